Context: an optimization exercise on an open-source flow, tuned for small area. The choices shown serve that exercise and are no tape-out recipe. Where RTL was checked, it was by simulation tests only, not by an equivalence proof against the original. Runs are listed by start time; runs that overlapped did not see each other's results, and the first one shown may already differ from the original design. Not every run is shown, and edits may drop behaviour that the tests do not exercise. For runs 9 and 14, only the layout was checked, not whether the RTL still works. No driver is modelled on the clock port, so clocking that relies on it looks cheaper here than on a real chip.

$ cat flow/config.mk
export PLATFORM = sky130hd
export DESIGN_NAME = mac_addr
export DESIGN_NICKNAME = mac_addr
export VERILOG_FILES = /design/flow/design.v
export SDC_FILE = /design/flow/constraint.sdc
export NUM_CORES = 4
export LEC_CHECK = 0
export CAP_MARGIN = 20
export CORE_MARGIN = 2
export CORE_UTILIZATION = 35
export SLEW_MARGIN = 20
$ cat flow/constraint.sdc
create_clock -name core_clock -period 10.0 [get_ports {sys_clk}]
set_input_delay 2.0000 -clock core_clock [delete_from_list [all_inputs] [get_ports {sys_clk}]]
set_output_delay 2.0000 -clock core_clock [all_outputs]
set_load 0.01 [all_outputs]
$ cat flow/design.v
module crc_10(
  input [47:0] data_in,
  input crc_en,
  input crc_init,
  output [9:0] crc_out,
  input rst_n,
  input clk);
  reg [9:0] lfsr_q,lfsr_c;
  assign crc_out = lfsr_q;
  always @(*) begin
    lfsr_c[0] = lfsr_q[1] ^ lfsr_q[3] ^ lfsr_q[4] ^ lfsr_q[8] ^ data_in[0] ^ data_in[1] ^ data_in[2] ^ data_in[3] ^ data_in[4] ^ data_in[9] ^ data_in[15] ^ data_in[16] ^ data_in[17] ^ data_in[19] ^ data_in[23] ^ data_in[24] ^ data_in[27] ^ data_in[28] ^ data_in[30] ^ data_in[31] ^ data_in[32] ^ data_in[33] ^ data_in[34] ^ data_in[36] ^ data_in[37] ^ data_in[39] ^ data_in[41] ^ data_in[42] ^ data_in[46];
    lfsr_c[1] = lfsr_q[0] ^ lfsr_q[1] ^ lfsr_q[2] ^ lfsr_q[3] ^ lfsr_q[5] ^ lfsr_q[8] ^ lfsr_q[9] ^ data_in[0] ^ data_in[5] ^ data_in[9] ^ data_in[10] ^ data_in[15] ^ data_in[18] ^ data_in[19] ^ data_in[20] ^ data_in[23] ^ data_in[25] ^ data_in[27] ^ data_in[29] ^ data_in[30] ^ data_in[35] ^ data_in[36] ^ data_in[38] ^ data_in[39] ^ data_in[40] ^ data_in[41] ^ data_in[43] ^ data_in[46] ^ data_in[47];
    lfsr_c[2] = lfsr_q[1] ^ lfsr_q[2] ^ lfsr_q[3] ^ lfsr_q[4] ^ lfsr_q[6] ^ lfsr_q[9] ^ data_in[1] ^ data_in[6] ^ data_in[10] ^ data_in[11] ^ data_in[16] ^ data_in[19] ^ data_in[20] ^ data_in[21] ^ data_in[24] ^ data_in[26] ^ data_in[28] ^ data_in[30] ^ data_in[31] ^ data_in[36] ^ data_in[37] ^ data_in[39] ^ data_in[40] ^ data_in[41] ^ data_in[42] ^ data_in[44] ^ data_in[47];
    lfsr_c[3] = lfsr_q[0] ^ lfsr_q[2] ^ lfsr_q[3] ^ lfsr_q[4] ^ lfsr_q[5] ^ lfsr_q[7] ^ data_in[2] ^ data_in[7] ^ data_in[11] ^ data_in[12] ^ data_in[17] ^ data_in[20] ^ data_in[21] ^ data_in[22] ^ data_in[25] ^ data_in[27] ^ data_in[29] ^ data_in[31] ^ data_in[32] ^ data_in[37] ^ data_in[38] ^ data_in[40] ^ data_in[41] ^ data_in[42] ^ data_in[43] ^ data_in[45];
    lfsr_c[4] = lfsr_q[0] ^ lfsr_q[5] ^ lfsr_q[6] ^ data_in[0] ^ data_in[1] ^ data_in[2] ^ data_in[4] ^ data_in[8] ^ data_in[9] ^ data_in[12] ^ data_in[13] ^ data_in[15] ^ data_in[16] ^ data_in[17] ^ data_in[18] ^ data_in[19] ^ data_in[21] ^ data_in[22] ^ data_in[24] ^ data_in[26] ^ data_in[27] ^ data_in[31] ^ data_in[34] ^ data_in[36] ^ data_in[37] ^ data_in[38] ^ data_in[43] ^ data_in[44];
    lfsr_c[5] = lfsr_q[0] ^ lfsr_q[3] ^ lfsr_q[4] ^ lfsr_q[6] ^ lfsr_q[7] ^ lfsr_q[8] ^ data_in[0] ^ data_in[4] ^ data_in[5] ^ data_in[10] ^ data_in[13] ^ data_in[14] ^ data_in[15] ^ data_in[18] ^ data_in[20] ^ data_in[22] ^ data_in[24] ^ data_in[25] ^ data_in[30] ^ data_in[31] ^ data_in[33] ^ data_in[34] ^ data_in[35] ^ data_in[36] ^ data_in[38] ^ data_in[41] ^ data_in[42] ^ data_in[44] ^ data_in[45] ^ data_in[46];
    lfsr_c[6] = lfsr_q[1] ^ lfsr_q[4] ^ lfsr_q[5] ^ lfsr_q[7] ^ lfsr_q[8] ^ lfsr_q[9] ^ data_in[1] ^ data_in[5] ^ data_in[6] ^ data_in[11] ^ data_in[14] ^ data_in[15] ^ data_in[16] ^ data_in[19] ^ data_in[21] ^ data_in[23] ^ data_in[25] ^ data_in[26] ^ data_in[31] ^ data_in[32] ^ data_in[34] ^ data_in[35] ^ data_in[36] ^ data_in[37] ^ data_in[39] ^ data_in[42] ^ data_in[43] ^ data_in[45] ^ data_in[46] ^ data_in[47];
    lfsr_c[7] = lfsr_q[0] ^ lfsr_q[2] ^ lfsr_q[5] ^ lfsr_q[6] ^ lfsr_q[8] ^ lfsr_q[9] ^ data_in[2] ^ data_in[6] ^ data_in[7] ^ data_in[12] ^ data_in[15] ^ data_in[16] ^ data_in[17] ^ data_in[20] ^ data_in[22] ^ data_in[24] ^ data_in[26] ^ data_in[27] ^ data_in[32] ^ data_in[33] ^ data_in[35] ^ data_in[36] ^ data_in[37] ^ data_in[38] ^ data_in[40] ^ data_in[43] ^ data_in[44] ^ data_in[46] ^ data_in[47];
    lfsr_c[8] = lfsr_q[0] ^ lfsr_q[1] ^ lfsr_q[3] ^ lfsr_q[6] ^ lfsr_q[7] ^ lfsr_q[9] ^ data_in[3] ^ data_in[7] ^ data_in[8] ^ data_in[13] ^ data_in[16] ^ data_in[17] ^ data_in[18] ^ data_in[21] ^ data_in[23] ^ data_in[25] ^ data_in[27] ^ data_in[28] ^ data_in[33] ^ data_in[34] ^ data_in[36] ^ data_in[37] ^ data_in[38] ^ data_in[39] ^ data_in[41] ^ data_in[44] ^ data_in[45] ^ data_in[47];
    lfsr_c[9] = lfsr_q[0] ^ lfsr_q[2] ^ lfsr_q[3] ^ lfsr_q[7] ^ data_in[0] ^ data_in[1] ^ data_in[2] ^ data_in[3] ^ data_in[8] ^ data_in[14] ^ data_in[15] ^ data_in[16] ^ data_in[18] ^ data_in[22] ^ data_in[23] ^ data_in[26] ^ data_in[27] ^ data_in[29] ^ data_in[30] ^ data_in[31] ^ data_in[32] ^ data_in[33] ^ data_in[35] ^ data_in[36] ^ data_in[38] ^ data_in[40] ^ data_in[41] ^ data_in[45];
  end  
  always @(posedge clk or negedge rst_n) begin
    if(!rst_n) begin
        lfsr_q <= {10{1'b1}};
    end
    else if(crc_init)
        lfsr_q <= {10{1'b1}};
    else begin
        lfsr_q <= crc_en ? lfsr_c : lfsr_q;
    end
  end  
endmodule  
module mac_table_ram #(
    parameter AW = 6
) (
    input  wire        clk,
    input  wire        rst_n,
    input  wire        wea,
    input  wire [AW-1:0] addra,
    input  wire [63:0] dina,
    output reg  [63:0] douta,
    input  wire        web,
    input  wire [AW-1:0] addrb,
    input  wire [63:0] dinb,
    output reg  [63:0] doutb
);
reg [61:0] mem [0:(1<<AW)-1];
reg [(1<<AW)-1:0] valid;
reg [(1<<AW)-1:0] seen;
reg [63:0] douta_s1;
reg [63:0] doutb_s1;
always @(posedge clk) begin
    if(web)
        mem[addrb] <= dinb[61:0];
    if(wea)
        mem[addra] <= dina[61:0];
end
always @(posedge clk or negedge rst_n) begin
    if(!rst_n) begin
        valid <= {(1<<AW){1'b0}};
        seen  <= {(1<<AW){1'b0}};
    end else begin
        if(web) begin
            valid[addrb] <= dinb[63];
            seen[addrb]  <= dinb[62];
        end
        if(wea) begin
            valid[addra] <= dina[63];
            seen[addra]  <= dina[62];
        end
    end
end
always @(posedge clk) begin
    douta_s1 <= {valid[addra], seen[addra], mem[addra]};
    douta    <= douta_s1;
    if(web)
        doutb_s1 <= dinb;
    else
        doutb_s1 <= {valid[addrb], seen[addrb], mem[addrb]};
    doutb    <= doutb_s1;
end
endmodule
module mac_addr#(
    parameter OLD_TIME = 16'd1500,
    parameter AW = 4, 
    parameter TABLE_END = 10'd1 << AW 
)
(
    input wire sys_clk,
    input wire sys_rst_n,
	input wire mac_addr_en		, 
	input wire [47:0] D_mac		, 
	input wire [47:0] S_mac		, 
    input wire [2:0] S_port_num, 
    output wire [2:0] D_port_num, 
    output reg D_port_num_en, 
    output reg flooding 
);
localparam IDLE     = 5'b0_0001;
localparam HASH     = 5'b0_0010;
localparam SEARCH   = 5'b0_0100; 
localparam WRITE    = 5'b0_1000; 
localparam FLOODING = 5'b1_0000;
reg [4:0] cur_state;
reg [4:0] next_state;
reg [2:0] search_cnt;
reg [2:0] write_cnt;
reg crc_en;
reg crc_init;
wire [9:0] D_mac_addr;
wire [9:0] S_mac_addr;
reg [9:0] mac_addr;
reg [63:0] D_mac_table;
reg [63:0] S_mac_table;
reg [63:0] S_mac_table_din;
reg S_mac_table_we;
wire [63:0] mac_table;
always @(posedge sys_clk or negedge sys_rst_n) begin
    if(!sys_rst_n)
        search_cnt <= 3'b0;
    else
        case(next_state)
            SEARCH:
                search_cnt <= search_cnt + 1;
            default: 
                search_cnt <= 3'b0;
        endcase
end
always @(posedge sys_clk or negedge sys_rst_n) begin
    if(!sys_rst_n)
        write_cnt <= 3'b0;
    else
        case(next_state)
            WRITE:
                write_cnt <= write_cnt + 1;
            default:
                write_cnt <= 3'b0;
        endcase
end
always @(posedge sys_clk or negedge sys_rst_n) begin
    if(!sys_rst_n)
        cur_state <= IDLE;
    else
        cur_state <= next_state;
end
always @(*) begin
    next_state = IDLE;
    case(cur_state)
        IDLE:
            if(mac_addr_en && D_mac == 48'hff_ff_ff_ff_ff_ff)
                next_state = FLOODING;
            else if(mac_addr_en)
                next_state = HASH;
            else    
                next_state = cur_state;
        HASH:
            next_state = SEARCH;
        SEARCH:
            if(search_cnt == 3'd3 && D_mac_table[63] == 1'b0)
                next_state = FLOODING;
            else if(search_cnt == 3'd3)
                next_state = WRITE;
            else
                next_state = cur_state;
        WRITE:
            if(write_cnt == 3'd4)
                next_state = IDLE;
            else
                next_state = cur_state;
        FLOODING:
            next_state = WRITE;
    endcase
end
always @(*) begin
    if(cur_state == FLOODING)
        flooding = 1'b1;
    else    
        flooding = 1'b0;
end
always @(posedge sys_clk or negedge sys_rst_n) begin
    if(!sys_rst_n)
        crc_en <= 1'b0;
    else
        case (next_state)
            HASH: 
                crc_en <= 1'b1;
            default: crc_en <= 1'b0;
        endcase
end
always @(*) begin
    if(!sys_rst_n)
        crc_init = 1'b0;
    else
        case (cur_state)
            IDLE: 
                if(mac_addr_en)
                    crc_init = 1'b1;
                else
                    crc_init = 1'b0;
            default: crc_init = 1'b0;
        endcase
end
always @(*) begin
    if(!sys_rst_n)
        mac_addr = 10'b0;
    else
        case (cur_state)
            SEARCH: 
                mac_addr = D_mac_addr;
            WRITE:
                mac_addr = S_mac_addr;
            default: mac_addr = 10'b0;
        endcase
end
assign D_port_num = D_mac_table[12:10];
reg [63:0] D_mac_table_q;
always @(posedge sys_clk or negedge sys_rst_n) begin
    if(!sys_rst_n)
        D_mac_table_q <= 64'b0;
    else if(cur_state == SEARCH && search_cnt == 3'd3)
        D_mac_table_q <= mac_table;
end
always @(*) begin
    if(cur_state == SEARCH && search_cnt == 3'd3)
        D_mac_table = mac_table;
    else
        D_mac_table = D_mac_table_q;
end
always @(*) begin
    if(!sys_rst_n)
        D_port_num_en = 1'b0;
    else
        case (cur_state)
            SEARCH: 
                if(search_cnt == 3'd3 && D_mac_table[63] != 1'b0)
                    D_port_num_en = 1'b1;
                else
                    D_port_num_en = 1'b0;
            default: 
                D_port_num_en = 1'b0;
        endcase
end
always @(posedge sys_clk or negedge sys_rst_n) begin
    if(!sys_rst_n)
        S_mac_table <= 64'b0;
    else if(cur_state == WRITE && write_cnt == 3'd3)
        S_mac_table <= mac_table;
end
always @(*) begin
    S_mac_table_we = 1'b0;
    S_mac_table_din = 64'b0;
    if(cur_state == WRITE && write_cnt == 3'd4) begin
        S_mac_table_we = 1'b1;
        if(S_mac_table[63] == 1'b1 && S_mac_table[60:13] == S_mac)
            S_mac_table_din = {1'b1, 1'b1, 1'b0, S_mac_table[60:0]};
        else
            S_mac_table_din = {1'b1, 1'b1, 1'b0, S_mac, S_port_num, 10'b0};
    end
end
localparam OLD_IDLE = 2'b01;
localparam OLDING  = 2'b10;
reg [15:0] old_cnt;
reg [3:0] search_write_cnt;
reg [1:0] old_cur_state;
reg [1:0] old_next_state;
reg olding_we;
reg [9:0] olding_addr;
reg [63:0] wr_olding_table;
wire [63:0] rd_olding_table;
always @(posedge sys_clk or negedge sys_rst_n) begin
    if(!sys_rst_n)
        old_cnt <= 16'd0;
    else
        case(old_next_state)
            OLD_IDLE:
                old_cnt <= old_cnt + 1;
            default:
                old_cnt <= 16'd0;
        endcase
end
always @(posedge sys_clk or negedge sys_rst_n) begin
    if(!sys_rst_n)
        search_write_cnt <= 4'd0;
    else 
        case(old_next_state)
            OLDING:
                if(search_write_cnt == 4'd2)
                    search_write_cnt <= 4'd0;
                else
                    search_write_cnt <= search_write_cnt + 1;
            default:
                search_write_cnt <= 4'd0;
        endcase
end
always @(posedge sys_clk or negedge sys_rst_n) begin
    if(!sys_rst_n)
        old_cur_state <= OLD_IDLE;
    else
        old_cur_state <= old_next_state;
end
always @(*) begin
    old_next_state = OLD_IDLE;
    case(old_cur_state)
        OLD_IDLE:
            if(old_cnt == OLD_TIME)
                old_next_state = OLDING;
            else
                old_next_state = old_cur_state;
        OLDING:
            if(olding_addr == TABLE_END) 
                old_next_state = OLD_IDLE;
            else
                old_next_state = old_cur_state;
        default: old_next_state = OLD_IDLE;
    endcase
end
always @(*) begin
    olding_we = 1'b0;
    wr_olding_table = 64'd0;
    if(old_cur_state == OLDING)
        case(search_write_cnt)
            4'd2: begin
                    case(rd_olding_table[63:62])
                        2'b11:
                            wr_olding_table = {2'b10,rd_olding_table[61:0]};
                        2'b10:
                            wr_olding_table = {2'b00,rd_olding_table[61:0]};
                        default:
                            wr_olding_table = 64'd0;
                    endcase
                    olding_we = 1'b1;
                end
            default:
                olding_we = 1'b0;
        endcase
end
always @(posedge sys_clk or negedge sys_rst_n) begin
    if(!sys_rst_n)
        olding_addr <= 10'd0;
    else
        case(old_next_state)
            OLDING:
                if(olding_we == 1'b1)
                    olding_addr <= olding_addr + 1;
                else
                    olding_addr <= olding_addr;
            default:
                olding_addr <= 10'd0;
        endcase
end
crc_10 crc_10_instD(
    .data_in    (D_mac), 
    .crc_en     (crc_en), 
    .crc_init   (crc_init), 
    .crc_out    (D_mac_addr), 
    .rst_n      (sys_rst_n), 
    .clk        (sys_clk) 
    );
crc_10 crc_10_instS(
    .data_in    (S_mac), 
    .crc_en     (crc_en), 
    .crc_init   (crc_init), 
    .crc_out    (S_mac_addr), 
    .rst_n      (sys_rst_n), 
    .clk        (sys_clk) 
    );
mac_table_ram #(.AW(AW)) mac_table_ram_inst (
    .clk(sys_clk),
    .rst_n(sys_rst_n),
    .wea(S_mac_table_we),
    .addra(mac_addr[AW-1:0]),
    .dina(S_mac_table_din),
    .douta(mac_table),
    .web(olding_we),
    .addrb(olding_addr[AW-1:0]),
    .dinb(wr_olding_table),
    .doutb(rd_olding_table)
);
endmodule
$ cat flow/run.sh
#!/bin/bash
# synth_recipe.tcl (not shown) runs the flow's synth.tcl, then flattens the netlist and writes it again
# the make line also repeats each setting of config.mk as NAME=value (left out here)
make -C /OpenROAD-flow-scripts/flow DESIGN_CONFIG=/design/flow/config.mk WORK_HOME=/design/flow/orfs CLKGATE_MAP_FILE= SYNTH_SCRIPT=/design/flow/synth_recipe.tcl finish
==> results.toml, run 1 <==
[status]
status = "finished clean"

[timing]
slew_headroom_pct = 14.2
skew_ns = 0.0434
report.final.slew_viol_count = 0
period_share_pct = 61.6
max_freq_mhz = 162
setup_tns_ns = 0
setup_viol_count_final = 0
holdWs_ns = 0.305
fin_crit_ns = 6.16
worst_pin_slew_ns = 1.27
hold_viol_final = 0
rsz0062_at_grt = "no"

[grt]
grt_pass1_wl_mm = 360
grt_overflow = 0
grt_pass1_vias = 51400
antenna_found_initial = 18
grt_max_degree = 147
grt_util_all_layers_pct = 25.8

[logic_synthesis]
yosys_warnings = 3
syn_nets = 6190
ys_types = 78
synth_cells = 6067
avgSynthCellArea_um2 = 10.7
seq_area_frac_synth_pct = 50.0
synth.ff_latch_count = 1177
async_flop_share_pct = 12.8
synth_edf_count = 816
synth_flop_cell = "edfxtp_1"
synthesis.area_um2 = 65000

[placement]
postPlaceCellArea_um2 = 67900
gp_congestion = 0.894
port_buffers = 106
placed_cells = 8110
hpwl_mm = 136

[clocking]
insertion_delay_ns = 0.81
hold_buffers = 0
root_buffer = "clkbuf_16"
postCtsSetupBuffers = 0
cts_sinks = 1177
cts_tree = "yes"
cts_max_path_buffers = 3
path_clk_slew_ns = 0.06
numCtsBuffers = 133
cts_resized = 0
h-tree-depth = 4

[setup_path]
slowest_stage = "nor2_4"
max_stage_delay_ns = 0.79
cp_top_family = "simple AND/OR/NAND/NOR gates"
path_class = "in -> reg"
start_kind = "input pin"
path_max_fanout = 97
r2r_setup_slack_ns = 5.00
end_kind = "flop"
critPathRequiredTime_ns = 10.40
crit_chain = "clkbuf_8 > or4b_4 > a21o_4 > inv_8 > ha_1 > nand2_1 > nor2_4 > inv_1 > nand2_4"
critical_path.n_buffers_inverters = 3
crit_arrival_ns = 6.55

[layout]
nFillCells = 17500
instances_no_fill = 8370
nets = 5889
syn_to_final_growth_pct = 11.5
layout-drive-gt1-share_pct = 12.9
fin_area_um2 = 72400

[die]
ios = 107
fp.dieW_um = 435
rows = 158
die_area_um2 = 189000
initial_core_util_pct = 35.1
die_height_um = 435
core_um2 = 185000

[routing]
drt-total-wl_mm = 252
vias = 53200
drt_iter0_markers = 7727
vias_per_cell = 6.35
ant_nets = 0
drcViolationCount = 0
dr.pass1.iters = 8
routedWlPerCell_um = 30.1

[job]
maxCapViolCount = 0

[min_path]
hold_class = "reg -> reg"
-- layer usage --
metal  GRT usage [%]  vias up  wire length [um]
met3            5.36      883             29500
met5               0        -                21
li1                -    22100                 -
met2            40.8     4022            115000
met4            15.1        4             15700
met1            32.7    26200             91500
-- registers in the layout (all words and copies together), names as in the netlist, 2 cells and up --
name / flops
D_mac_table_q: 3
S_mac_table: 52
crc_10_instD.lfsr_q: 10
crc_10_instS.lfsr_q: 10
cur_state: 5
mac_table_ram_inst.douta: 52
mac_table_ram_inst.douta_s1: 52
mac_table_ram_inst.doutb: 53
mac_table_ram_inst.doutb_s1: 53
mac_table_ram_inst.mem: 816
mac_table_ram_inst.seen: 16
mac_table_ram_inst.valid: 16
old_cnt: 16
old_cur_state: 2
olding_addr: 10
search_cnt: 3
search_write_cnt: 4
write_cnt: 3
-- Yosys cell counts, drive strengths merged, types with 53 or more instances --
| library cell | count | area share [%] |
|---|---|---|
| a311oi | 208 | 2.8 |
| and3 | 217 | 2.1 |
| buf | 232 | 1.9 |
| clkbuf | 446 | 2.6 |
| dfrtp | 129 | 5.0 |
| dfxtp | 210 | 6.5 |
| edfxtp | 816 | 38 |
| mux2 | 53 | 0.92 |
| mux4 | 265 | 9.2 |
| nand2 | 1626 | 9.4 |
| nor2 | 93 | 0.60 |
| o21ai | 295 | 2.3 |
| o31ai | 771 | 8.9 |
| or4 | 55 | 0.64 |
| xnor2 | 183 | 2.5 |
| xor2 | 96 | 1.3 |
-- layout by cell type, fill, tap and decap left out, types with 32 or more instances in the layout --
master | synthesis | layout
nand2_1 | 1623 | 1605
and3_1 | 217 | 217
or3_1 | 51 | 51
nor2_1 | 83 | 76
xor2_1 | 96 | 96
clkbuf_16 | 0 | 142
buf_4 | 20 | 124
xnor2_1 | 183 | 183
xnor3_1 | 45 | 45
dfrtp_1 | 129 | 126
a311oi_1 | 208 | 208
clkdlybuf4s50_1 | 0 | 104
mux4_2 | 265 | 265
o21ai_0 | 283 | 281
dfxtp_1 | 210 | 210
mux2_2 | 53 | 53
o31ai_1 | 771 | 771
nand3_1 | 43 | 32
or4_1 | 54 | 54
clkbuf_1 | 446 | 32
edfxtp_1 | 816 | 816
-- area by class of cell --
class / count / area, um^2 / share of cell area [%]
sequential: 1177 / 32500 / 44.9
multi-input combinational: 4183 / 29900 / 41.3
clock buffer: 199 / 4010 / 5.54
tap: 2480 / 3100 / 4.28
timing repair buffer: 242 / 2230 / 3.08
clock inverter: 49 / 507 / 0.700
inverter: 29 / 131 / 0.181
antenna: 11 / 27.5 / 0.0380
-- worst reg2reg max path, cell delays in order, from the launching register on --
cell     delay (ns)
dfrtp_1        0.49
or4b_4         0.61
a21o_4         0.34
inv_8          0.61
ha_1           0.39
nand2_1        0.25
nor2_4         0.79
inv_1          0.26
nand2_4        0.79
-- worst paths after layout --
kind / from / end / cells past startpoint
setup / recovery: sys_rst_n / mac_table_ram_inst.mem[5][30] / 9
hold / removal: mac_table_ram_inst.doutb_s1[25] / mac_table_ram_inst.doutb[25] / 0
setup reg to reg: cur_state[4] / mac_table_ram_inst.mem[5][30] / 8
hold reg to reg: mac_table_ram_inst.doutb_s1[25] / mac_table_ram_inst.doutb[25] / 0
max in group asynchronous: sys_rst_n / S_mac_table[44] / 2
min in group asynchronous: sys_rst_n / search_cnt[2] / 1
-- through the flow --
step	setup WS [ns]	utilization [%]
final	3.84	39.2
after CTS	3.72	39.2
after global routing	3.61	39.2
after global placement	2.97	36.7
after floorplan	2.91	-
after detailed placement	2.89	36.7
-- kinds of logic after synthesis --
logic type | Yosys count | share of synthesized area (%)
multiplexers | 326 | 10.3
buffers and inverters | 707 | 4.63
AND/OR/NAND/NOR | 2169 | 14.4
XOR/XNOR | 326 | 5.39
AO/OA/AOI/OAI | 1341 | 14.8
flip-flops | 1177 | 50.0
adder cells (fa/ha/maj) | 21 | 0.404
Power of run 1 is not shown: the default activity estimate is doubtful for this run.
==> inputs of run 2 (changes only) <==
==> flow/design.v (replaced) <==
module crc_10(
  input  [47:0] data_in,
  output [3:0]  crc_out);
  assign crc_out[0] =   ^(data_in & 48'h46b7d98b821f);
  assign crc_out[1] = ~(^(data_in & 48'hcbd86a9c8621));
  assign crc_out[2] =   ^(data_in & 48'h97b0d5390c42);
  assign crc_out[3] =   ^(data_in & 48'h2f61aa721884);
endmodule
module mac_table_ram (
    input  wire        clk,
    input  wire        rst_n,
    input  wire [3:0]  idx,
    input  wire [47:0] mac,        
    input  wire [2:0]  port,       
    input  wire        we,         
    input  wire        we_port,    
    output reg         rd_valid,
    output reg  [2:0]  rd_port,
    output wire        rd_match,   
    input  wire        age,        
    input  wire [3:0]  age_addr
);
wire [43:0] key = {mac[47:8], mac[4], mac[2:0]};
wire [3:0]  ext = {mac[7], mac[6], mac[5], mac[3]};
reg [43:0] tab_key  [0:15];
reg [2:0]  tab_port [0:15];
reg [3:0]  ext15;
reg [15:0] valid;
reg [15:0] seen;
wire [15:0] sel = 16'd1 << idx;
wire [15:0] asel = 16'd1 << age_addr;
integer k;
always @(posedge clk) begin
    for (k = 0; k < 16; k = k + 1) begin
        if (we && sel[k])
            tab_key[k] <= key;
        if (we && we_port && sel[k])
            tab_port[k] <= port;
    end
    if (we && sel[15])
        ext15 <= ext;
end
always @(posedge clk or negedge rst_n) begin
    if (!rst_n) begin
        valid <= 16'd0;
        seen  <= 16'd0;
    end else begin
        for (k = 0; k < 16; k = k + 1) begin
            if (we && sel[k]) begin
                valid[k] <= 1'b1;
                seen[k]  <= 1'b1;
            end else if (age && asel[k]) begin
                valid[k] <= seen[k];
                seen[k]  <= 1'b0;
            end
        end
    end
end
reg [43:0] rd_key;
always @(*) begin
    rd_valid = 1'b0;
    rd_port  = 3'd0;
    rd_key   = 44'd0;
    for (k = 0; k < 16; k = k + 1) begin
        rd_valid = rd_valid | (sel[k] & valid[k]);
        rd_port  = rd_port  | ({3{sel[k]}} & tab_port[k]);
        rd_key   = rd_key   | ({44{sel[k]}} & tab_key[k]);
    end
end
assign rd_match = (rd_key == key) && (!sel[15] || ext15 == ext);
endmodule
module mac_addr#(
    parameter OLD_TIME = 16'd1500,
    parameter AW = 4, 
    parameter TABLE_END = 10'd1 << AW 
)
(
    input wire sys_clk,
    input wire sys_rst_n,
    input wire mac_addr_en,
    input wire [47:0] D_mac,
    input wire [47:0] S_mac,
    input wire [2:0] S_port_num,
    output wire [2:0] D_port_num,
    output wire D_port_num_en,
    output wire flooding
);
localparam [3:0] IDLE = 4'd0, HASH = 4'd1, S1 = 4'd2, S2 = 4'd3, S3 = 4'd4,
                 FLOOD = 4'd5, W1 = 4'd6, W2 = 4'd7, W3 = 4'd8, W4 = 4'd9;
reg [3:0] st;
reg [3:0] st_nx;
reg       vsnap;         
wire bcast = &D_mac;
always @(*) begin
    case (st)
        IDLE:    st_nx = mac_addr_en ? (bcast ? FLOOD : HASH) : IDLE;
        S3:      st_nx = vsnap ? W1 : FLOOD;
        W4:      st_nx = IDLE;
        default: st_nx = st + 4'd1;
    endcase
end
always @(posedge sys_clk or negedge sys_rst_n) begin
    if (!sys_rst_n)
        st <= IDLE;
    else
        st <= st_nx;
end
assign flooding      = (st == FLOOD);
assign D_port_num_en = (st == S3) && vsnap;
wire        dphase = (st == HASH) || (st == S1) || (st == S2) || (st == S3);
wire [3:0]  h;
crc_10 crc_10_inst(
    .data_in (dphase ? D_mac : S_mac),
    .crc_out (h)
);
wire [3:0] idx = (!dphase && bcast) ? 4'd15 : h;
reg [1:0] sub;
reg [9:0] grp;
always @(posedge sys_clk or negedge sys_rst_n) begin
    if (!sys_rst_n) begin
        sub <= 2'd0;
        grp <= 10'd508;
    end else if (sub == 2'd2) begin
        sub <= 2'd0;
        grp <= (grp == 10'd1023) ? 10'd508 : grp + 10'd1;
    end else
        sub <= sub + 2'd1;
end
wire sweep = &grp[9:4];
wire age   = sweep && (sub == 2'd2);
wire age_soon = sweep && (sub != 2'd2) && (grp[3:0] == idx);
wire rd_valid;
wire rd_match;
always @(posedge sys_clk or negedge sys_rst_n) begin
    if (!sys_rst_n)
        vsnap <= 1'b0;
    else if (st == S1 || st == W1)
        vsnap <= rd_valid;
end
mac_table_ram mac_table_ram_inst (
    .clk      (sys_clk),
    .rst_n    (sys_rst_n),
    .idx      (idx),
    .mac      (S_mac),
    .port     (S_port_num),
    .we       ((st == W4) && !age_soon),
    .we_port  (!(vsnap && rd_match)),
    .rd_valid (rd_valid),
    .rd_port  (D_port_num),
    .rd_match (rd_match),
    .age      (age),
    .age_addr (grp[3:0])
);
endmodule
==> run 2 against run 1 <==
  * Still clean
  * First-iteration DRC count is 58% lower
  * Global-route usage is 2.8 points lower
  * Hold slack better by 0.16 ns
  * Die area is 50% lower
  * Final cell count is 56% lower
  * Count of clock-buffer cells in the layout is 98 lower
  * Design area is 47% lower
  * Maximum frequency is 31% lower
  * Register-to-register slack worse by 2.4 ns
  * Largest cell class unchanged
==> results.toml, run 2 <==
[setup_path]
crit_path_start = "S_mac[0]"
path_max_fanout = 18
slowest_stage = "or2_2"
ff2ff_path_depth = 21
end_kind = "output port"
crit_path_end = "D_port_num[1]"
crit_arrival_ns = 6.87
critPathRequiredTime_ns = 8.00
start_kind = "input pin"
max_stage_delay_ns = 0.71
path_class = "in -> out"
timing.rr.start = "st[0]"
crit_chain = "clkdlybuf4s50_1 > buf_4 > xnor3_1 > xnor2_1 > xnor3_1 > mux2i_1 > xnor2_2 > nor4_1 > or2_2 > a211oi_1 > nand4_1 > clkdlybuf4s50_1"
r2r_setup_slack_ns = 2.58
r2r_end = "mac_table_ram_inst.tab_port[15][0]"

[logic_synthesis]
synthesis.area_um2 = 32500
ys_types = 72
avgSynthCellArea_um2 = 15.4
yosys.area_share.simple_pct = 7.73
synth_flop_cell = "edfxtp_1"
synthAdderAreaFrac_pct = 0.385
synth-compound-area-share_pct = 9.30
synth_cells = 2106
synth_top_family_by_area = "compound AO/OA/AOI/OAI gates"
yosys-top-cells-area = "edfxtp_1 (70%), dfrtp_1 (3.2%), nand2_1 (2.9%)"
synth_edf_count = 756
synth_top_area_share_pct = 69.8
synth_mux_area_share_pct = 2.45
synthXorXnorAreaFrac_pct = 4.73
synth.ff_latch_count = 805
yosys.area.top_type = "edfxtp_1"
seq_area_frac_synth_pct = 73.6
ys_top_cells_by_count = "edfxtp_1 (756), nand2_1 (252), a21oi_1 (94)"
syn_nets = 2218
synth_most_common_cell = "edfxtp_1"
yosys_warnings = 4
async_flop_share_pct = 6.09

[clocking]
root_buffer = "clkbuf_16"
path_clk_slew_ns = 0.06
numCtsBuffers = 84
insertion_delay_ns = 0.66
h-tree-depth = 3
cts_sinks = 805
postCtsSetupBuffers = 0
hold_buffers = 0
cts_tree = "yes"
cts_resized = 0
cts_max_path_buffers = 3

[layout]
layout-drive-gt1-share_pct = 13.0
nFillCells = 8215
fin_area_um2 = 38600
regMostFlops = "mac_table_ram_inst.tab_key"
syn_to_final_growth_pct = 18.6
largest_reg_flops = 704
n_antenna_cell = 0
final_common_cell = "edfxtp_1"
nets = 2444
top_regs = "mac_table_ram_inst.tab_key (704), mac_table_ram_inst.tab_port (48)"
mostFrequentLayoutCells = "edfxtp_1 (756), nand2_1 (252), buf_4 (113)"

[placement]
port_buffers = 106
gp_congestion = 0.897
hpwl_mm = 69.0
postPlaceCellArea_um2 = 36000

[grt]
antenna_found_initial = 3
use_met1_pct = 31.4
grt_overflow = 0
met2_usage_pct = 36.4
grt.busiest_layer = "met2"
grt_pass1_vias = 20800
grt_util_met3_pct = 4.71
grt_max_degree = 50
grt_pass1_wl_mm = 156
grt_util_all_layers_pct = 23.0

[routing]
routedWlPerCell_um = 30.4
vias = 21300
drt_iter0_markers = 3269
drt-total-wl_mm = 111
ant_nets = 0
vias_per_cell = 5.85
dr.pass1.iters = 6
drcViolationCount = 0

[job]
maxCapViolCount = 0

[min_path]
hold_class = "reg -> reg"
worst_hold_startpoint = "sub[1]"

[timing]
setup_viol_count_final = 0
max_freq_mhz = 113
fin_crit_ns = 8.87
slew_headroom_pct = 32.8
setup_tns_ns = 0
worst_pin_slew_ns = 1.01
report.final.slew_viol_count = 0
hold_viol_final = 0
skew_ns = 0.0269
period_share_pct = 88.7
rsz0062_at_grt = "no"

[die]
die_area_um2 = 95300
ios = 107
rows = 111
fp.dieW_um = 309
initial_core_util_pct = 35.4
die_height_um = 309
core_um2 = 91800

[status]
status = "finished clean"
-- run 2: worst min path at each step --
stage / to / slack, ns / cells after the start
after floorplan: sub[0] / 0.43 / 1
after global placement: sub[0] / 0.45 / 1
after detailed placement: mac_table_ram_inst.seen[7] / 0.46 / 2
after CTS: sub[0] / 0.47 / 1
after global routing: sub[0] / 0.48 / 1
final: sub[0] / 0.47 / 1
-- run 2: cells by family (layout without fill, tap and decap cells) --
| kind of cell | after synthesis | after routing |
|---|---|---|
| adder cells (fa/ha/maj) | 10 | 10 |
| XOR/XNOR | 133 | 133 |
| multiplexers | 78 | 78 |
| AO/OA/AOI/OAI | 411 | 411 |
| flip-flops | 805 | 805 |
| AND/OR/NAND/NOR | 542 | 542 |
| buffers and inverters | 127 | 420 |
-- run 2: worst max-delay path, delay by kind of cell --
family                    cells  cell delay, ns
xor gates and xnor gates      4            1.54
and+or+nand+nor               3            1.26
buffers and inverters         3            1.23
muxes                         1            0.64
AOI/OAI and AO/OA             1            0.19
-- run 2: through the flow --
| stage | instances | worst slack (ns) | hold slack [ns] | utilization, % |
|---|---|---|---|---|
| 6_report | 3642 | 1.13 | 0.465 | 42.0 |
| 5_1_grt | 3642 | 0.911 | 0.480 | 42.0 |
| 4_1_cts | 3642 | 1.17 | 0.472 | 42.0 |
| 3_5_place_dp | 3489 | 0.926 | 0.463 | 39.2 |
| 3_3_place_gp | 3488 | 0.988 | 0.452 | 39.2 |
| 2_1_floorplan | 2106 | 2.93 | 0.431 | - |
-- run 2: per-layer routing --
layer | share of wire, % | up-vias
met5 | 0.0099 | -
met4 | 4.0 | 2
met3 | 11 | 228
met2 | 46 | 1401
met1 | 39 | 10900
li1 | - | 8781
-- run 2: area by class of cell --
class / instances / area, um^2 / share of cell area [%]
Sequential cell: 805 / 23900 / 62.1
Inverter: 31 / 116 / 0.302
Clock buffer: 101 / 2170 / 5.62
Multi-Input combinational cell: 1174 / 8110 / 21.0
Tap cell: 1243 / 1560 / 4.03
Timing Repair Buffer: 236 / 2240 / 5.82
Clock inverter: 52 / 424 / 1.10
Power of run 2 is not shown: default switching activity piles up to over one toggle a cycle in this logic, so the estimate is an artifact.
==> inputs of run 3 (changes only) <==
==> flow/design.v (replaced) <==
module crc_10(
  input  [47:0] data_in,
  output [3:0]  crc_out);
  assign crc_out[0] =   ^(data_in & 48'h46b7d98b821f);
  assign crc_out[1] = ~(^(data_in & 48'hcbd86a9c8621));
  assign crc_out[2] =   ^(data_in & 48'h97b0d5390c42);
  assign crc_out[3] =   ^(data_in & 48'h2f61aa721884);
endmodule
module mac_table_ram (
    input  wire        clk,
    input  wire        rst_n,
    input  wire [3:0]  idx,        
    input  wire [47:0] mac,        
    input  wire [2:0]  port,       
    input  wire        we,         
    input  wire        keep_v,     
    input  wire        flag_we,    
    output wire        rd_valid,   
    output wire [2:0]  rd_port,    
    input  wire        age,        
    input  wire [3:0]  age_addr
);
localparam W = 47;   
wire [43:0] key = {mac[47:8], mac[4], mac[2:0]};
wire [3:0]  ext = {mac[7], mac[6], mac[5], mac[3]};
reg  [16*W-1:0] ring;
reg  [3:0]      pos;
reg  [3:0]      ext15;
reg  [15:0]     valid;
reg  [15:0]     seen;
wire [3:0] slot = pos - idx;
wire       at_tap = (slot[1:0] == 2'd0);
wire [1:0] tap = slot[3:2];
wire [W-1:0] tap_q [0:3];
assign tap_q[0] = ring[ 0*W +: W];
assign tap_q[1] = ring[ 4*W +: W];
assign tap_q[2] = ring[ 8*W +: W];
assign tap_q[3] = ring[12*W +: W];
wire [W-1:0] cur = tap_q[tap];
wire match = (cur[43:0] == key) && (idx != 4'd15 || ext15 == ext);
wire [2:0] new_port = (keep_v && match) ? cur[46:44] : port;
wire wr = we && at_tap;
integer x;
always @(posedge clk) begin
    for (x = 0; x < 16; x = x + 1) begin
        if (x % 4 == 0 && wr && tap == x / 4)
            ring[((x + 1) % 16)*W +: W] <= {new_port, key};
        else
            ring[((x + 1) % 16)*W +: W] <= ring[x*W +: W];
    end
    if (wr && idx == 4'd15)
        ext15 <= ext;
end
always @(posedge clk or negedge rst_n) begin
    if (!rst_n)
        pos <= 4'd0;
    else
        pos <= pos + 4'd1;
end
reg [2:0] rd_port_r;
always @(*) begin
    rd_port_r = 3'd0;
    for (x = 0; x < 16; x = x + 1)
        if (slot == x)
            rd_port_r = ring[x*W + 44 +: 3];
end
assign rd_port = rd_port_r;
wire [15:0] sel  = 16'd1 << idx;
wire [15:0] asel = 16'd1 << age_addr;
always @(posedge clk or negedge rst_n) begin
    if (!rst_n) begin
        valid <= 16'd0;
        seen  <= 16'd0;
    end else begin
        for (x = 0; x < 16; x = x + 1) begin
            if (flag_we && sel[x]) begin
                valid[x] <= 1'b1;
                seen[x]  <= 1'b1;
            end else if (age && asel[x]) begin
                valid[x] <= seen[x];
                seen[x]  <= 1'b0;
            end
        end
    end
end
assign rd_valid = valid[idx];
endmodule
module mac_addr#(
    parameter OLD_TIME = 16'd1500,
    parameter AW = 4, 
    parameter TABLE_END = 10'd1 << AW 
)
(
    input wire sys_clk,
    input wire sys_rst_n,
    input wire mac_addr_en,
    input wire [47:0] D_mac,
    input wire [47:0] S_mac,
    input wire [2:0] S_port_num,
    output wire [2:0] D_port_num,
    output wire D_port_num_en,
    output wire flooding
);
localparam [3:0] IDLE = 4'd0, HASH = 4'd1, S1 = 4'd2, S2 = 4'd3, S3 = 4'd4,
                 FLOOD = 4'd5, W1 = 4'd6, W2 = 4'd7, W3 = 4'd8, W4 = 4'd9;
reg [3:0] st;
reg [3:0] st_nx;
reg       vsnap;         
reg       skip_q;        
wire bcast = &D_mac;
always @(*) begin
    case (st)
        IDLE:    st_nx = mac_addr_en ? (bcast ? FLOOD : HASH) : IDLE;
        S3:      st_nx = vsnap ? W1 : FLOOD;
        W4:      st_nx = IDLE;
        default: st_nx = st + 4'd1;
    endcase
end
always @(posedge sys_clk or negedge sys_rst_n) begin
    if (!sys_rst_n)
        st <= IDLE;
    else
        st <= st_nx;
end
assign flooding      = (st == FLOOD);
assign D_port_num_en = (st == S3) && vsnap;
wire        dphase = (st == HASH) || (st == S1) || (st == S2) || (st == S3);
wire [3:0]  h;
crc_10 crc_10_inst(
    .data_in (dphase ? D_mac : S_mac),
    .crc_out (h)
);
wire [3:0] idx = (!dphase && bcast) ? 4'd15 : h;
reg  [1:0] sub;
reg  [9:0] grp;
wire [9:0] grp_inc = grp + 10'd1;
always @(posedge sys_clk or negedge sys_rst_n) begin
    if (!sys_rst_n) begin
        sub <= 2'd0;
        grp <= 10'd508;
    end else if (sub == 2'd2) begin
        sub <= 2'd0;
        grp <= (grp == 10'd1023) ? 10'd508 : grp_inc;
    end else
        sub <= sub + 2'd1;
end
wire age = (&grp[9:4]) && (sub == 2'd2);
wire skip_w1 = (&grp_inc[9:4]) && (sub != 2'd2) && (grp_inc[3:0] == idx);
wire skip = (st == W1) ? skip_w1 : skip_q;
wire in_w = (st == W1) || (st == W2) || (st == W3) || (st == W4);
wire rd_valid;
always @(posedge sys_clk or negedge sys_rst_n) begin
    if (!sys_rst_n) begin
        vsnap  <= 1'b0;
        skip_q <= 1'b0;
    end else begin
        if (st == S1 || st == W1)
            vsnap <= rd_valid;
        if (st == W1)
            skip_q <= skip_w1;
    end
end
mac_table_ram mac_table_ram_inst (
    .clk      (sys_clk),
    .rst_n    (sys_rst_n),
    .idx      (idx),
    .mac      (S_mac),
    .port     (S_port_num),
    .we       (in_w && !skip),
    .keep_v   ((st == W1) ? rd_valid : vsnap),
    .flag_we  ((st == W4) && !skip),
    .rd_valid (rd_valid),
    .rd_port  (D_port_num),
    .age      (age),
    .age_addr (grp[3:0])
);
endmodule
==> run 3 against run 2 <==
  * Final cell count shrank 22%
  * Critical path type unchanged
  * Global-route usage shrank 8.4 points
  * Via count shrank 39%
  * Sequential share of layout area shrank 5.8 points
  * Synthesized cell count shrank 19%
  * Maximum frequency shrank 7.2%
  * Largest cell class unchanged
  * Design area shrank 24%
  * First-iteration DRC count shrank 76%
  * Hold slack lost 0.15 ns
  * Count of clock-buffer cells in the layout grew 11
==> results.toml, run 3 <==
[status]
status = "finished clean"

[layout]
mostFrequentLayoutCells = "dfxtp_1 (752), mux2_2 (180), clkdlybuf4s50_1 (105)"
syn_to_final_growth_pct = 21.4
regMostFlops = "mac_table_ram_inst.ring"
nets = 1989
nFillCells = 6195
top_regs = "mac_table_ram_inst.ring (752), mac_table_ram_inst.seen (16), mac_table_ram_inst.valid (16)"
layout-drive-gt1-share_pct = 21.9
finalCoreUtilization_pct = 42.9
largest_reg_flops = 752
final_common_cell = "dfxtp_1"

[die]
core_um2 = 68500
rows = 96
initial_core_util_pct = 35.3
ios = 107
die_area_um2 = 71200
die_height_um = 267
fp.dieW_um = 267

[logic_synthesis]
synthesis.area_um2 = 24200
yosys-top-cells-area = "dfxtp_1 (62%), mux2_2 (8.4%), dfrtp_1 (4.9%)"
synth_most_common_cell = "dfxtp_1"
synth_top_area_share_pct = 62.2
synth_flop_cell = "dfxtp_1"
ys_top_cells_by_count = "dfxtp_1 (752), mux2_2 (180), nand2_1 (104)"
ys_types = 73
avgSynthCellArea_um2 = 14.1
yosys_warnings = 2
syn_nets = 1828
async_flop_share_pct = 6.67
seq_area_frac_synth_pct = 68.3
yosys.area.top_type = "dfxtp_1"
synth.ff_latch_count = 810
synth_cells = 1711
synth_edf_count = 4

[timing]
holdWs_ns = 0.316
report.final.slew_viol_count = 0
skew_ns = 0.0198
period_share_pct = 95.6
setup_viol_count_final = 0
slew_headroom_pct = 34.4
setup_tns_ns = 0
rsz0062_at_grt = "no"
max_freq_mhz = 105
fin_crit_ns = 9.56
hold_viol_final = 0
worst_pin_slew_ns = 0.984

[routing]
ant_nets = 0
drcViolationCount = 0
vias_per_cell = 4.63
routedWlPerCell_um = 18.1
drt_iter0_markers = 788
vias = 13100
dr.pass1.iters = 5
drt-total-wl_mm = 51.2

[placement]
hpwl_mm = 33.7
port_buffers = 106
gp_congestion = 0.876

[clocking]
cts_tree = "yes"
cts_max_path_buffers = 3
path_clk_slew_ns = 0.06
insertion_delay_ns = 0.62
cts_sinks = 810
h-tree-depth = 3
numCtsBuffers = 82
root_buffer = "clkbuf_16"
postCtsSetupBuffers = 0

[setup_path]
path_max_fanout = 6
path_class = "in -> out"
crit_arrival_ns = 7.56
ff2ff_path_depth = 19
start_kind = "input pin"
end_kind = "output port"
critPathRequiredTime_ns = 8.00

[grt]
grt_pass1_wl_mm = 79.5
antenna_found_initial = 8
grt_max_degree = 55
grt_util_all_layers_pct = 14.7
grt_overflow = 0
grt_pass1_vias = 13500

[min_path]
min_path_cells = 0
hold_class = "reg -> reg"

[job]
maxCapViolCount = 0
[run 3: cell types whose count changed after synthesis, sizes merged, moves of 37 or more]
cell / before / now
a22oi: 86 / 4
nand4: 65 / 25
a21oi: 94 / 17
nand2: 254 / 104
a221oi: 38 / 1
dfxtp: 0 / 752
mux2: 2 / 181
edfxtp: 756 / 4
mux4: 0 / 44
nand3: 85 / 37
[run 3: area by class of cell]
| type | count | area, um^2 | area share (%) |
|---|---|---|---|
| diodes | 3 | 7.51 | 0.0256 |
| clock buffers | 112 | 2370 | 8.06 |
| clock inverters | 40 | 568 | 1.93 |
| inverters | 18 | 67.6 | 0.230 |
| multi-input cells | 820 | 7370 | 25.1 |
| flip-flops and latches | 810 | 16500 | 56.3 |
| well taps | 882 | 1100 | 3.76 |
| repair buffers | 140 | 1340 | 4.55 |
[run 3: cell families after synthesis]
group / synth area share, %
buf+inv: 1.40
flops: 68.3
xor+xnor: 6.39
mux: 14.3
compound gates: 3.28
simple gates: 5.53
fa+ha+maj: 0.807
[run 3: repair_timing]
| item | in CTS | in global routing |
|---|---|---|
| hold buffers | 0 | 0 |
| setup endpoints to repair | 0 | 2 |
| resized for setup | 0 | 1 |
[run 3: per-stage QoR]
stage               instance area, um^2  setup WS, ns  cells
finish                            29400         0.440   2825
global route                      29400        0.0704   2823
CTS                               29300         0.344   2822
detailed placement                26400         0.406   2670
global placement                  26400         0.428   2670
floorplan                         24200          1.21   1711
[run 3: critical path, stage by stage]
cell and delay (ns):
clkdlybuf4s50_1 0.65, xnor3_1 0.41, xnor3_1 0.20, xnor3_1 0.35
mux2_2 0.37, or3_1 0.41, and3_1 0.24, inv_1 0.09
ha_1 0.19, inv_1 0.05, a21o_1 0.15, a21oi_1 0.22
xnor2_2 0.24, xor2_4 0.24, nand2_1 0.16, o32a_1 0.33
o221a_2 0.25, o22ai_1 0.21, o21ai_0 0.12, o211a_1 0.14
clkdlybuf4s50_1 0.51
[run 3: path summary, 6_finish.rpt]
| kind | startpoint | endpoint | slack (ns) |
|---|---|---|---|
| worst min-delay path | mac_table_ram_inst.ring[309] | mac_table_ram_inst.ring[356] | 0.32 |
| worst max register to register | st[0] | mac_table_ram_inst.ring[655] | 2.60 |
| worst min register to register | mac_table_ram_inst.ring[309] | mac_table_ram_inst.ring[356] | 0.32 |
| min in group asynchronous | sys_rst_n | grp[9] | 1.52 |
| worst max-delay path | S_mac[37] | D_port_num[2] | 0.44 |
| max in group asynchronous | sys_rst_n | mac_table_ram_inst.seen[0] | 7.99 |
[run 3: per-layer routing]
metal | up-vias | GRT usage, % | wire (um) | share of wire (%)
met4 | 10 | 5.62 | 1410 | 2.8
met1 | 6437 | 19.7 | 24000 | 47
li1 | 6251 | - | - | -
met2 | 274 | 22.9 | 23200 | 45
met5 | - | 0 | 55 | 0.11
met3 | 99 | 3.44 | 2650 | 5.2
Power of run 3 is not shown: the default activity estimate is doubtful for this run.
==> inputs of run 4 (changes only) <==
--- a/flow/config.mk
+++ b/flow/config.mk
@@ -8,4 +8,7 @@
 export CAP_MARGIN = 20
 export CORE_MARGIN = 2
-export CORE_UTILIZATION = 35
+export CORE_UTILIZATION = 50
+export CTS_BUF_LIST = sky130_fd_sc_hd__clkbuf_8
+export CTS_CLUSTER_DIAMETER = 60
+export CTS_CLUSTER_SIZE = 20
 export SLEW_MARGIN = 20
==> run 4 against run 3 <==
  * Still clean
  * Synthesized cell count unchanged
  * Non-clock buffer count fell by 6
  * First-iteration DRC count shrank 5.2%
==> results.toml, run 4 <==
[status]
status = "finished clean"

[setup_path]
max_stage_delay_ns = 0.58
critical_path.n_buffers_inverters = 5
end_kind = "output port"
crit_arrival_ns = 7.70
path_max_fanout = 7
start_kind = "input pin"
path_class = "in -> out"
slowest_stage = "clkdlybuf4s50_1"
cp_top_family = "XOR/XNOR gates"
crit_chain = "clkdlybuf4s50_1 > xnor2_1 > buf_4 > xnor3_1 > xnor3_1 > mux2_2 > or3_1 > and3_1 > inv_1 > ha_1 > inv_1 > a21o_1 > a21oi_1 > xnor2_2 > xor2_4 > nand2_1 > o32a_1 > o221a_2 > o22ai_1 > o21ai_0 > o211a_1 > clkdlybuf4s50_1"
critPathRequiredTime_ns = 8.00

[logic_synthesis]
synth_most_common_cell = "dfxtp_1"
yosys-top-cells-area = "dfxtp_1 (62%), mux2_2 (8.4%), dfrtp_1 (4.9%)"
seq_area_frac_synth_pct = 68.3
syn_nets = 1828
ys_types = 73
synth_top_area_share_pct = 62.2
synth_cells = 1711
synth_flop_cell = "dfxtp_1"
yosys.area.top_type = "dfxtp_1"
ys_top_cells_by_count = "dfxtp_1 (752), mux2_2 (180), nand2_1 (104)"
yosys_warnings = 2
avgSynthCellArea_um2 = 14.1
synth.ff_latch_count = 810
synthesis.area_um2 = 24200
async_flop_share_pct = 6.67
synth_edf_count = 4

[die]
die_height_um = 224
fp.dieW_um = 224
ios = 107
core_um2 = 47700
initial_core_util_pct = 50.7
rows = 80
die_area_um2 = 50200

[job]
maxCapViolCount = 0

[clocking]
numCtsBuffers = 51
root_buffer = "clkbuf_8"
cts_resized = 0
cts_max_path_buffers = 3
cts_tree = "yes"
cts_sinks = 810
insertion_delay_ns = 0.69
hold_buffers = 0
h-tree-depth = 2
path_clk_slew_ns = 0.12
postCtsSetupBuffers = 0

[layout]
regMostFlops = "mac_table_ram_inst.ring"
largest_reg_flops = 752
final_common_cell = "dfxtp_1"
syn_to_final_growth_pct = 11.5
top_regs = "mac_table_ram_inst.ring (752), mac_table_ram_inst.seen (16), mac_table_ram_inst.valid (16)"
nFillCells = 3922
layout-drive-gt1-share_pct = 18.6
nets = 1952
mostFrequentLayoutCells = "dfxtp_1 (752), mux2_2 (180), clkdlybuf4s50_1 (105)"
finalCoreUtilization_pct = 56.5

[timing]
period_share_pct = 97.0
slew_headroom_pct = 36.7
hold_viol_final = 0
worst_pin_slew_ns = 0.950
setup_viol_count_final = 0
report.final.slew_viol_count = 0
max_freq_mhz = 103
skew_ns = 0.0356
finalWorstSetupSlack_ns = 0.297
rsz0062_at_grt = "no"
setup_tns_ns = 0
fin_crit_ns = 9.70

[routing]
ant_nets = 0
drt_iter0_markers = 747
dr.pass1.iters = 5
routedWlPerCell_um = 19.5
drt-total-wl_mm = 48.1
vias = 12700
vias_per_cell = 5.14
drcViolationCount = 0

[grt]
antenna_found_initial = 4
grt_overflow = 0
grt_pass1_wl_mm = 75.1
grt_pass1_vias = 13000
grt_util_all_layers_pct = 19.6
grt_max_degree = 55

[placement]
hpwl_mm = 31.5
dp_slack_ns = 0.362
port_buffers = 106
gp_congestion = 0.850

[min_path]
hold_class = "reg -> reg"
==> run 4: per-layer routing <==
metal	track usage (%)	vias to the layer above	part of all wire, %
li1	-	6103	-
met1	27.3	6271	48
met2	30.8	233	45
met3	3.88	80	4.3
met4	6.11	4	2.8
met5	0	-	0.062
==> run 4: worst reg2reg max path, cell delays in order, from the launching register on <==
cell and delay, ns:
dfrtp_1 0.43, inv_1 0.10, ha_1 0.27, nor4_2 0.65
or3_1 0.38, mux2i_1 0.35, or4_1 0.17, o2111ai_1 0.16
o21ai_1 0.44, inv_1 0.09, ha_1 0.28, a21o_1 0.18
a21oi_1 0.22, xnor2_2 0.21, xor2_4 0.28, buf_4 0.47
mux4_2 0.43, xor2_1 0.21, nor4_1 0.57, nand4_1 0.24
buf_4 0.22, or4_1 0.55, o21ai_1 0.28, a31oi_1 0.14
==> run 4: layout make-up <==
class	instances	area, um^2	share of cell area, %
antenna	2	5.00	0.0185
tap	615	769	2.85
inverter	18	67.6	0.250
timing repair buffer	134	1300	4.83
sequential	810	16500	61.3
multi-input combinational	820	7370	27.3
clock buffer	53	729	2.70
clock inverter	19	199	0.737
==> run 4: logic make-up after synthesis <==
| group | share of synthesized area, % |
|---|---|
| flip-flops | 68.3 |
| XOR/XNOR | 6.39 |
| buffers and inverters | 1.40 |
| AO/OA/AOI/OAI | 3.28 |
| multiplexers | 14.3 |
| AND/OR/NAND/NOR | 5.53 |
| adder cells (fa/ha/maj) | 0.807 |
==> run 4: path summary, 6_finish.rpt <==
path / start / end / slack [ns] / depth (start not counted)
worst max-delay path: S_mac[19] / D_port_num[2] / 0.30 / 22
worst min-delay path: mac_table_ram_inst.ring[651] / mac_table_ram_inst.ring[698] / 0.31 / 0
worst max register to register: st[0] / mac_table_ram_inst.ring[91] / 2.59 / 23
worst min register to register: mac_table_ram_inst.ring[651] / mac_table_ram_inst.ring[698] / 0.31 / 0
max in group asynchronous: sys_rst_n / st[1] / 8.10 / 2
min in group asynchronous: sys_rst_n / grp[9] / 1.44 / 2
==> run 4: stage by stage <==
stage / hold slack (ns) / instances / cell area [um^2]
after global routing: 0.317 / 2470 / 27000
after CTS: 0.315 / 2469 / 27000
final: 0.313 / 2471 / 27000
after floorplan: 0.310 / 1711 / 24200
after global placement: 0.310 / 2397 / 26000
after detailed placement: 0.312 / 2397 / 26000
Power of run 4 is not shown: the default activity estimate is doubtful for this run.
==> inputs of run 5 (changes only) <==
--- a/flow/config.mk
+++ b/flow/config.mk
@@ -9,6 +9,6 @@
 export CORE_MARGIN = 2
 export CORE_UTILIZATION = 50
-export CTS_BUF_LIST = sky130_fd_sc_hd__clkbuf_8
-export CTS_CLUSTER_DIAMETER = 60
-export CTS_CLUSTER_SIZE = 20
+export CTS_BUF_LIST = sky130_fd_sc_hd__clkbuf_16
+export CTS_CLUSTER_DIAMETER = 100
+export CTS_CLUSTER_SIZE = 30
 export SLEW_MARGIN = 20
==> run 5 against run 4 <==
  * Area after synthesis unchanged
  * Routed wire length decreased by 1.6%
  * Final cell count decreased by 1.4%
  * Critical endpoint unchanged
  * Register-to-register slack got worse by 0.04 ns
  * Maximum frequency increased by 0.49%
  * Via count decreased by 1.2%
  * Non-clock buffer count unchanged
  * Setup slack improved by 0.047 ns
  * First-iteration DRC count increased by 6.3%
  * Count of clock-buffer cells in the layout decreased by 22
  * Die area unchanged
  * Design area decreased by 0.37%
  * Critical path type unchanged
==> results.toml, run 5 <==
[die]
ios = 107
rows = 80
die_height_um = 224
initial_core_util_pct = 50.7
fp.dieW_um = 224
die_area_um2 = 50200
core_um2 = 47700

[setup_path]
max_stage_delay_ns = 0.57
crit_chain = "clkdlybuf4s50_1 > xnor2_1 > buf_4 > xnor3_1 > xnor3_1 > mux2_2 > or3_1 > and3_1 > inv_1 > ha_1 > inv_1 > a21o_1 > a21oi_1 > xnor2_2 > xor2_4 > nand2_1 > o32a_1 > o221a_2 > o22ai_1 > o21ai_0 > o211a_1 > clkdlybuf4s50_1"
path_class = "in -> out"
path_max_fanout = 7
start_kind = "input pin"
cp_top_family = "XOR/XNOR gates"
end_kind = "output port"
critPathRequiredTime_ns = 8.00
critical_path.n_buffers_inverters = 5
slowest_stage = "clkdlybuf4s50_1"
crit_arrival_ns = 7.66

[layout]
finalCoreUtilization_pct = 56.3
syn_to_final_growth_pct = 11.1
largest_reg_flops = 752
final_common_cell = "dfxtp_1"
mostFrequentLayoutCells = "dfxtp_1 (752), mux2_2 (180), clkdlybuf4s50_1 (105)"
regMostFlops = "mac_table_ram_inst.ring"
nets = 1932
top_regs = "mac_table_ram_inst.ring (752), mac_table_ram_inst.seen (16), mac_table_ram_inst.valid (16)"
layout-drive-gt1-share_pct = 17.2
instances_no_fill = 2437

[logic_synthesis]
yosys_warnings = 2
synth_cells = 1711
synth_edf_count = 4
synthesis.area_um2 = 24200
yosys-top-cells-area = "dfxtp_1 (62%), mux2_2 (8.4%), dfrtp_1 (4.9%)"
async_flop_share_pct = 6.67
ys_top_cells_by_count = "dfxtp_1 (752), mux2_2 (180), nand2_1 (104)"
ys_types = 73
yosys.area.top_type = "dfxtp_1"
synth_most_common_cell = "dfxtp_1"
synth.ff_latch_count = 810
synth_flop_cell = "dfxtp_1"
syn_nets = 1828
synth_top_area_share_pct = 62.2
seq_area_frac_synth_pct = 68.3
avgSynthCellArea_um2 = 14.1

[timing]
period_share_pct = 96.6
worst_pin_slew_ns = 0.956
max_freq_mhz = 104
fin_crit_ns = 9.66
slew_headroom_pct = 36.3
skew_ns = 0.0213
setup_tns_ns = 0
report.final.slew_viol_count = 0
setup_viol_count_final = 0
hold_viol_final = 0
finalWorstSetupSlack_ns = 0.344
rsz0062_at_grt = "no"

[grt]
grt_pass1_wl_mm = 74.2
grt_overflow = 0
antenna_found_initial = 3
grt_util_all_layers_pct = 19.1
grt_pass1_vias = 12800
grt_max_degree = 55

[routing]
drt-total-wl_mm = 47.3
ant_nets = 0
vias_per_cell = 5.15
drcViolationCount = 0
vias = 12500
dr.pass1.iters = 5
drt_iter0_markers = 794
routedWlPerCell_um = 19.4

[placement]
dp_slack_ns = 0.362
port_buffers = 106
gp_congestion = 0.850
placed_cells = 2397
hpwl_mm = 31.5

[clocking]
postCtsSetupBuffers = 0
path_clk_slew_ns = 0.11
cts_max_path_buffers = 3
hold_buffers = 0
root_buffer = "clkbuf_16"
numCtsBuffers = 31
insertion_delay_ns = 0.63
cts_tree = "yes"
h-tree-depth = 1
cts_sinks = 810
cts_resized = 0

[min_path]
hold_class = "reg -> reg"

[job]
maxCapViolCount = 0

[status]
status = "finished clean"
## run 5: layer usage
| metal | vias up | routed length (um) | global-route usage, % |
|---|---|---|---|
| li1 | 6064 | - | - |
| met1 | 6197 | 22900 | 27.3 |
| met2 | 214 | 21500 | 30.9 |
| met3 | 60 | 2000 | 2.78 |
| met4 | 4 | 907 | 4.52 |
| met5 | - | 30 | 0 |
## run 5: cell type report
cell class                 instances  area [um^2]
antenna                            1         2.50
clock buffer                      31          776
clock inverter                     8         56.3
fill                            3912        20900
inverter                          18         67.6
multi-input combinational        820         7370
sequential                       810        16500
tap                              615          769
timing repair buffer             134         1300
## run 5: logic make-up after synthesis
kind of cell             share of synthesized area [%]
AO/OA/AOI/OAI                                     3.28
XOR/XNOR                                          6.39
adder cells (fa/ha/maj)                          0.807
buffers and inverters                             1.40
flip-flops                                        68.3
multiplexers                                      14.3
AND/OR/NAND/NOR                                   5.53
## run 5: metrics by stage
stage	instance area (um^2)	hold slack, ns
2_1_floorplan	24200	0.310
3_5_place_dp	26000	0.312
6_report	26900	0.322
3_3_place_gp	26000	0.310
5_1_grt	26900	0.330
4_1_cts	26900	0.328
## run 5: final timing paths
kind / start / endpoint / slack [ns] / depth (start not counted)
worst max register to register: st[0] / mac_table_ram_inst.ring[656] / 2.55 / 23
min in group asynchronous: sys_rst_n / grp[1] / 1.49 / 2
worst max-delay path: S_mac[19] / D_port_num[2] / 0.34 / 22
worst min-delay path: mac_table_ram_inst.ring[747] / mac_table_ram_inst.ring[42] / 0.32 / 0
max in group asynchronous: sys_rst_n / mac_table_ram_inst.valid[8] / 8.05 / 2
worst min register to register: mac_table_ram_inst.ring[747] / mac_table_ram_inst.ring[42] / 0.32 / 0
Power of run 5 is not shown: the default activity estimate is doubtful for this run.
==> inputs of run 6 (changes only) <==
==> flow/flow/run.sh (new file) <==
#!/bin/bash
# The standard layout (standard.sh: the standard flow's synthesis and ORFS flow) with two
# changes: the port buffers are the smallest buffer (buf_1), and clock tree
# synthesis uses larger sink clusters and no dummy loads.
set -e
export BUFFER_PORTS_ARGS="-buffer_cell sky130_fd_sc_hd__buf_1"
export CTS_ARGS="-sink_clustering_enable -repair_clock_nets -sink_clustering_size 30 -sink_clustering_max_diameter 100 -buf_list sky130_fd_sc_hd__clkbuf_16 -dont_use_dummy_load"
bash standard.sh > standard.log 2>&1
==> flow/standard.sh (new file) <==
#!/bin/bash
# synth_recipe.tcl (not shown) runs the flow's synth.tcl, then flattens the netlist and writes it again
# the make line also repeats each setting of config.mk as NAME=value (left out here)
make -C /OpenROAD-flow-scripts/flow DESIGN_CONFIG=/design/flow/config.mk WORK_HOME=/design/flow/orfs CLKGATE_MAP_FILE= SYNTH_SCRIPT=/design/flow/synth_recipe.tcl "${@:-finish}"
--- a/flow/config.mk
+++ b/flow/config.mk
@@ -9,6 +9,3 @@
 export CORE_MARGIN = 2
 export CORE_UTILIZATION = 50
-export CTS_BUF_LIST = sky130_fd_sc_hd__clkbuf_16
-export CTS_CLUSTER_DIAMETER = 100
-export CTS_CLUSTER_SIZE = 30
 export SLEW_MARGIN = 20
removed: flow/run.sh
==> run 6 against run 5 <==
  * Synthesized cell count did not move
  * First-iteration DRC count fell by 2.1%
  * Routed wire length rose by 2.7%
  * Register-to-register slack got worse by 0.18 ns
  * Final cell count fell by 0.62%
  * Still clean
  * Sequential share of layout area rose by 1.8 points
  * Hold slack got worse by 0.025 ns
  * Setup slack improved by 0.50 ns
  * Via count fell by 0.65%
  * Flip-flop and latch count did not move
  * Core utilization fell by 1.6 points
  * Clock skew rose by 0.039 ns
==> results.toml, run 6 <==
[status]
status = "finished clean"

[logic_synthesis]
yosys-top-cells-area = "dfxtp_1 (62%), mux2_2 (8.4%), dfrtp_1 (4.9%)"
ys_top_cells_by_count = "dfxtp_1 (752), mux2_2 (180), nand2_1 (104)"
synthesis.area_um2 = 24200
synth.ff_latch_count = 810
async_flop_share_pct = 6.67
synth_edf_count = 4
syn_nets = 1828
avgSynthCellArea_um2 = 14.1
ys_types = 73
yosys_warnings = 2
synth_cells = 1711
yosys.area.top_type = "dfxtp_1"
synth_top_area_share_pct = 62.2
seq_area_frac_synth_pct = 68.3
synth_flop_cell = "dfxtp_1"
synth_most_common_cell = "dfxtp_1"

[layout]
layout-drive-gt1-share_pct = 16.7
regMostFlops = "mac_table_ram_inst.ring"
fin_area_um2 = 26100
final_common_cell = "dfxtp_1"
largest_reg_flops = 752
nets = 1925
finalCoreUtilization_pct = 54.7
top_regs = "mac_table_ram_inst.ring (752), mac_table_ram_inst.seen (16), mac_table_ram_inst.valid (16)"
mostFrequentLayoutCells = "dfxtp_1 (752), mux2_2 (180), buf_1 (105)"
syn_to_final_growth_pct = 7.93

[routing]
drt_iter0_markers = 777
vias_per_cell = 5.14
dr.pass1.iters = 5
ant_nets = 0
vias = 12500
routedWlPerCell_um = 20.1
drt-total-wl_mm = 48.6
drcViolationCount = 0

[timing]
report.final.slew_viol_count = 0
skew_ns = 0.0606
holdWs_ns = 0.297
period_share_pct = 91.6
rsz0062_at_grt = "no"
slew_headroom_pct = 39.2
setup_tns_ns = 0
fin_crit_ns = 9.16
setup_viol_count_final = 0
worst_pin_slew_ns = 0.910
hold_viol_final = 0
max_freq_mhz = 109

[placement]
port_buffers = 106
gp_congestion = 0.932
postPlaceCellArea_um2 = 25300
hpwl_mm = 33.3

[setup_path]
ff2ff_path_depth = 22
r2r_end = "mac_table_ram_inst.ring[657]"
critPathRequiredTime_ns = 8.00
r2r_setup_slack_ns = 2.37
crit_arrival_ns = 7.16
end_kind = "output port"
path_max_fanout = 17
crit_path_end = "D_port_num[2]"
crit_path_start = "S_mac[31]"
start_kind = "input pin"
timing.rr.start = "st[0]"
path_class = "in -> out"

[clocking]
numCtsBuffers = 31
path_clk_slew_ns = 0.11
cts_resized = 0
hold_buffers = 0
cts_sinks = 810
h-tree-depth = 1
cts_tree = "yes"
root_buffer = "clkbuf_16"
cts_max_path_buffers = 3
insertion_delay_ns = 0.63
postCtsSetupBuffers = 0

[die]
initial_core_util_pct = 50.7
die_area_um2 = 50200
ios = 107
core_um2 = 47700
die_height_um = 224
rows = 80
fp.dieW_um = 224

[min_path]
hold_class = "reg -> reg"
min_path_cells = 0

[grt]
grt_pass1_vias = 12700
grt_util_all_layers_pct = 19.5
grt_overflow = 0
grt_pass1_wl_mm = 75.0
antenna_found_initial = 5
grt_max_degree = 55

[job]
maxCapViolCount = 0
==> run 6: cell families after synthesis <==
group	synth area share, %
fa+ha+maj	0.807
flops	68.3
xor+xnor	6.39
buf+inv	1.40
compound gates	3.28
simple gates	5.53
mux	14.3
==> run 6: per-layer routing <==
metal	track usage, %	wire length [um]	vias to the layer above
li1	-	-	6027
met1	27.8	23500	6133
met2	30.8	21800	215
met3	3.36	2210	75
met4	5.03	1050	8
met5	0	52	-
==> run 6: worst min-delay path by stage <==
stage	end	start	slack [ns]
after floorplan	mac_table_ram_inst.ring[0]	mac_table_ram_inst.ring[705]	0.31
after global placement	mac_table_ram_inst.ring[130]	mac_table_ram_inst.ring[83]	0.31
after detailed placement	mac_table_ram_inst.ring[14]	mac_table_ram_inst.ring[719]	0.31
after CTS	mac_table_ram_inst.ring[179]	mac_table_ram_inst.ring[132]	0.29
after global routing	mac_table_ram_inst.ring[573]	mac_table_ram_inst.ring[526]	0.30
final	mac_table_ram_inst.ring[179]	mac_table_ram_inst.ring[132]	0.30
==> run 6: cell type report <==
type / count / area, um^2
Tap cell: 615 / 769
Sequential cell: 810 / 16500
Clock buffer: 31 / 776
Fill cell: 3952 / 21600
Antenna cell: 1 / 2.50
Multi-Input combinational cell: 820 / 7370
Inverter: 18 / 67.6
Timing Repair Buffer: 127 / 594
==> run 6: worst max-delay path, stage by stage <==
cell and delay, ns:
buf_1 0.39, xnor3_1 0.55, xnor3_1 0.20, xnor3_1 0.33, mux2_2 0.37, o21ai_0 0.23, and3_1 0.27, inv_1 0.09
ha_1 0.22, fa_1 0.51, xor2_4 0.62, nand2_1 0.27, o32a_1 0.25, o221a_2 0.25, o22ai_1 0.19, o21ai_0 0.13
o211a_1 0.16, buf_1 0.13
==> run 6: through the flow <==
step	cells	worst slack [ns]
finish	2422	0.845
global placement	2390	0.798
detailed placement	2390	0.676
CTS	2421	0.839
floorplan	1711	1.21
global route	2421	0.508
Power of run 6 is not shown: the default activity estimate is doubtful for this run.
==> inputs of run 7 (changes only) <==
==> flow/flow/run.sh (replaced) <==
#!/bin/bash
# The standard layout (standard.sh: the standard flow's synthesis and ORFS flow) with two
# changes: the port buffers are the smallest buffer (buf_1), and clock tree
# synthesis uses larger sink clusters and no dummy loads.
set -e
export BUFFER_PORTS_ARGS="-buffer_cell sky130_fd_sc_hd__buf_1"
export CTS_ARGS="-sink_clustering_enable -repair_clock_nets -sink_clustering_size 40 -sink_clustering_max_diameter 45 -buf_list sky130_fd_sc_hd__clkbuf_16 -dont_use_dummy_load"
bash standard.sh > standard.log 2>&1
==> run 7 against run 6 <==
  * Still clean
  * Design area is 4.4% higher
  * Final cell count is 1.9% higher
  * Clock skew is 0.010 ns higher
  * First-iteration DRC count is 1.7% higher
  * Global-route usage is 0.70 points higher
  * Maximum frequency is 0.25% higher
  * Area after synthesis stayed put
==> results.toml, run 7 <==
[clocking]
numCtsBuffers = 77
cts_max_path_buffers = 3
cts_resized = 0
path_clk_slew_ns = 0.08
cts_sinks = 810
hold_buffers = 0
postCtsSetupBuffers = 0
cts_tree = "yes"
root_buffer = "clkbuf_16"
h-tree-depth = 3
insertion_delay_ns = 0.62

[routing]
routedWlPerCell_um = 20.0
vias = 12800
drt-total-wl_mm = 49.5
drcViolationCount = 0
dr.pass1.iters = 5
ant_nets = 0
drt_iter0_markers = 790
vias_per_cell = 5.17

[logic_synthesis]
synthXorXnorAreaFrac_pct = 6.39
ys_types = 73
synth_top_area_share_pct = 62.2
yosys_warnings = 2
synthAdderAreaFrac_pct = 0.807
synthesis.area_um2 = 24200
yosys.area_share.simple_pct = 5.53
async_flop_share_pct = 6.67
synth.ff_latch_count = 810
synth_flop_cell = "dfxtp_1"
yosys-top-cells-area = "dfxtp_1 (62%), mux2_2 (8.4%), dfrtp_1 (4.9%)"
synth_cells = 1711
synth_top_family_by_area = "multiplexers"
avgSynthCellArea_um2 = 14.1
synth_most_common_cell = "dfxtp_1"
synth_edf_count = 4
synth-compound-area-share_pct = 3.28
syn_nets = 1828
synth_mux_area_share_pct = 14.3
ys_top_cells_by_count = "dfxtp_1 (752), mux2_2 (180), nand2_1 (104)"
yosys.area.top_type = "dfxtp_1"
seq_area_frac_synth_pct = 68.3

[layout]
nets = 1971
syn_to_final_growth_pct = 12.7
ff_latch_area_um2 = 16500
final_common_cell = "dfxtp_1"
top_regs = "mac_table_ram_inst.ring (752), mac_table_ram_inst.seen (16), mac_table_ram_inst.valid (16)"
nFillCells = 3838
instances_no_fill = 2469
multi_input_area_um2 = 7370
layout-drive-gt1-share_pct = 18.7
regMostFlops = "mac_table_ram_inst.ring"
mostFrequentLayoutCells = "dfxtp_1 (752), mux2_2 (180), buf_1 (105)"
largest_reg_flops = 752

[setup_path]
crit_path_end = "D_port_num[2]"
r2r_end = "mac_table_ram_inst.ring[657]"
timing.rr.start = "st[0]"
path_max_fanout = 17
start_kind = "input pin"
path_class = "in -> out"
r2r_setup_slack_ns = 2.36
crit_arrival_ns = 7.13
critPathRequiredTime_ns = 8.00
crit_path_start = "S_mac[19]"
ff2ff_path_depth = 22
end_kind = "output port"

[timing]
report.final.slew_viol_count = 0
worst_pin_slew_ns = 0.862
fin_crit_ns = 9.13
setup_viol_count_final = 0
period_share_pct = 91.3
setup_tns_ns = 0
slew_headroom_pct = 42.4
max_freq_mhz = 109
rsz0062_at_grt = "no"
skew_ns = 0.0707
hold_viol_final = 0

[grt]
grt_pass1_vias = 13000
grt_overflow = 0
grt_pass1_wl_mm = 76.6
grt_max_degree = 55
antenna_found_initial = 5
grt_util_all_layers_pct = 20.2

[status]
status = "finished clean"

[die]
die_height_um = 224
ios = 107
initial_core_util_pct = 50.7
rows = 80
fp.dieW_um = 224
core_um2 = 47700
die_area_um2 = 50200

[placement]
gp_congestion = 0.932
placed_cells = 2390
port_buffers = 106
hpwl_mm = 33.3

[min_path]
min_path_cells = 0
hold_class = "reg -> reg"
worst_hold_startpoint = "mac_table_ram_inst.ring[312]"

[job]
maxCapViolCount = 0
[run 7: logic make-up after synthesis]
family                   count (synthesis)
adder cells (fa/ha/maj)                 15
AND/OR/NAND/NOR                        276
AO/OA/AOI/OAI                          120
buffers and inverters                   81
multiplexers                           265
XOR/XNOR                               144
flip-flops                             810
[run 7: area by class of cell]
type,count,share of cell area (%)
Antenna cell,2,0.0184
Clock buffer,77,7.07
Inverter,18,0.248
Multi-Input combinational cell,820,27.0
Sequential cell,810,60.6
Tap cell,615,2.82
Timing Repair Buffer,127,2.18
[run 7: through the flow]
step | worst slack, ns | instance area (um^2) | utilization [%] | hold slack [ns]
3_5_place_dp | 0.676 | 25300 | 53.1 | 0.312
2_1_floorplan | 1.21 | 24200 | - | 0.310
6_report | 0.868 | 27300 | 57.1 | 0.280
4_1_cts | 0.867 | 27300 | 57.1 | 0.283
5_1_grt | 0.518 | 27300 | 57.1 | 0.283
3_3_place_gp | 0.798 | 25300 | 53.1 | 0.310
[run 7: how the worst min path moves through the flow]
stage	slack [ns]	endpoint
6_report	0.28	mac_table_ram_inst.ring[359]
5_1_grt	0.28	mac_table_ram_inst.ring[359]
4_1_cts	0.28	mac_table_ram_inst.ring[359]
3_5_place_dp	0.31	mac_table_ram_inst.ring[14]
3_3_place_gp	0.31	mac_table_ram_inst.ring[130]
2_1_floorplan	0.31	mac_table_ram_inst.ring[0]
[run 7: metal layers]
layer / vias up / wire, um / global-route usage [%]
met3: 98 / 2380 / 5.13
met5: - / 52 / 0
met1: 6290 / 23500 / 27.8
li1: 6136 / - / -
met4: 8 / 1340 / 6.45
met2: 241 / 22200 / 31.2
[run 7: worst max-delay path, stage by stage]
cell and delay, ns:
buf_1 0.18, xnor2_1 0.54, xnor3_1 0.43, xnor3_1 0.33, mux2_2 0.37, o21ai_0 0.24
and3_1 0.28, inv_1 0.09, ha_1 0.21, fa_1 0.51, xor2_4 0.61, nand2_1 0.26
o32a_1 0.23, o221a_2 0.25, o22ai_1 0.19, o21ai_0 0.13, o211a_1 0.16, buf_1 0.13
Power of run 7 is not shown: the default activity estimate is doubtful for this run.
==> inputs of run 8 (changes only) <==
==> flow/flow/run.sh (replaced) <==
#!/bin/bash
# The standard layout (standard.sh: the standard flow's synthesis and ORFS flow) with two
# changes: the port buffers are the smallest buffer (buf_1), and clock tree
# synthesis uses larger sink clusters and no dummy loads.
set -e
export BUFFER_PORTS_ARGS="-buffer_cell sky130_fd_sc_hd__buf_1"
export CTS_ARGS="-sink_clustering_enable -repair_clock_nets -sink_clustering_size 36 -sink_clustering_max_diameter 60 -buf_list sky130_fd_sc_hd__clkbuf_16 -dont_use_dummy_load"
bash standard.sh > standard.log 2>&1
==> run 8 against run 7 <==
  * Still clean
  * Setup slack worse by 0.0059 ns
  * Register-to-register slack better by 0.02 ns
  * Non-clock buffer count unchanged
  * Maximum frequency about the same
  * Routed wire length down 0.95%
  * Area after synthesis unchanged
  * Critical path depth unchanged
  * Core utilization down 1.8 points
  * Via count down 1.8%
  * Clock skew down 0.0014 ns
==> results.toml, run 8 <==
[routing]
vias = 12500
drt-total-wl_mm = 49.0
drcViolationCount = 0
dr.pass1.iters = 5
routedWlPerCell_um = 20.1
drt_iter0_markers = 757
vias_per_cell = 5.15
ant_nets = 0

[layout]
regMostFlops = "mac_table_ram_inst.ring"
ff_latch_area_um2 = 16500
nets = 1936
mostFrequentLayoutCells = "dfxtp_1 (752), mux2_2 (180), buf_1 (105)"
syn_to_final_growth_pct = 9.09
nFillCells = 3919
layout-drive-gt1-share_pct = 17.2
largest_reg_flops = 752
multi_input_area_um2 = 7370
final_common_cell = "dfxtp_1"
top_regs = "mac_table_ram_inst.ring (752), mac_table_ram_inst.seen (16), mac_table_ram_inst.valid (16)"

[setup_path]
r2r_end = "mac_table_ram_inst.ring[657]"
path_class = "in -> out"
end_kind = "output port"
critPathRequiredTime_ns = 8.00
timing.rr.start = "st[0]"
start_kind = "input pin"
ff2ff_path_depth = 19
crit_arrival_ns = 7.14
r2r_setup_slack_ns = 2.38
path_max_fanout = 17

[placement]
hpwl_mm = 33.3
port_buffers = 106
gp_congestion = 0.932

[timing]
setup_tns_ns = 0
period_share_pct = 91.4
max_freq_mhz = 109
skew_ns = 0.0694
report.final.slew_viol_count = 0
fin_crit_ns = 9.14
worst_pin_slew_ns = 0.886
rsz0062_at_grt = "no"
setup_viol_count_final = 0
hold_viol_final = 0
slew_headroom_pct = 40.8

[grt]
grt_overflow = 0
antenna_found_initial = 5
grt_pass1_wl_mm = 75.6
grt_util_all_layers_pct = 19.8
grt_pass1_vias = 12700
grt_max_degree = 55

[logic_synthesis]
synth_flop_cell = "dfxtp_1"
ys_types = 73
async_flop_share_pct = 6.67
synth.ff_latch_count = 810
synth_most_common_cell = "dfxtp_1"
yosys_warnings = 2
syn_nets = 1828
avgSynthCellArea_um2 = 14.1
synth_cells = 1711
yosys.area.top_type = "dfxtp_1"
ys_top_cells_by_count = "dfxtp_1 (752), mux2_2 (180), nand2_1 (104)"
synthesis.area_um2 = 24200
synth_top_area_share_pct = 62.2
synth_edf_count = 4
yosys-top-cells-area = "dfxtp_1 (62%), mux2_2 (8.4%), dfrtp_1 (4.9%)"
seq_area_frac_synth_pct = 68.3

[clocking]
insertion_delay_ns = 0.61
cts_sinks = 810
h-tree-depth = 2
postCtsSetupBuffers = 0
hold_buffers = 0
cts_resized = 0
cts_max_path_buffers = 3
root_buffer = "clkbuf_16"
numCtsBuffers = 42
path_clk_slew_ns = 0.08
cts_tree = "yes"

[die]
rows = 80
core_um2 = 47700
die_height_um = 224
fp.dieW_um = 224
ios = 107
die_area_um2 = 50200
initial_core_util_pct = 50.7

[status]
status = "finished clean"

[job]
maxCapViolCount = 0

[min_path]
holdPathEnd = "mac_table_ram_inst.ring[210]"
hold_class = "reg -> reg"
min_path_cells = 0
worst_hold_startpoint = "mac_table_ram_inst.ring[163]"
-- run 8: kinds of logic (layout without fill, tap and decap cells) --
group / after synthesis / in the layout / synth area share (%)
flip-flops: 810 / 810 / 68.3
multiplexers: 265 / 265 / 14.3
AND/OR/NAND/NOR: 276 / 276 / 5.53
buffers and inverters: 81 / 187 / 1.40
adder cells (fa/ha/maj): 15 / 15 / 0.807
XOR/XNOR: 144 / 144 / 6.39
AO/OA/AOI/OAI: 120 / 120 / 3.28
other: 0 / 3 / 0
-- run 8: critical path, stage by stage --
cell and delay, ns:
buf_1 0.19, xnor2_1 0.54, xnor3_1 0.43, xnor3_1 0.33, mux2_2 0.37, o21ai_0 0.24
and3_1 0.28, inv_1 0.09, ha_1 0.21, fa_1 0.51, xor2_4 0.62, nand2_1 0.26
o32a_1 0.23, o221a_2 0.25, o22ai_1 0.19, o21ai_0 0.12, o211a_1 0.16, buf_1 0.13
-- run 8: routing by layer --
layer | GRT usage, % | part of all wire [%] | up-vias
li1 | - | - | 6063
met1 | 27.8 | 48 | 6158
met2 | 31.0 | 45 | 233
met3 | 3.97 | 4.6 | 82
met4 | 6.45 | 2.6 | 6
met5 | 0 | 0.084 | -
-- run 8: through the flow --
stage | hold slack (ns) | area [um^2] | util, % | setup WS (ns) | std cells
floorplan | 0.310 | 24200 | - | 1.21 | 1711
global placement | 0.310 | 25300 | 53.1 | 0.798 | 2390
detailed placement | 0.312 | 25300 | 53.1 | 0.676 | 2390
CTS | 0.277 | 26400 | 55.3 | 0.868 | 2432
global route | 0.277 | 26400 | 55.3 | 0.519 | 2432
finish | 0.278 | 26400 | 55.3 | 0.862 | 2435
-- run 8: how the worst max path moves through the flow --
stage	start	to
2_1_floorplan	S_mac[17]	D_port_num[2]
3_3_place_gp	S_mac[19]	mac_table_ram_inst.ring[657]
3_5_place_dp	S_mac[19]	mac_table_ram_inst.ring[657]
4_1_cts	S_mac[19]	D_port_num[2]
5_1_grt	S_mac[19]	D_port_num[2]
6_report	S_mac[19]	D_port_num[2]
-- run 8: final cells by class --
type                    instances  area share, %
well taps                     615           2.92
diodes                          3         0.0284
inverters                      18          0.256
multi-input cells             820           27.9
repair buffers                127           2.25
flip-flops and latches        810           62.7
clock buffers                  42           3.98
Power of run 8 is not shown: the default activity estimate is doubtful for this run.
==> inputs of run 9 (changes only) <==
--- a/flow/design.v
+++ b/flow/design.v
@@ -13,9 +13,10 @@
     input  wire [47:0] mac,        
     input  wire [2:0]  port,       
-    input  wire        we,         
+    input  wire        we_nx,      
     input  wire        keep_v,     
     input  wire        flag_we,    
+    input  wire        port_cap,   
     output wire        rd_valid,   
-    output wire [2:0]  rd_port,    
+    output reg  [2:0]  rd_port,    
     input  wire        age,        
     input  wire [3:0]  age_addr
@@ -29,41 +30,42 @@
 reg  [15:0]     valid;
 reg  [15:0]     seen;
-wire [3:0] slot = pos - idx;
-wire       at_tap = (slot[1:0] == 2'd0);
-wire [1:0] tap = slot[3:2];
-wire [W-1:0] tap_q [0:3];
-assign tap_q[0] = ring[ 0*W +: W];
-assign tap_q[1] = ring[ 4*W +: W];
-assign tap_q[2] = ring[ 8*W +: W];
-assign tap_q[3] = ring[12*W +: W];
-wire [W-1:0] cur = tap_q[tap];
+reg  [3:0]      wr;          
+wire [3:0] slot    = pos - idx;
+wire [3:0] slot_nx = slot + 4'd1;
+wire [3:0] wr_nx   = {4{we_nx && slot_nx[1:0] == 2'd0}} & (4'd1 << slot_nx[3:2]);
+always @(posedge clk or negedge rst_n) begin
+    if (!rst_n) begin
+        pos <= 4'd0;
+        wr  <= 4'd0;
+    end else begin
+        pos <= pos + 4'd1;
+        wr  <= wr_nx;
+    end
+end
+wire [W-1:0] cur = ({W{wr[0]}} & ring[ 0*W +: W]) | ({W{wr[1]}} & ring[ 4*W +: W]) |
+                   ({W{wr[2]}} & ring[ 8*W +: W]) | ({W{wr[3]}} & ring[12*W +: W]);
 wire match = (cur[43:0] == key) && (idx != 4'd15 || ext15 == ext);
 wire [2:0] new_port = (keep_v && match) ? cur[46:44] : port;
-wire wr = we && at_tap;
 integer x;
 always @(posedge clk) begin
     for (x = 0; x < 16; x = x + 1) begin
-        if (x % 4 == 0 && wr && tap == x / 4)
+        if (x % 4 == 0 && wr[x / 4])
             ring[((x + 1) % 16)*W +: W] <= {new_port, key};
         else
             ring[((x + 1) % 16)*W +: W] <= ring[x*W +: W];
     end
-    if (wr && idx == 4'd15)
+    if (|wr && idx == 4'd15)
         ext15 <= ext;
 end
-always @(posedge clk or negedge rst_n) begin
-    if (!rst_n)
-        pos <= 4'd0;
-    else
-        pos <= pos + 4'd1;
-end
-reg [2:0] rd_port_r;
+reg [2:0] slot_port;
 always @(*) begin
-    rd_port_r = 3'd0;
+    slot_port = 3'd0;
     for (x = 0; x < 16; x = x + 1)
         if (slot == x)
-            rd_port_r = ring[x*W + 44 +: 3];
+            slot_port = ring[x*W + 44 +: 3];
 end
-assign rd_port = rd_port_r;
+always @(posedge clk)
+    if (port_cap)
+        rd_port <= slot_port;
 wire [15:0] sel  = 16'd1 << idx;
 wire [15:0] asel = 16'd1 << age_addr;
@@ -125,5 +127,5 @@
 assign flooding      = (st == FLOOD);
 assign D_port_num_en = (st == S3) && vsnap;
-wire        dphase = (st == HASH) || (st == S1) || (st == S2) || (st == S3);
+wire        dphase = (st == HASH) || (st == S1);
 wire [3:0]  h;
 crc_10 crc_10_inst(
@@ -146,7 +148,9 @@
 end
 wire age = (&grp[9:4]) && (sub == 2'd2);
-wire skip_w1 = (&grp_inc[9:4]) && (sub != 2'd2) && (grp_inc[3:0] == idx);
-wire skip = (st == W1) ? skip_w1 : skip_q;
-wire in_w = (st == W1) || (st == W2) || (st == W3) || (st == W4);
+wire [9:0] grp_inc2 = grp + 10'd2;
+wire skip_nx = (sub == 2'd0 && (&grp_inc[9:4]) && grp_inc[3:0] == idx) ||
+               (sub == 2'd2 && (&grp_inc2[9:4]) && grp_inc2[3:0] == idx);
+wire nx_w1 = (st == S3 && vsnap) || (st == FLOOD);
+wire nx_w  = nx_w1 || (st == W1) || (st == W2) || (st == W3);
 wire rd_valid;
 always @(posedge sys_clk or negedge sys_rst_n) begin
@@ -157,6 +161,6 @@
         if (st == S1 || st == W1)
             vsnap <= rd_valid;
-        if (st == W1)
-            skip_q <= skip_w1;
+        if (nx_w1)
+            skip_q <= skip_nx;
     end
 end
@@ -167,7 +171,8 @@
     .mac      (S_mac),
     .port     (S_port_num),
-    .we       (in_w && !skip),
+    .we_nx    (nx_w && !(nx_w1 ? skip_nx : skip_q)),
     .keep_v   ((st == W1) ? rd_valid : vsnap),
-    .flag_we  ((st == W4) && !skip),
+    .flag_we  ((st == W4) && !skip_q),
+    .port_cap (st == S1),
     .rd_valid (rd_valid),
     .rd_port  (D_port_num),
==> flow/flow/run.sh (replaced) <==
#!/bin/bash
# The standard layout (standard.sh: the standard flow's synthesis and ORFS flow) with two
# changes: the port buffers are the smallest buffer (buf_1), and clock tree
# synthesis uses larger sink clusters and no dummy loads.
set -e
export BUFFER_PORTS_ARGS="-buffer_cell sky130_fd_sc_hd__buf_1"
export CTS_ARGS="-sink_clustering_enable -repair_clock_nets -sink_clustering_size 30 -sink_clustering_max_diameter 100 -buf_list sky130_fd_sc_hd__clkbuf_16 -dont_use_dummy_load"
bash standard.sh > standard.log 2>&1
==> run 9 against run 8 <==
  * Design area down 1.3%
  * Register-to-register slack improved by 2.5 ns
  * Critical path type is now in -> reg
  * First-iteration DRC count is 1.5% higher
  * Final cell count is 0.12% higher
  * Sequential share of layout area up 1.6 points
  * Highest routed layer unchanged
  * Count of clock-buffer cells in the layout shrank 11
  * Still clean on timing, DRC and antenna
  * Clock skew is 0.021 ns lower
  * Setup slack improved by 2.6 ns
  * Die area grew 0.38%
  * Critical path depth is the same
  * Flip-flop and latch count increased by 7
  * Core utilization shrank 0.82 points
==> results.toml, run 9 <==
[setup_path]
max_stage_delay_ns = 0.59
critPathRequiredTime_ns = 10.34
path_max_fanout = 16
crit_path_end = "mac_table_ram_inst.rd_port[0]"
r2r_setup_slack_ns = 4.90
start_kind = "input pin"
critical_path_depth = 18
path_class = "in -> reg"
crit_chain = "buf_1 > xnor3_1 > xnor2_1 > xnor3_1 > mux2i_2 > xor2_2 > nand2_1 > inv_1 > ha_1 > a21o_1 > a21oi_1 > xnor2_1 > xnor2_2 > and2_1 > a22o_1 > a22o_1 > a221oi_1 > a311oi_1"
crit_arrival_ns = 6.89
ff2ff_path_depth = 17
cp_top_family = "XOR/XNOR gates"
timing.rr.start = "st[0]"
slowest_stage = "xor2_2"
crit_path_start = "S_mac[27]"
end_kind = "flop"
r2r_end = "mac_table_ram_inst.rd_port[0]"
critical_path.n_buffers_inverters = 2

[routing]
drt_iter0_markers = 768
drt-total-wl_mm = 44.7
dr.pass1.iters = 6
ant_nets = 0
routedWlPerCell_um = 18.3
drcViolationCount = 0
vias_per_cell = 5.17
vias = 12600

[die]
core_um2 = 47800
die_area_um2 = 50400
die_height_um = 224
fp.dieW_um = 224
initial_core_util_pct = 50.8
rows = 80
ios = 107

[logic_synthesis]
ys_top_cells_by_count = "dfxtp_1 (752), mux2_2 (183), xnor2_1 (102)"
synth_cells = 1747
synth_edf_count = 7
syn_nets = 1865
yosys_warnings = 2
seq_area_frac_synth_pct = 68.9
synth_most_common_cell = "dfxtp_1"
synth_top_area_share_pct = 62.0
ys_types = 73
async_flop_share_pct = 7.10
avgSynthCellArea_um2 = 13.9
synth.ff_latch_count = 817
synth_flop_cell = "dfxtp_1"
yosys.area.top_type = "dfxtp_1"
yosys-top-cells-area = "dfxtp_1 (62%), mux2_2 (8.5%), dfrtp_1 (5.3%)"
synthesis.area_um2 = 24300

[timing]
setup_viol_count_final = 0
slew_headroom_pct = 42.0
report.final.slew_viol_count = 0
max_freq_mhz = 153
setup_tns_ns = 0
hold_viol_final = 0
rsz0062_at_grt = "no"
fin_crit_ns = 6.55
period_share_pct = 65.5
skew_ns = 0.0481
worst_pin_slew_ns = 0.866

[layout]
n_antenna_cell = 0
largest_reg_flops = 752
mostFrequentLayoutCells = "dfxtp_1 (752), mux2_2 (183), buf_1 (105)"
final_common_cell = "dfxtp_1"
nFillCells = 4044
nets = 1943
regMostFlops = "mac_table_ram_inst.ring"
layout-drive-gt1-share_pct = 15.1
top_regs = "mac_table_ram_inst.ring (752), mac_table_ram_inst.seen (16), mac_table_ram_inst.valid (16)"
finalCoreUtilization_pct = 54.4
syn_to_final_growth_pct = 7.27

[clocking]
cts_tree = "yes"
h-tree-depth = 1
root_buffer = "clkbuf_16"
insertion_delay_ns = 0.62
postCtsSetupBuffers = 0
cts_resized = 0
path_clk_slew_ns = 0.11
cts_sinks = 817
numCtsBuffers = 31
hold_buffers = 0
cts_max_path_buffers = 3

[grt]
grt_util_all_layers_pct = 17.8
grt_pass1_vias = 12600
grt_pass1_wl_mm = 71.0
grt_max_degree = 59
antenna_found_initial = 3
grt_overflow = 0

[min_path]
hold_class = "reg -> reg"

[placement]
gp_congestion = 0.881
port_buffers = 106
hpwl_mm = 29.9

[status]
status = "finished clean"

[job]
maxCapViolCount = 0
run 9: changes by cell type in the layout (fill, tap and decap cells not counted), moves of 19 or more:
cell      before  now
a22o_1         1   52
xnor2_1       81  101
a221oi_1       0   46
mux2i_1       40   21
mux4_2        39    5
xor2_1        41   19
run 9: cells by family (layout without fill, tap and decap cells):
logic type      count (synthesis)  count (layout)  share of synthesized area (%)
buf+inv                        90             166                           1.48
simple gates                  257             257                           5.11
flops                         817             817                           68.9
mux                           228             228                           11.0
xor+xnor                      145             145                           6.51
compound gates                194             194                           6.18
fa+ha+maj                      16              16                          0.855
run 9: metal layers:
layer | global-route usage (%) | part of all wire [%]
met1 | 25.3 | 49
met2 | 28.3 | 45
met3 | 3.03 | 3.8
met4 | 5.15 | 2.8
met5 | 0 | 0.090
run 9: layout make-up:
class / count / area, um^2 / share of cell area (%)
sequential: 817 / 16700 / 64.3
multi-input combinational: 840 / 7210 / 27.7
clock buffer: 31 / 776 / 2.98
tap: 615 / 769 / 2.95
timing repair buffer: 118 / 489 / 1.88
inverter: 17 / 63.8 / 0.245
run 9: worst min path at each step:
| stage | to | from | cells past startpoint |
|---|---|---|---|
| after floorplan | mac_table_ram_inst.ring[0] | mac_table_ram_inst.ring[705] | 0 |
| after global placement | mac_table_ram_inst.ring[599] | mac_table_ram_inst.ring[552] | 0 |
| after detailed placement | mac_table_ram_inst.ring[378] | mac_table_ram_inst.ring[331] | 0 |
| after CTS | mac_table_ram_inst.ring[34] | mac_table_ram_inst.ring[739] | 0 |
| after global routing | mac_table_ram_inst.ring[175] | mac_table_ram_inst.ring[128] | 0 |
| final | mac_table_ram_inst.ring[175] | mac_table_ram_inst.ring[128] | 0 |
run 9: metrics by stage:
step | std cells | hold slack (ns) | cell area [um^2] | setup WS (ns)
2_1_floorplan | 1747 | 0.310 | 24300 | 4.02
3_3_place_gp | 2407 | 0.310 | 25300 | 2.77
3_5_place_dp | 2407 | 0.312 | 25300 | 2.56
4_1_cts | 2438 | 0.293 | 26000 | 3.20
5_1_grt | 2438 | 0.290 | 26100 | 3.05
6_report | 2438 | 0.291 | 26100 | 3.45
Power of run 9 is not shown: the default activity estimate is doubtful for this run.
==> inputs of run 10 (changes only) <==
--- a/flow/design.v
+++ b/flow/design.v
@@ -31,4 +31,5 @@
 reg  [15:0]     seen;
 reg  [3:0]      wr;          
+reg  [3:0]      hold;        
 wire [3:0] slot    = pos - idx;
 wire [3:0] slot_nx = slot + 4'd1;
@@ -36,9 +37,11 @@
 always @(posedge clk or negedge rst_n) begin
     if (!rst_n) begin
-        pos <= 4'd0;
-        wr  <= 4'd0;
+        pos  <= 4'd0;
+        wr   <= 4'd0;
+        hold <= 4'hf;
     end else begin
-        pos <= pos + 4'd1;
-        wr  <= wr_nx;
+        pos  <= pos + 4'd1;
+        wr   <= wr_nx;
+        hold <= ~wr_nx;
     end
 end
@@ -50,6 +53,7 @@
 always @(posedge clk) begin
     for (x = 0; x < 16; x = x + 1) begin
-        if (x % 4 == 0 && wr[x / 4])
-            ring[((x + 1) % 16)*W +: W] <= {new_port, key};
+        if (x % 4 == 0)
+            ring[((x + 1) % 16)*W +: W] <= ({W{wr[x / 4]}} & {new_port, key}) |
+                                           ({W{hold[x / 4]}} & ring[x*W +: W]);
         else
             ring[((x + 1) % 16)*W +: W] <= ring[x*W +: W];
==> run 10 against run 9 <==
  * Non-clock buffer count increased by 2
  * Global-route usage increased by 2.4 points
  * Final cell count increased by 1.4%
  * Critical path depth decreased by 4
  * First-iteration DRC count increased by 14%
  * Design area decreased by 0.30%
  * Flip-flop and latch count increased by 4
  * Critical path type unchanged
  * Critical endpoint is now mac_table_ram_inst.rd_port[2]
==> results.toml, run 10 <==
[setup_path]
crit_chain = "buf_1 > xnor2_1 > xnor3_1 > mux2_2 > xnor3_2 > xnor2_4 > nand2_1 > ha_1 > fa_1 > xnor2_1 > o21ai_0 > a211o_1 > a211o_1 > a22oi_1"
path_max_fanout = 12
crit_path_end = "mac_table_ram_inst.rd_port[2]"
crit_arrival_ns = 7.16
end_kind = "flop"
r2r_end = "mac_table_ram_inst.rd_port[2]"
critPathRequiredTime_ns = 10.45
slowest_stage = "xnor2_1"
path_class = "in -> reg"
timing.rr.start = "st[0]"
max_stage_delay_ns = 0.71
crit_path_start = "S_mac[37]"
start_kind = "input pin"
r2r_setup_slack_ns = 4.81
ff2ff_path_depth = 15
critical_path.n_buffers_inverters = 1
cp_top_family = "XOR/XNOR gates"
critical_path_depth = 14

[grt]
grt_overflow = 0
antenna_found_initial = 1
grt_pass1_wl_mm = 78.6
grt_max_degree = 65
grt_pass1_vias = 13400
grt_util_all_layers_pct = 20.2

[clocking]
path_clk_slew_ns = 0.11
cts_max_path_buffers = 3
postCtsSetupBuffers = 0
root_buffer = "clkbuf_16"
hold_buffers = 0
cts_resized = 0
cts_tree = "yes"
cts_sinks = 821
h-tree-depth = 1
numCtsBuffers = 31
insertion_delay_ns = 0.63

[timing]
hold_viol_final = 0
fin_crit_ns = 6.71
slew_headroom_pct = 34.8
report.final.slew_viol_count = 0
setup_tns_ns = 0
setup_viol_count_final = 0
finalWorstSetupSlack_ns = 3.29
period_share_pct = 67.1
max_freq_mhz = 149
rsz0062_at_grt = "no"
worst_pin_slew_ns = 0.976
skew_ns = 0.0566

[logic_synthesis]
synth_most_common_cell = "dfxtp_1"
synth-compound-area-share_pct = 13.4
syn_nets = 1943
synth_top_area_share_pct = 61.8
yosys.area.top_type = "dfxtp_1"
yosys-top-cells-area = "dfxtp_1 (62%), a22o_1 (8.1%), dfrtp_1 (5.2%)"
seq_area_frac_synth_pct = 69.0
synth_edf_count = 7
synth_top_family_by_area = "compound AO/OA/AOI/OAI gates"
synth_mux_area_share_pct = 2.27
synth_cells = 1825
ys_types = 74
synth_flop_cell = "dfxtp_1"
yosys.area_share.simple_pct = 5.13
yosys_warnings = 2
ys_top_cells_by_count = "dfxtp_1 (752), a22o_1 (225), nand2_1 (84)"
avgSynthCellArea_um2 = 13.4
synthXorXnorAreaFrac_pct = 7.04
synth.ff_latch_count = 821
synthesis.area_um2 = 24400
async_flop_share_pct = 7.55
synthAdderAreaFrac_pct = 0.852

[placement]
gp_congestion = 0.887
dp_slack_ns = 2.61
port_buffers = 106
hpwl_mm = 32.8

[layout]
largest_reg_flops = 752
nFillCells = 4030
final_common_cell = "dfxtp_1"
nets = 1976
syn_to_final_growth_pct = 6.56
ff_latch_area_um2 = 16800
regMostFlops = "mac_table_ram_inst.ring"
n_antenna_cell = 0
multi_input_area_um2 = 7000
top_regs = "mac_table_ram_inst.ring (752), mac_table_ram_inst.seen (16), mac_table_ram_inst.valid (16)"
layout-drive-gt1-share_pct = 5.39
mostFrequentLayoutCells = "dfxtp_1 (752), a22o_1 (225), buf_1 (105)"

[die]
die_area_um2 = 50500
initial_core_util_pct = 50.8
rows = 80
ios = 107
core_um2 = 47900
die_height_um = 225
fp.dieW_um = 225

[routing]
drt_iter0_markers = 875
vias_per_cell = 5.56
routedWlPerCell_um = 20.8
drcViolationCount = 0
drt-total-wl_mm = 51.3
ant_nets = 0
vias = 13700
dr.pass1.iters = 5

[status]
status = "finished clean"

[min_path]
min_path_cells = 0
hold_class = "reg -> reg"
worst_hold_startpoint = "mac_table_ram_inst.ring[653]"

[job]
maxCapViolCount = 0
==> run 10: metal layers <==
metal / up-vias / track usage [%] / share of wire [%] / routed length (um)
li1: 6493 / - / - / -
met1: 6778 / 29.2 / 48 / 24600
met2: 378 / 31.0 / 44 / 22400
met3: 82 / 3.31 / 5.5 / 2830
met4: 2 / 6.45 / 2.8 / 1450
met5: - / 0 / 0.025 / 13
==> run 10: final cells by class <==
| cell class | count | area share, % |
|---|---|---|
| well taps | 615 | 2.96 |
| multi-input cells | 864 | 27.0 |
| inverters | 20 | 0.289 |
| repair buffers | 120 | 1.94 |
| clock buffers | 31 | 2.99 |
| flip-flops and latches | 821 | 64.9 |
==> run 10: how the worst min path moves through the flow <==
stage,endpoint,slack [ns]
floorplan,mac_table_ram_inst.ring[0],0.31
global placement,mac_table_ram_inst.ring[177],0.31
detailed placement,mac_table_ram_inst.ring[191],0.31
CTS,mac_table_ram_inst.ring[700],0.29
global route,mac_table_ram_inst.ring[700],0.30
finish,mac_table_ram_inst.ring[700],0.29
==> run 10: cell families (layout without fill, tap and decap cells) <==
family / after synthesis / after routing
muxes: 48 / 48
buffers and inverters: 140 / 171
AOI/OAI and AO/OA: 402 / 402
and+or+nand+nor: 250 / 250
DFF: 821 / 821
xor gates and xnor gates: 148 / 148
adders and majority gates: 16 / 16
==> run 10: metrics by stage <==
step	hold slack [ns]	utilization (%)	cell area [um^2]	cells
detailed placement	0.312	52.5	25200	2440
global placement	0.310	52.5	25200	2440
floorplan	0.310	-	24400	1825
CTS	0.291	54.2	26000	2471
finish	0.294	54.2	26000	2471
global route	0.296	54.2	26000	2471
Power of run 10 is not shown: the default activity estimate is doubtful for this run.
==> inputs of run 11 (changes only) <==
==> flow/flow/run.sh (replaced) <==
#!/bin/bash
# The standard layout (standard.sh: the standard flow's synthesis and ORFS flow) with two
# changes: the port buffers are the smallest buffer (buf_1), and clock tree
# synthesis uses larger sink clusters and no dummy loads.
set -e
export BUFFER_PORTS_ARGS="-buffer_cell sky130_fd_sc_hd__buf_1"
export CTS_ARGS="-sink_clustering_enable -repair_clock_nets -sink_clustering_size 36 -sink_clustering_max_diameter 100 -buf_list sky130_fd_sc_hd__clkbuf_16 -dont_use_dummy_load"
bash standard.sh > standard.log 2>&1
==> run 11 against run 10 <==
  * Final cell count down 0.12%
  * Clock skew decreased by 0.021 ns
  * Die area stayed put
  * Still clean
  * Hold slack gained 0.017 ns
  * Area after synthesis did not move
==> results.toml, run 11 <==
[layout]
nFillCells = 4030
layout-drive-gt1-share_pct = 5.18
ff_latch_area_um2 = 16800
multi_input_area_um2 = 7000
regMostFlops = "mac_table_ram_inst.ring"
syn_to_final_growth_pct = 6.15
final_common_cell = "dfxtp_1"
nets = 1972
largest_reg_flops = 752
instances_no_fill = 2468
top_regs = "mac_table_ram_inst.ring (752), mac_table_ram_inst.seen (16), mac_table_ram_inst.valid (16)"
mostFrequentLayoutCells = "dfxtp_1 (752), a22o_1 (225), buf_1 (105)"

[logic_synthesis]
synthesis.area_um2 = 24400
yosys-top-cells-area = "dfxtp_1 (62%), a22o_1 (8.1%), dfrtp_1 (5.2%)"
avgSynthCellArea_um2 = 13.4
synth_flop_cell = "dfxtp_1"
synth_most_common_cell = "dfxtp_1"
synth_top_area_share_pct = 61.8
async_flop_share_pct = 7.55
synth_edf_count = 7
syn_nets = 1943
synth.ff_latch_count = 821
seq_area_frac_synth_pct = 69.0
ys_types = 74
synth_cells = 1825
yosys.area.top_type = "dfxtp_1"
ys_top_cells_by_count = "dfxtp_1 (752), a22o_1 (225), nand2_1 (84)"
yosys_warnings = 2

[setup_path]
critPathRequiredTime_ns = 10.45
ff2ff_path_depth = 15
timing.rr.start = "st[0]"
crit_arrival_ns = 7.17
end_kind = "flop"
crit_path_start = "S_mac[37]"
r2r_setup_slack_ns = 4.79
start_kind = "input pin"
path_class = "in -> reg"
path_max_fanout = 12

[job]
maxCapViolCount = 0

[routing]
routedWlPerCell_um = 20.7
drcViolationCount = 0
vias = 13700
dr.pass1.iters = 5
drt_iter0_markers = 1039
drt-total-wl_mm = 51.1
vias_per_cell = 5.55
ant_nets = 0

[die]
die_height_um = 225
core_um2 = 47900
initial_core_util_pct = 50.8
fp.dieW_um = 225
die_area_um2 = 50500
ios = 107
rows = 80

[timing]
worst_pin_slew_ns = 0.973
fin_crit_ns = 6.72
rsz0062_at_grt = "no"
finalWorstSetupSlack_ns = 3.28
setup_tns_ns = 0
skew_ns = 0.0353
report.final.slew_viol_count = 0
slew_headroom_pct = 35.0
period_share_pct = 67.2
max_freq_mhz = 149
hold_viol_final = 0
setup_viol_count_final = 0

[grt]
antenna_found_initial = 1
grt_util_all_layers_pct = 20.1
grt_pass1_vias = 13400
grt_pass1_wl_mm = 78.3
grt_overflow = 0
grt_max_degree = 65

[min_path]
hold_class = "reg -> reg"
worst_hold_startpoint = "mac_table_ram_inst.ring[512]"
min_path_cells = 0

[clocking]
cts_resized = 0
numCtsBuffers = 27
cts_sinks = 821
h-tree-depth = 1
postCtsSetupBuffers = 0
cts_tree = "yes"
root_buffer = "clkbuf_16"
insertion_delay_ns = 0.61
cts_max_path_buffers = 3
path_clk_slew_ns = 0.12
hold_buffers = 0

[placement]
gp_congestion = 0.887
placed_cells = 2440
dp_slack_ns = 2.61
hpwl_mm = 32.8
port_buffers = 106

[status]
status = "finished clean"
[run 11: changes by cell type in the layout (fill, tap and decap cells not counted)]
cell       before  now
clkbuf_16      31   27
diode_2         0    1
[run 11: layout make-up]
cell class | instances | area share (%)
Tap cell | 615 | 2.97
Clock buffer | 27 | 2.61
Sequential cell | 821 | 65.1
Inverter | 20 | 0.290
Multi-Input combinational cell | 864 | 27.1
Timing Repair Buffer | 120 | 1.95
Antenna cell | 1 | 0.00967
[run 11: worst paths after layout]
| path | end |
|---|---|
| max | mac_table_ram_inst.rd_port[2] |
| min reg2reg | mac_table_ram_inst.ring[559] |
| max reg2reg | mac_table_ram_inst.rd_port[2] |
| max in group asynchronous | mac_table_ram_inst.wr[3] |
| min in group asynchronous | mac_table_ram_inst.valid[10] |
| min | mac_table_ram_inst.ring[559] |
[run 11: cells by family after synthesis]
| group | after synthesis | share of synthesized area, % |
|---|---|---|
| mux | 48 | 2.27 |
| fa+ha+maj | 16 | 0.852 |
| buf+inv | 140 | 2.25 |
| xor+xnor | 148 | 7.04 |
| simple gates | 250 | 5.13 |
| flops | 821 | 69.0 |
| compound gates | 402 | 13.4 |
[run 11: worst max-delay path: stages]
cell,delay [ns]
buf_1,0.17
xnor2_1,0.65
xnor3_1,0.53
mux2_2,0.34
xnor3_2,0.53
xnor2_4,0.35
nand2_1,0.20
ha_1,0.30
fa_1,0.46
xnor2_1,0.70
o21ai_0,0.21
a211o_1,0.30
a211o_1,0.29
a22oi_1,0.13
[run 11: through the flow]
step | area (um^2) | utilization (%) | hold WS [ns]
6_report | 25900 | 54.0 | 0.311
5_1_grt | 25900 | 54.0 | 0.306
4_1_cts | 25900 | 53.9 | 0.303
3_5_place_dp | 25200 | 52.5 | 0.312
3_3_place_gp | 25200 | 52.5 | 0.310
2_1_floorplan | 24400 | - | 0.310
[run 11: metal layers]
metal  track usage [%]  part of all wire (%)  vias to the layer above
li1                  -                     -                     6478
met1              29.3                    48                     6788
met2              31.0                    44                      359
met3              3.29                   5.3                       76
met4              5.75                   2.8                        0
met5                 0                     0                        -
Power of run 11 is not shown: the default activity estimate is doubtful for this run.
==> inputs of run 12 (changes only) <==
==> flow/flow/run.sh (replaced) <==
#!/bin/bash
# The standard layout (standard.sh: the standard flow's synthesis and ORFS flow) with two
# changes: the port buffers are the smallest buffer (buf_1), and clock tree
# synthesis uses larger sink clusters and no dummy loads.
set -e
export BUFFER_PORTS_ARGS="-buffer_cell sky130_fd_sc_hd__buf_1"
export CTS_ARGS="-sink_clustering_enable -repair_clock_nets -sink_clustering_size 34 -sink_clustering_max_diameter 130 -buf_list sky130_fd_sc_hd__clkbuf_16 -dont_use_dummy_load"
bash standard.sh > standard.log 2>&1
==> run 12 against run 11 <==
  * First-iteration DRC count is 7.5% lower
  * Count of clock-buffer cells in the layout is 1 higher
  * Maximum frequency is 0.47% higher
  * Die area stayed put
  * Critical endpoint unchanged
  * Critical path depth stayed put
  * Synthesized cell count stayed put
  * Global-route usage is 0.065 points higher
  * Flip-flop and latch count stayed put
==> results.toml, run 12 <==
[status]
status = "finished clean"

[setup_path]
ff2ff_path_depth = 15
crit_chain = "buf_1 > xnor2_1 > xnor3_1 > mux2_2 > xnor3_2 > xnor2_4 > nand2_1 > ha_1 > fa_1 > xnor2_1 > o21ai_0 > a211o_1 > a211o_1 > a22oi_1"
r2r_setup_slack_ns = 4.81
crit_arrival_ns = 7.15
r2r_end = "mac_table_ram_inst.rd_port[2]"
critPathRequiredTime_ns = 10.46
end_kind = "flop"
max_stage_delay_ns = 0.71
path_max_fanout = 12
timing.rr.start = "st[0]"
start_kind = "input pin"
slowest_stage = "xnor2_1"
path_class = "in -> reg"

[clocking]
postCtsSetupBuffers = 0
hold_buffers = 0
numCtsBuffers = 28
cts_max_path_buffers = 3
root_buffer = "clkbuf_16"
cts_tree = "yes"
h-tree-depth = 1
cts_resized = 0
insertion_delay_ns = 0.62
cts_sinks = 821
path_clk_slew_ns = 0.12

[logic_synthesis]
yosys.area_share.simple_pct = 5.13
synthAdderAreaFrac_pct = 0.852
async_flop_share_pct = 7.55
synth_top_area_share_pct = 61.8
synth-compound-area-share_pct = 13.4
synthesis.area_um2 = 24400
yosys.area.top_type = "dfxtp_1"
synth_cells = 1825
synth_edf_count = 7
ys_top_cells_by_count = "dfxtp_1 (752), a22o_1 (225), nand2_1 (84)"
syn_nets = 1943
synth_top_family_by_area = "compound AO/OA/AOI/OAI gates"
synth_flop_cell = "dfxtp_1"
synth_mux_area_share_pct = 2.27
avgSynthCellArea_um2 = 13.4
ys_types = 74
seq_area_frac_synth_pct = 69.0
synth.ff_latch_count = 821
yosys-top-cells-area = "dfxtp_1 (62%), a22o_1 (8.1%), dfrtp_1 (5.2%)"
yosys_warnings = 2
synthXorXnorAreaFrac_pct = 7.04
synth_most_common_cell = "dfxtp_1"

[layout]
n_antenna_cell = 0
syn_to_final_growth_pct = 6.25
layout-drive-gt1-share_pct = 5.23
regMostFlops = "mac_table_ram_inst.ring"
mostFrequentLayoutCells = "dfxtp_1 (752), a22o_1 (225), buf_1 (105)"
largest_reg_flops = 752
final_common_cell = "dfxtp_1"
top_regs = "mac_table_ram_inst.ring (752), mac_table_ram_inst.seen (16), mac_table_ram_inst.valid (16)"
nets = 1973

[die]
rows = 80
fp.dieW_um = 225
initial_core_util_pct = 50.8
ios = 107
die_height_um = 225
die_area_um2 = 50500
core_um2 = 47900

[routing]
vias = 13600
dr.pass1.iters = 5
drt-total-wl_mm = 51.2
highest_layer = "met5"
wl_met2_mm = 22.5
drt_iter0_markers = 961
wl_met3_mm = 2.67
vias_per_cell = 5.52
met1_length_mm = 24.6
ant_nets = 0
drcViolationCount = 0
routedWlPerCell_um = 20.7

[grt]
grt_pass1_vias = 13400
grt_max_degree = 65
grt_util_all_layers_pct = 20.2
grt_overflow = 0
antenna_found_initial = 1
grt_pass1_wl_mm = 78.5

[timing]
max_freq_mhz = 149
hold_viol_final = 0
rsz0062_at_grt = "no"
setup_viol_count_final = 0
fin_crit_ns = 6.69
report.final.slew_viol_count = 0
skew_ns = 0.0585
worst_pin_slew_ns = 0.951
slew_headroom_pct = 36.5
period_share_pct = 66.9
setup_tns_ns = 0

[placement]
gp_congestion = 0.887
hpwl_mm = 32.8
port_buffers = 106

[job]
maxCapViolCount = 0

[min_path]
min_path_cells = 0
holdPathEnd = "mac_table_ram_inst.ring[719]"
hold_class = "reg -> reg"
worst_hold_startpoint = "mac_table_ram_inst.ring[672]"
-- run 12: cell type report --
cell class                      count  area [um^2]
Clock buffer                       28          701
Fill cell                        4035        22000
Inverter                           20         75.1
Multi-Input combinational cell    864         7000
Sequential cell                   821        16800
Tap cell                          615          769
Timing Repair Buffer              120          504
-- run 12: critical path, delay by kind of cell --
kind                     cells  cell delay (ns)
buffers and inverters        1             0.16
XOR/XNOR                     5             2.76
multiplexers                 1             0.34
AND/OR/NAND/NOR              1             0.20
adder cells (fa/ha/maj)      2             0.76
AO/OA/AOI/OAI                4             0.92
-- run 12: kinds of logic after synthesis --
kind of cell             after synthesis
AND/OR/NAND/NOR                      250
flip-flops                           821
buffers and inverters                140
XOR/XNOR                             148
AO/OA/AOI/OAI                        402
adder cells (fa/ha/maj)               16
multiplexers                          48
-- run 12: worst max path at each step --
stage	slack, ns	cells past startpoint	from	end
after floorplan	3.89	17	S_mac[37]	mac_table_ram_inst.rd_port[2]
after global placement	2.73	14	S_mac[37]	mac_table_ram_inst.rd_port[2]
after detailed placement	2.61	14	S_mac[37]	mac_table_ram_inst.rd_port[2]
after global routing	2.96	14	S_mac[37]	mac_table_ram_inst.rd_port[2]
after CTS	3.25	14	S_mac[37]	mac_table_ram_inst.rd_port[2]
final	3.31	14	S_mac[37]	mac_table_ram_inst.rd_port[2]
-- run 12: metrics by stage --
step / setup slack, ns / util [%] / instances / hold WS, ns / cell area, um^2
after floorplan: 3.89 / - / 1825 / 0.310 / 24400
final: 3.31 / 54.0 / 2468 / 0.293 / 25900
after global placement: 2.73 / 52.5 / 2440 / 0.310 / 25200
after CTS: 3.25 / 54.0 / 2468 / 0.295 / 25900
after global routing: 2.96 / 54.0 / 2468 / 0.297 / 25900
after detailed placement: 2.61 / 52.5 / 2440 / 0.312 / 25200
-- run 12: per-layer routing --
layer  vias up  global-route usage [%]
li1       6475                       -
met1      6727                    29.4
met2       348                    31.0
met3        77                    3.32
met4         2                    5.79
met5         -                       0
Power of run 12 is not shown: the default activity estimate is doubtful for this run.
==> inputs of run 13 (changes only) <==
==> flow/flow/run.sh (replaced) <==
#!/bin/bash
# The standard layout (standard.sh: the standard flow's synthesis and ORFS flow) with two
# changes: the port buffers are the smallest buffer (buf_1), and clock tree
# synthesis uses larger sink clusters and no dummy loads.
set -e
export BUFFER_PORTS_ARGS="-buffer_cell sky130_fd_sc_hd__buf_1"
export CTS_ARGS="-sink_clustering_enable -repair_clock_nets -sink_clustering_size 30 -sink_clustering_max_diameter 100 -buf_list sky130_fd_sc_hd__clkbuf_16 -dont_use_dummy_load"
bash standard.sh > standard.log 2>&1
--- a/flow/config.mk
+++ b/flow/config.mk
@@ -8,4 +8,4 @@
 export CAP_MARGIN = 20
 export CORE_MARGIN = 2
-export CORE_UTILIZATION = 50
+export CORE_UTILIZATION = 70
 export SLEW_MARGIN = 20
==> run 13 against run 12 <==
  * Still clean
  * Die area shrank 28%
  * Global-route usage grew 8.4 points
  * Sequential share of layout area grew 0.32 points
  * Non-clock buffer count shrank 1
  * Synthesized cell count is the same
  * Highest routed layer is now met4
==> results.toml, run 13 <==
[status]
status = "finished clean"

[timing]
skew_ns = 0.0750
slew_headroom_pct = 36.7
fin_crit_ns = 6.63
rsz0062_at_grt = "no"
setup_tns_ns = 0
setup_viol_count_final = 0
max_freq_mhz = 151
period_share_pct = 66.3
hold_viol_final = 0
report.final.slew_viol_count = 0
worst_pin_slew_ns = 0.943

[logic_synthesis]
yosys_warnings = 2
ys_types = 74
async_flop_share_pct = 7.55
synth_top_area_share_pct = 61.8
synthesis.area_um2 = 24400
synth_cells = 1825
synth_edf_count = 7
synth_most_common_cell = "dfxtp_1"
synth_flop_cell = "dfxtp_1"
syn_nets = 1943
ys_top_cells_by_count = "dfxtp_1 (752), a22o_1 (225), nand2_1 (84)"
yosys.area.top_type = "dfxtp_1"
seq_area_frac_synth_pct = 69.0
synth.ff_latch_count = 821
avgSynthCellArea_um2 = 13.4
yosys-top-cells-area = "dfxtp_1 (62%), a22o_1 (8.1%), dfrtp_1 (5.2%)"

[layout]
top_regs = "mac_table_ram_inst.ring (752), mac_table_ram_inst.seen (16), mac_table_ram_inst.valid (16)"
regMostFlops = "mac_table_ram_inst.ring"
largest_reg_flops = 752
finalCoreUtilization_pct = 74.8
syn_to_final_growth_pct = 5.73
layout-drive-gt1-share_pct = 5.34
mostFrequentLayoutCells = "dfxtp_1 (752), a22o_1 (225), buf_1 (105)"
fin_area_um2 = 25800
nets = 1975
final_common_cell = "dfxtp_1"

[setup_path]
path_max_fanout = 12
crit_arrival_ns = 7.11
start_kind = "input pin"
max_stage_delay_ns = 0.77
ff2ff_path_depth = 15
r2r_setup_slack_ns = 4.79
slowest_stage = "xnor2_1"
end_kind = "flop"
critical_path_depth = 14
path_class = "in -> reg"
cp_top_family = "XOR/XNOR gates"
critPathRequiredTime_ns = 10.48
crit_chain = "buf_1 > xnor2_1 > xnor3_1 > mux2_2 > xnor3_2 > xnor2_4 > nand2_1 > ha_1 > fa_1 > xnor2_1 > o21ai_0 > a211o_1 > a211o_1 > a22oi_1"
critical_path.n_buffers_inverters = 1

[die]
die_area_um2 = 36300
rows = 68
ios = 107
fp.dieW_um = 191
core_um2 = 34500
initial_core_util_pct = 70.7
die_height_um = 191

[placement]
port_buffers = 106
hpwl_mm = 32.6
postPlaceCellArea_um2 = 25000
gp_congestion = 0.942

[clocking]
cts_max_path_buffers = 3
cts_sinks = 821
hold_buffers = 0
cts_tree = "yes"
h-tree-depth = 1
cts_resized = 0
postCtsSetupBuffers = 0
numCtsBuffers = 31
insertion_delay_ns = 0.63
root_buffer = "clkbuf_16"
path_clk_slew_ns = 0.11

[min_path]
min_path_cells = 0
hold_class = "reg -> reg"

[routing]
vias_per_cell = 6.05
routedWlPerCell_um = 22.2
vias = 14000
ant_nets = 0
drt-total-wl_mm = 51.2
drcViolationCount = 0
drt_iter0_markers = 1019
dr.pass1.iters = 5

[grt]
grt_pass1_vias = 14000
grt_pass1_wl_mm = 79.8
grt_util_all_layers_pct = 28.6
grt_overflow = 0
grt_max_degree = 63
antenna_found_initial = 2

[job]
maxCapViolCount = 0
==> run 13: path summary, 6_finish.rpt <==
check,from,endpoint
setup reg to reg,st[0],mac_table_ram_inst.rd_port[2]
max in group asynchronous,sys_rst_n,mac_table_ram_inst.wr[1]
hold / removal,mac_table_ram_inst.ring[306],mac_table_ram_inst.ring[353]
hold reg to reg,mac_table_ram_inst.ring[306],mac_table_ram_inst.ring[353]
setup / recovery,S_mac[37],mac_table_ram_inst.rd_port[2]
min in group asynchronous,sys_rst_n,mac_table_ram_inst.wr[3]
==> run 13: kinds of logic (layout without fill, tap and decap cells) <==
logic type,Yosys count,after routing,synth area share (%)
flip-flops,821,821,69.0
adder cells (fa/ha/maj),16,16,0.852
XOR/XNOR,148,148,7.04
multiplexers,48,48,2.27
AND/OR/NAND/NOR,250,250,5.13
other,0,3,0
buffers and inverters,140,170,2.25
AO/OA/AOI/OAI,402,402,13.4
==> run 13: final cells by class <==
type                            count  area (um^2)
Sequential cell                   821        16800
Fill cell                        2252         8690
Multi-Input combinational cell    864         7000
Clock buffer                       31          776
Tap cell                          455          569
Timing Repair Buffer              119          497
Inverter                           20         75.1
Antenna cell                        3         7.51
==> run 13: stage by stage <==
stage          std cells  worst slack, ns  hold WS, ns
5_1_grt             2310             3.23        0.298
4_1_cts             2310             3.34        0.292
3_3_place_gp        2279             2.91        0.310
2_1_floorplan       1825             3.89        0.310
3_5_place_dp        2279             2.68        0.312
6_report            2313             3.37        0.297
==> run 13: routing by layer <==
layer / part of all wire, % / vias to the layer above / track usage (%)
met3: 5.9 / 86 / 4.09
met4: 2.2 / 0 / 6.86
met2: 46 / 435 / 46.1
met1: 46 / 6981 / 41.1
met5: 0 / - / 0
li1: - / 6501 / -
Power of run 13 is not shown: the default activity estimate is doubtful for this run.
==> inputs of run 14 (changes only) <==
--- a/flow/design.v
+++ b/flow/design.v
@@ -13,6 +13,8 @@
     input  wire [47:0] mac,        
     input  wire [2:0]  port,       
-    input  wire        we_nx,      
-    input  wire        keep_v,     
+    input  wire        we,         
+    input  wire        pv_age,     
+    input  wire        pv_snap,    
+    input  wire        pv_use_snap,  
     input  wire        flag_we,    
     input  wire        port_cap,   
@@ -30,35 +32,31 @@
 reg  [15:0]     valid;
 reg  [15:0]     seen;
-reg  [3:0]      wr;          
-reg  [3:0]      hold;        
-wire [3:0] slot    = pos - idx;
-wire [3:0] slot_nx = slot + 4'd1;
-wire [3:0] wr_nx   = {4{we_nx && slot_nx[1:0] == 2'd0}} & (4'd1 << slot_nx[3:2]);
-always @(posedge clk or negedge rst_n) begin
-    if (!rst_n) begin
-        pos  <= 4'd0;
-        wr   <= 4'd0;
-        hold <= 4'hf;
-    end else begin
-        pos  <= pos + 4'd1;
-        wr   <= wr_nx;
-        hold <= ~wr_nx;
-    end
-end
-wire [W-1:0] cur = ({W{wr[0]}} & ring[ 0*W +: W]) | ({W{wr[1]}} & ring[ 4*W +: W]) |
-                   ({W{wr[2]}} & ring[ 8*W +: W]) | ({W{wr[3]}} & ring[12*W +: W]);
+wire [3:0] slot = pos - idx;
+wire [2:0] tsel = {slot == 4'd10, slot == 4'd5, slot == 4'd0};
+wire [W-1:0] cur = ({W{tsel[0]}} & ring[ 0*W +: W]) |
+                   ({W{tsel[1]}} & ring[ 5*W +: W]) |
+                   ({W{tsel[2]}} & ring[10*W +: W]);
+wire rd_seen = seen[idx];
+assign rd_valid = valid[idx];
+wire pv = pv_use_snap ? pv_snap : (pv_age ? rd_seen : rd_valid);
 wire match = (cur[43:0] == key) && (idx != 4'd15 || ext15 == ext);
-wire [2:0] new_port = (keep_v && match) ? cur[46:44] : port;
+wire [2:0] new_port = (pv && match) ? cur[46:44] : port;
+wire [2:0] wr = {3{we}} & tsel;
 integer x;
 always @(posedge clk) begin
     for (x = 0; x < 16; x = x + 1) begin
-        if (x % 4 == 0)
-            ring[((x + 1) % 16)*W +: W] <= ({W{wr[x / 4]}} & {new_port, key}) |
-                                           ({W{hold[x / 4]}} & ring[x*W +: W]);
+        if ((x == 0 && wr[0]) || (x == 5 && wr[1]) || (x == 10 && wr[2]))
+            ring[((x + 1) % 16)*W +: W] <= {new_port, key};
         else
             ring[((x + 1) % 16)*W +: W] <= ring[x*W +: W];
     end
-    if (|wr && idx == 4'd15)
+    if (we && |tsel && idx == 4'd15)
         ext15 <= ext;
+end
+always @(posedge clk or negedge rst_n) begin
+    if (!rst_n)
+        pos <= 4'd0;
+    else
+        pos <= pos + 4'd1;
 end
 reg [2:0] slot_port;
@@ -90,5 +88,4 @@
     end
 end
-assign rd_valid = valid[idx];
 endmodule
 module mac_addr#(
@@ -113,6 +110,6 @@
 reg [3:0] st_nx;
 reg       vsnap;         
-reg       skip_q;        
 wire bcast = &D_mac;
+wire start_bc = (st == IDLE) && mac_addr_en && bcast;
 always @(*) begin
     case (st)
@@ -140,5 +137,6 @@
 reg  [1:0] sub;
 reg  [9:0] grp;
-wire [9:0] grp_inc = grp + 10'd1;
+wire [9:0] grp1 = grp + 10'd1;
+wire [9:0] grp2 = grp + 10'd2;
 always @(posedge sys_clk or negedge sys_rst_n) begin
     if (!sys_rst_n) begin
@@ -147,40 +145,62 @@
     end else if (sub == 2'd2) begin
         sub <= 2'd0;
-        grp <= (grp == 10'd1023) ? 10'd508 : grp_inc;
+        grp <= (grp == 10'd1023) ? 10'd508 : grp1;
     end else
         sub <= sub + 2'd1;
 end
 wire age = (&grp[9:4]) && (sub == 2'd2);
-wire [9:0] grp_inc2 = grp + 10'd2;
-wire skip_nx = (sub == 2'd0 && (&grp_inc[9:4]) && grp_inc[3:0] == idx) ||
-               (sub == 2'd2 && (&grp_inc2[9:4]) && grp_inc2[3:0] == idx);
-wire nx_w1 = (st == S3 && vsnap) || (st == FLOOD);
-wire nx_w  = nx_w1 || (st == W1) || (st == W2) || (st == W3);
+wire in_w = (st == W1) || (st == W2) || (st == W3) || (st == W4);
+wire wwin = start_bc || (st == S2) || (st == S3) || (st == FLOOD) || in_w;
+reg  [2:0] d;
+reg  [1:0] n_w;
+always @(*) begin
+    case (st)
+        IDLE:    begin d = 3'd5;              n_w = 2'd2; end
+        S2:      begin d = vsnap ? 3'd5 : 3'd6; n_w = vsnap ? 2'd2 : 2'd3; end
+        S3:      begin d = vsnap ? 3'd4 : 3'd5; n_w = vsnap ? 2'd1 : 2'd2; end
+        FLOOD:   begin d = 3'd4;              n_w = 2'd1; end
+        W1:      begin d = 3'd3;              n_w = 2'd0; end
+        W2:      begin d = 3'd2;              n_w = 2'd0; end
+        W3:      begin d = 3'd1;              n_w = 2'd0; end
+        default: begin d = 3'd0;              n_w = 2'd0; end
+    endcase
+end
+wire [3:0] u = {1'b0, d} + {2'b00, sub};
+reg  [1:0] j;
+reg        hit12;
+always @(*) begin
+    case (u)
+        4'd0, 4'd1: begin j = 2'd0; hit12 = 1'b1; end
+        4'd3, 4'd4: begin j = 2'd1; hit12 = 1'b1; end
+        4'd6, 4'd7: begin j = 2'd2; hit12 = 1'b1; end
+        default:    begin j = 2'd0; hit12 = 1'b0; end
+    endcase
+end
+wire [9:0] grp_j = (j == 2'd0) ? grp : (j == 2'd1) ? grp1 : grp2;
+wire skip = hit12 && (&grp_j[9:4]) && (grp_j[3:0] == idx);
+wire pv_age = (&grp[9:4]) && (grp[3:0] == idx) && ({1'b0, 2'd2 - sub} < {1'b0, n_w});
 wire rd_valid;
 always @(posedge sys_clk or negedge sys_rst_n) begin
-    if (!sys_rst_n) begin
-        vsnap  <= 1'b0;
-        skip_q <= 1'b0;
-    end else begin
-        if (st == S1 || st == W1)
-            vsnap <= rd_valid;
-        if (nx_w1)
-            skip_q <= skip_nx;
-    end
+    if (!sys_rst_n)
+        vsnap <= 1'b0;
+    else if (st == S1 || st == W1)
+        vsnap <= rd_valid;
 end
 mac_table_ram mac_table_ram_inst (
-    .clk      (sys_clk),
-    .rst_n    (sys_rst_n),
-    .idx      (idx),
-    .mac      (S_mac),
-    .port     (S_port_num),
-    .we_nx    (nx_w && !(nx_w1 ? skip_nx : skip_q)),
-    .keep_v   ((st == W1) ? rd_valid : vsnap),
-    .flag_we  ((st == W4) && !skip_q),
-    .port_cap (st == S1),
-    .rd_valid (rd_valid),
-    .rd_port  (D_port_num),
-    .age      (age),
-    .age_addr (grp[3:0])
+    .clk         (sys_clk),
+    .rst_n       (sys_rst_n),
+    .idx         (idx),
+    .mac         (S_mac),
+    .port        (S_port_num),
+    .we          (wwin && !skip),
+    .pv_age      (pv_age),
+    .pv_snap     (vsnap),
+    .pv_use_snap ((st == W2) || (st == W3) || (st == W4)),
+    .flag_we     ((st == W4) && !skip),
+    .port_cap    (st == S1),
+    .rd_valid    (rd_valid),
+    .rd_port     (D_port_num),
+    .age         (age),
+    .age_addr    (grp[3:0])
 );
 endmodule
--- a/flow/config.mk
+++ b/flow/config.mk
@@ -8,4 +8,4 @@
 export CAP_MARGIN = 20
 export CORE_MARGIN = 2
-export CORE_UTILIZATION = 70
+export CORE_UTILIZATION = 50
 export SLEW_MARGIN = 20
==> run 14 against run 13 <==
  * Largest cell class unchanged
  * Core utilization is 20 points lower
  * Hold slack worse by 0.020 ns
  * Non-clock buffer count is 28 higher
  * Critical path type unchanged
  * First-iteration DRC count is 3.3% higher
  * Die area is 45% higher
  * Routed wire length is 24% higher
  * Critical endpoint is now mac_table_ram_inst.ring[91]
==> results.toml, run 14 <==
[status]
status = "finished clean"

[timing]
hold_viol_final = 0
max_freq_mhz = 117
setup_viol_count_final = 0
fin_crit_ns = 8.54
report.final.slew_viol_count = 0
worst_pin_slew_ns = 0.961
skew_ns = 0.0588
period_share_pct = 85.4
rsz0062_at_grt = "no"
slew_headroom_pct = 35.9
holdWs_ns = 0.277
setup_tns_ns = 0

[routing]
dr.pass1.iters = 6
wl_met2_mm = 28.0
met1_length_mm = 29.8
drt-total-wl_mm = 63.4
wl_met3_mm = 3.59
ant_nets = 0
drcViolationCount = 0
vias = 15300
drt_iter0_markers = 1053
routedWlPerCell_um = 22.7
vias_per_cell = 5.49
highest_layer = "met5"

[clocking]
postCtsSetupBuffers = 0
hold_buffers = 0
cts_max_path_buffers = 3
path_clk_slew_ns = 0.11
cts_tree = "yes"
cts_resized = 0
insertion_delay_ns = 0.58
root_buffer = "clkbuf_16"
cts_sinks = 812
h-tree-depth = 2
numCtsBuffers = 34

[die]
initial_core_util_pct = 50.7
die_area_um2 = 52700
ios = 107
die_height_um = 229
fp.dieW_um = 229
core_um2 = 50200
rows = 82

[logic_synthesis]
async_flop_share_pct = 6.53
synth_most_common_cell = "dfxtp_1"
yosys_warnings = 2
avgSynthCellArea_um2 = 12.5
synth_flop_cell = "dfxtp_1"
ys_top_cells_by_count = "dfxtp_1 (752), nand2_1 (162), o21ai_0 (113)"
syn_nets = 2154
synth.ff_latch_count = 812
ys_types = 91
synthesis.area_um2 = 25400
synth_cells = 2029
yosys-top-cells-area = "dfxtp_1 (59%), mux2_2 (4.7%), dfrtp_1 (4.5%)"
seq_area_frac_synth_pct = 65.3
synth_top_area_share_pct = 59.2
yosys.area.top_type = "dfxtp_1"
synth_edf_count = 7

[setup_path]
slowest_stage = "fa_2"
crit_path_frequent_cell = "xnor2_1"
max_stage_delay_ns = 0.85
crit_arrival_ns = 8.97
end_kind = "flop"
start_kind = "input pin"
crit_path_start = "S_mac[19]"
timing.rr.start = "st[0]"
crit_chain = "buf_1 > xnor2_1 > xnor3_1 > xnor3_1 > mux2i_2 > buf_4 > xnor2_1 > nand2_1 > ha_1 > fa_2 > buf_4 > nand2b_1 > nor2_2 > a22oi_1 > xnor2_1 > or3_1 > nor4_1 > mux2i_1 > a211o_1 > nor4_4 > and3_4 > a311oi_2 > mux2_1"
path_max_fanout = 19
path_class = "in -> reg"
critPathRequiredTime_ns = 10.43

[layout]
nets = 2242
largest_reg_flops = 752
final_common_cell = "dfxtp_1"
mostFrequentLayoutCells = "dfxtp_1 (752), nand2_1 (162), o21ai_0 (113)"
layout-drive-gt1-share_pct = 12.0
regMostFlops = "mac_table_ram_inst.ring"
syn_to_final_growth_pct = 8.10
top_regs = "mac_table_ram_inst.ring (752), mac_table_ram_inst.seen (16), mac_table_ram_inst.valid (16)"

[placement]
port_buffers = 106
gp_congestion = 0.981
hpwl_mm = 46.1

[grt]
grt_pass1_wl_mm = 94.8
grt_pass1_vias = 14900
grt_util_all_layers_pct = 24.0
grt_overflow = 0
grt_max_degree = 61
antenna_found_initial = 3

[job]
maxCapViolCount = 0

[min_path]
hold_class = "reg -> reg"
worst_hold_startpoint = "mac_table_ram_inst.ring[231]"
-- run 14: changes by cell type in the layout (fill, tap and decap cells not counted), sizes merged, moves of 26 or more --
cell,delta
a221oi,-41
o21ai,+71
nand2,+77
mux2,+115
a22o,-214
buf,+28
inv,+26
nor2,+37
xor2,-28
-- run 14: final cells by class --
cell class                      count  area (um^2)
Tap cell                          672          841
Multi-Input combinational cell   1076         8280
Antenna cell                        2         5.00
Clock buffer                       34          851
Inverter                           46          173
Fill cell                        4292        22700
Sequential cell                   812        16600
Timing Repair Buffer              147          732
-- run 14: worst paths after layout --
check	slack (ns)	endpoint	depth (start not counted)
max in group asynchronous	7.95	vsnap	2
min reg2reg	0.28	mac_table_ram_inst.ring[278]	0
max reg2reg	2.34	mac_table_ram_inst.ring[91]	22
min	0.28	mac_table_ram_inst.ring[278]	0
max	1.46	mac_table_ram_inst.ring[91]	23
min in group asynchronous	1.55	sub[1]	2
-- run 14: logic make-up after synthesis --
group,after synthesis,share of synthesized area (%)
AO/OA/AOI/OAI,328,8.58
XOR/XNOR,106,5.74
adder cells (fa/ha/maj),23,1.19
buffers and inverters,141,2.40
flip-flops,812,65.3
multiplexers,179,8.29
AND/OR/NAND/NOR,440,8.50
-- run 14: worst max-delay path: cells and delay by family --
| family | cells | cell delay [ns] |
|---|---|---|
| AND/OR/NAND/NOR | 7 | 2.05 |
| multiplexers | 3 | 0.60 |
| AO/OA/AOI/OAI | 3 | 0.70 |
| buffers and inverters | 3 | 0.74 |
| adder cells (fa/ha/maj) | 2 | 1.07 |
| XOR/XNOR | 5 | 1.77 |
-- run 14: through the flow --
step | utilization (%) | instance area, um^2 | instances | setup WS, ns
floorplan | - | 25400 | 2029 | 2.30
global placement | 53.1 | 26600 | 2753 | 1.22
detailed placement | 53.1 | 26600 | 2753 | 1.05
CTS | 54.8 | 27500 | 2787 | 1.59
global route | 54.8 | 27500 | 2787 | 1.10
finish | 54.8 | 27500 | 2789 | 1.46
-- run 14: per-layer routing --
layer / vias to the layer above / global-route usage (%)
met5: - / 0
met4: 2 / 7.06
met3: 109 / 3.70
met2: 468 / 38.0
met1: 7477 / 34.0
li1: 7245 / -
Power of run 14 is not shown: the default activity estimate is doubtful for this run.
==> inputs of run 15 (changes only) <==
==> flow/design.v: back to that of run 10 <==
==> flow/flow/run.sh (replaced) <==
#!/bin/bash
# The standard layout (standard.sh: the standard flow's synthesis and ORFS flow) with two
# changes: the port buffers are the smallest buffer (buf_1), and clock tree
# synthesis uses larger sink clusters and no dummy loads.
set -e
export BUFFER_PORTS_ARGS="-buffer_cell sky130_fd_sc_hd__buf_1"
export CTS_ARGS="-sink_clustering_enable -repair_clock_nets -sink_clustering_size 30 -sink_clustering_max_diameter 100 -buf_list {sky130_fd_sc_hd__clkbuf_8 sky130_fd_sc_hd__clkbuf_16} -dont_use_dummy_load"
bash standard.sh > standard.log 2>&1
==> run 15 against run 14 <==
  * First-iteration DRC count is 17% lower
  * Critical path type unchanged
  * Critical endpoint is now mac_table_ram_inst.rd_port[2]
  * Maximum frequency is 27% higher
  * Core utilization is 0.60 points lower
  * Highest routed layer unchanged
==> results.toml, run 15 <==
[clocking]
numCtsBuffers = 31
cts_tree = "yes"
cts_resized = 0
hold_buffers = 0
cts_max_path_buffers = 3
path_clk_slew_ns = 0.11
h-tree-depth = 1
cts_sinks = 821
postCtsSetupBuffers = 0
root_buffer = "clkbuf_16"
insertion_delay_ns = 0.63

[setup_path]
r2r_setup_slack_ns = 4.81
max_stage_delay_ns = 0.71
path_class = "in -> reg"
crit_arrival_ns = 7.16
slowest_stage = "xnor2_1"
ff2ff_path_depth = 15
critPathRequiredTime_ns = 10.45
timing.rr.start = "st[0]"
critical_path_depth = 14
path_max_fanout = 12
crit_path_end = "mac_table_ram_inst.rd_port[2]"
crit_chain = "buf_1 > xnor2_1 > xnor3_1 > mux2_2 > xnor3_2 > xnor2_4 > nand2_1 > ha_1 > fa_1 > xnor2_1 > o21ai_0 > a211o_1 > a211o_1 > a22oi_1"
start_kind = "input pin"
critical_path.n_buffers_inverters = 1
r2r_end = "mac_table_ram_inst.rd_port[2]"
crit_path_start = "S_mac[37]"
end_kind = "flop"
cp_top_family = "XOR/XNOR gates"

[timing]
setup_viol_count_final = 0
max_freq_mhz = 149
period_share_pct = 67.1
worst_pin_slew_ns = 0.976
fin_crit_ns = 6.71
hold_viol_final = 0
setup_tns_ns = 0
finalWorstSetupSlack_ns = 3.29
skew_ns = 0.0566
rsz0062_at_grt = "no"
report.final.slew_viol_count = 0
slew_headroom_pct = 34.8

[die]
rows = 80
initial_core_util_pct = 50.8
ios = 107
die_height_um = 225
fp.dieW_um = 225
core_um2 = 47900
die_area_um2 = 50500

[routing]
vias = 13700
drt_iter0_markers = 875
vias_per_cell = 5.56
ant_nets = 0
drcViolationCount = 0
routedWlPerCell_um = 20.8
dr.pass1.iters = 5
drt-total-wl_mm = 51.3

[layout]
layout-drive-gt1-share_pct = 5.39
mostFrequentLayoutCells = "dfxtp_1 (752), a22o_1 (225), buf_1 (105)"
largest_reg_flops = 752
n_antenna_cell = 0
ff_latch_area_um2 = 16800
nets = 1976
final_common_cell = "dfxtp_1"
top_regs = "mac_table_ram_inst.ring (752), mac_table_ram_inst.seen (16), mac_table_ram_inst.valid (16)"
regMostFlops = "mac_table_ram_inst.ring"
syn_to_final_growth_pct = 6.56
nFillCells = 4030
finalCoreUtilization_pct = 54.2
multi_input_area_um2 = 7000
fin_area_um2 = 26000

[logic_synthesis]
synthesis.area_um2 = 24400
synth_most_common_cell = "dfxtp_1"
synth_top_area_share_pct = 61.8
yosys-top-cells-area = "dfxtp_1 (62%), a22o_1 (8.1%), dfrtp_1 (5.2%)"
ys_types = 74
ys_top_cells_by_count = "dfxtp_1 (752), a22o_1 (225), nand2_1 (84)"
synth_edf_count = 7
syn_nets = 1943
synth_cells = 1825
async_flop_share_pct = 7.55
avgSynthCellArea_um2 = 13.4
yosys_warnings = 2
synth_flop_cell = "dfxtp_1"
yosys.area.top_type = "dfxtp_1"
seq_area_frac_synth_pct = 69.0
synth.ff_latch_count = 821

[min_path]
hold_class = "reg -> reg"

[status]
status = "finished clean"

[grt]
grt_util_all_layers_pct = 20.2
grt_max_degree = 65
antenna_found_initial = 1
grt_pass1_wl_mm = 78.6
grt_pass1_vias = 13400
grt_overflow = 0

[job]
maxCapViolCount = 0

[placement]
dp_slack_ns = 2.61
port_buffers = 106
gp_congestion = 0.887
postPlaceCellArea_um2 = 25200
hpwl_mm = 32.8
==> run 15: cell types whose count changed in the layout (fill, tap and decap cells not counted), moves of 28 or more <==
| cell | change |
|---|---|
| a22o_1 | +214 |
| mux2_2 | -102 |
| nand2_1 | -78 |
| o21ai_0 | -72 |
| a221oi_1 | +40 |
| nor2_1 | -36 |
| xor2_1 | +28 |
==> run 15: per-layer routing <==
layer  global-route usage [%]  wire length [um]  vias to the layer above
li1                         -                 -                     6493
met1                     29.2             24600                     6778
met2                     31.0             22400                      378
met3                     3.31              2830                       82
met4                     6.45              1450                        2
met5                        0                13                        -
==> run 15: worst min-delay path by stage <==
stage | to | cells after the start | slack, ns | from
floorplan | mac_table_ram_inst.ring[0] | 0 | 0.31 | mac_table_ram_inst.ring[705]
global placement | mac_table_ram_inst.ring[177] | 0 | 0.31 | mac_table_ram_inst.ring[130]
detailed placement | mac_table_ram_inst.ring[191] | 0 | 0.31 | mac_table_ram_inst.ring[144]
CTS | mac_table_ram_inst.ring[700] | 0 | 0.29 | mac_table_ram_inst.ring[653]
global route | mac_table_ram_inst.ring[700] | 0 | 0.30 | mac_table_ram_inst.ring[653]
finish | mac_table_ram_inst.ring[700] | 0 | 0.29 | mac_table_ram_inst.ring[653]
==> run 15: final cells by class <==
type	count	area share (%)
clock buffer	31	2.99
inverter	20	0.289
multi-input combinational	864	27.0
sequential	821	64.9
tap	615	2.96
timing repair buffer	120	1.94
==> run 15: per-stage QoR <==
| stage | hold WS (ns) | cells |
|---|---|---|
| 2_1_floorplan | 0.310 | 1825 |
| 3_3_place_gp | 0.310 | 2440 |
| 3_5_place_dp | 0.312 | 2440 |
| 4_1_cts | 0.291 | 2471 |
| 5_1_grt | 0.296 | 2471 |
| 6_report | 0.294 | 2471 |
==> run 15: cells by family after synthesis <==
logic type,synth area share [%]
flops,69.0
compound gates,13.4
simple gates,5.13
fa+ha+maj,0.852
xor+xnor,7.04
buf+inv,2.25
mux,2.27
Power of run 15 is not shown: the default activity estimate is doubtful for this run.
==> inputs of run 16 (changes only) <==
==> flow/flow/run.sh (replaced) <==
#!/bin/bash
# The standard layout (standard.sh: the standard flow's synthesis and ORFS flow) with two
# changes: the port buffers are the smallest buffer (buf_1), and clock tree
# synthesis uses larger sink clusters and no dummy loads.
set -e
export BUFFER_PORTS_ARGS="-buffer_cell sky130_fd_sc_hd__buf_1"
export CTS_ARGS="-sink_clustering_enable -repair_clock_nets -sink_clustering_size 18 -sink_clustering_max_diameter 80 -buf_list sky130_fd_sc_hd__clkbuf_8 -dont_use_dummy_load"
bash standard.sh > standard.log 2>&1
==> run 16 against run 15 <==
  * Still clean
  * Maximum frequency is 0.15% higher
  * Routed wire length increased by 0.71%
  * Register-to-register slack got worse by 0.04 ns
  * Non-clock buffer count is the same
  * Clock skew increased by 0.0040 ns
  * First-iteration DRC count fell by 0.34%
  * Die area unchanged
  * Global-route usage up 0.37 points
  * Synthesized cell count unchanged
  * Sequential share of layout area increased by 0.14 points
  * Critical path depth did not move
  * Setup slack better by 0.010 ns
  * Critical path type unchanged
  * Critical endpoint unchanged
  * Largest cell class unchanged
==> results.toml, run 16 <==
[status]
status = "finished clean"

[routing]
drcViolationCount = 0
ant_nets = 0
vias_per_cell = 5.53
vias = 13800
dr.pass1.iters = 7
routedWlPerCell_um = 20.7
drt-total-wl_mm = 51.7
drt_iter0_markers = 872

[logic_synthesis]
async_flop_share_pct = 7.55
yosys.area.top_type = "dfxtp_1"
synth_cells = 1825
synthesis.area_um2 = 24400
synth_top_area_share_pct = 61.8
yosys_warnings = 2
synth_edf_count = 7
ys_types = 74
avgSynthCellArea_um2 = 13.4
synth.ff_latch_count = 821
synth_most_common_cell = "dfxtp_1"
yosys-top-cells-area = "dfxtp_1 (62%), a22o_1 (8.1%), dfrtp_1 (5.2%)"
seq_area_frac_synth_pct = 69.0
ys_top_cells_by_count = "dfxtp_1 (752), a22o_1 (225), nand2_1 (84)"
syn_nets = 1943
synth_flop_cell = "dfxtp_1"

[layout]
layout-drive-gt1-share_pct = 6.45
multi_input_area_um2 = 7000
ff_latch_area_um2 = 16800
nets = 1997
largest_reg_flops = 752
top_regs = "mac_table_ram_inst.ring (752), mac_table_ram_inst.seen (16), mac_table_ram_inst.valid (16)"
nFillCells = 4048
syn_to_final_growth_pct = 6.32
final_common_cell = "dfxtp_1"
regMostFlops = "mac_table_ram_inst.ring"
mostFrequentLayoutCells = "dfxtp_1 (752), a22o_1 (225), buf_1 (105)"

[grt]
grt_max_degree = 65
grt_pass1_wl_mm = 79.4
antenna_found_initial = 2
grt_pass1_vias = 13700
grt_util_all_layers_pct = 20.6
grt_overflow = 0

[clocking]
root_buffer = "clkbuf_8"
numCtsBuffers = 52
insertion_delay_ns = 0.67
path_clk_slew_ns = 0.10
cts_sinks = 821
cts_tree = "yes"
postCtsSetupBuffers = 0
cts_resized = 0
hold_buffers = 0
cts_max_path_buffers = 3
h-tree-depth = 2

[die]
die_height_um = 225
fp.dieW_um = 225
core_um2 = 47900
ios = 107
rows = 80
initial_core_util_pct = 50.8
die_area_um2 = 50500

[timing]
fin_crit_ns = 6.70
hold_viol_final = 0
slew_headroom_pct = 34.5
worst_pin_slew_ns = 0.981
setup_tns_ns = 0
setup_viol_count_final = 0
rsz0062_at_grt = "no"
report.final.slew_viol_count = 0
max_freq_mhz = 149
period_share_pct = 67.0
skew_ns = 0.0607

[placement]
port_buffers = 106
hpwl_mm = 32.8
gp_congestion = 0.887

[setup_path]
critPathRequiredTime_ns = 10.45
path_max_fanout = 12
start_kind = "input pin"
end_kind = "flop"
crit_arrival_ns = 7.16
path_class = "in -> reg"

[job]
maxCapViolCount = 0

[min_path]
hold_class = "reg -> reg"
==> run 16: cell counts after synthesis <==
No cell type changed its count.
==> run 16: cells by family (layout without fill, tap and decap cells) <==
group                    count (synthesis)  after routing  share of synthesized area, %
flip-flops                             821            821                          69.0
AO/OA/AOI/OAI                          402            402                          13.4
AND/OR/NAND/NOR                        250            250                          5.13
XOR/XNOR                               148            148                          7.04
buffers and inverters                  140            192                          2.25
multiplexers                            48             48                          2.27
adder cells (fa/ha/maj)                 16             16                         0.852
other                                    0              1                             0
==> run 16: path summary, 6_finish.rpt <==
check	from	endpoint	slack (ns)	depth (start not counted)
setup reg to reg	st[0]	mac_table_ram_inst.rd_port[2]	4.77	15
setup / recovery	S_mac[37]	mac_table_ram_inst.rd_port[2]	3.30	14
max in group asynchronous	sys_rst_n	mac_table_ram_inst.wr[1]	7.90	2
hold / removal	mac_table_ram_inst.ring[536]	mac_table_ram_inst.ring[583]	0.30	0
hold reg to reg	mac_table_ram_inst.ring[536]	mac_table_ram_inst.ring[583]	0.30	0
min in group asynchronous	sys_rst_n	mac_table_ram_inst.wr[3]	1.52	2
==> run 16: cell type report <==
class,instances,area share (%)
antenna,1,0.00966
multi-input combinational,864,27.0
timing repair buffer,120,1.95
tap,615,2.97
sequential,821,65.0
inverter,20,0.290
clock buffer,52,2.76
==> run 16: worst max-delay path: stages <==
cell and delay (ns):
buf_1 0.16, xnor2_1 0.64, xnor3_1 0.53, mux2_2 0.34
xnor3_2 0.53, xnor2_4 0.35, nand2_1 0.20, ha_1 0.30
fa_1 0.46, xnor2_1 0.72, o21ai_0 0.20, a211o_1 0.30
a211o_1 0.29, a22oi_1 0.14
==> run 16: through the flow <==
step / hold WS, ns / cell area [um^2] / cells / util (%) / setup slack (ns)
2_1_floorplan: 0.310 / 24400 / 1825 / - / 3.89
3_3_place_gp: 0.310 / 25200 / 2440 / 52.5 / 2.73
3_5_place_dp: 0.312 / 25200 / 2440 / 52.5 / 2.61
4_1_cts: 0.289 / 25900 / 2492 / 54.0 / 3.28
5_1_grt: 0.309 / 25900 / 2493 / 54.1 / 2.97
6_report: 0.302 / 25900 / 2493 / 54.1 / 3.30
==> run 16: layer usage <==
layer / GRT usage, % / share of wire, % / vias to the layer above
li1: - / - / 6528
met1: 29.1 / 48 / 6819
met2: 31.3 / 44 / 343
met3: 4.36 / 5.6 / 100
met4: 7.09 / 3.0 / 2
met5: 0 / 0.025 / -
Power of run 16 is not shown: the default activity estimate is doubtful for this run.
==> inputs of run 17 (changes only) <==
--- a/flow/design.v
+++ b/flow/design.v
@@ -46,14 +46,18 @@
     end
 end
-wire [W-1:0] cur = ({W{wr[0]}} & ring[ 0*W +: W]) | ({W{wr[1]}} & ring[ 4*W +: W]) |
-                   ({W{wr[2]}} & ring[ 8*W +: W]) | ({W{wr[3]}} & ring[12*W +: W]);
-wire match = (cur[43:0] == key) && (idx != 4'd15 || ext15 == ext);
-wire [2:0] new_port = (keep_v && match) ? cur[46:44] : port;
+wire [43:0] cur = ({44{wr[0]}} & ring[ 0*W +: 44]) | ({44{wr[1]}} & ring[ 4*W +: 44]) |
+                  ({44{wr[2]}} & ring[ 8*W +: 44]) | ({44{wr[3]}} & ring[12*W +: 44]);
+wire match = (cur == key) && (idx != 4'd15 || ext15 == ext);
+wire [3:0] wr_port = wr & {4{!(keep_v && match)}};
+wire [3:0] hold_port = hold | (wr & {4{keep_v && match}});
 integer x;
 always @(posedge clk) begin
     for (x = 0; x < 16; x = x + 1) begin
-        if (x % 4 == 0)
-            ring[((x + 1) % 16)*W +: W] <= ({W{wr[x / 4]}} & {new_port, key}) |
-                                           ({W{hold[x / 4]}} & ring[x*W +: W]);
+        if (x % 4 == 0) begin
+            ring[((x + 1) % 16)*W +: 44] <= ({44{wr[x / 4]}} & key) |
+                                            ({44{hold[x / 4]}} & ring[x*W +: 44]);
+            ring[((x + 1) % 16)*W + 44 +: 3] <= ({3{wr_port[x / 4]}} & port) |
+                                                ({3{hold_port[x / 4]}} & ring[x*W + 44 +: 3]);
+        end
         else
             ring[((x + 1) % 16)*W +: W] <= ring[x*W +: W];
--- a/flow/flow/run.sh
+++ b/flow/flow/run.sh
@@ -2,5 +2,6 @@
 # The standard layout (standard.sh: the standard flow's synthesis and ORFS flow) with two
 # changes: the port buffers are the smallest buffer (buf_1), and clock tree
-# synthesis uses larger sink clusters and no dummy loads.
+# synthesis uses clkbuf_8 buffers on clusters of up to 18 sinks and no dummy
+# loads.
 set -e
 export BUFFER_PORTS_ARGS="-buffer_cell sky130_fd_sc_hd__buf_1"
==> run 17 against run 16 <==
  * First-iteration DRC count increased by 4.4%
  * Via count decreased by 0.84%
  * Core utilization decreased by 0.17 points
  * Global-route usage decreased by 0.13 points
  * Design area decreased by 0.52%
  * Setup slack improved by 0.34 ns
  * Highest routed layer unchanged
==> results.toml, run 17 <==
[timing]
max_freq_mhz = 157
hold_viol_final = 0
worst_pin_slew_ns = 0.870
setup_tns_ns = 0
skew_ns = 0.0866
report.final.slew_viol_count = 0
setup_viol_count_final = 0
rsz0062_at_grt = "no"
period_share_pct = 63.6
slew_headroom_pct = 41.6
fin_crit_ns = 6.36
holdWs_ns = 0.240

[layout]
final_common_cell = "dfxtp_1"
nFillCells = 4110
n_antenna_cell = 0
regMostFlops = "mac_table_ram_inst.ring"
multi_input_area_um2 = 6910
syn_to_final_growth_pct = 6.21
fin_area_um2 = 25800
top_regs = "mac_table_ram_inst.ring (752), mac_table_ram_inst.seen (16), mac_table_ram_inst.valid (16)"
mostFrequentLayoutCells = "dfxtp_1 (752), a22o_1 (220), nand2_1 (143)"
ff_latch_area_um2 = 16900
layout-drive-gt1-share_pct = 6.12
nets = 1998
largest_reg_flops = 752

[logic_synthesis]
yosys-top-cells-area = "dfxtp_1 (62%), a22o_1 (7.9%), dfrtp_1 (5.3%)"
synth_most_common_cell = "dfxtp_1"
avgSynthCellArea_um2 = 13.3
yosys_warnings = 2
async_flop_share_pct = 7.55
synth_edf_count = 7
yosys.area.top_type = "dfxtp_1"
syn_nets = 1947
seq_area_frac_synth_pct = 69.3
ys_top_cells_by_count = "dfxtp_1 (752), a22o_1 (220), nand2_1 (143)"
synth_top_area_share_pct = 62.0
ys_types = 72
synth.ff_latch_count = 821
synth_cells = 1829
synth_flop_cell = "dfxtp_1"
synthesis.area_um2 = 24300

[setup_path]
path_class = "in -> reg"
slowest_stage = "fa_1"
max_stage_delay_ns = 0.94
crit_arrival_ns = 6.73
critPathRequiredTime_ns = 10.37
start_kind = "input pin"
path_max_fanout = 17
end_kind = "flop"
r2r_end = "mac_table_ram_inst.ring[469]"
timing.rr.start = "mac_table_ram_inst.wr[3]"
r2r_setup_slack_ns = 4.86
crit_path_frequent_cell = "xnor3_1"
crit_chain = "buf_1 > xnor2_1 > xnor3_1 > xnor3_1 > mux2i_4 > xor2_4 > nand2_1 > ha_1 > fa_1 > mux4_2 > a2111oi_0 > a21oi_1"
ff2ff_path_depth = 11

[routing]
highest_layer = "met5"
wl_met2_mm = 23.4
drt-total-wl_mm = 51.1
dr.pass1.iters = 5
vias = 13700
vias_per_cell = 5.49
ant_nets = 0
drcViolationCount = 0
routedWlPerCell_um = 20.5
wl_met3_mm = 2.06
met1_length_mm = 24.6
drt_iter0_markers = 910

[grt]
grt_pass1_wl_mm = 79.0
grt_pass1_vias = 13600
grt_max_degree = 63
grt_util_all_layers_pct = 20.4
antenna_found_initial = 4
grt_overflow = 0

[clocking]
h-tree-depth = 2
numCtsBuffers = 52
cts_tree = "yes"
postCtsSetupBuffers = 0
insertion_delay_ns = 0.68
cts_sinks = 821
hold_buffers = 0
cts_resized = 0
root_buffer = "clkbuf_8"
cts_max_path_buffers = 3
path_clk_slew_ns = 0.11

[min_path]
holdPathEnd = "mac_table_ram_inst.ring[193]"
hold_class = "reg -> reg"
worst_hold_startpoint = "mac_table_ram_inst.ring[146]"
min_path_cells = 0

[placement]
port_buffers = 106
hpwl_mm = 31.8
postPlaceCellArea_um2 = 25100
gp_congestion = 0.873

[die]
core_um2 = 47800
ios = 107
initial_core_util_pct = 50.7
die_area_um2 = 50300
fp.dieW_um = 224
rows = 80
die_height_um = 224

[status]
status = "finished clean"

[job]
maxCapViolCount = 0
## run 17: logic make-up after synthesis
logic type                 after synthesis  synth area share (%)
AOI/OAI and AO/OA                      356                  12.3
xor gates and xnor gates               140                  6.72
adders and majority gates               16                 0.856
buffers and inverters                  134                  2.19
DFF                                    821                  69.3
muxes                                   27                  1.79
and+or+nand+nor                        335                  6.82
## run 17: worst max-delay path, delay by kind of cell
kind	cells	cell delay, ns
and+or+nand+nor	1	0.18
AOI/OAI and AO/OA	2	0.52
buffers and inverters	1	0.19
xor gates and xnor gates	4	1.89
adders and majority gates	2	1.20
muxes	2	0.73
## run 17: cell type report
type / count / area share, %
inverter: 15 / 0.218
timing repair buffer: 116 / 1.84
sequential: 821 / 65.4
multi-input combinational: 874 / 26.8
tap: 615 / 2.98
clock buffer: 52 / 2.78
## run 17: per-stage QoR
step                setup WS [ns]  cells  util (%)
finish                       3.64   2493      53.9
global route                 3.42   2493      53.9
CTS                          3.70   2493      53.9
detailed placement           2.98   2441      52.4
global placement             3.05   2441      52.4
floorplan                    3.98   1829         -
## run 17: layer usage
layer	up-vias	global-route usage [%]
li1	6501	-
met5	-	0
met2	272	32.7
met3	89	3.50
met1	6806	28.9
met4	8	5.06
## run 17: worst max-delay path by stage
stage               startpoint                            end  slack, ns  depth (start not counted)
detailed placement   S_mac[42]  mac_table_ram_inst.rd_port[0]       2.98                         12
global route         S_mac[42]  mac_table_ram_inst.rd_port[0]       3.42                         12
CTS                  S_mac[42]  mac_table_ram_inst.rd_port[0]       3.70                         12
finish               S_mac[42]  mac_table_ram_inst.rd_port[0]       3.64                         12
floorplan            S_mac[30]  mac_table_ram_inst.rd_port[0]       3.98                         14
global placement     S_mac[42]  mac_table_ram_inst.rd_port[0]       3.05                         12
Power of run 17 is not shown: the default activity estimate is doubtful for this run.
==> inputs of run 18 (changes only) <==
==> flow/flow/run.sh (replaced) <==
#!/bin/bash
# The standard layout (standard.sh: the standard flow's synthesis and ORFS flow) with two
# changes: the port buffers are the smallest buffer (buf_1), and clock tree
# synthesis uses larger sink clusters and no dummy loads.
set -e
export BUFFER_PORTS_ARGS="-buffer_cell sky130_fd_sc_hd__buf_1"
export CTS_ARGS="-sink_clustering_enable -repair_clock_nets -sink_clustering_size 30 -sink_clustering_max_diameter 100 -buf_list sky130_fd_sc_hd__clkbuf_16 -dont_use_dummy_load"
bash standard.sh > standard.log 2>&1
==> run 18 against run 17 <==
  * Area after synthesis unchanged
  * Core utilization up 0.13 points
  * Die area unchanged
  * Maximum frequency is 0.13% higher
  * Sequential share of layout area shrank 0.16 points
  * Count of clock-buffer cells in the layout shrank 21
  * Critical path type unchanged
  * First-iteration DRC count is 0.44% lower
  * Critical path depth is the same
  * Setup slack better by 0.0085 ns
  * Routed wire length is 1.7% lower
  * Hold slack gained 0.038 ns
==> results.toml, run 18 <==
[setup_path]
start_kind = "input pin"
crit_path_frequent_cell = "xnor3_1"
ff2ff_path_depth = 11
crit_chain = "buf_1 > xnor3_1 > xnor3_2 > xnor3_1 > mux2i_4 > xor2_4 > nand2_1 > ha_1 > fa_1 > mux4_2 > a2111oi_0 > a21oi_1"
slowest_stage = "fa_1"
timing.rr.start = "mac_table_ram_inst.wr[2]"
max_stage_delay_ns = 0.92
end_kind = "flop"
path_class = "in -> reg"
r2r_setup_slack_ns = 4.83
crit_path_start = "S_mac[31]"
critPathRequiredTime_ns = 10.31
crit_arrival_ns = 6.66
r2r_end = "mac_table_ram_inst.ring[469]"
path_max_fanout = 17
crit_path_end = "mac_table_ram_inst.rd_port[0]"

[min_path]
hold_class = "reg -> reg"

[routing]
vias_per_cell = 5.46
drt_iter0_markers = 906
vias = 13500
ant_nets = 0
drt-total-wl_mm = 50.2
drcViolationCount = 0
routedWlPerCell_um = 20.3
dr.pass1.iters = 5

[die]
core_um2 = 47800
rows = 80
die_area_um2 = 50300
fp.dieW_um = 224
die_height_um = 224
initial_core_util_pct = 50.7
ios = 107

[grt]
grt_pass1_wl_mm = 78.2
grt_util_all_layers_pct = 20.0
grt_max_degree = 63
antenna_found_initial = 5
grt_pass1_vias = 13400
grt_overflow = 0

[clocking]
cts_max_path_buffers = 3
h-tree-depth = 1
path_clk_slew_ns = 0.10
hold_buffers = 0
cts_sinks = 821
cts_tree = "yes"
numCtsBuffers = 31
cts_resized = 0
insertion_delay_ns = 0.64
postCtsSetupBuffers = 0
root_buffer = "clkbuf_16"

[logic_synthesis]
yosys.area.top_type = "dfxtp_1"
yosys-top-cells-area = "dfxtp_1 (62%), a22o_1 (7.9%), dfrtp_1 (5.3%)"
synth.ff_latch_count = 821
synth_most_common_cell = "dfxtp_1"
synth_top_area_share_pct = 62.0
synth_cells = 1829
synth_top_family_by_area = "compound AO/OA/AOI/OAI gates"
seq_area_frac_synth_pct = 69.3
yosys_warnings = 2
async_flop_share_pct = 7.55
synthAdderAreaFrac_pct = 0.856
synth_flop_cell = "dfxtp_1"
synth_edf_count = 7
yosys.area_share.simple_pct = 6.82
ys_types = 72
synthesis.area_um2 = 24300
syn_nets = 1947
synth-compound-area-share_pct = 12.3
avgSynthCellArea_um2 = 13.3
ys_top_cells_by_count = "dfxtp_1 (752), a22o_1 (220), nand2_1 (143)"
synthXorXnorAreaFrac_pct = 6.72
synth_mux_area_share_pct = 1.79

[timing]
worst_pin_slew_ns = 0.889
period_share_pct = 63.5
max_freq_mhz = 158
setup_tns_ns = 0
rsz0062_at_grt = "no"
setup_viol_count_final = 0
fin_crit_ns = 6.35
hold_viol_final = 0
report.final.slew_viol_count = 0
skew_ns = 0.0633
slew_headroom_pct = 40.3

[placement]
gp_congestion = 0.873
port_buffers = 106
postPlaceCellArea_um2 = 25100
hpwl_mm = 31.8

[layout]
nets = 1977
fin_area_um2 = 25800
largest_reg_flops = 752
top_regs = "mac_table_ram_inst.ring (752), mac_table_ram_inst.seen (16), mac_table_ram_inst.valid (16)"
final_common_cell = "dfxtp_1"
regMostFlops = "mac_table_ram_inst.ring"
layout-drive-gt1-share_pct = 5.06
syn_to_final_growth_pct = 6.46
mostFrequentLayoutCells = "dfxtp_1 (752), a22o_1 (220), nand2_1 (143)"

[job]
maxCapViolCount = 0

[status]
status = "finished clean"
==> run 18: cell counts after synthesis <==
Identical to the previous run, type by type.
==> run 18: critical path: cells and delay by family <==
family / cells / cell delay, ns
mux: 2 / 0.72
simple gates: 1 / 0.18
xor+xnor: 4 / 1.70
buf+inv: 1 / 0.34
compound gates: 2 / 0.52
fa+ha+maj: 2 / 1.18
==> run 18: final cells by class <==
| class | instances | area [um^2] |
|---|---|---|
| inverters | 15 | 56.3 |
| multi-input cells | 874 | 6910 |
| well taps | 615 | 769 |
| repair buffers | 116 | 474 |
| fillers | 4087 | 22000 |
| clock buffers | 31 | 776 |
| diodes | 1 | 2.50 |
| flip-flops and latches | 821 | 16900 |
==> run 18: logic make-up (layout without fill, tap and decap cells) <==
group	Yosys count	in the layout
adder cells (fa/ha/maj)	16	16
AND/OR/NAND/NOR	335	335
AO/OA/AOI/OAI	356	356
multiplexers	27	27
flip-flops	821	821
buffers and inverters	134	162
XOR/XNOR	140	140
other	0	1
==> run 18: worst min path at each step <==
stage | startpoint | end | slack [ns] | depth (start not counted)
5_1_grt | mac_table_ram_inst.ring[536] | mac_table_ram_inst.ring[583] | 0.30 | 0
2_1_floorplan | mac_table_ram_inst.ring[705] | mac_table_ram_inst.ring[0] | 0.31 | 0
4_1_cts | mac_table_ram_inst.ring[146] | mac_table_ram_inst.ring[193] | 0.28 | 0
6_report | mac_table_ram_inst.ring[644] | mac_table_ram_inst.ring[691] | 0.28 | 0
3_3_place_gp | mac_table_ram_inst.ring[174] | mac_table_ram_inst.ring[221] | 0.31 | 0
3_5_place_dp | mac_table_ram_inst.ring[137] | mac_table_ram_inst.ring[184] | 0.31 | 0
==> run 18: stage by stage <==
| stage | util, % | hold slack, ns | instances | worst slack (ns) |
|---|---|---|---|---|
| detailed placement | 52.4 | 0.312 | 2441 | 2.98 |
| CTS | 54.0 | 0.281 | 2472 | 3.60 |
| global placement | 52.4 | 0.310 | 2441 | 3.05 |
| floorplan | - | 0.310 | 1829 | 3.98 |
| finish | 54.0 | 0.278 | 2473 | 3.65 |
| global route | 54.0 | 0.296 | 2473 | 3.34 |
==> run 18: metal layers <==
metal / up-vias / global-route usage (%) / part of all wire, %
li1: 6467 / - / -
met1: 6705 / 29.1 / 48
met2: 247 / 32.3 / 46
met3: 70 / 2.42 / 3.8
met4: 8 / 3.95 / 1.9
met5: - / 0 / 0.11
Power of run 18 is not shown: the default activity estimate is doubtful for this run.

==> static timing again, ports no longer ideal <==
Ports are ideal in the flow. The routed layouts listed here were re-timed in OpenROAD.
Step 1, drivers: a clkbuf_16 drives sys_clk and a buf_2 each remaining input, both assumed.
Step 2, shift: input delay + t, output delay - t, t = (earliest + latest rising clock arrival at the registers) / 2. This alone moves slack from input paths to output paths.
Slacks: ideal ports / drivers / drivers and shift; pairs: ideal ports / drivers.
run	t, ns	setup slack, ns	worst setup path after step 2	slew at the worst register clock pin (ns)	cell pins on the clock port's net
run 1	0.863	3.842 / 3.844 / 2.980	input to register	0.07 / 0.07	1
run 2	0.706	1.128 / 1.051 / 0.737	input to register	0.06 / 0.06	1
run 3	0.667	0.440 / 0.394 / 0.394	input to output	0.06 / 0.06	1
run 4	0.721	0.297 / 0.270 / 0.270	input to output	0.12 / 0.12	1
run 5	0.669	0.344 / 0.317 / 0.317	input to output	0.11 / 0.11	1
run 6	0.656	0.845 / 0.822 / 0.722	input to register	0.11 / 0.11	1
run 7	0.640	0.868 / 0.847 / 0.680	input to register	0.09 / 0.09	1
run 8	0.632	0.862 / 0.841 / 0.679	input to register	0.12 / 0.12	1
run 9	0.649	3.452 / 3.483 / 2.835	input to register	0.11 / 0.11	1
run 10	0.668	3.288 / 3.319 / 2.651	input to register	0.11 / 0.11	1
run 11	0.655	3.279 / 3.312 / 2.657	input to register	0.12 / 0.12	1
run 12	0.647	3.310 / 3.335 / 2.688	input to register	0.13 / 0.13	1
run 13	0.652	3.369 / 3.402 / 2.750	input to register	0.11 / 0.11	1
run 14	0.611	1.465 / 1.507 / 0.895	input to register	0.11 / 0.11	1
run 15	0.668	3.288 / 3.319 / 2.651	input to register	0.11 / 0.11	1
run 16	0.695	3.298 / 3.326 / 2.632	input to register	0.11 / 0.11	1
run 17	0.695	3.643 / 3.669 / 2.974	input to register	0.12 / 0.12	1
run 18	0.664	3.651 / 3.671 / 3.007	input to register	0.11 / 0.11	1
After both steps setup and hold are still met in every run listed. For run 1, which loses most, drivers alone change the setup slack by +0.002 ns; drivers and shift together by -0.862 ns.
